What follows belongs to an exercise in optimizing a design on an open flow for small area and a short achievable clock period; a production flow would make more cautious choices.
RTL that was checked went through simulation tests only; none was proved equivalent to the original.
Order is by start time. A run may have started before the one above it ended, and the first run may already hold edits.
The series may have gaps, and a smaller design here may also do less where the tests do not look.
The RTL of runs 2 to 13, 17 and 19 to 21 was laid out without a check of its function.

[flow/design.v]
module multiplier_bf16 (
    input  [15:0] A,
    input  [15:0] B,
    output [15:0] P
);
    wire sign;
    wire [9:0] exponent_sum;
    wire [7:0] exponent;
    wire [15:0] mantissa_product;
    wire [6:0] mantissa;
    wire normalized;
    wire A_is_zero = (A[14:7] == 8'b0);    
    wire B_is_zero = (B[14:7] == 8'b0);
    wire A_is_inf  = (A[14:7] == 8'hFF) && (A[6:0] == 0);
    wire B_is_inf  = (B[14:7] == 8'hFF) && (B[6:0] == 0);
    wire A_is_nan  = (A[14:7] == 8'hFF) && (A[6:0] != 0);
    wire B_is_nan  = (B[14:7] == 8'hFF) && (B[6:0] != 0);
    assign sign = A[15] ^ B[15]; 
    assign exponent_sum = {2'b0, A[14:7]} + {2'b0, B[14:7]} - 10'd127; 
    assign mantissa_product = {1'b1, A[6:0]} * {1'b1, B[6:0]}; 
    assign normalized = mantissa_product[15];  
    assign mantissa   = normalized ? mantissa_product[14:8] : mantissa_product[13:7];  
    wire [9:0] exponent_full = normalized ? exponent_sum + 10'd1 : exponent_sum;  
    assign exponent   = exponent_full[7:0];
    wire underflow = exponent_full[9] | (exponent_full == 10'd0);
    wire overflow  = ~exponent_full[9] & (exponent_full[8] | (exponent_full[7:0] == 8'hFF));
    assign P = (A_is_nan | B_is_nan) ? {1'b0, 8'hFF, 7'b1} :     
               ((A_is_inf & B_is_zero) | (B_is_inf & A_is_zero)) ? {1'b0, 8'hFF, 7'b1} :  
               (A_is_inf | B_is_inf) ? {sign, 8'hFF, 7'b0} :   
               (A_is_zero | B_is_zero) ? {sign, 15'b0} :      
               underflow ? {sign, 15'b0} :                    
               overflow ? {sign, 8'hFF, 7'b0} :               
               {sign, exponent[7:0], mantissa};              
endmodule
module adder_bf16 (
    input  [15:0] A,    
    input  [15:0] B,    
    output [15:0] S     
);
    wire signA, signB, signS;
    wire [7:0] exponentA, exponentB, exponentS;
    wire [7:0] mantissaA, mantissaB;          
    wire [9:0] aligned_mantissaA, aligned_mantissaB;
    wire [10:0] sum_mantissa;
    wire [7:0] exponent_diff;
    wire [7:0] final_exponent;
    wire [6:0] final_mantissa;
    wire [7:0] adjusted_exponent;
    wire A_is_zero = (A[14:0] == 0);
    wire B_is_zero = (B[14:0] == 0);
    wire A_is_inf  = (A[14:7] == 8'hFF) && (A[6:0] == 0);
    wire B_is_inf  = (B[14:7] == 8'hFF) && (B[6:0] == 0);
    wire A_is_nan  = (A[14:7] == 8'hFF) && (A[6:0] != 0);
    wire B_is_nan  = (B[14:7] == 8'hFF) && (B[6:0] != 0);
    assign signA = A[15];
    assign signB = B[15];
    assign exponentA = A[14:7];
    assign exponentB = B[14:7];
    assign mantissaA = (exponentA == 0) ? {1'b0, A[6:0]} : {1'b1, A[6:0]};
    assign mantissaB = (exponentB == 0) ? {1'b0, B[6:0]} : {1'b1, B[6:0]};
    assign exponent_diff    = (exponentA > exponentB) ? (exponentA - exponentB) : (exponentB - exponentA);
    wire       a_ge_b = (exponentA >= exponentB);
    wire [7:0] mantissa_small = a_ge_b ? mantissaB : mantissaA;
    wire [9:0] shifted_small  = {mantissa_small, 2'b00} >> exponent_diff;
    assign aligned_mantissaA = a_ge_b ? {mantissaA, 2'b00} : shifted_small;
    assign aligned_mantissaB = a_ge_b ? shifted_small : {mantissaB, 2'b00};
    assign exponentS = (exponentA >= exponentB) ? exponentA : exponentB;
    assign sum_mantissa = (signA == signB) ? (aligned_mantissaA + aligned_mantissaB) :
                                             (aligned_mantissaA >= aligned_mantissaB ?
                                              (aligned_mantissaA - aligned_mantissaB) :
                                              (aligned_mantissaB - aligned_mantissaA));
    assign signS = (aligned_mantissaA >= aligned_mantissaB) ? signA : signB;
    reg [3:0] lz;
    reg       lz_found;
    integer   lz_i;
    always @* begin
        lz = 4'd0;
        lz_found = 1'b0;
        for (lz_i = 9; lz_i >= 0; lz_i = lz_i - 1) begin
            if (!lz_found) begin
                if (sum_mantissa[lz_i]) lz_found = 1'b1;
                else lz = lz + 4'd1;
            end
        end
    end
    wire [9:0] norm_mantissa = sum_mantissa[9:0] << lz;
    wire       sum_is_zero   = (sum_mantissa == 11'd0);
    wire       underflow     = ~sum_mantissa[10] & ({4'b0, exponentS} <= {8'b0, lz});
    wire       overflow      = sum_mantissa[10] & (exponentS == 8'hFE);
    assign adjusted_exponent = sum_mantissa[10] ? (exponentS + 8'd1) : (exponentS - {4'b0, lz});
    assign final_mantissa    = sum_mantissa[10] ? sum_mantissa[9:3] : norm_mantissa[8:2];
    assign final_exponent    = adjusted_exponent;
    wire [15:0] normal_result = sum_is_zero ? 16'h0000 :
                                underflow   ? {signS, 15'b0} :
                                overflow    ? {signS, 8'hFF, 7'b0} :
                                {signS, final_exponent, final_mantissa};
    assign S = (A_is_nan | B_is_nan) ? {1'b0, 8'hFF, 7'b1} :                  
               (A_is_inf & B_is_inf & (signA != signB)) ? {1'b0, 8'hFF, 7'b1} :  
               (A_is_inf) ? A :
               (B_is_inf) ? B :
               (A_is_zero & B_is_zero) ? {signA & signB, 15'b0} :
               (A_is_zero) ? B :
               (B_is_zero) ? A :
               normal_result;
endmodule
module bf16_mac_tree (
    input clk,
    input reset,
    input [15:0] in0, in1, in2, in3,
    input [15:0] in4, in5, in6, in7,
    input [15:0] in8, in9, in10, in11,
    input [15:0] in12, in13, in14, in15,
    output reg [15:0] out
);
    reg [15:0] in_reg[0:15];
    wire [15:0] prod[0:7];
    wire [15:0] sum[0:6];
    wire [15:0] final_sum;
    always @(posedge clk or posedge reset) begin
        if (reset) begin
            in_reg[0]  <= 0; in_reg[1]  <= 0; in_reg[2]  <= 0; in_reg[3]  <= 0;
            in_reg[4]  <= 0; in_reg[5]  <= 0; in_reg[6]  <= 0; in_reg[7]  <= 0;
            in_reg[8]  <= 0; in_reg[9]  <= 0; in_reg[10] <= 0; in_reg[11] <= 0;
            in_reg[12] <= 0; in_reg[13] <= 0; in_reg[14] <= 0; in_reg[15] <= 0;
        end else begin
            in_reg[0]  <= in0;  in_reg[1]  <= in1;  in_reg[2]  <= in2;  in_reg[3]  <= in3;
            in_reg[4]  <= in4;  in_reg[5]  <= in5;  in_reg[6]  <= in6;  in_reg[7]  <= in7;
            in_reg[8]  <= in8;  in_reg[9]  <= in9;  in_reg[10] <= in10; in_reg[11] <= in11;
            in_reg[12] <= in12; in_reg[13] <= in13; in_reg[14] <= in14; in_reg[15] <= in15;
        end
    end
    multiplier_bf16 m0 (.A(in_reg[0]), .B(in_reg[1]), .P(prod[0]));
    multiplier_bf16 m1 (.A(in_reg[2]), .B(in_reg[3]), .P(prod[1]));
    multiplier_bf16 m2 (.A(in_reg[4]), .B(in_reg[5]), .P(prod[2]));
    multiplier_bf16 m3 (.A(in_reg[6]), .B(in_reg[7]), .P(prod[3]));
    multiplier_bf16 m4 (.A(in_reg[8]), .B(in_reg[9]), .P(prod[4]));
    multiplier_bf16 m5 (.A(in_reg[10]), .B(in_reg[11]), .P(prod[5]));
    multiplier_bf16 m6 (.A(in_reg[12]), .B(in_reg[13]), .P(prod[6]));
    multiplier_bf16 m7 (.A(in_reg[14]), .B(in_reg[15]), .P(prod[7]));
    adder_bf16 a0 (.A(prod[0]), .B(prod[1]), .S(sum[0]));
    adder_bf16 a1 (.A(prod[2]), .B(prod[3]), .S(sum[1]));
    adder_bf16 a2 (.A(prod[4]), .B(prod[5]), .S(sum[2]));
    adder_bf16 a3 (.A(prod[6]), .B(prod[7]), .S(sum[3]));
    adder_bf16 a4 (.A(sum[0]), .B(sum[1]), .S(sum[4]));
    adder_bf16 a5 (.A(sum[2]), .B(sum[3]), .S(sum[5]));
    adder_bf16 a6 (.A(sum[4]), .B(sum[5]), .S(final_sum));
    always @(posedge clk or posedge reset) begin
        if (reset)
            out <= 16'b0;
        else
            out <= final_sum;
    end
endmodule
[flow/run.sh]
#!/bin/bash
# synth_recipe.tcl (not shown) runs the flow's synth.tcl, then flattens the netlist and writes it again
# the make line also repeats each setting of config.mk as NAME=value (left out here)
make -C /OpenROAD-flow-scripts/flow DESIGN_CONFIG=/design/flow/config.mk WORK_HOME=/design/flow/orfs CLKGATE_MAP_FILE= SYNTH_SCRIPT=/design/flow/synth_recipe.tcl finish
[flow/config.mk]
export PLATFORM = sky130hd
export DESIGN_NAME = bf16_mac_tree
export DESIGN_NICKNAME = bf16_mac_tree
export VERILOG_FILES = /design/flow/design.v
export SDC_FILE = /design/flow/constraint.sdc
export NUM_CORES = 4
export LEC_CHECK = 0
export CAP_MARGIN = 20
export CORE_MARGIN = 2
export CORE_UTILIZATION = 40
export SLEW_MARGIN = 20
[flow/constraint.sdc]
create_clock -name core_clock -period 46.0 [get_ports {clk}]
set_input_delay 9.2000 -clock core_clock [delete_from_list [all_inputs] [get_ports {clk}]]
set_output_delay 9.2000 -clock core_clock [all_outputs]
set_load 0.01 [all_outputs]
==> results of run 1 <==
## metal layers
layer / GRT usage / vias up / share of wire
met1: 0.363 / 40400 / 0.42
met4: 0.125 / 0 / 0.050
li1: - / 39300 / -
met2: 0.485 / 3435 / 0.47
met5: 0 / - / 0
met3: 0.0297 / 759 / 0.062
## stage by stage
stage | hold WS (ps) | TNS, ps | instance area (µm²)
3_3_place_gp | 1530 | -30700 | 84800
5_1_grt | 1600 | -3790 | 89800
3_5_place_dp | 1540 | -35550 | 84900
6_report | 1590 | 0 | 89800
4_1_cts | 1560 | 0 | 86200
2_1_floorplan | 891 | 0 | 75100
## cells by family (layout without fill, tap and decap cells)
| group | after synthesis | count (layout) | share of synthesized area |
|---|---|---|---|
| and+or+nand+nor | 3992 | 3993 | 0.270 |
| AOI/OAI and AO/OA | 2995 | 2995 | 0.281 |
| buffers and inverters | 1384 | 2209 | 0.0709 |
| adders and majority gates | 1037 | 1037 | 0.203 |
| xor gates and xnor gates | 391 | 391 | 0.0478 |
| DFF | 272 | 272 | 0.0906 |
| muxes | 257 | 257 | 0.0363 |
## worst max-delay path: cells and delay by family (launching register included)
| family | cells | cell delay (ps) |
|---|---|---|
| XOR/XNOR | 7 | 1310 |
| adder cells (fa/ha/maj) | 34 | 10220 |
| buffers and inverters | 31 | 3730 |
| multiplexers | 13 | 3400 |
| flip-flops | 1 | 470 |
| AO/OA/AOI/OAI | 81 | 14000 |
| AND/OR/NAND/NOR | 74 | 10710 |
## cell usage in the layout, fill, tap and decap left out, drive strengths merged, types with 45 or more instances in the layout
cell	n
inv	1031
nor2	985
nand2	898
buf	841
ha	728
a21oi	638
o21ai	567
and2	371
nor3	319
fa	307
nand3	300
clkdlybuf4s50	273
dfrtp	272
xnor2	261
nand4	186
mux2i	174
nor4	167
a21o	161
o211ai	149
a211oi	142
a31oi	135
xor2	122
or3	113
o21a	108
and3	105
or2	105
nand2b	101
o21bai	95
nor2b	93
mux2	80
o31ai	79
o22ai	65
or4	59
a211o	57
o221ai	54
a221oi	50
a31o	47
a21boi	46
o311ai	45
a2111oi	45
## repair_timing
| item | in CTS | in global routing |
|---|---|---|
| pin swaps | 4 | 146 |
| setup endpoints to repair | 15 | 15 |
| gates cloned | 0 | 1 |
| hold buffers | 0 | 0 |
| resized for setup | 60 | 582 |
| setup buffers | 3 | 143 |
## how the worst max path moves through the flow
stage                            start  depth (start not counted)  slack (ps)                end
2_1_floorplan  in_reg[13][5]$_DFF_PP0_                        234        1280  out[12]$_DFF_PP0_
3_3_place_gp    in_reg[3][2]$_DFF_PP0_                        229       -2180   out[4]$_DFF_PP0_
3_5_place_dp    in_reg[3][2]$_DFF_PP0_                        228       -2580   out[4]$_DFF_PP0_
4_1_cts         in_reg[5][2]$_DFF_PP0_                        232          20  out[14]$_DFF_PP0_
6_report        in_reg[3][2]$_DFF_PP0_                        240        1970  out[14]$_DFF_PP0_
5_1_grt         in_reg[3][2]$_DFF_PP0_                        241        -370   out[2]$_DFF_PP0_
## area by class of cell
| class | count | share of cell area |
|---|---|---|
| repair buffers | 1114 | 0.102 |
| inverters | 1038 | 0.0437 |
| multi-input cells | 8673 | 0.731 |
| flip-flops and latches | 272 | 0.0764 |
| clock buffers | 40 | 0.00935 |
| well taps | 2495 | 0.0348 |
| clock inverters | 17 | 0.00247 |
==> impl_metrics.py, run 1 <==
metrics = {
    "synth": {
        "yosysSeqAreaShare": 0.0906,
        "ys.flop_type": "dfrtp_1",
        "synth.area.top_cells": "ha_1 12%, dfrtp_1 9.1%, fa_1 8.2%, inv_1 5.1%, nor2_1 4.9%",
        "synth_edf_count": 0,
        "syn-cell-area_um2": 75100,
        "synth.distinct_cells": 151,
        "yosysTopAreaCellShare": 0.121,
        "synth_top_cells_by_count": "1013 x inv_1, 983 x nor2_1, 894 x nand2_1",
        "synthArstFlopShare": 1.00,
        "yosys_warnings": 4,
        "ys_seq_elements": 272,
        "synth.avg_cell_area_um2": 7.28,
        "syn_nets": 11600,
        "synthCells": 10300,
        "yosys.cell_count.top_type": "inv_1",
        "yosys.area.top_type": "ha_1",
    },
    "setup_path": {
        "r2r_cells": 240,
        "crit_arrival_ps": 44650,
        "max_stage_delay_ps": 540,
        "reg2reg_from": "in_reg[3][2]$_DFF_PP0_",
        "critPathKind": "flop to flop",
        "critPathRequiredTime_ps": 46610,
        "rrSetupSlack_ps": 1970,
        "worst_setup_path_start_kind": "flop",
        "cp-end-kind": "flop",
        "cp_max_fo": 11,
        "slowest_stage": "fa_1",
        "cpMostUsedCell": "ha_1",
        "r2r_end": "out[14]$_DFF_PP0_",
    },
    "placed_design": {
        "gp_congestion": 1.00,
        "portBuffers": 273,
        "dp_slack_ps": -2580,
        "dp_hpwl_um": 234000,
        "dp.cells": 13400,
    },
    "global_routing": {
        "antenna_found_initial": 1,
        "grt_pass1_vias": 81800,
        "grt_pass1_wl_um": 449000,
        "grt_start_max_net_pins": 89,
        "grt_usage": 0.285,
        "grt-ovfl-total": 0,
    },
    "finish": {
        "seqCellArea_um2": 6860,
        "largest_reg_flops": 256,
        "area_growth_syn_to_layout_pct": 19.5,
        "finalCoreUtilization": 0.480,
        "nets": 12400,
        "drive_gt1_frac": 0.156,
        "fillers": 18600,
        "antenna_cells": 0,
        "stdcell_count": 13600,
        "multiInputGateArea_um2": 65700,
    },
    "route": {
        "drc": 0,
        "ant_nets": 0,
        "vias_per_cell": 6.15,
        "drt-total-wl_um": 287000,
        "dr_total_vias": 83900,
        "dr.pass1.iters": 7,
        "drtIter0Drc": 7925,
        "routedWlPerCell_um": 21.0,
    },
    "worst_hold_path": {
        "hold_path_class": "flop to flop",
        "whs_path_depth": 6,
        "hold_start": "in_reg[0][15]$_DFF_PP0_",
        "hold_end": "out[15]$_DFF_PP0_",
    },
    "clock_tree": {
        "cts_buffers": 31,
        "cts_buffer_depth": 3,
        "clock_latency_ps": 680,
        "htreeDepth": 1,
        "clkTransAtPathRegs_ps": 60,
        "numClockSinks": 272,
        "clock-root-buffer": "clkbuf_16",
        "cts_tree": "done",
    },
    "sta": {
        "timing.fmax_mhz": 22.7,
        "slew_headroom": 0.222,
        "tightestPinTransition_ps": 1160,
        "skew_ps": 48.9,
        "finalSetupViolCount": 0,
        "fin_crit_sh": 0.957,
        "finalCriticalPeriod_ps": 44030,
        "final_hold_viol_count": 0,
        "finalMaxSlewViolations": 0,
        "fin_ws_ps": 1970,
    },
    "die": {
        "fp.dieH_um": 437,
        "initial_core_util": 0.401,
        "core_area_um2": 187000,
        "die_w_um": 437,
        "io_pins": 274,
        "die_area_um2": 191000,
        "rows": 159,
    },
    "flow_run": {
        "cap_violations": 0,
    },
    "outcome": {
        "outcome": "finished clean",
    },
}
Power of run 1 is left out: the tool's default activity adds up to more than one toggle a clock period on the data nets, which glitch-free logic cannot reach.
==> run 2, diff against run 1 <==
==> flow/design.v (replaced) <==
module multiplier_bf16 (
    input  [15:0] A,
    input  [15:0] B,
    output [15:0] P
);
    wire [7:0] ea = A[14:7];
    wire [7:0] eb = B[14:7];
    wire       sign = A[15] ^ B[15];
    wire za = ~|ea;
    wire zb = ~|eb;
    wire ma = &ea;
    wire mb = &eb;
    wire na = ma & (|A[6:0]);
    wire nb = mb & (|B[6:0]);
    wire ia = ma & ~(|A[6:0]);
    wire ib = mb & ~(|B[6:0]);
    wire [7:0] x = {1'b1, A[6:0]};
    wire [7:0] y = {1'b1, B[6:0]};
    wire [8:0] s [0:7];
    wire [7:0] c [0:7];
    wire [15:0] mp;
    genvar i, j;
    generate
        for (i = 0; i < 8; i = i + 1) begin : r0
            assign s[0][i] = x[i] & y[0];
            assign c[0][i] = 1'b0;
        end
        assign s[0][8] = 1'b0;
        assign mp[0] = s[0][0];
        for (j = 1; j < 8; j = j + 1) begin : rows
            for (i = 0; i < 8; i = i + 1) begin : cols
                wire pp = x[i] & y[j];
                wire a1 = s[j-1][i+1];
                wire a2 = c[j-1][i];
                assign s[j][i] = pp ^ a1 ^ a2;
                assign c[j][i] = (pp & a1) | (pp & a2) | (a1 & a2);
            end
            assign s[j][8] = 1'b0;
            assign mp[j] = s[j][0];
        end
        wire [8:0] rc;
        assign rc[0] = 1'b0;
        for (i = 0; i < 8; i = i + 1) begin : fin
            wire a1 = s[7][i+1];
            wire a2 = c[7][i];
            assign mp[8+i] = a1 ^ a2 ^ rc[i];
            assign rc[i+1] = (a1 & a2) | (a1 & rc[i]) | (a2 & rc[i]);
        end
    endgenerate
    wire       nrm = mp[15];
    wire [6:0] m   = nrm ? mp[14:8] : mp[13:7];
    wire [8:0] t;
    wire [8:0] tc;
    assign tc[0] = nrm;
    generate
        for (i = 0; i < 8; i = i + 1) begin : ex
            assign t[i]    = ea[i] ^ eb[i] ^ tc[i];
            assign tc[i+1] = (ea[i] & eb[i]) | (ea[i] & tc[i]) | (eb[i] & tc[i]);
        end
    endgenerate
    assign t[8] = tc[8];
    wire       uf = ~t[8] & ~t[7];                         
    wire       of = t[8] & (t[7] | (&t[6:1]));            
    wire [7:0] e  = t[7:0] - 8'd127;
    assign P = (na | nb | (ia & zb) | (ib & za)) ? 16'h7F81 :
               (ia | ib)                        ? {sign, 8'hFF, 7'b0} :
               (za | zb | uf)                   ? {sign, 15'b0} :
               of                               ? {sign, 8'hFF, 7'b0} :
                                                  {sign, e, m};
endmodule
module adder_bf16 (
    input  [15:0] A,
    input  [15:0] B,
    output [15:0] S
);
    wire       sa = A[15];
    wire       sb = B[15];
    wire [7:0] ea = A[14:7];
    wire [7:0] eb = B[14:7];
    wire za = ~|ea;
    wire zb = ~|eb;
    wire ma = &ea;
    wire mb = &eb;
    wire na = ma & (|A[6:0]);
    wire nb = mb & (|B[6:0]);
    wire ia = ma & ~(|A[6:0]);
    wire ib = mb & ~(|B[6:0]);
    wire [15:0] gc;
    assign gc[0] = 1'b1;
    genvar i;
    generate
        for (i = 0; i < 15; i = i + 1) begin : cmp
            assign gc[i+1] = (A[i] & ~B[i]) | (A[i] & gc[i]) | (~B[i] & gc[i]);
        end
    endgenerate
    wire agb = gc[15];
    wire [14:0] big   = agb ? A[14:0] : B[14:0];
    wire [14:0] sml = agb ? B[14:0] : A[14:0];
    wire        sbig  = agb ? sa : sb;
    wire [7:0]  eg    = big[14:7];
    wire [7:0] d;
    wire [8:0] dc;
    assign dc[0] = 1'b1;
    generate
        for (i = 0; i < 8; i = i + 1) begin : ds
            assign d[i]    = eg[i] ^ ~sml[7+i] ^ dc[i];
            assign dc[i+1] = (eg[i] & ~sml[7+i]) | (eg[i] & dc[i]) | (~sml[7+i] & dc[i]);
        end
    endgenerate
    wire [9:0] xs = {1'b1, sml[6:0], 2'b00};
    wire [9:0] ys = (|d[7:4]) ? 10'd0 : (xs >> d[3:0]);
    wire [9:0] xb = {1'b1, big[6:0], 2'b00};
    wire       op = sa ^ sb;
    wire [9:0] yo = ys ^ {10{op}};
    wire [10:0] sc;
    wire [10:0] sum;
    assign sc[0] = op;
    generate
        for (i = 0; i < 10; i = i + 1) begin : ad
            assign sum[i]  = xb[i] ^ yo[i] ^ sc[i];
            assign sc[i+1] = (xb[i] & yo[i]) | (xb[i] & sc[i]) | (yo[i] & sc[i]);
        end
    endgenerate
    assign sum[10] = sc[10] & ~op;
    reg [3:0] lz;
    integer k;
    always @* begin
        lz = 4'd11;
        for (k = 0; k <= 10; k = k + 1)
            if (sum[k]) lz = 4'd10 - k[3:0];
    end
    wire [10:0] ns = sum << lz;
    wire [8:0]  ex = {1'b0, eg} + 9'd1 - {5'b0, lz};
    wire zero = ~|sum;
    wire uf   = ex[8] | ~|ex;
    wire of   = &ex[7:0];
    wire [15:0] nres = zero ? 16'h0000 :
                       uf   ? {sbig, 15'b0} :
                       of   ? {sbig, 8'hFF, 7'b0} :
                              {sbig, ex[7:0], ns[9:3]};
    assign S = (na | nb | (ia & ib & (sa ^ sb))) ? 16'h7F81 :
               ia        ? A :
               ib        ? B :
               (za & zb) ? {sa & sb, 15'b0} :
               za        ? B :
               zb        ? A :
                           nres;
endmodule
module bf16_mac_tree (
    input clk,
    input reset,
    input [15:0] in0, in1, in2, in3,
    input [15:0] in4, in5, in6, in7,
    input [15:0] in8, in9, in10, in11,
    input [15:0] in12, in13, in14, in15,
    output reg [15:0] out
);
    wire [15:0] prod[0:7];
    wire [15:0] sum[0:3];
    reg  [15:0] sum_reg[0:3];
    wire [15:0] s4, s5, final_sum;
    multiplier_bf16 m0 (.A(in0),  .B(in1),  .P(prod[0]));
    multiplier_bf16 m1 (.A(in2),  .B(in3),  .P(prod[1]));
    multiplier_bf16 m2 (.A(in4),  .B(in5),  .P(prod[2]));
    multiplier_bf16 m3 (.A(in6),  .B(in7),  .P(prod[3]));
    multiplier_bf16 m4 (.A(in8),  .B(in9),  .P(prod[4]));
    multiplier_bf16 m5 (.A(in10), .B(in11), .P(prod[5]));
    multiplier_bf16 m6 (.A(in12), .B(in13), .P(prod[6]));
    multiplier_bf16 m7 (.A(in14), .B(in15), .P(prod[7]));
    adder_bf16 a0 (.A(prod[0]), .B(prod[1]), .S(sum[0]));
    adder_bf16 a1 (.A(prod[2]), .B(prod[3]), .S(sum[1]));
    adder_bf16 a2 (.A(prod[4]), .B(prod[5]), .S(sum[2]));
    adder_bf16 a3 (.A(prod[6]), .B(prod[7]), .S(sum[3]));
    reg live;
    always @(posedge clk) begin
        sum_reg[0] <= sum[0];
        sum_reg[1] <= sum[1];
        sum_reg[2] <= sum[2];
        sum_reg[3] <= sum[3];
    end
    always @(posedge clk or posedge reset) begin
        if (reset) live <= 1'b0;
        else       live <= 1'b1;
    end
    adder_bf16 a4 (.A(sum_reg[0]), .B(sum_reg[1]), .S(s4));
    adder_bf16 a5 (.A(sum_reg[2]), .B(sum_reg[3]), .S(s5));
    adder_bf16 a6 (.A(s4), .B(s5), .S(final_sum));
    always @(posedge clk or posedge reset) begin
        if (reset)
            out <= 16'b0;
        else
            out <= live ? final_sum : 16'b0;
    end
endmodule
==> impl_metrics.py, run 2 <==
metrics = {
    "outcome": {
        "outcome": "finished clean",
    },
    "finish": {
        "nets": 6489,
        "antenna_cells": 0,
        "fillers": 10100,
        "layout_common_cells": "787 x inv_1, 587 x nor2_1, 456 x fa_1, 438 x nand2_1, 286 x a21oi_1",
        "layout_commonest_cell": "inv_1",
        "area_growth_syn_to_layout_pct": 10.7,
        "largest_reg_flops": 64,
        "drive_gt1_frac": 0.0432,
    },
    "clock_tree": {
        "clock-root-buffer": "clkbuf_16",
        "holdBufCountCts": 0,
        "htreeDepth": 3,
        "post-cts-setup-buffers": 0,
        "numClockSinks": 81,
        "clock_latency_ps": 380,
        "cts_resized": 0,
        "cts_buffer_depth": 2,
        "cts_buffers": 9,
        "cts_tree": "done",
        "clkTransAtPathRegs_ps": 70,
    },
    "setup_path": {
        "slowest_stage": "nor3_1",
        "cpMostUsedCell": "fa_1",
        "max_stage_delay_ps": 770,
        "cp_max_fo": 39,
        "crit_arrival_ps": 31750,
        "cpLargestDelayFamily": "adder cells",
        "cp-end-kind": "flop",
        "worst_setup_path_start_kind": "input port",
        "critPathRequiredTime_ps": 46220,
        "cp_num_buf_inv": 13,
        "critPathKind": "input port to flop",
    },
    "sta": {
        "finalSetupViolCount": 0,
        "fin_ws_ps": 14470,
        "slew_headroom": 0.245,
        "grt_setup_unrepaired": "false",
        "skew_ps": 13.5,
        "timing.fmax_mhz": 31.7,
        "final_hold_viol_count": 0,
        "fin_setup_tns_ps": 0,
        "tightestPinTransition_ps": 1120,
        "fin_crit_sh": 0.685,
        "finalMaxSlewViolations": 0,
        "finalCriticalPeriod_ps": 31530,
    },
    "synth": {
        "ys_seq_elements": 81,
        "synth_edf_count": 0,
        "syn-cell-area_um2": 40300,
        "synthCells": 5371,
        "synth.distinct_cells": 120,
        "yosysSeqAreaShare": 0.0424,
        "syn_nets": 6333,
        "ys.flop_type": "dfxtp_1",
        "synth.avg_cell_area_um2": 7.50,
        "synthArstFlopShare": 0.210,
        "synth_top_cells_by_count": "787 x inv_1, 587 x nor2_1, 456 x fa_1",
        "yosys.area.top_type": "fa_1",
        "yosys_warnings": 5,
        "yosysTopAreaCellShare": 0.227,
        "synth.area.top_cells": "fa_1 23%, ha_1 7.7%, inv_1 7.3%, mux2i_1 6.0%, nor2_1 5.5%",
        "yosys.cell_count.top_type": "inv_1",
    },
    "die": {
        "die_w_um": 321,
        "core_area_um2": 100000,
        "fp.dieH_um": 321,
        "initial_core_util": 0.403,
        "die_area_um2": 103000,
        "rows": 116,
        "io_pins": 274,
    },
    "global_routing": {
        "grt-ovfl-total": 0,
        "grt_usage": 0.223,
        "grt_pass1_vias": 37700,
        "antenna_found_initial": 2,
        "grt_pass1_wl_um": 193000,
        "grt_start_max_net_pins": 46,
    },
    "placed_design": {
        "portBuffers": 273,
        "gp_congestion": 0.932,
        "dp_hpwl_um": 98200,
        "dp_slack_ps": 14110,
    },
    "route": {
        "ant_nets": 0,
        "dr_total_vias": 38500,
        "vias_per_cell": 5.64,
        "dr.pass1.iters": 6,
        "drc": 0,
        "drt-total-wl_um": 116000,
        "drtIter0Drc": 2776,
        "routedWlPerCell_um": 17.0,
    },
    "flow_run": {
        "cap_violations": 0,
    },
    "worst_hold_path": {
        "hold_path_class": "flop to flop",
    },
}
==> run 2: cell types whose count changed in the layout (fill, tap and decap cells not counted), moves of 219 or more <==
cell,before,now
nor2_1,946,587
ha_1,696,248
a21oi_1,571,286
nand2_1,881,438
buf_4,828,36
inv_1,1006,787
==> run 2: worst register-to-register path, delay by kind of cell (launching register included) <==
family | cells | cell delay, ps
xor gates and xnor gates | 5 | 1840
and+or+nand+nor | 14 | 2720
buffers and inverters | 10 | 1170
DFF | 1 | 490
adders and majority gates | 25 | 8170
AOI/OAI and AO/OA | 27 | 6520
muxes | 5 | 1800
==> run 2: cell families after synthesis <==
group | Yosys count | synth area share
AOI/OAI and AO/OA | 1182 | 0.197
xor gates and xnor gates | 199 | 0.0438
adders and majority gates | 730 | 0.310
buffers and inverters | 968 | 0.0919
DFF | 81 | 0.0424
muxes | 310 | 0.0807
other | 1 | 0.0000931
and+or+nand+nor | 1900 | 0.234
==> run 2: worst paths after layout <==
path	from	to	cells after the start	slack (ps)
setup reg to reg	sum_reg[0][0]$_SDFF_PP1_	out[5]$_DFF_PP0_	86	23090
min in group asynchronous	reset	out[10]$_DFF_PP0_	2	9260
max in group asynchronous	reset	out[6]$_DFF_PP0_	2	36240
hold / removal	live$_DFF_PP0_	out[12]$_DFF_PP0_	2	720
setup / recovery	in8[6]	sum_reg[2][3]$_SDFF_PP0_	79	14470
hold reg to reg	live$_DFF_PP0_	out[12]$_DFF_PP0_	2	720
==> run 2: stage by stage <==
step / utilization / instances / hold slack (ps) / cell area [µm²]
final: 0.446 / 6830 / 719 / 44600
after global placement: 0.443 / 6814 / 711 / 44300
after CTS: 0.446 / 6830 / 705 / 44600
after global routing: 0.446 / 6830 / 762 / 44600
after detailed placement: 0.443 / 6814 / 725 / 44300
after floorplan: - / 5371 / 548 / 40300
==> run 2: routing by layer <==
metal | wire [µm] | track usage
met1 | 53800 | 0.310
met2 | 55300 | 0.381
met3 | 5230 | 0.0184
met4 | 1650 | 0.0355
met5 | 13 | 0
==> run 2: final cells by class <==
| class | count | area (µm²) | area share |
|---|---|---|---|
| multi-input combinational | 4322 | 34900 | 0.784 |
| inverter | 804 | 3020 | 0.0677 |
| timing repair buffer | 309 | 3000 | 0.0674 |
| sequential | 81 | 1710 | 0.0383 |
| tap | 1298 | 1620 | 0.0364 |
| clock buffer | 11 | 243 | 0.00544 |
| clock inverter | 5 | 40.0 | 0.000898 |
Power of run 2 is left out for the same reason.
==> run 3, diff against run 2 <==
==> flow/flow/run.sh (new file) <==
#!/bin/bash
# Own layout flow: the standard flow, with an area-oriented ABC mapping and
# full-adder extraction only (no half adders) in the otherwise standard synthesis.
set -euo pipefail
W=$(pwd)
F=$W/flow
cat > $W/my_synth.tcl <<EOT
proc abc {args} {
  set i [lsearch -exact \$args -script]
  if {\$i >= 0} { set args [lreplace \$args [expr {\$i+1}] [expr {\$i+1}] $F/area.abc] }
  yosys abc {*}\$args
}
proc extract_fa {args} { yosys extract_fa -fa }
source $W/synth_recipe.tcl
EOT
bash standard.sh SYNTH_SCRIPT=$W/my_synth.tcl synth > $W/synth.log 2>&1
bash standard.sh > $W/layout.log 2>&1
==> flow/flow/area.abc (new file) <==
strash
dch
map -a
==> flow/standard.sh (new file) <==
#!/bin/bash
# synth_recipe.tcl (not shown) runs the flow's synth.tcl, then flattens the netlist and writes it again
# the make line also repeats each setting of config.mk as NAME=value (left out here)
make -C /OpenROAD-flow-scripts/flow DESIGN_CONFIG=/design/flow/config.mk WORK_HOME=/design/flow/orfs CLKGATE_MAP_FILE= SYNTH_SCRIPT=/design/flow/synth_recipe.tcl "${@:-finish}"
removed: flow/run.sh
==> impl_metrics.py, run 3 <==
metrics = {
    "synth": {
        "ys.flop_type": "dfxtp_1",
        "yosys_warnings": 5,
        "synth_xor_xnor_area_share": 0.0343,
        "synth_edf_count": 0,
        "synthCells": 5777,
        "synth_compound_area_frac": 0.208,
        "syn_nets": 6491,
        "synthAdderAreaFrac": 0.262,
        "yosysTopAreaCellShare": 0.261,
        "synth_top_cells_by_count": "1223 x clkinv_1, 1048 x nor2_1, 1046 x nand2_1",
        "synthArstFlopShare": 0.210,
        "synth.distinct_cells": 48,
        "synth.area.top_cells": "fa_1 26%, clkinv_1 13%, nor2_1 11%, nand2_1 11%, o21ai_0 7.8%",
        "yosys.area.top_type": "fa_1",
        "yosys.cell_count.top_type": "clkinv_1",
        "synth_top_family_by_area": "simple AND/OR/NAND/NOR gates",
        "syn-cell-area_um2": 35000,
        "ys_seq_elements": 81,
        "synth.avg_cell_area_um2": 6.05,
        "muxShareOfSynthArea": 0.00258,
        "synth_simple_gate_area_frac": 0.313,
        "yosysSeqAreaShare": 0.0488,
    },
    "sta": {
        "timing.fmax_mhz": 30.2,
        "fin_setup_tns_ps": 0,
        "tightestPinTransition_ps": 1010,
        "skew_ps": 9.13,
        "finalCriticalPeriod_ps": 33150,
        "slew_headroom": 0.316,
        "fin_crit_sh": 0.721,
        "final_hold_viol_count": 0,
        "finalMaxSlewViolations": 0,
        "finalSetupViolCount": 0,
        "grt_setup_unrepaired": "false",
    },
    "route": {
        "drt-total-wl_um": 110000,
        "drtIter0Drc": 3353,
        "ant_nets": 0,
        "drc": 0,
        "dr.pass1.iters": 6,
        "vias_per_cell": 5.36,
        "dr_total_vias": 38800,
        "routedWlPerCell_um": 15.2,
    },
    "clock_tree": {
        "cts_tree": "done",
        "cts_buffers": 9,
        "numClockSinks": 81,
        "cts_resized": 0,
        "clkTransAtPathRegs_ps": 70,
        "clock-root-buffer": "clkbuf_16",
        "htreeDepth": 3,
        "post-cts-setup-buffers": 0,
        "clock_latency_ps": 380,
        "holdBufCountCts": 0,
        "cts_buffer_depth": 2,
    },
    "global_routing": {
        "grt_pass1_wl_um": 181000,
        "antenna_found_initial": 0,
        "grt_pass1_vias": 35600,
        "grt_start_max_net_pins": 43,
        "top_usage_layer": "met2",
        "grt-ovfl-total": 0,
        "grtUsageMet2": 0.380,
        "met3_usage": 0.0254,
        "globalRouteMet1Util": 0.363,
        "grt_usage": 0.241,
    },
    "die": {
        "die_w_um": 300,
        "core_area_um2": 86600,
        "fp.dieH_um": 300,
        "initial_core_util": 0.404,
        "io_pins": 274,
        "die_area_um2": 89800,
        "rows": 108,
    },
    "setup_path": {
        "critPathRequiredTime_ps": 46220,
        "cp-end-kind": "flop",
        "cpMostUsedCell": "fa_1",
        "max_stage_delay_ps": 720,
        "cp_max_fo": 36,
        "crit_arrival_ps": 33380,
        "critPathKind": "input port to flop",
        "worst_setup_path_start_kind": "input port",
        "slowest_stage": "nand2_1",
    },
    "flow_run": {
        "cap_violations": 0,
    },
    "finish": {
        "drive_gt1_frac": 0.0136,
        "layout_common_cells": "1223 x clkinv_1, 1047 x nor2_1, 1046 x nand2_1, 544 x o21ai_0, 456 x fa_1",
        "nets": 6793,
        "layout_commonest_cell": "clkinv_1",
        "largest_reg_flops": 64,
        "antenna_cells": 0,
        "area_growth_syn_to_layout_pct": 13.3,
    },
    "worst_hold_path": {
        "hold_path_class": "flop to flop",
    },
    "placed_design": {
        "dp_hpwl_um": 95400,
        "portBuffers": 273,
        "gp_congestion": 0.985,
    },
    "outcome": {
        "outcome": "finished clean",
    },
}
## run 3: final timing paths
path	startpoint	end	slack, ps	cells past startpoint
worst min-delay path	live$_DFF_PP0_	out[7]$_DFF_PP0_	750	2
min in group asynchronous	reset	out[11]$_DFF_PP0_	9120	2
worst max-delay path	in15[1]	sum_reg[3][4]$_SDFF_PP0_	12850	99
worst min register to register	live$_DFF_PP0_	out[7]$_DFF_PP0_	750	2
worst max register to register	sum_reg[3][1]$_SDFF_PP0_	out[6]$_DFF_PP0_	21550	120
max in group asynchronous	reset	out[4]$_DFF_PP0_	36590	2
## run 3: kinds of logic (layout without fill, tap and decap cells)
logic type	Yosys count	after routing
and+or+nand+nor	2633	2633
AOI/OAI and AO/OA	1235	1235
buffers and inverters	1223	1529
adders and majority gates	458	458
xor gates and xnor gates	137	137
DFF	81	81
muxes	9	9
other	1	1
## run 3: final cells by class
cell class / count / area (µm²)
clock inverter: 4 / 32.5
sequential: 81 / 1710
fill: 9319 / 47000
multi-input combinational: 4473 / 28700
clock buffer: 11 / 264
inverter: 1223 / 4590
tap: 1155 / 1450
timing repair buffer: 291 / 2870
## run 3: worst max-delay path, delay by kind of cell
kind	cells	cell delay [ps]
xor+xnor	3	550
buf+inv	17	3190
simple gates	30	5750
compound gates	22	3870
fa+ha+maj	27	10820
## run 3: layer usage
layer,wire (µm),vias up
li1,-,19600
met1,53600,17800
met2,47600,1250
met3,7210,80
met4,1170,0
met5,0,-
## run 3: metrics by stage
stage	util	setup slack, ps	hold WS, ps	cells	cell area [µm²]
after CTS	0.457	13040	725	7237	39600
after global routing	0.457	10790	773	7238	39600
after floorplan	-	15500	586	5777	35000
final	0.457	12850	754	7238	39600
after detailed placement	0.453	12670	697	7222	39300
after global placement	0.453	13200	694	7222	39300
Power of run 3 is left out for the same reason.
==> run 4, diff against run 3 <==
--- a/flow/design.v
+++ b/flow/design.v
@@ -14,43 +14,132 @@
     wire nb = mb & (|B[6:0]);
     wire ia = ma & ~(|A[6:0]);
     wire ib = mb & ~(|B[6:0]);
-    wire [7:0] x = {1'b1, A[6:0]};
-    wire [7:0] y = {1'b1, B[6:0]};
-    wire [8:0] s [0:7];
-    wire [7:0] c [0:7];
+    wire [6:0] a = A[6:0];
+    wire [6:0] b = B[6:0];
     wire [15:0] mp;
-    genvar i, j;
-    generate
-        for (i = 0; i < 8; i = i + 1) begin : r0
-            assign s[0][i] = x[i] & y[0];
-            assign c[0][i] = 1'b0;
-        end
-        assign s[0][8] = 1'b0;
-        assign mp[0] = s[0][0];
-        for (j = 1; j < 8; j = j + 1) begin : rows
-            for (i = 0; i < 8; i = i + 1) begin : cols
-                wire pp = x[i] & y[j];
-                wire a1 = s[j-1][i+1];
-                wire a2 = c[j-1][i];
-                assign s[j][i] = pp ^ a1 ^ a2;
-                assign c[j][i] = (pp & a1) | (pp & a2) | (a1 & a2);
-            end
-            assign s[j][8] = 1'b0;
-            assign mp[j] = s[j][0];
-        end
-        wire [8:0] rc;
-        assign rc[0] = 1'b0;
-        for (i = 0; i < 8; i = i + 1) begin : fin
-            wire a1 = s[7][i+1];
-            wire a2 = c[7][i];
-            assign mp[8+i] = a1 ^ a2 ^ rc[i];
-            assign rc[i+1] = (a1 & a2) | (a1 & rc[i]) | (a2 & rc[i]);
-        end
-    endgenerate
+    wire w1 = (a[0] & b[6]) ^ (a[1] & b[5]);
+    wire w2 = (a[0] & b[6]) & (a[1] & b[5]);
+    wire w3 = (a[1] & b[6]) ^ (a[2] & b[5]) ^ (a[3] & b[4]);
+    wire w4 = ((a[1] & b[6]) & (a[2] & b[5])) | ((a[1] & b[6]) & (a[3] & b[4])) | ((a[2] & b[5]) & (a[3] & b[4]));
+    wire w5 = (a[4] & b[3]) ^ (a[5] & b[2]);
+    wire w6 = (a[4] & b[3]) & (a[5] & b[2]);
+    wire w7 = (a[2] & b[6]) ^ (a[3] & b[5]) ^ (a[4] & b[4]);
+    wire w8 = ((a[2] & b[6]) & (a[3] & b[5])) | ((a[2] & b[6]) & (a[4] & b[4])) | ((a[3] & b[5]) & (a[4] & b[4]));
+    wire w9 = (a[5] & b[3]) ^ (a[6] & b[2]);
+    wire w10 = (a[5] & b[3]) & (a[6] & b[2]);
+    wire w11 = (a[3] & b[6]) ^ (a[4] & b[5]) ^ (a[5] & b[4]);
+    wire w12 = ((a[3] & b[6]) & (a[4] & b[5])) | ((a[3] & b[6]) & (a[5] & b[4])) | ((a[4] & b[5]) & (a[5] & b[4]));
+    wire w13 = (a[0] & b[4]) ^ (a[1] & b[3]);
+    wire w14 = (a[0] & b[4]) & (a[1] & b[3]);
+    wire w15 = (a[0] & b[5]) ^ (a[1] & b[4]) ^ (a[2] & b[3]);
+    wire w16 = ((a[0] & b[5]) & (a[1] & b[4])) | ((a[0] & b[5]) & (a[2] & b[3])) | ((a[1] & b[4]) & (a[2] & b[3]));
+    wire w17 = (a[3] & b[2]) ^ (a[4] & b[1]);
+    wire w18 = (a[3] & b[2]) & (a[4] & b[1]);
+    wire w19 = w1 ^ (a[2] & b[4]) ^ (a[3] & b[3]);
+    wire w20 = (w1 & (a[2] & b[4])) | (w1 & (a[3] & b[3])) | ((a[2] & b[4]) & (a[3] & b[3]));
+    wire w21 = (a[4] & b[2]) ^ (a[5] & b[1]) ^ (a[6] & b[0]);
+    wire w22 = ((a[4] & b[2]) & (a[5] & b[1])) | ((a[4] & b[2]) & (a[6] & b[0])) | ((a[5] & b[1]) & (a[6] & b[0]));
+    wire w23 = w3 ^ w5 ^ (a[6] & b[1]);
+    wire w24 = (w3 & w5) | (w3 & (a[6] & b[1])) | (w5 & (a[6] & b[1]));
+    wire w25 = a[0] ^ b[0] ^ w2;
+    wire w26 = (a[0] & b[0]) | (a[0] & w2) | (b[0] & w2);
+    wire w27 = w7 ^ w9 ^ a[1];
+    wire w28 = (w7 & w9) | (w7 & a[1]) | (w9 & a[1]);
+    wire w29 = b[1] ^ w4 ^ w6;
+    wire w30 = (b[1] & w4) | (b[1] & w6) | (w4 & w6);
+    wire w31 = w11 ^ (a[6] & b[3]) ^ a[2];
+    wire w32 = (w11 & (a[6] & b[3])) | (w11 & a[2]) | ((a[6] & b[3]) & a[2]);
+    wire w33 = b[2] ^ w8 ^ w10;
+    wire w34 = (b[2] & w8) | (b[2] & w10) | (w8 & w10);
+    wire w35 = (a[4] & b[6]) ^ (a[5] & b[5]) ^ (a[6] & b[4]);
+    wire w36 = ((a[4] & b[6]) & (a[5] & b[5])) | ((a[4] & b[6]) & (a[6] & b[4])) | ((a[5] & b[5]) & (a[6] & b[4]));
+    wire w37 = a[3] ^ b[3] ^ w12;
+    wire w38 = (a[3] & b[3]) | (a[3] & w12) | (b[3] & w12);
+    wire w39 = (a[5] & b[6]) ^ (a[6] & b[5]) ^ a[4];
+    wire w40 = ((a[5] & b[6]) & (a[6] & b[5])) | ((a[5] & b[6]) & a[4]) | ((a[6] & b[5]) & a[4]);
+    wire w41 = (a[0] & b[3]) ^ (a[1] & b[2]);
+    wire w42 = (a[0] & b[3]) & (a[1] & b[2]);
+    wire w43 = w13 ^ (a[2] & b[2]) ^ (a[3] & b[1]);
+    wire w44 = (w13 & (a[2] & b[2])) | (w13 & (a[3] & b[1])) | ((a[2] & b[2]) & (a[3] & b[1]));
+    wire w45 = w15 ^ w17 ^ (a[5] & b[0]);
+    wire w46 = (w15 & w17) | (w15 & (a[5] & b[0])) | (w17 & (a[5] & b[0]));
+    wire w47 = w19 ^ w21 ^ w16;
+    wire w48 = (w19 & w21) | (w19 & w16) | (w21 & w16);
+    wire w49 = w23 ^ w25 ^ w20;
+    wire w50 = (w23 & w25) | (w23 & w20) | (w25 & w20);
+    wire w51 = w27 ^ w29 ^ w24;
+    wire w52 = (w27 & w29) | (w27 & w24) | (w29 & w24);
+    wire w53 = w31 ^ w33 ^ w28;
+    wire w54 = (w31 & w33) | (w31 & w28) | (w33 & w28);
+    wire w55 = w35 ^ w37 ^ w32;
+    wire w56 = (w35 & w37) | (w35 & w32) | (w37 & w32);
+    wire w57 = w39 ^ b[4] ^ w36;
+    wire w58 = (w39 & b[4]) | (w39 & w36) | (b[4] & w36);
+    wire w59 = (a[6] & b[6]) ^ a[5] ^ b[5];
+    wire w60 = ((a[6] & b[6]) & a[5]) | ((a[6] & b[6]) & b[5]) | (a[5] & b[5]);
+    wire w61 = (a[0] & b[2]) ^ (a[1] & b[1]);
+    wire w62 = (a[0] & b[2]) & (a[1] & b[1]);
+    wire w63 = w41 ^ (a[2] & b[1]) ^ (a[3] & b[0]);
+    wire w64 = (w41 & (a[2] & b[1])) | (w41 & (a[3] & b[0])) | ((a[2] & b[1]) & (a[3] & b[0]));
+    wire w65 = w43 ^ (a[4] & b[0]) ^ w42;
+    wire w66 = (w43 & (a[4] & b[0])) | (w43 & w42) | ((a[4] & b[0]) & w42);
+    wire w67 = w45 ^ w14 ^ w44;
+    wire w68 = (w45 & w14) | (w45 & w44) | (w14 & w44);
+    wire w69 = w47 ^ w18 ^ w46;
+    wire w70 = (w47 & w18) | (w47 & w46) | (w18 & w46);
+    wire w71 = w49 ^ w22 ^ w48;
+    wire w72 = (w49 & w22) | (w49 & w48) | (w22 & w48);
+    wire w73 = w51 ^ w26 ^ w50;
+    wire w74 = (w51 & w26) | (w51 & w50) | (w26 & w50);
+    wire w75 = w53 ^ w30 ^ w52;
+    wire w76 = (w53 & w30) | (w53 & w52) | (w30 & w52);
+    wire w77 = w55 ^ w34 ^ w54;
+    wire w78 = (w55 & w34) | (w55 & w54) | (w34 & w54);
+    wire w79 = w57 ^ w38 ^ w56;
+    wire w80 = (w57 & w38) | (w57 & w56) | (w38 & w56);
+    wire w81 = w59 ^ w40 ^ w58;
+    wire w82 = (w59 & w40) | (w59 & w58) | (w40 & w58);
+    wire w83 = a[6] ^ b[6] ^ w60;
+    wire w84 = (a[6] & b[6]) | (a[6] & w60) | (b[6] & w60);
+    wire [16:0] rc;
+    assign rc[0] = 1'b0;
+    assign mp[0] = (a[0] & b[0]) ^ 1'b0 ^ rc[0];
+    assign rc[1] = ((a[0] & b[0]) & 1'b0) | ((a[0] & b[0]) & rc[0]) | (1'b0 & rc[0]);
+    assign mp[1] = (a[0] & b[1]) ^ (a[1] & b[0]) ^ rc[1];
+    assign rc[2] = ((a[0] & b[1]) & (a[1] & b[0])) | ((a[0] & b[1]) & rc[1]) | ((a[1] & b[0]) & rc[1]);
+    assign mp[2] = w61 ^ (a[2] & b[0]) ^ rc[2];
+    assign rc[3] = (w61 & (a[2] & b[0])) | (w61 & rc[2]) | ((a[2] & b[0]) & rc[2]);
+    assign mp[3] = w63 ^ w62 ^ rc[3];
+    assign rc[4] = (w63 & w62) | (w63 & rc[3]) | (w62 & rc[3]);
+    assign mp[4] = w65 ^ w64 ^ rc[4];
+    assign rc[5] = (w65 & w64) | (w65 & rc[4]) | (w64 & rc[4]);
+    assign mp[5] = w67 ^ w66 ^ rc[5];
+    assign rc[6] = (w67 & w66) | (w67 & rc[5]) | (w66 & rc[5]);
+    assign mp[6] = w69 ^ w68 ^ rc[6];
+    assign rc[7] = (w69 & w68) | (w69 & rc[6]) | (w68 & rc[6]);
+    assign mp[7] = w71 ^ w70 ^ rc[7];
+    assign rc[8] = (w71 & w70) | (w71 & rc[7]) | (w70 & rc[7]);
+    assign mp[8] = w73 ^ w72 ^ rc[8];
+    assign rc[9] = (w73 & w72) | (w73 & rc[8]) | (w72 & rc[8]);
+    assign mp[9] = w75 ^ w74 ^ rc[9];
+    assign rc[10] = (w75 & w74) | (w75 & rc[9]) | (w74 & rc[9]);
+    assign mp[10] = w77 ^ w76 ^ rc[10];
+    assign rc[11] = (w77 & w76) | (w77 & rc[10]) | (w76 & rc[10]);
+    assign mp[11] = w79 ^ w78 ^ rc[11];
+    assign rc[12] = (w79 & w78) | (w79 & rc[11]) | (w78 & rc[11]);
+    assign mp[12] = w81 ^ w80 ^ rc[12];
+    assign rc[13] = (w81 & w80) | (w81 & rc[12]) | (w80 & rc[12]);
+    assign mp[13] = w83 ^ w82 ^ rc[13];
+    assign rc[14] = (w83 & w82) | (w83 & rc[13]) | (w82 & rc[13]);
+    assign mp[14] = 1'b1 ^ w84 ^ rc[14];
+    assign rc[15] = (1'b1 & w84) | (1'b1 & rc[14]) | (w84 & rc[14]);
+    assign mp[15] = 1'b0 ^ 1'b0 ^ rc[15];
+    assign rc[16] = (1'b0 & 1'b0) | (1'b0 & rc[15]) | (1'b0 & rc[15]);
     wire       nrm = mp[15];
     wire [6:0] m   = nrm ? mp[14:8] : mp[13:7];
     wire [8:0] t;
     wire [8:0] tc;
+    genvar i;
     assign tc[0] = nrm;
     generate
         for (i = 0; i < 8; i = i + 1) begin : ex
@@ -77,14 +166,17 @@
     wire       sb = B[15];
     wire [7:0] ea = A[14:7];
     wire [7:0] eb = B[14:7];
-    wire za = ~|ea;
-    wire zb = ~|eb;
-    wire ma = &ea;
-    wire mb = &eb;
-    wire na = ma & (|A[6:0]);
-    wire nb = mb & (|B[6:0]);
-    wire ia = ma & ~(|A[6:0]);
-    wire ib = mb & ~(|B[6:0]);
+    wire ma  = &ea;
+    wire mb  = &eb;
+    wire nfa = |A[6:0];
+    wire nfb = |B[6:0];
+    wire na  = ma & nfa;
+    wire nb  = mb & nfb;
+    wire ia  = ma & ~nfa;
+    wire ib  = mb & ~nfb;
+    wire nan_out = na | nb | (ia & ib & (sa ^ sb));
+    wire inf_out = ia | ib;
+    wire sinf    = ia ? sa : sb;
     wire [15:0] gc;
     assign gc[0] = 1'b1;
     genvar i;
@@ -94,22 +186,23 @@
         end
     endgenerate
     wire agb = gc[15];
-    wire [14:0] big   = agb ? A[14:0] : B[14:0];
-    wire [14:0] sml = agb ? B[14:0] : A[14:0];
-    wire        sbig  = agb ? sa : sb;
-    wire [7:0]  eg    = big[14:7];
+    wire [14:0] big  = agb ? A[14:0] : B[14:0];
+    wire [14:0] sml  = agb ? B[14:0] : A[14:0];
+    wire        sbig = agb ? sa : sb;
+    wire [7:0]  eg   = big[14:7];
+    wire [7:0]  es   = sml[14:7];
     wire [7:0] d;
     wire [8:0] dc;
     assign dc[0] = 1'b1;
     generate
         for (i = 0; i < 8; i = i + 1) begin : ds
-            assign d[i]    = eg[i] ^ ~sml[7+i] ^ dc[i];
-            assign dc[i+1] = (eg[i] & ~sml[7+i]) | (eg[i] & dc[i]) | (~sml[7+i] & dc[i]);
-        end
-    endgenerate
-    wire [9:0] xs = {1'b1, sml[6:0], 2'b00};
+            assign d[i]    = eg[i] ^ ~es[i] ^ dc[i];
+            assign dc[i+1] = (eg[i] & ~es[i]) | (eg[i] & dc[i]) | (~es[i] & dc[i]);
+        end
+    endgenerate
+    wire [9:0] xs = {|es, sml[6:0], 2'b00};
+    wire [9:0] xb = {|eg, big[6:0], 2'b00};
     wire [9:0] ys = (|d[7:4]) ? 10'd0 : (xs >> d[3:0]);
-    wire [9:0] xb = {1'b1, big[6:0], 2'b00};
     wire       op = sa ^ sb;
     wire [9:0] yo = ys ^ {10{op}};
     wire [10:0] sc;
@@ -122,29 +215,35 @@
         end
     endgenerate
     assign sum[10] = sc[10] & ~op;
-    reg [3:0] lz;
-    integer k;
-    always @* begin
-        lz = 4'd11;
-        for (k = 0; k <= 10; k = k + 1)
-            if (sum[k]) lz = 4'd10 - k[3:0];
-    end
-    wire [10:0] ns = sum << lz;
-    wire [8:0]  ex = {1'b0, eg} + 9'd1 - {5'b0, lz};
+    wire        z8 = ~|sum[10:3];
+    wire [10:0] v1 = z8 ? {sum[2:0], 8'b0} : sum;
+    wire        z4 = ~|v1[10:7];
+    wire [10:0] v2 = z4 ? {v1[6:0], 4'b0} : v1;
+    wire        z2 = ~|v2[10:9];
+    wire [10:0] v3 = z2 ? {v2[8:0], 2'b0} : v2;
+    wire        z1 = ~v3[10];
+    wire [10:0] v4 = z1 ? {v3[9:0], 1'b0} : v3;
+    wire [3:0]  lz = {z8, z4, z2, z1};
+    wire [8:0] u = 9'd1 - {5'b0, lz};
+    wire [8:0] ex;
+    wire [9:0] xc;
+    assign xc[0] = 1'b0;
+    generate
+        for (i = 0; i < 9; i = i + 1) begin : xa
+            wire g = (i < 8) ? eg[i] : 1'b0;
+            assign ex[i]   = g ^ u[i] ^ xc[i];
+            assign xc[i+1] = (g & u[i]) | (g & xc[i]) | (u[i] & xc[i]);
+        end
+    endgenerate
     wire zero = ~|sum;
-    wire uf   = ex[8] | ~|ex;
+    wire uf   = ex[8] | ~|ex[7:0];
     wire of   = &ex[7:0];
-    wire [15:0] nres = zero ? 16'h0000 :
-                       uf   ? {sbig, 15'b0} :
-                       of   ? {sbig, 8'hFF, 7'b0} :
-                              {sbig, ex[7:0], ns[9:3]};
-    assign S = (na | nb | (ia & ib & (sa ^ sb))) ? 16'h7F81 :
-               ia        ? A :
-               ib        ? B :
-               (za & zb) ? {sa & sb, 15'b0} :
-               za        ? B :
-               zb        ? A :
-                           nres;
+    assign S = nan_out ? 16'h7F81 :
+               inf_out ? {sinf, 8'hFF, 7'b0} :
+               zero    ? {sa & sb, 15'b0} :
+               uf      ? {sbig, 15'b0} :
+               of      ? {sbig, 8'hFF, 7'b0} :
+                         {sbig, ex[7:0], v4[9:3]};
 endmodule
 module bf16_mac_tree (
     input clk,
==> impl_metrics.py, run 4 <==
metrics = {
    "clock_tree": {
        "cts_buffers": 9,
        "clock_latency_ps": 350,
        "cts_buffer_depth": 2,
        "clkTransAtPathRegs_ps": 70,
        "post-cts-setup-buffers": 0,
        "numClockSinks": 81,
        "holdBufCountCts": 0,
        "htreeDepth": 3,
        "clock-root-buffer": "clkbuf_16",
        "cts_tree": "done",
        "cts_resized": 0,
    },
    "sta": {
        "slew_headroom": 0.336,
        "fin_ws_ps": 10830,
        "skew_ps": 8.21,
        "finalCriticalPeriod_ps": 35170,
        "finalSetupViolCount": 0,
        "fin_crit_sh": 0.765,
        "timing.fmax_mhz": 28.4,
        "finalMaxSlewViolations": 0,
        "final_hold_viol_count": 0,
        "grt_setup_unrepaired": "false",
        "tightestPinTransition_ps": 986,
        "fin_setup_tns_ps": 0,
    },
    "die": {
        "fp.dieH_um": 292,
        "core_area_um2": 82000,
        "die_area_um2": 85100,
        "rows": 105,
        "initial_core_util": 0.404,
        "die_w_um": 292,
        "io_pins": 274,
    },
    "flow_run": {
        "cap_violations": 0,
    },
    "global_routing": {
        "grt_start_max_net_pins": 53,
        "antenna_found_initial": 0,
        "grt-ovfl-total": 0,
        "grt_pass1_vias": 32700,
        "grt_usage": 0.219,
        "grt_pass1_wl_um": 158000,
    },
    "route": {
        "routedWlPerCell_um": 14.0,
        "drtIter0Drc": 1819,
        "drt-total-wl_um": 93500,
        "drc": 0,
        "vias_per_cell": 5.09,
        "ant_nets": 0,
        "dr.pass1.iters": 5,
        "dr_total_vias": 34000,
    },
    "synth": {
        "yosysTopAreaCellShare": 0.305,
        "synthCells": 5301,
        "syn_nets": 6064,
        "synth_top_cells_by_count": "1207 x clkinv_1, 993 x nand2_1, 937 x nor2_1",
        "synth.avg_cell_area_um2": 6.24,
        "synthArstFlopShare": 0.210,
        "syn-cell-area_um2": 33100,
        "yosys.cell_count.top_type": "clkinv_1",
        "synth.distinct_cells": 46,
        "ys.flop_type": "dfxtp_1",
        "yosys_warnings": 3,
        "yosys.area.top_type": "fa_1",
        "yosysSeqAreaShare": 0.0516,
        "ys_seq_elements": 81,
        "synth.area.top_cells": "fa_1 31%, clkinv_1 14%, nand2_1 11%, nor2_1 11%, o21ai_0 6.1%",
        "synth_edf_count": 0,
    },
    "finish": {
        "layout_commonest_cell": "clkinv_1",
        "antenna_cells": 0,
        "area_growth_syn_to_layout_pct": 13.6,
        "layout_common_cells": "1207 x clkinv_1, 993 x nand2_1, 937 x nor2_1, 505 x fa_1, 398 x o21ai_0",
        "drive_gt1_frac": 0.0113,
        "finalCoreUtilization": 0.459,
        "nets": 6358,
        "largest_reg_flops": 64,
        "fillers": 8838,
        "stdcell_count": 6670,
    },
    "setup_path": {
        "crit_arrival_ps": 35440,
        "cpLargestDelayFamily": "adder cells",
        "critPathRequiredTime_ps": 46270,
        "worst_setup_path_start_kind": "input port",
        "cp-end-kind": "flop",
        "cp_max_fo": 45,
        "cpMostUsedCell": "fa_1",
        "slowest_stage": "clkdlybuf4s50_1",
        "max_stage_delay_ps": 720,
        "cp_num_buf_inv": 16,
        "critPathKind": "input port to flop",
    },
    "placed_design": {
        "portBuffers": 273,
        "dp.cells": 6654,
        "dp_hpwl_um": 82800,
        "dp_slack_ps": 10490,
        "gp_congestion": 0.942,
    },
    "outcome": {
        "outcome": "finished clean",
    },
    "worst_hold_path": {
        "hold_path_class": "flop to flop",
    },
}
[run 4: cell count changes in the layout (fill, tap and decap cells not counted), sizes merged, moves of 18 or more]
cell / delta
o211ai: -27
o221ai: -38
nor2: -111
o22ai: -18
a211oi: -18
nand2: -53
a221oi: -26
fa: +49
o21ai: -143
nand4: -45
maj3: +28
[run 4: cell families (layout without fill, tap and decap cells)]
group,count (synthesis),after routing,share of synthesized area
AO/OA/AOI/OAI,921,921,0.157
XOR/XNOR,124,124,0.0328
adder cells (fa/ha/maj),535,535,0.315
buffers and inverters,1207,1506,0.137
flip-flops,81,81,0.0516
multiplexers,16,16,0.00484
other,1,1,0.000113
AND/OR/NAND/NOR,2416,2416,0.302
[run 4: tightest hold or removal path, delay by kind of cell (launching register included)]
| family | cells | cell delay (ps) |
|---|---|---|
| compound gates | 1 | 60 |
| simple gates | 1 | 120 |
| flops | 1 | 380 |
[run 4: cell type report]
| class | instances | area [µm²] | share of cell area |
|---|---|---|---|
| multi-input cells | 4013 | 26900 | 0.715 |
| inverters | 1207 | 4530 | 0.120 |
| repair buffers | 283 | 2810 | 0.0747 |
| flip-flops and latches | 81 | 1710 | 0.0454 |
| well taps | 1070 | 1340 | 0.0356 |
| clock buffers | 9 | 225 | 0.00599 |
| clock inverters | 7 | 109 | 0.00289 |
[run 4: final timing paths]
path	start	end	slack, ps	cells after the start
max	in9[3]	sum_reg[2][0]$_SDFF_PP1_	10830	101
min	live$_DFF_PP0_	out[15]$_DFF_PP0_	600	2
max reg2reg	sum_reg[1][2]$_SDFF_PP0_	out[0]$_DFF_PP0_	16110	150
min reg2reg	live$_DFF_PP0_	out[15]$_DFF_PP0_	600	2
max in group asynchronous	reset	out[10]$_DFF_PP0_	36550	2
min in group asynchronous	reset	out[6]$_DFF_PP0_	9150	2
[run 4: layer usage]
layer	routed length [µm]	vias up	GRT usage	share of wire
li1	-	17400	-	-
met1	44800	15800	0.310	0.48
met2	43900	661	0.369	0.47
met3	3450	86	0.0148	0.037
met4	1340	0	0.0404	0.014
met5	0	-	0	0
[run 4: per-stage QoR]
stage | hold WS (ps) | area [µm²]
global route | 621 | 37600
detailed placement | 590 | 37300
finish | 599 | 37600
floorplan | 521 | 33100
global placement | 588 | 37300
CTS | 601 | 37600
Power of run 4 is left out for the same reason.
==> run 5, diff against run 4 <==
==> flow/flow/run.sh (replaced) <==
#!/bin/bash
# Own layout flow: the standard flow, with an area-oriented ABC mapping and no
# full- or half-adder extraction in the otherwise standard synthesis.
set -euo pipefail
W=$(pwd)
F=$W/flow
cat > $W/my_synth.tcl <<EOT
proc abc {args} {
  set i [lsearch -exact \$args -script]
  if {\$i >= 0} { set args [lreplace \$args [expr {\$i+1}] [expr {\$i+1}] $F/area.abc] }
  yosys abc {*}\$args
}
proc extract_fa {args} { }
source $W/synth_recipe.tcl
EOT
bash standard.sh SYNTH_SCRIPT=$W/my_synth.tcl synth > $W/synth.log 2>&1
bash standard.sh > $W/layout.log 2>&1
==> impl_metrics.py, run 5 <==
metrics = {
    "global_routing": {
        "grt_pass1_vias": 40700,
        "grt_usage": 0.233,
        "grt_pass1_wl_um": 190000,
        "grt-ovfl-total": 0,
        "antenna_found_initial": 0,
        "grt_start_max_net_pins": 49,
    },
    "route": {
        "drtIter0Drc": 2855,
        "dr_total_vias": 45600,
        "ant_nets": 0,
        "dr.pass1.iters": 6,
        "drt-total-wl_um": 113000,
        "routedWlPerCell_um": 12.4,
        "vias_per_cell": 5.02,
        "drc": 0,
    },
    "sta": {
        "fin_setup_tns_ps": 0,
        "grt_setup_unrepaired": "false",
        "finalSetupViolCount": 0,
        "final_hold_viol_count": 0,
        "timing.fmax_mhz": 34.1,
        "slew_headroom": 0.273,
        "skew_ps": 4.26,
        "tightestPinTransition_ps": 1090,
        "hold_slack_ps": 657,
        "fin_crit_sh": 0.637,
        "finalMaxSlewViolations": 0,
        "finalCriticalPeriod_ps": 29300,
    },
    "setup_path": {
        "cp_num_buf_inv": 22,
        "worst_setup_path_start_kind": "input port",
        "slowest_stage": "o21ai_0",
        "critPathKind": "input port to flop",
        "reg2reg_from": "sum_reg[1][1]$_SDFF_PP0_",
        "cp-end-kind": "flop",
        "startpoint": "in6[2]",
        "max_stage_delay_ps": 710,
        "crit_arrival_ps": 29500,
        "cpLargestDelayFamily": "simple AND/OR/NAND/NOR gates",
        "cp_max_fo": 44,
        "cpMostUsedCell": "nand2_1",
        "critPathRequiredTime_ps": 46200,
    },
    "synth": {
        "synthArstFlopShare": 0.210,
        "synth.distinct_cells": 48,
        "yosysTopAreaCellShare": 0.178,
        "syn-cell-area_um2": 36800,
        "yosys_warnings": 3,
        "ys.flop_type": "dfxtp_1",
        "yosys.area.top_type": "nor2_1",
        "synth_top_cells_by_count": "1743 x nor2_1, 1742 x nand2_1, 1408 x clkinv_1",
        "synth.area.top_cells": "nor2_1 18%, nand2_1 18%, clkinv_1 14%, o21ai_0 8.0%, xor2_1 7.4%",
        "synth_edf_count": 0,
        "yosys.cell_count.top_type": "nor2_1",
        "syn_nets": 7870,
        "synthCells": 7612,
        "synth.avg_cell_area_um2": 4.83,
        "yosysSeqAreaShare": 0.0464,
        "ys_seq_elements": 81,
    },
    "clock_tree": {
        "htreeDepth": 3,
        "clock_latency_ps": 360,
        "cts_buffers": 9,
        "clkTransAtPathRegs_ps": 60,
        "holdBufCountCts": 0,
        "post-cts-setup-buffers": 0,
        "clock-root-buffer": "clkbuf_16",
        "cts_resized": 0,
        "cts_buffer_depth": 2,
        "numClockSinks": 81,
        "cts_tree": "done",
    },
    "worst_hold_path": {
        "hold_start": "live$_DFF_PP0_",
        "hold_path_class": "flop to flop",
    },
    "finish": {
        "antenna_cells": 0,
        "layout_common_cells": "1742 x nand2_1, 1742 x nor2_1, 1408 x clkinv_1, 582 x o21ai_0, 532 x a21oi_1",
        "area_growth_syn_to_layout_pct": 12.6,
        "fin_area_um2": 41400,
        "fillers": 10200,
        "drive_gt1_frac": 0.0277,
        "largest_reg_flops": 64,
        "nets": 8162,
        "stdcell_count": 9095,
    },
    "placed_design": {
        "dp.cells": 9079,
        "placed_cell_area_um2": 41100,
        "dp_hpwl_um": 98000,
        "gp_congestion": 0.975,
        "portBuffers": 273,
    },
    "die": {
        "rows": 111,
        "initial_core_util": 0.402,
        "core_area_um2": 91400,
        "die_w_um": 307,
        "io_pins": 274,
        "fp.dieH_um": 307,
        "die_area_um2": 94400,
    },
    "outcome": {
        "outcome": "finished clean",
    },
    "flow_run": {
        "cap_violations": 0,
    },
}
-- run 5: logic make-up after synthesis --
| family | after synthesis | synth area share |
|---|---|---|
| adders and majority gates | 22 | 0.00599 |
| and+or+nand+nor | 4127 | 0.459 |
| AOI/OAI and AO/OA | 1423 | 0.213 |
| other | 1 | 0.000102 |
| buffers and inverters | 1408 | 0.144 |
| xor gates and xnor gates | 539 | 0.128 |
| DFF | 81 | 0.0464 |
| muxes | 11 | 0.00303 |
-- run 5: worst register-to-register path: cells and delay by family (launching register included) --
kind	cells	cell delay, ps
adders and majority gates	4	1140
buffers and inverters	20	3060
xor gates and xnor gates	5	990
and+or+nand+nor	62	8510
AOI/OAI and AO/OA	52	10230
DFF	1	320
-- run 5: metal layers --
metal | vias up | wire length (µm) | global-route usage
met5 | - | 0 | 0
met4 | 0 | 1540 | 0.0398
met3 | 101 | 4420 | 0.0131
met2 | 953 | 51500 | 0.410
met1 | 19700 | 55000 | 0.318
li1 | 24900 | - | -
-- run 5: cell type report --
type | count | area [µm²] | share of cell area
clock buffers | 9 | 225 | 0.00544
well taps | 1186 | 1480 | 0.0358
repair buffers | 281 | 2790 | 0.0675
flip-flops and latches | 81 | 1710 | 0.0412
clock inverters | 7 | 86.3 | 0.00209
inverters | 1408 | 5290 | 0.128
multi-input cells | 6123 | 29800 | 0.720
-- run 5: metrics by stage --
step                      setup WS [ps]   util
final                             16700  0.453
after global routing              13570  0.453
after CTS                         16930  0.453
after detailed placement          16580  0.449
after global placement            16740  0.449
after floorplan                   18950      -
-- run 5: path summary, 6_finish.rpt --
check                      cells after the start                       end  slack [ps]
hold / removal                                 2         out[10]$_DFF_PP0_         660
setup reg to reg                             143          out[5]$_DFF_PP0_       21640
setup / recovery                             133  sum_reg[1][5]$_SDFF_PP0_       16700
max in group asynchronous                      2            live$_DFF_PP0_       36560
min in group asynchronous                      2          out[6]$_DFF_PP0_        9140
hold reg to reg                                2         out[10]$_DFF_PP0_         660
Power of run 5 is left out for the same reason.
==> run 6, diff against run 5 <==
--- a/flow/design.v
+++ b/flow/design.v
@@ -252,12 +252,12 @@
     input [15:0] in4, in5, in6, in7,
     input [15:0] in8, in9, in10, in11,
     input [15:0] in12, in13, in14, in15,
-    output reg [15:0] out
+    output [15:0] out
 );
-    wire [15:0] prod[0:7];
-    wire [15:0] sum[0:3];
-    reg  [15:0] sum_reg[0:3];
-    wire [15:0] s4, s5, final_sum;
+    wire [15:0] prod [0:7];
+    reg  [15:0] prod_r [0:7];
+    wire [15:0] sum [0:5];
+    reg  [15:0] s4_r, s5_r;
     multiplier_bf16 m0 (.A(in0),  .B(in1),  .P(prod[0]));
     multiplier_bf16 m1 (.A(in2),  .B(in3),  .P(prod[1]));
     multiplier_bf16 m2 (.A(in4),  .B(in5),  .P(prod[2]));
@@ -266,28 +266,31 @@
     multiplier_bf16 m5 (.A(in10), .B(in11), .P(prod[5]));
     multiplier_bf16 m6 (.A(in12), .B(in13), .P(prod[6]));
     multiplier_bf16 m7 (.A(in14), .B(in15), .P(prod[7]));
-    adder_bf16 a0 (.A(prod[0]), .B(prod[1]), .S(sum[0]));
-    adder_bf16 a1 (.A(prod[2]), .B(prod[3]), .S(sum[1]));
-    adder_bf16 a2 (.A(prod[4]), .B(prod[5]), .S(sum[2]));
-    adder_bf16 a3 (.A(prod[6]), .B(prod[7]), .S(sum[3]));
     reg live;
     always @(posedge clk) begin
-        sum_reg[0] <= sum[0];
-        sum_reg[1] <= sum[1];
-        sum_reg[2] <= sum[2];
-        sum_reg[3] <= sum[3];
+        prod_r[0] <= prod[0]; prod_r[1] <= prod[1];
+        prod_r[2] <= prod[2]; prod_r[3] <= prod[3];
+        prod_r[4] <= prod[4]; prod_r[5] <= prod[5];
+        prod_r[6] <= prod[6]; prod_r[7] <= prod[7];
     end
     always @(posedge clk or posedge reset) begin
         if (reset) live <= 1'b0;
         else       live <= 1'b1;
     end
-    adder_bf16 a4 (.A(sum_reg[0]), .B(sum_reg[1]), .S(s4));
-    adder_bf16 a5 (.A(sum_reg[2]), .B(sum_reg[3]), .S(s5));
-    adder_bf16 a6 (.A(s4), .B(s5), .S(final_sum));
+    adder_bf16 a0 (.A(prod_r[0]), .B(prod_r[1]), .S(sum[0]));
+    adder_bf16 a1 (.A(prod_r[2]), .B(prod_r[3]), .S(sum[1]));
+    adder_bf16 a2 (.A(prod_r[4]), .B(prod_r[5]), .S(sum[2]));
+    adder_bf16 a3 (.A(prod_r[6]), .B(prod_r[7]), .S(sum[3]));
+    adder_bf16 a4 (.A(sum[0]), .B(sum[1]), .S(sum[4]));
+    adder_bf16 a5 (.A(sum[2]), .B(sum[3]), .S(sum[5]));
     always @(posedge clk or posedge reset) begin
-        if (reset)
-            out <= 16'b0;
-        else
-            out <= live ? final_sum : 16'b0;
+        if (reset) begin
+            s4_r <= 16'b0;
+            s5_r <= 16'b0;
+        end else begin
+            s4_r <= live ? sum[4] : 16'b0;
+            s5_r <= live ? sum[5] : 16'b0;
+        end
     end
+    adder_bf16 a6 (.A(s4_r), .B(s5_r), .S(out));
 endmodule
==> impl_metrics.py, run 6 <==
metrics = {
    "outcome": {
        "outcome": "finished clean",
    },
    "clock_tree": {
        "holdBufCountCts": 0,
        "numClockSinks": 161,
        "cts_tree": "done",
        "cts_buffer_depth": 2,
        "clock-root-buffer": "clkbuf_16",
        "htreeDepth": 4,
        "cts_buffers": 17,
        "clock_latency_ps": 490,
        "cts_resized": 0,
        "post-cts-setup-buffers": 0,
        "clkTransAtPathRegs_ps": 70,
    },
    "finish": {
        "largest_reg_flops": 128,
        "layout_common_cells": "1687 x nor2_1, 1625 x nand2_1, 1453 x clkinv_1, 629 x a21oi_1, 535 x o21ai_0",
        "nets": 8155,
        "layout_commonest_cell": "nor2_1",
        "stdcell_count": 9176,
        "drive_gt1_frac": 0.0250,
        "area_growth_syn_to_layout_pct": 13.3,
    },
    "setup_path": {
        "cp_max_fo": 45,
        "crit_arrival_ps": 24430,
        "rrSetupSlack_ps": 21950,
        "max_stage_delay_ps": 630,
        "r2r_end": "s5_r[2]$_DFF_PP0_",
        "startpoint": "prod_r[7][1]$_SDFF_PP0_",
        "reg2reg_from": "prod_r[7][1]$_SDFF_PP0_",
        "slowest_stage": "a32oi_1",
        "critPathKind": "flop to flop",
        "critPathRequiredTime_ps": 46370,
        "cpMostUsedCell": "nand2_1",
        "worst_setup_path_start_kind": "flop",
        "cp-end-kind": "flop",
        "r2r_cells": 139,
        "crit_end": "s5_r[2]$_DFF_PP0_",
    },
    "sta": {
        "timing.fmax_mhz": 41.6,
        "tightestPinTransition_ps": 923,
        "grt_setup_unrepaired": "false",
        "finalSetupViolCount": 0,
        "finalCriticalPeriod_ps": 24050,
        "skew_ps": 16.2,
        "final_hold_viol_count": 0,
        "fin_crit_sh": 0.523,
        "fin_setup_tns_ps": 0,
        "finalMaxSlewViolations": 0,
        "slew_headroom": 0.379,
    },
    "placed_design": {
        "dp.cells": 9143,
        "dp_hpwl_um": 99000,
        "portBuffers": 273,
        "gp_congestion": 0.960,
    },
    "route": {
        "drt-total-wl_um": 114000,
        "drtIter0Drc": 2558,
        "routedWlPerCell_um": 12.4,
        "ant_nets": 0,
        "dr.pass1.iters": 5,
        "drc": 0,
        "vias_per_cell": 4.99,
        "dr_total_vias": 45800,
    },
    "global_routing": {
        "grt_pass1_wl_um": 192000,
        "grt_start_max_net_pins": 52,
        "grt_usage": 0.229,
        "antenna_found_initial": 1,
        "grt-ovfl-total": 0,
        "grt_pass1_vias": 41400,
    },
    "synth": {
        "synth.avg_cell_area_um2": 5.03,
        "synth.area.top_cells": "nor2_1 17%, nand2_1 16%, clkinv_1 14%, a21oi_1 8.3%, xor2_1 7.5%",
        "syn-cell-area_um2": 38200,
        "yosysTopAreaCellShare": 0.166,
        "synth_compound_area_frac": 0.211,
        "synthAdderAreaFrac": 0.00708,
        "ys_seq_elements": 161,
        "synth_simple_gate_area_frac": 0.414,
        "ys.flop_type": "dfxtp_1",
        "muxShareOfSynthArea": 0.00341,
        "synth_top_cells_by_count": "1689 x nor2_1, 1625 x nand2_1, 1454 x clkinv_1",
        "yosysSeqAreaShare": 0.0888,
        "synth_edf_count": 0,
        "yosys_warnings": 3,
        "synthCells": 7586,
        "synth.distinct_cells": 47,
        "syn_nets": 7844,
        "yosys.area.top_type": "nor2_1",
        "synth_top_family_by_area": "simple AND/OR/NAND/NOR gates",
        "synthArstFlopShare": 0.205,
        "yosys.cell_count.top_type": "nor2_1",
        "synth_xor_xnor_area_share": 0.133,
    },
    "die": {
        "initial_core_util": 0.403,
        "io_pins": 274,
        "fp.dieH_um": 313,
        "die_area_um2": 97900,
        "die_w_um": 313,
        "core_area_um2": 94700,
        "rows": 113,
    },
    "worst_hold_path": {
        "hold_path_class": "flop to flop",
    },
    "flow_run": {
        "cap_violations": 0,
    },
}
[run 6: cell types whose count changed in the layout (fill, tap and decap cells not counted), moves of 16 or more]
| cell | change |
|---|---|
| a221oi_1 | +16 |
| nand4_1 | -17 |
| nor2_1 | -55 |
| o21ai_0 | -47 |
| dfxtp_1 | +64 |
| o211ai_1 | -29 |
| a21oi_1 | +97 |
| or2_2 | -35 |
| nand2_1 | -117 |
| xnor2_1 | +25 |
| dfrtp_1 | +16 |
| clkinv_1 | +45 |
[run 6: worst min-delay path by stage]
stage                              start                 end  slack (ps)  cells past startpoint
after detailed placement  live$_DFF_PP0_  s5_r[14]$_DFF_PP0_         800                      2
after global placement    live$_DFF_PP0_   s5_r[3]$_DFF_PP0_         790                      4
final                     live$_DFF_PP0_   s5_r[0]$_DFF_PP0_         800                      2
after global routing      live$_DFF_PP0_   s5_r[0]$_DFF_PP0_         890                      2
after floorplan           live$_DFF_PP0_   s5_r[3]$_DFF_PP0_         700                      4
after CTS                 live$_DFF_PP0_   s5_r[0]$_DFF_PP0_         820                      2
[run 6: logic make-up (layout without fill, tap and decap cells)]
group,Yosys count,in the layout
AO/OA/AOI/OAI,1462,1462
AND/OR/NAND/NOR,3890,3890
buffers and inverters,1454,1778
multiplexers,13,13
XOR/XNOR,578,578
flip-flops,161,161
other,1,2
adder cells (fa/ha/maj),27,27
[run 6: through the flow]
stage / setup slack, ps / hold WS [ps] / instance area [µm²] / util
2_1_floorplan: 21180 / 696 / 38200 / -
3_3_place_gp: 22860 / 793 / 42700 / 0.450
3_5_place_dp: 21830 / 803 / 42700 / 0.450
4_1_cts: 21740 / 816 / 43300 / 0.457
5_1_grt: 18480 / 889 / 43300 / 0.457
6_report: 21950 / 804 / 43300 / 0.457
[run 6: worst max-delay path: cells and delay by family, from the launching register on]
| family | cells | cell delay, ps |
|---|---|---|
| buffers and inverters | 23 | 3900 |
| xor gates and xnor gates | 5 | 910 |
| AOI/OAI and AO/OA | 54 | 10680 |
| and+or+nand+nor | 53 | 6950 |
| adders and majority gates | 4 | 1040 |
| DFF | 1 | 350 |
[run 6: metal layers]
metal  vias up  part of all wire  track usage
met3       114             0.035       0.0169
met2       902              0.47        0.409
met1     19900              0.48        0.298
met5         -                 0            0
li1      24800                 -            -
met4         0             0.018       0.0547
[run 6: area by class of cell]
| class | count | area, µm² |
|---|---|---|
| clock inverter | 15 | 173 |
| inverter | 1454 | 5460 |
| tap | 1265 | 1580 |
| clock buffer | 17 | 425 |
| sequential | 161 | 3390 |
| antenna | 1 | 2.50 |
| timing repair buffer | 292 | 2880 |
| fill | 10700 | 51500 |
| multi-input combinational | 5971 | 29400 |
Power of run 6 is left out for the same reason.
==> run 7, diff against run 6 <==
==> flow/flow/run.sh (replaced) <==
#!/bin/bash
# Own layout flow: the standard flow with three changes.
#  - Synthesis keeps the module hierarchy until the final flatten (SYNTH_HIERARCHICAL=1),
#    maps with an area-oriented ABC script (flow/area.abc), and extracts full-adder
#    cells only inside multiplier_bf16 (no half adders, no adder cells elsewhere).
#  - Port buffers are sky130_fd_sc_hd__buf_1.
# Each step's full output goes to its own log in this folder.
set -euo pipefail
W=$(pwd)
F=$W/flow
cat > $W/my_synth.tcl <<EOT
proc abc {args} {
  set i [lsearch -exact \$args -script]
  if {\$i >= 0} { set args [lreplace \$args [expr {\$i+1}] [expr {\$i+1}] $F/area.abc] }
  yosys abc {*}\$args
}
proc extract_fa {args} { yosys extract_fa -fa multiplier_bf16 }
source $W/synth_recipe.tcl
EOT
bash standard.sh SYNTH_SCRIPT=$W/my_synth.tcl SYNTH_HIERARCHICAL=1 synth > $W/synth.log 2>&1
bash standard.sh "BUFFER_PORTS_ARGS=-buffer_cell sky130_fd_sc_hd__buf_1" > $W/layout.log 2>&1
==> impl_metrics.py, run 7 <==
metrics = {
    "outcome": {
        "outcome": "finished clean",
    },
    "synth": {
        "syn_nets": 6534,
        "synth_edf_count": 0,
        "synth_top_cells_by_count": "1245 x clkinv_1, 1188 x nand2_1, 1164 x nor2_1",
        "synth.distinct_cells": 36,
        "syn-cell-area_um2": 35800,
        "yosys.cell_count.top_type": "clkinv_1",
        "synthArstFlopShare": 0.205,
        "yosysSeqAreaShare": 0.0947,
        "yosysTopAreaCellShare": 0.224,
        "synth.avg_cell_area_um2": 6.09,
        "yosys.area.top_type": "fa_1",
        "ys_seq_elements": 161,
        "ys.flop_type": "dfxtp_1",
        "synth.area.top_cells": "fa_1 22%, clkinv_1 13%, nand2_1 12%, nor2_1 12%, dfxtp_1 7.2%",
        "synthCells": 5876,
        "yosys_warnings": 9,
    },
    "setup_path": {
        "slowest_stage": "nor4_1",
        "crit_arrival_ps": 23450,
        "cp-end-kind": "flop",
        "cpMostUsedCell": "nand2_1",
        "reg2reg_from": "prod_r[3][2]$_DFF_P_",
        "r2r_end": "s4_r[3]$_DFF_PP0_",
        "max_stage_delay_ps": 800,
        "critPathRequiredTime_ps": 46390,
        "worst_setup_path_start_kind": "flop",
        "r2r_cells": 148,
        "critPathKind": "flop to flop",
        "rrSetupSlack_ps": 22940,
        "cp_max_fo": 59,
    },
    "finish": {
        "largest_reg_flops": 128,
        "area_growth_syn_to_layout_pct": 9.14,
        "drive_gt1_frac": 0.0191,
        "nets": 6838,
        "layout_commonest_cell": "clkinv_1",
        "fillers": 9556,
        "layout_common_cells": "1245 x clkinv_1, 1188 x nand2_1, 1157 x nor2_1, 490 x o21ai_0, 400 x fa_1",
    },
    "placed_design": {
        "dp_slack_ps": 23250,
        "gp_congestion": 0.939,
        "dp_hpwl_um": 84700,
        "portBuffers": 273,
    },
    "die": {
        "core_area_um2": 88500,
        "fp.dieH_um": 303,
        "rows": 109,
        "initial_core_util": 0.404,
        "io_pins": 274,
        "die_w_um": 303,
        "die_area_um2": 91800,
    },
    "sta": {
        "slew_headroom": 0.262,
        "finalSetupViolCount": 0,
        "finalMaxSlewViolations": 0,
        "tightestPinTransition_ps": 1100,
        "skew_ps": 10.2,
        "grt_setup_unrepaired": "false",
        "fin_ws_ps": 22940,
        "fin_crit_sh": 0.501,
        "fin_setup_tns_ps": 0,
        "finalCriticalPeriod_ps": 23060,
        "final_hold_viol_count": 0,
        "timing.fmax_mhz": 43.4,
    },
    "worst_hold_path": {
        "whs_path_depth": 2,
        "hold_end": "s5_r[12]$_DFF_PP0_",
        "hold_path_class": "flop to flop",
        "hold_start": "live$_DFF_PP0_",
    },
    "route": {
        "routedWlPerCell_um": 13.2,
        "dr_total_vias": 37100,
        "vias_per_cell": 5.03,
        "dr.pass1.iters": 25,
        "drtIter0Drc": 2144,
        "ant_nets": 0,
        "drt-total-wl_um": 97500,
        "drc": 0,
    },
    "global_routing": {
        "grt-ovfl-total": 0,
        "grt_start_max_net_pins": 60,
        "antenna_found_initial": 4,
        "grt_pass1_vias": 34500,
        "grt_pass1_wl_um": 164000,
        "grt_usage": 0.213,
    },
    "clock_tree": {
        "numClockSinks": 161,
        "clock_latency_ps": 480,
        "htreeDepth": 4,
        "clock-root-buffer": "clkbuf_16",
        "holdBufCountCts": 0,
        "clkTransAtPathRegs_ps": 70,
        "cts_tree": "done",
        "cts_buffers": 17,
        "cts_buffer_depth": 2,
        "cts_resized": 0,
        "post-cts-setup-buffers": 0,
    },
    "flow_run": {
        "cap_violations": 0,
    },
}
[run 7: Yosys stat by module, one instance, submodules excluded]
module / cell area, µm² / cells inside
adder_bf16: 2290 / 488
bf16_mac_tree: 3640 / 228
multiplier_bf16: 2010 / 279
[run 7: final cells by class]
type / instances / area, µm² / area share
Antenna cell: 4 / 10.0 / 0.000256
Inverter: 1245 / 4670 / 0.120
Clock buffer: 21 / 503 / 0.0129
Multi-Input combinational cell: 4470 / 27800 / 0.711
Sequential cell: 161 / 3390 / 0.0868
Timing Repair Buffer: 285 / 1110 / 0.0286
Clock inverter: 11 / 136 / 0.00349
Tap cell: 1165 / 1460 / 0.0373
[run 7: kinds of logic (layout without fill, tap and decap cells)]
family / after synthesis / count (layout) / synth area share
fa+ha+maj: 407 / 407 / 0.226
other cells: 1 / 5 / 0.000105
simple gates: 2838 / 2838 / 0.327
mux: 21 / 21 / 0.00612
buf+inv: 1245 / 1562 / 0.131
xor+xnor: 245 / 245 / 0.0600
flops: 161 / 161 / 0.0947
compound gates: 958 / 958 / 0.155
[run 7: how the worst max path moves through the flow]
stage | start | endpoint | slack (ps) | cells past startpoint
2_1_floorplan | prod_r[4][2]$_DFF_P_ | s5_r[12]$_DFF_PP0_ | 24820 | 144
3_3_place_gp | prod_r[3][2]$_DFF_P_ | s4_r[14]$_DFF_PP0_ | 23230 | 150
3_5_place_dp | prod_r[3][2]$_DFF_P_ | s4_r[3]$_DFF_PP0_ | 23250 | 148
4_1_cts | prod_r[3][2]$_DFF_P_ | s4_r[3]$_DFF_PP0_ | 23130 | 148
5_1_grt | prod_r[3][1]$_DFF_P_ | s4_r[12]$_DFF_PP0_ | 19680 | 150
6_report | prod_r[3][2]$_DFF_P_ | s4_r[3]$_DFF_PP0_ | 22940 | 148
[run 7: through the flow]
step,area (µm²),hold WS (ps),utilization,cells
floorplan,35800,775,-,5876
global placement,38400,943,0.434,7326
detailed placement,38400,952,0.434,7326
CTS,39000,966,0.441,7358
global route,39000,1040,0.441,7362
finish,39000,964,0.441,7362
[run 7: worst max-delay path, delay by kind of cell, from the launching register on]
| kind | cells | cell delay [ps] |
|---|---|---|
| flops | 1 | 310 |
| mux | 2 | 820 |
| compound gates | 43 | 8270 |
| xor+xnor | 4 | 770 |
| simple gates | 78 | 10360 |
| buf+inv | 21 | 2390 |
[run 7: routing by layer]
layer,track usage,up-vias,part of all wire
li1,-,19400,-
met1,0.293,16900,0.47
met2,0.363,746,0.48
met3,0.0196,88,0.039
met4,0.0453,0,0.015
met5,0,-,0
Power of run 7 is left out for the same reason.
==> run 8, diff against run 7 <==
--- a/flow/design.v
+++ b/flow/design.v
@@ -177,32 +177,36 @@
     wire nan_out = na | nb | (ia & ib & (sa ^ sb));
     wire inf_out = ia | ib;
     wire sinf    = ia ? sa : sb;
-    wire [15:0] gc;
-    assign gc[0] = 1'b1;
+    wire [7:0] t;
+    wire [8:0] tc;
+    assign tc[0] = 1'b0;
     genvar i;
     generate
-        for (i = 0; i < 15; i = i + 1) begin : cmp
-            assign gc[i+1] = (A[i] & ~B[i]) | (A[i] & gc[i]) | (~B[i] & gc[i]);
-        end
-    endgenerate
-    wire agb = gc[15];
-    wire [14:0] big  = agb ? A[14:0] : B[14:0];
-    wire [14:0] sml  = agb ? B[14:0] : A[14:0];
-    wire        sbig = agb ? sa : sb;
-    wire [7:0]  eg   = big[14:7];
-    wire [7:0]  es   = sml[14:7];
-    wire [7:0] d;
-    wire [8:0] dc;
-    assign dc[0] = 1'b1;
-    generate
-        for (i = 0; i < 8; i = i + 1) begin : ds
-            assign d[i]    = eg[i] ^ ~es[i] ^ dc[i];
-            assign dc[i+1] = (eg[i] & ~es[i]) | (eg[i] & dc[i]) | (~es[i] & dc[i]);
-        end
-    endgenerate
-    wire [9:0] xs = {|es, sml[6:0], 2'b00};
-    wire [9:0] xb = {|eg, big[6:0], 2'b00};
-    wire [9:0] ys = (|d[7:4]) ? 10'd0 : (xs >> d[3:0]);
+        for (i = 0; i < 8; i = i + 1) begin : td
+            assign t[i]    = ea[i] ^ ~eb[i] ^ tc[i];
+            assign tc[i+1] = (ea[i] & ~eb[i]) | (ea[i] & tc[i]) | (~eb[i] & tc[i]);
+        end
+    endgenerate
+    wire ce = tc[8];
+    wire ee = &t;                       
+    wire [7:0] fc;
+    assign fc[0] = 1'b1;
+    generate
+        for (i = 0; i < 7; i = i + 1) begin : fcmp
+            assign fc[i+1] = (A[i] & ~B[i]) | (A[i] & fc[i]) | (~B[i] & fc[i]);
+        end
+    endgenerate
+    wire agb = ce | (ee & fc[7]);       
+    wire [6:0] fbig = agb ? A[6:0] : B[6:0];
+    wire [6:0] fsml = agb ? B[6:0] : A[6:0];
+    wire       hsml = agb ? |eb : |ea;
+    wire       sbig = agb ? sa : sb;
+    wire [7:0] eg   = ce ? ea : eb;
+    wire [9:0] xb = {|eg, fbig, 2'b00};
+    wire [9:0] xs = {hsml, fsml, 2'b00};
+    wire [9:0] xp = ce ? {1'b0, xs[9:1]} : xs;
+    wire [7:0] sh = t ^ {8{~ce}};
+    wire [9:0] ys = (|sh[7:4]) ? 10'd0 : (xp >> sh[3:0]);
     wire       op = sa ^ sb;
     wire [9:0] yo = ys ^ {10{op}};
     wire [10:0] sc;
==> impl_metrics.py, run 8 <==
metrics = {
    "outcome": {
        "outcome": "finished clean",
    },
    "global_routing": {
        "grt_pass1_vias": 34800,
        "globalRouteMet1Util": 0.287,
        "met3_usage": 0.0161,
        "grt_usage": 0.210,
        "grt_start_max_net_pins": 34,
        "grtUsageMet2": 0.359,
        "antenna_found_initial": 5,
        "top_usage_layer": "met2",
        "grt_pass1_wl_um": 162000,
        "grt-ovfl-total": 0,
    },
    "worst_hold_path": {
        "hold_start": "live$_DFF_PP0_",
        "whs_path_depth": 2,
        "hold_path_class": "flop to flop",
        "hold_end": "s5_r[12]$_DFF_PP0_",
    },
    "synth": {
        "synth_edf_count": 0,
        "yosys.area.top_type": "fa_1",
        "yosysSeqAreaShare": 0.0945,
        "synth_top_cells_by_count": "1273 x clkinv_1, 1160 x nand2_1, 961 x nor2_1",
        "yosys_warnings": 9,
        "yosys.cell_count.top_type": "clkinv_1",
        "synthCells": 5813,
        "ys_seq_elements": 161,
        "syn-cell-area_um2": 35800,
        "ys.flop_type": "dfxtp_1",
        "synth.avg_cell_area_um2": 6.16,
        "synth.area.top_cells": "fa_1 22%, clkinv_1 13%, nand2_1 12%, nor2_1 10%, dfxtp_1 7.2%",
        "syn_nets": 6471,
        "synthArstFlopShare": 0.205,
        "synth.distinct_cells": 33,
        "yosysTopAreaCellShare": 0.223,
    },
    "sta": {
        "timing.fmax_mhz": 45.1,
        "fin_setup_tns_ps": 0,
        "grt_setup_unrepaired": "false",
        "final_hold_viol_count": 0,
        "skew_ps": 15.9,
        "tightestPinTransition_ps": 927,
        "finalCriticalPeriod_ps": 22200,
        "fin_ws_ps": 23800,
        "slew_headroom": 0.378,
        "finalMaxSlewViolations": 0,
        "fin_crit_sh": 0.483,
        "finalSetupViolCount": 0,
    },
    "setup_path": {
        "critPathKind": "flop to flop",
        "cp-end-kind": "flop",
        "cpMostUsedCell": "nand2_1",
        "slowest_stage": "nand2_1",
        "r2r_cells": 127,
        "r2r_end": "s5_r[4]$_DFF_PP0_",
        "rrSetupSlack_ps": 23800,
        "reg2reg_from": "prod_r[4][7]$_DFF_P_",
        "max_stage_delay_ps": 780,
        "critPathRequiredTime_ps": 46390,
        "crit_arrival_ps": 22590,
        "cp_max_fo": 27,
        "worst_setup_path_start_kind": "flop",
    },
    "clock_tree": {
        "htreeDepth": 4,
        "numClockSinks": 161,
        "cts_resized": 0,
        "holdBufCountCts": 0,
        "clock_latency_ps": 490,
        "cts_buffer_depth": 2,
        "clkTransAtPathRegs_ps": 70,
        "clock-root-buffer": "clkbuf_16",
        "cts_tree": "done",
        "cts_buffers": 17,
        "post-cts-setup-buffers": 0,
    },
    "route": {
        "vias_per_cell": 5.05,
        "dr_total_vias": 36800,
        "drc": 0,
        "ant_nets": 0,
        "routedWlPerCell_um": 13.0,
        "drtIter0Drc": 2010,
        "drt-total-wl_um": 95000,
        "dr.pass1.iters": 6,
    },
    "finish": {
        "layout_commonest_cell": "clkinv_1",
        "largest_reg_flops": 128,
        "layout_common_cells": "1273 x clkinv_1, 1160 x nand2_1, 961 x nor2_1, 469 x o21ai_0, 400 x fa_1",
        "nets": 6765,
        "drive_gt1_frac": 0.0139,
        "area_growth_syn_to_layout_pct": 8.70,
    },
    "die": {
        "die_area_um2": 92000,
        "initial_core_util": 0.404,
        "core_area_um2": 88600,
        "rows": 109,
        "fp.dieH_um": 303,
        "die_w_um": 303,
        "io_pins": 274,
    },
    "placed_design": {
        "gp_congestion": 0.907,
        "portBuffers": 273,
        "dp_hpwl_um": 82500,
        "dp_slack_ps": 24110,
    },
    "flow_run": {
        "cap_violations": 0,
    },
}
==> run 8: Yosys stat by module, one instance, submodules excluded <==
module | times used | flip-flops and latches | area [µm²]
bf16_mac_tree | 1 | 161 | 3640
adder_bf16 | 7 | 0 | 2300
multiplier_bf16 | 8 | 0 | 2010
==> run 8: metal layers <==
metal | vias to the layer above | wire, µm
li1 | 19200 | -
met4 | 4 | 1480
met5 | - | 24
met3 | 92 | 3420
met1 | 16700 | 46200
met2 | 751 | 43900
==> run 8: logic make-up (layout without fill, tap and decap cells) <==
kind of cell / count (synthesis) / in the layout / share of synthesized area
AO/OA/AOI/OAI: 979 / 979 / 0.156
adder cells (fa/ha/maj): 400 / 400 / 0.223
multiplexers: 21 / 21 / 0.00587
other: 1 / 4 / 0.000105
XOR/XNOR: 301 / 301 / 0.0736
AND/OR/NAND/NOR: 2677 / 2677 / 0.313
flip-flops: 161 / 161 / 0.0945
buffers and inverters: 1273 / 1580 / 0.133
==> run 8: worst max-delay path by stage <==
| stage | startpoint | endpoint | depth (start not counted) |
|---|---|---|---|
| finish | prod_r[4][7]$_DFF_P_ | s5_r[4]$_DFF_PP0_ | 127 |
| global placement | prod_r[4][7]$_DFF_P_ | s5_r[2]$_DFF_PP0_ | 126 |
| floorplan | s4_r[7]$_DFF_PP0_ | out[1] | 62 |
| global route | prod_r[0][7]$_DFF_P_ | s4_r[1]$_DFF_PP0_ | 127 |
| CTS | prod_r[4][7]$_DFF_P_ | s5_r[4]$_DFF_PP0_ | 127 |
| detailed placement | prod_r[4][7]$_DFF_P_ | s5_r[6]$_DFF_PP0_ | 127 |
==> run 8: worst max-delay path: cells and delay by family, from the launching register on <==
kind | cells | cell delay (ps)
flip-flops | 1 | 360
XOR/XNOR | 4 | 960
buffers and inverters | 20 | 3080
AND/OR/NAND/NOR | 71 | 11010
AO/OA/AOI/OAI | 32 | 6600
==> run 8: per-stage QoR <==
stage          cell area, µm²  utilization  std cells  hold WS, ps
2_1_floorplan           35800            -       5813          777
3_3_place_gp            38300        0.432       7253          905
3_5_place_dp            38300        0.432       7253          917
4_1_cts                 38900        0.439       7285          929
5_1_grt                 39000        0.439       7288         1020
6_report                39000        0.439       7288          901
==> run 8: cell type report <==
type,instances,area (µm²)
diodes,3,7.51
clock buffers,17,425
clock inverters,15,188
fillers,9572,49700
inverters,1273,4780
multi-input cells,4379,27700
flip-flops and latches,161,3390
well taps,1165,1460
repair buffers,275,1040
Power of run 8 is left out for the same reason.
==> run 9, diff against run 8 <==
--- a/flow/flow/run.sh
+++ b/flow/flow/run.sh
@@ -1,7 +1,7 @@
 #!/bin/bash
 # Own layout flow: the standard flow with three changes.
 #  - Synthesis keeps the module hierarchy until the final flatten (SYNTH_HIERARCHICAL=1),
-#    maps with an area-oriented ABC script (flow/area.abc), and extracts full-adder
+#    maps with the ABC script flow/area.abc, and extracts full-adder
 #    cells only inside multiplier_bf16 (no half adders, no adder cells elsewhere).
 #  - Port buffers are sky130_fd_sc_hd__buf_1.
 # Each step's full output goes to its own log in this folder.
==> flow/flow/area.abc (replaced) <==
strash
dc2
dch
map -D 4000
==> impl_metrics.py, run 9 <==
metrics = {
    "route": {
        "vias_per_cell": 5.47,
        "ant_nets": 0,
        "drc": 0,
        "drtIter0Drc": 3164,
        "routedWlPerCell_um": 14.4,
        "drt-total-wl_um": 116000,
        "dr_total_vias": 44100,
        "dr.pass1.iters": 8,
    },
    "sta": {
        "hold_slack_ps": 923,
        "tightestPinTransition_ps": 1060,
        "skew_ps": 20.6,
        "fin_setup_tns_ps": 0,
        "slew_headroom": 0.284,
        "finalMaxSlewViolations": 0,
        "finalSetupViolCount": 0,
        "finalCriticalPeriod_ps": 19000,
        "final_hold_viol_count": 0,
        "timing.fmax_mhz": 52.6,
        "grt_setup_unrepaired": "false",
        "fin_crit_sh": 0.413,
    },
    "setup_path": {
        "cp_max_fo": 21,
        "worst_setup_path_start_kind": "flop",
        "crit_arrival_ps": 9800,
        "critPathRequiredTime_ps": 36800,
        "max_stage_delay_ps": 840,
        "cp-end-kind": "output port",
        "slowest_stage": "nand2_1",
        "critPathKind": "flop to output port",
    },
    "synth": {
        "yosys.area.top_type": "fa_1",
        "synth_xor_xnor_area_share": 0.0400,
        "synth_edf_count": 0,
        "synth_compound_area_frac": 0.160,
        "synthArstFlopShare": 0.205,
        "syn-cell-area_um2": 39700,
        "synth_top_cells_by_count": "1393 x nand2_1, 1140 x clkinv_1, 890 x nand3_1",
        "synth.area.top_cells": "fa_1 20%, nand2_1 13%, nand3_1 11%, clkinv_1 11%, nor2_1 7.2%",
        "synthCells": 6451,
        "synthAdderAreaFrac": 0.202,
        "synth.distinct_cells": 38,
        "synth.avg_cell_area_um2": 6.15,
        "yosysSeqAreaShare": 0.0854,
        "ys.flop_type": "dfxtp_1",
        "yosys.cell_count.top_type": "nand2_1",
        "syn_nets": 7109,
        "ys_seq_elements": 161,
        "yosys_warnings": 9,
        "muxShareOfSynthArea": 0.00706,
        "synth_top_family_by_area": "simple AND/OR/NAND/NOR gates",
        "yosysTopAreaCellShare": 0.202,
        "synth_simple_gate_area_frac": 0.397,
    },
    "die": {
        "die_area_um2": 102000,
        "core_area_um2": 98400,
        "die_w_um": 319,
        "initial_core_util": 0.403,
        "rows": 115,
        "fp.dieH_um": 319,
        "io_pins": 274,
    },
    "outcome": {
        "outcome": "finished clean",
    },
    "clock_tree": {
        "holdBufCountCts": 0,
        "numClockSinks": 161,
        "clkTransAtPathRegs_ps": 70,
        "cts_tree": "done",
        "clock-root-buffer": "clkbuf_16",
        "post-cts-setup-buffers": 0,
        "htreeDepth": 4,
        "clock_latency_ps": 500,
        "cts_resized": 0,
        "cts_buffer_depth": 2,
        "cts_buffers": 17,
    },
    "global_routing": {
        "antenna_found_initial": 0,
        "grt_pass1_vias": 41200,
        "grt_usage": 0.229,
        "grt_start_max_net_pins": 39,
        "grt-ovfl-total": 0,
        "grt_pass1_wl_um": 199000,
    },
    "placed_design": {
        "dp_hpwl_um": 99200,
        "portBuffers": 273,
        "gp_congestion": 0.948,
    },
    "finish": {
        "antenna_cells": 0,
        "seqCellArea_um2": 3390,
        "drive_gt1_frac": 0.0267,
        "largest_reg_flops": 128,
        "layout_common_cells": "1393 x nand2_1, 1140 x clkinv_1, 890 x nand3_1, 761 x nor2_1, 400 x fa_1",
        "area_growth_syn_to_layout_pct": 8.72,
        "layout_commonest_cell": "nand2_1",
        "multiInputGateArea_um2": 32000,
        "fillers": 10700,
        "nets": 7422,
    },
    "flow_run": {
        "cap_violations": 0,
    },
    "worst_hold_path": {
        "hold_path_class": "flop to flop",
    },
}
-- run 9: cell count changes after synthesis, moves of 113 or more --
cell / before / now
clkinv_1: 1273 / 1140
nand4_1: 112 / 293
nor2_1: 961 / 761
o211ai_1: 14 / 127
o21ai_0: 469 / 299
nand3_1: 151 / 890
nand2_1: 1160 / 1393
xor2_1: 212 / 87
-- run 9: stage by stage --
step / util / setup slack [ps] / std cells / cell area [µm²]
detailed placement: 0.432 / 27460 / 8032 / 42500
CTS: 0.438 / 27060 / 8064 / 43100
floorplan: - / 28440 / 6451 / 39700
global placement: 0.432 / 27510 / 8031 / 42500
global route: 0.438 / 25090 / 8064 / 43100
finish: 0.438 / 27000 / 8064 / 43100
-- run 9: logic make-up after synthesis --
logic type | after synthesis
other | 1
AOI/OAI and AO/OA | 1011
DFF | 161
adders and majority gates | 400
xor gates and xnor gates | 153
buffers and inverters | 1140
and+or+nand+nor | 3557
muxes | 28
-- run 9: cell type report --
class,instances,share of cell area
inverter,1140,0.0992
timing repair buffer,294,0.0279
clock buffer,19,0.0105
clock inverter,13,0.00374
multi-input combinational,5150,0.743
tap,1287,0.0373
sequential,161,0.0785
-- run 9: critical path, delay by kind of cell, from the launching register on --
kind	cells	cell delay (ps)
and+or+nand+nor	23	4770
buffers and inverters	4	770
AOI/OAI and AO/OA	12	3370
DFF	1	410
-- run 9: per-layer routing --
metal	global-route usage	up-vias	wire length, µm
met5	0	-	0
met4	0.0421	0	1210
met3	0.0202	91	5330
met2	0.377	1125	53600
met1	0.327	20400	56000
li1	-	22500	-
-- run 9: Yosys stat by module (local to each module, per instance) --
module / cells / copies in the design / flops+latches
bf16_mac_tree: 228 / 1 / 161
adder_bf16: 569 / 7 / 0
multiplier_bf16: 280 / 8 / 0
-- run 9: final timing paths --
check                                startpoint  cells past startpoint  slack [ps]                  to
setup / recovery              s4_r[7]$_DFF_PP0_                     39       27000              out[2]
min in group asynchronous                 reset                      2        8660   s4_r[5]$_DFF_PP0_
hold reg to reg                  live$_DFF_PP0_                      2         920   s4_r[6]$_DFF_PP0_
hold / removal                   live$_DFF_PP0_                      2         920   s4_r[6]$_DFF_PP0_
max in group asynchronous                 reset                      3       36900  s4_r[11]$_DFF_PP0_
setup reg to reg           prod_r[0][7]$_DFF_P_                     82       27580  s4_r[11]$_DFF_PP0_
Power of run 9 is left out for the same reason.
==> run 10, diff against run 9 <==
==> flow/flow/area.abc (replaced) <==
strash
dc2
dch
map -D 7000
==> impl_metrics.py, run 10 <==
metrics = {
    "finish": {
        "drive_gt1_frac": 0.0234,
        "nets": 6711,
        "fillers": 9385,
        "multiInputGateArea_um2": 27600,
        "largest_reg_flops": 128,
        "seqCellArea_um2": 3390,
        "area_growth_syn_to_layout_pct": 8.78,
        "fin_area_um2": 38500,
        "layout_common_cells": "1463 x nand2_1, 1153 x clkinv_1, 733 x nor2_1, 439 x o21ai_0, 400 x fa_1",
        "layout_commonest_cell": "nand2_1",
    },
    "sta": {
        "grt_setup_unrepaired": "false",
        "finalMaxSlewViolations": 0,
        "fin_setup_tns_ps": 0,
        "final_hold_viol_count": 0,
        "fin_crit_sh": 0.440,
        "tightestPinTransition_ps": 967,
        "slew_headroom": 0.348,
        "finalCriticalPeriod_ps": 20250,
        "skew_ps": 12.7,
        "timing.fmax_mhz": 49.4,
        "finalSetupViolCount": 0,
    },
    "clock_tree": {
        "clock_latency_ps": 480,
        "cts_tree": "done",
        "cts_buffer_depth": 2,
        "cts_resized": 0,
        "clock-root-buffer": "clkbuf_16",
        "numClockSinks": 161,
        "cts_buffers": 17,
        "htreeDepth": 4,
        "clkTransAtPathRegs_ps": 60,
        "holdBufCountCts": 0,
        "post-cts-setup-buffers": 0,
    },
    "placed_design": {
        "placed_cell_area_um2": 37900,
        "gp_congestion": 0.942,
        "dp_hpwl_um": 83500,
        "portBuffers": 273,
    },
    "route": {
        "dr_total_vias": 36700,
        "drt-total-wl_um": 96200,
        "routedWlPerCell_um": 13.3,
        "vias_per_cell": 5.07,
        "ant_nets": 0,
        "dr.pass1.iters": 5,
        "drtIter0Drc": 2079,
        "drc": 0,
    },
    "synth": {
        "synthArstFlopShare": 0.205,
        "synth_compound_area_frac": 0.149,
        "yosys.cell_count.top_type": "nand2_1",
        "synth.distinct_cells": 34,
        "synth_simple_gate_area_frac": 0.335,
        "synth_top_family_by_area": "simple AND/OR/NAND/NOR gates",
        "synth.avg_cell_area_um2": 6.14,
        "muxShareOfSynthArea": 0.00198,
        "yosysTopAreaCellShare": 0.226,
        "synthAdderAreaFrac": 0.226,
        "synthCells": 5758,
        "synth_xor_xnor_area_share": 0.0691,
        "synth_top_cells_by_count": "1463 x nand2_1, 1154 x clkinv_1, 733 x nor2_1",
        "ys.flop_type": "dfxtp_1",
        "yosysSeqAreaShare": 0.0958,
        "yosys_warnings": 9,
        "syn-cell-area_um2": 35400,
        "yosys.area.top_type": "fa_1",
        "ys_seq_elements": 161,
        "syn_nets": 6416,
        "synth_edf_count": 0,
        "synth.area.top_cells": "fa_1 23%, nand2_1 16%, clkinv_1 12%, nor2_1 7.8%, dfxtp_1 7.2%",
    },
    "setup_path": {
        "cp-end-kind": "output port",
        "cpMostUsedCell": "nand2_1",
        "worst_setup_path_start_kind": "flop",
        "slowest_stage": "nand2_1",
        "critPathKind": "flop to output port",
        "max_stage_delay_ps": 850,
        "critPathRequiredTime_ps": 36800,
        "cp_max_fo": 32,
        "crit_arrival_ps": 11050,
    },
    "worst_hold_path": {
        "hold_path_class": "flop to flop",
    },
    "die": {
        "initial_core_util": 0.402,
        "die_w_um": 301,
        "io_pins": 274,
        "core_area_um2": 88000,
        "die_area_um2": 90800,
        "rows": 109,
        "fp.dieH_um": 301,
    },
    "global_routing": {
        "antenna_found_initial": 0,
        "grt-ovfl-total": 0,
        "grt_usage": 0.215,
        "grt_pass1_vias": 35000,
        "grt_pass1_wl_um": 165000,
        "grt_start_max_net_pins": 34,
    },
    "outcome": {
        "outcome": "finished clean",
    },
    "flow_run": {
        "cap_violations": 0,
    },
}
[run 10: cell types whose count changed in the layout (fill, tap and decap cells not counted), moves of 70 or more]
cell      change
o211ai_1     -98
nand3_1     -665
nand2_1      +70
xor2_1      +105
nand4_1     -168
o21ai_0     +147
[run 10: per-module statistics from Yosys, one instance, submodules excluded]
module	flops+latches	cells	copies in the design
bf16_mac_tree	161	228	1
multiplier_bf16	0	280	8
adder_bf16	0	470	7
[run 10: cell families (layout without fill, tap and decap cells)]
logic type / Yosys count / in the layout
compound gates: 934 / 934
xor+xnor: 279 / 279
fa+ha+maj: 400 / 400
buf+inv: 1154 / 1462
flops: 161 / 161
mux: 7 / 7
other cells: 1 / 2
simple gates: 2822 / 2822
[run 10: worst paths after layout]
kind / slack (ps) / to / start / cells past startpoint
max: 25750 / out[3] / s4_r[7]$_DFF_PP0_ / 65
min: 920 / s5_r[12]$_DFF_PP0_ / live$_DFF_PP0_ / 2
max reg2reg: 26280 / s5_r[1]$_DFF_PP0_ / prod_r[4][7]$_DFF_P_ / 135
min reg2reg: 920 / s5_r[12]$_DFF_PP0_ / live$_DFF_PP0_ / 2
max in group asynchronous: 36930 / s5_r[12]$_DFF_PP0_ / reset / 2
min in group asynchronous: 8730 / s4_r[3]$_DFF_PP0_ / reset / 2
[run 10: layer usage]
metal  share of wire  global-route usage
met1            0.46               0.282
met2            0.48               0.378
met3           0.037              0.0204
met4           0.021              0.0578
met5               0                   0
[run 10: worst max-delay path, delay by kind of cell (launching register included)]
kind	cells	cell delay [ps]
DFF	1	350
AOI/OAI and AO/OA	8	1640
buffers and inverters	8	1210
xor gates and xnor gates	2	170
and+or+nand+nor	47	7170
[run 10: cell type report]
type                    instances  area share
flip-flops and latches        161      0.0881
repair buffers                276      0.0272
well taps                    1165      0.0379
multi-input cells            4443       0.719
clock buffers                  18      0.0112
inverters                    1154       0.113
diodes                          1   0.0000651
clock inverters                14     0.00433
[run 10: stage by stage]
step | hold WS, ps | util | worst slack [ps] | cells
after global placement | 940 | 0.430 | 26320 | 7199
after detailed placement | 922 | 0.430 | 26370 | 7199
after CTS | 932 | 0.437 | 25800 | 7231
after global routing | 1020 | 0.437 | 23450 | 7231
after floorplan | 777 | - | 28180 | 5758
final | 917 | 0.437 | 25750 | 7232
Power of run 10 is left out for the same reason.
==> run 11, diff against run 10 <==
--- a/flow/config.mk
+++ b/flow/config.mk
@@ -8,4 +8,5 @@
 export CAP_MARGIN = 20
 export CORE_MARGIN = 2
 export CORE_UTILIZATION = 40
+export CTS_BUF_LIST = sky130_fd_sc_hd__clkbuf_4 sky130_fd_sc_hd__clkbuf_8
 export SLEW_MARGIN = 20
==> impl_metrics.py, run 11 <==
metrics = {
    "flow_run": {
        "cap_violations": 0,
    },
    "global_routing": {
        "grt_start_max_net_pins": 34,
        "grt-ovfl-total": 0,
        "top_usage_layer": "met2",
        "met3_usage": 0.0191,
        "grt_usage": 0.215,
        "grtUsageMet2": 0.378,
        "grt_pass1_wl_um": 165000,
        "grt_pass1_vias": 35000,
        "globalRouteMet1Util": 0.281,
        "antenna_found_initial": 1,
    },
    "clock_tree": {
        "cts_resized": 0,
        "cts_buffer_depth": 2,
        "clkTransAtPathRegs_ps": 90,
        "post-cts-setup-buffers": 0,
        "clock_latency_ps": 540,
        "cts_buffers": 17,
        "htreeDepth": 4,
        "cts_tree": "done",
        "clock-root-buffer": "clkbuf_8",
        "numClockSinks": 161,
        "holdBufCountCts": 0,
    },
    "placed_design": {
        "dp_hpwl_um": 83500,
        "portBuffers": 273,
        "gp_congestion": 0.942,
        "dp_slack_ps": 26370,
    },
    "synth": {
        "synth.area.top_cells": "fa_1 23%, nand2_1 16%, clkinv_1 12%, nor2_1 7.8%, dfxtp_1 7.2%",
        "syn-cell-area_um2": 35400,
        "yosys_warnings": 9,
        "yosys.area.top_type": "fa_1",
        "yosysSeqAreaShare": 0.0958,
        "yosysTopAreaCellShare": 0.226,
        "syn_nets": 6416,
        "synth.avg_cell_area_um2": 6.14,
        "synth.distinct_cells": 34,
        "yosys.cell_count.top_type": "nand2_1",
        "synth_top_cells_by_count": "1463 x nand2_1, 1154 x clkinv_1, 733 x nor2_1",
        "synthArstFlopShare": 0.205,
        "ys_seq_elements": 161,
        "ys.flop_type": "dfxtp_1",
        "synthCells": 5758,
        "synth_edf_count": 0,
    },
    "sta": {
        "timing.fmax_mhz": 49.2,
        "tightestPinTransition_ps": 968,
        "final_hold_viol_count": 0,
        "slew_headroom": 0.353,
        "fin_crit_sh": 0.441,
        "finalCriticalPeriod_ps": 20310,
        "fin_setup_tns_ps": 0,
        "skew_ps": 14.7,
        "finalSetupViolCount": 0,
        "grt_setup_unrepaired": "false",
        "fin_ws_ps": 25690,
        "finalMaxSlewViolations": 0,
    },
    "route": {
        "dr.pass1.iters": 6,
        "dr_total_vias": 36600,
        "drt-total-wl_um": 96200,
        "ant_nets": 0,
        "drtIter0Drc": 1920,
        "drc": 0,
        "routedWlPerCell_um": 13.3,
        "vias_per_cell": 5.07,
    },
    "finish": {
        "largest_reg_flops": 128,
        "drive_gt1_frac": 0.0236,
        "layout_common_cells": "1463 x nand2_1, 1153 x clkinv_1, 733 x nor2_1, 439 x o21ai_0, 400 x fa_1",
        "fillers": 9414,
        "area_growth_syn_to_layout_pct": 8.25,
        "nets": 6711,
        "layout_commonest_cell": "nand2_1",
    },
    "outcome": {
        "outcome": "finished clean",
    },
    "setup_path": {
        "cpMostUsedCell": "nand2_1",
        "crit_arrival_ps": 11110,
        "critPathRequiredTime_ps": 36800,
        "slowest_stage": "nand2_1",
        "max_stage_delay_ps": 850,
        "cp_max_fo": 32,
        "cp-end-kind": "output port",
        "worst_setup_path_start_kind": "flop",
        "critPathKind": "flop to output port",
    },
    "die": {
        "core_area_um2": 88000,
        "rows": 109,
        "die_area_um2": 90800,
        "fp.dieH_um": 301,
        "initial_core_util": 0.402,
        "io_pins": 274,
        "die_w_um": 301,
    },
    "worst_hold_path": {
        "hold_path_class": "flop to flop",
    },
}
-- run 11: changes by cell type in the layout (fill, tap and decap cells not counted), sizes merged --
cell	before	now
diode	1	2
-- run 11: metal layers --
layer  wire length, µm  part of all wire  vias to the layer above
met4              2020             0.021                        0
met1             44600              0.46                    16700
met2             46200              0.48                      791
li1                  -                 -                    19000
met5                 0                 0                        -
met3              3420             0.036                      114
-- run 11: path summary, 6_finish.rpt --
kind | start | cells past startpoint | slack, ps | end
max | s4_r[7]$_DFF_PP0_ | 65 | 25690 | out[3]
min | live$_DFF_PP0_ | 2 | 920 | s5_r[12]$_DFF_PP0_
max reg2reg | prod_r[4][7]$_DFF_P_ | 135 | 26260 | s5_r[1]$_DFF_PP0_
min reg2reg | live$_DFF_PP0_ | 2 | 920 | s5_r[12]$_DFF_PP0_
max in group asynchronous | reset | 2 | 36990 | s5_r[15]$_DFF_PP0_
min in group asynchronous | reset | 2 | 8660 | s4_r[3]$_DFF_PP0_
-- run 11: final cells by class --
cell class	count	area, µm²	area share
Multi-Input combinational cell	4443	27600	0.722
Inverter	1154	4330	0.113
Sequential cell	161	3390	0.0885
Tap cell	1165	1460	0.0381
Timing Repair Buffer	276	1050	0.0274
Clock buffer	18	241	0.00631
Clock inverter	14	166	0.00435
Antenna cell	2	5.00	0.000131
-- run 11: cells by family (layout without fill, tap and decap cells) --
kind of cell	count (synthesis)	after routing	share of synthesized area
AOI/OAI and AO/OA	934	934	0.149
xor gates and xnor gates	279	279	0.0691
adders and majority gates	400	400	0.226
buffers and inverters	1154	1462	0.122
DFF	161	161	0.0958
muxes	7	7	0.00198
other	1	3	0.000106
and+or+nand+nor	2822	2822	0.335
-- run 11: worst max-delay path, delay by kind of cell (launching register included) --
kind | cells | cell delay [ps]
XOR/XNOR | 2 | 170
buffers and inverters | 8 | 1210
flip-flops | 1 | 360
AO/OA/AOI/OAI | 8 | 1640
AND/OR/NAND/NOR | 47 | 7180
-- run 11: metrics by stage --
stage          utilization  area [µm²]  hold slack, ps  instances
4_1_cts              0.435       38300             939       7231
3_5_place_dp         0.430       37900             922       7199
6_report             0.435       38300             923       7233
5_1_grt              0.435       38300            1020       7232
3_3_place_gp         0.430       37900             940       7199
2_1_floorplan            -       35400             777       5758
-- run 11: per-module statistics from Yosys (local to each module, per instance) --
module           times used  cell area [µm²]
adder_bf16                7             2250
bf16_mac_tree             1             3640
multiplier_bf16           8             2000
Power of run 11 is left out for the same reason.
==> run 12, diff against run 11 <==
--- a/flow/config.mk
+++ b/flow/config.mk
@@ -7,6 +7,6 @@
 export LEC_CHECK = 0
 export CAP_MARGIN = 20
 export CORE_MARGIN = 2
-export CORE_UTILIZATION = 40
-export CTS_BUF_LIST = sky130_fd_sc_hd__clkbuf_4 sky130_fd_sc_hd__clkbuf_8
+export CORE_UTILIZATION = 60
+export PLACE_DENSITY = 0.7
 export SLEW_MARGIN = 20
==> impl_metrics.py, run 12 <==
metrics = {
    "outcome": {
        "outcome": "finished clean",
    },
    "setup_path": {
        "r2r_end": "s4_r[3]$_DFF_PP0_",
        "reg2reg_from": "prod_r[2][7]$_DFF_P_",
        "max_stage_delay_ps": 850,
        "slowest_stage": "nand2_1",
        "critPathRequiredTime_ps": 36800,
        "cp-end-kind": "output port",
        "worst_setup_path_start_kind": "flop",
        "crit_arrival_ps": 11010,
        "critPathKind": "flop to output port",
        "r2r_cells": 126,
        "cp_max_fo": 32,
        "rrSetupSlack_ps": 26130,
        "cpMostUsedCell": "nand2_1",
    },
    "global_routing": {
        "grt_usage": 0.314,
        "grt_pass1_wl_um": 160000,
        "grt-ovfl-total": 0,
        "grt_start_max_net_pins": 34,
        "top_usage_layer": "met2",
        "grtUsageMet2": 0.524,
        "antenna_found_initial": 1,
        "grt_pass1_vias": 34800,
        "globalRouteMet1Util": 0.434,
        "met3_usage": 0.0349,
    },
    "synth": {
        "synthCells": 5758,
        "ys_seq_elements": 161,
        "synth_top_cells_by_count": "1463 x nand2_1, 1154 x clkinv_1, 733 x nor2_1",
        "ys.flop_type": "dfxtp_1",
        "synthArstFlopShare": 0.205,
        "yosys.area.top_type": "fa_1",
        "yosys_warnings": 9,
        "synth.distinct_cells": 34,
        "syn_nets": 6416,
        "synth.avg_cell_area_um2": 6.14,
        "synth.area.top_cells": "fa_1 23%, nand2_1 16%, clkinv_1 12%, nor2_1 7.8%, dfxtp_1 7.2%",
        "yosysSeqAreaShare": 0.0958,
        "synth_edf_count": 0,
        "yosysTopAreaCellShare": 0.226,
        "syn-cell-area_um2": 35400,
        "yosys.cell_count.top_type": "nand2_1",
    },
    "finish": {
        "nets": 6710,
        "layout_common_cells": "1463 x nand2_1, 1153 x clkinv_1, 733 x nor2_1, 439 x o21ai_0, 400 x fa_1",
        "layout_commonest_cell": "nand2_1",
        "largest_reg_flops": 128,
        "drive_gt1_frac": 0.0234,
        "fillers": 5615,
        "area_growth_syn_to_layout_pct": 7.41,
    },
    "clock_tree": {
        "clock_latency_ps": 490,
        "cts_tree": "done",
        "htreeDepth": 4,
        "post-cts-setup-buffers": 0,
        "clkTransAtPathRegs_ps": 70,
        "cts_resized": 0,
        "cts_buffer_depth": 2,
        "numClockSinks": 161,
        "clock-root-buffer": "clkbuf_16",
        "cts_buffers": 17,
        "holdBufCountCts": 0,
    },
    "die": {
        "io_pins": 274,
        "fp.dieH_um": 247,
        "core_area_um2": 58000,
        "initial_core_util": 0.609,
        "rows": 88,
        "die_area_um2": 60900,
        "die_w_um": 247,
    },
    "worst_hold_path": {
        "hold_start": "live$_DFF_PP0_",
        "hold_end": "s5_r[12]$_DFF_PP0_",
        "whs_path_depth": 2,
        "hold_path_class": "flop to flop",
    },
    "route": {
        "dr.pass1.iters": 6,
        "dr_total_vias": 37500,
        "drc": 0,
        "routedWlPerCell_um": 13.8,
        "ant_nets": 0,
        "drtIter0Drc": 2678,
        "vias_per_cell": 5.49,
        "drt-total-wl_um": 94100,
    },
    "sta": {
        "grt_setup_unrepaired": "false",
        "finalCriticalPeriod_ps": 20210,
        "slew_headroom": 0.352,
        "final_hold_viol_count": 0,
        "fin_setup_tns_ps": 0,
        "timing.fmax_mhz": 49.5,
        "finalMaxSlewViolations": 0,
        "fin_ws_ps": 25790,
        "finalSetupViolCount": 0,
        "tightestPinTransition_ps": 970,
        "fin_crit_sh": 0.439,
        "skew_ps": 22.5,
    },
    "flow_run": {
        "cap_violations": 0,
    },
    "placed_design": {
        "dp_hpwl_um": 81000,
        "dp_slack_ps": 26460,
        "gp_congestion": 1.01,
        "portBuffers": 273,
    },
}
[run 12: critical path, delay by kind of cell, from the launching register on]
| family | cells | cell delay [ps] |
|---|---|---|
| buffers and inverters | 9 | 1370 |
| XOR/XNOR | 2 | 230 |
| flip-flops | 1 | 350 |
| AO/OA/AOI/OAI | 7 | 1130 |
| AND/OR/NAND/NOR | 50 | 7450 |
[run 12: modules after synthesis (local to each module, per instance)]
| module | copies in the design | flops+latches |
|---|---|---|
| bf16_mac_tree | 1 | 161 |
| adder_bf16 | 7 | 0 |
| multiplier_bf16 | 8 | 0 |
[run 12: how the worst max path moves through the flow]
stage	startpoint	slack, ps	depth (start not counted)	endpoint
floorplan	s4_r[7]$_DFF_PP0_	28180	67	out[3]
global placement	s4_r[7]$_DFF_PP0_	26550	67	out[5]
detailed placement	s4_r[7]$_DFF_PP0_	26460	68	out[5]
CTS	s4_r[7]$_DFF_PP0_	25900	68	out[5]
global route	prod_r[2][7]$_DFF_P_	23530	134	s4_r[3]$_DFF_PP0_
finish	s4_r[7]$_DFF_PP0_	25790	68	out[5]
[run 12: cell type report]
type / count / area, µm² / area share
multi-input combinational: 4443 / 27600 / 0.728
inverter: 1154 / 4330 / 0.114
sequential: 161 / 3390 / 0.0892
timing repair buffer: 275 / 1040 / 0.0274
tap: 765 / 957 / 0.0252
clock buffer: 17 / 425 / 0.0112
clock inverter: 15 / 190 / 0.00501
antenna: 2 / 5.00 / 0.000132
[run 12: cell families after synthesis]
| logic type | after synthesis | synth area share |
|---|---|---|
| other | 1 | 0.000106 |
| AOI/OAI and AO/OA | 934 | 0.149 |
| xor gates and xnor gates | 279 | 0.0691 |
| buffers and inverters | 1154 | 0.122 |
| adders and majority gates | 400 | 0.226 |
| DFF | 161 | 0.0958 |
| and+or+nand+nor | 2822 | 0.335 |
| muxes | 7 | 0.00198 |
[run 12: through the flow]
step	cells	utilization	hold slack (ps)	instance area (µm²)
2_1_floorplan	5758	-	777	35400
3_3_place_gp	6798	0.644	926	37400
3_5_place_dp	6798	0.644	941	37400
4_1_cts	6830	0.654	942	38000
5_1_grt	6831	0.655	1010	38000
6_report	6832	0.655	936	38000
[run 12: per-layer routing]
metal  wire length (µm)  up-vias
met1              43400    17100
met4               2110        0
met5                  0        -
met2              43000     1219
met3               5610      157
li1                   -    19100
Power of run 12 is left out for the same reason.
==> run 13, diff against run 12 <==
==> flow/flow/area.abc (replaced) <==
strash
dc2
dch
map -D 7000
topo
buffer -c
dnsize -c
--- a/flow/config.mk
+++ b/flow/config.mk
@@ -7,6 +7,5 @@
 export LEC_CHECK = 0
 export CAP_MARGIN = 20
 export CORE_MARGIN = 2
-export CORE_UTILIZATION = 60
-export PLACE_DENSITY = 0.7
+export CORE_UTILIZATION = 40
 export SLEW_MARGIN = 20
==> impl_metrics.py, run 13 <==
metrics = {
    "sta": {
        "fin_crit_sh": 0.428,
        "skew_ps": 17.9,
        "timing.fmax_mhz": 50.8,
        "grt_setup_unrepaired": "false",
        "slew_headroom": 0.358,
        "finalMaxSlewViolations": 0,
        "final_hold_viol_count": 0,
        "tightestPinTransition_ps": 960,
        "finalCriticalPeriod_ps": 19680,
        "fin_setup_tns_ps": 0,
        "finalSetupViolCount": 0,
    },
    "die": {
        "fp.dieH_um": 302,
        "io_pins": 274,
        "initial_core_util": 0.403,
        "core_area_um2": 88200,
        "die_area_um2": 91400,
        "die_w_um": 302,
        "rows": 109,
    },
    "route": {
        "routedWlPerCell_um": 13.2,
        "drt-total-wl_um": 95600,
        "drc": 0,
        "drtIter0Drc": 2117,
        "vias_per_cell": 5.07,
        "dr.pass1.iters": 6,
        "dr_total_vias": 36700,
        "ant_nets": 0,
    },
    "finish": {
        "layout_commonest_cell": "nand2_1",
        "antenna_cells": 0,
        "area_growth_syn_to_layout_pct": 7.92,
        "layout_common_cells": "1463 x nand2_1, 1140 x inv_1, 733 x nor2_1, 439 x o21ai_0, 400 x fa_1",
        "nets": 6712,
        "largest_reg_flops": 128,
        "drive_gt1_frac": 0.0175,
    },
    "clock_tree": {
        "clkTransAtPathRegs_ps": 80,
        "cts_resized": 0,
        "cts_tree": "done",
        "post-cts-setup-buffers": 0,
        "cts_buffers": 17,
        "numClockSinks": 161,
        "htreeDepth": 4,
        "clock-root-buffer": "clkbuf_16",
        "cts_buffer_depth": 2,
        "clock_latency_ps": 490,
        "holdBufCountCts": 0,
    },
    "global_routing": {
        "grt_pass1_wl_um": 165000,
        "grt_usage": 0.212,
        "grt_start_max_net_pins": 34,
        "antenna_found_initial": 0,
        "grt_pass1_vias": 35100,
        "grt-ovfl-total": 0,
    },
    "synth": {
        "synthCells": 5819,
        "yosys.cell_count.top_type": "nand2_1",
        "ys.flop_type": "dfxtp_1",
        "yosys_warnings": 9,
        "synth_edf_count": 0,
        "ys_seq_elements": 161,
        "synth.area.top_cells": "fa_1 22%, nand2_1 15%, inv_1 12%, nor2_1 7.7%, dfxtp_1 7.2%",
        "synth.avg_cell_area_um2": 6.12,
        "syn_nets": 6477,
        "yosysSeqAreaShare": 0.0952,
        "synth.distinct_cells": 38,
        "synth_top_cells_by_count": "1463 x nand2_1, 1140 x inv_1, 733 x nor2_1",
        "yosys.area.top_type": "fa_1",
        "syn-cell-area_um2": 35600,
        "synthArstFlopShare": 0.205,
        "yosysTopAreaCellShare": 0.225,
    },
    "setup_path": {
        "critPathRequiredTime_ps": 36800,
        "rrSetupSlack_ps": 27110,
        "critPathKind": "flop to output port",
        "crit_arrival_ps": 10480,
        "cp-end-kind": "output port",
        "max_stage_delay_ps": 690,
        "r2r_end": "s4_r[3]$_DFF_PP0_",
        "r2r_cells": 131,
        "worst_setup_path_start_kind": "flop",
        "cp_max_fo": 32,
        "cpMostUsedCell": "nand2_1",
        "reg2reg_from": "prod_r[0][7]$_DFF_P_",
        "slowest_stage": "nand2_1",
    },
    "placed_design": {
        "portBuffers": 273,
        "gp_congestion": 0.935,
        "dp_hpwl_um": 82400,
    },
    "flow_run": {
        "cap_violations": 0,
    },
    "outcome": {
        "outcome": "finished clean",
    },
    "worst_hold_path": {
        "hold_end": "s4_r[12]$_DFF_PP0_",
        "hold_start": "live$_DFF_PP0_",
        "hold_path_class": "flop to flop",
        "whs_path_depth": 2,
    },
}
run 13: cell types whose count changed after synthesis, moves of 15 or more:
| cell | change |
|---|---|
| clkinv_1 | -1140 |
| inv_1 | +1140 |
| clkbuf_1 | +43 |
| and2_1 | +15 |
| and2_2 | -15 |
| buf_2 | +15 |
run 13: area by class of cell:
| type | count | area [µm²] |
|---|---|---|
| Inverter | 1154 | 4330 |
| Clock buffer | 18 | 439 |
| Tap cell | 1165 | 1460 |
| Multi-Input combinational cell | 4443 | 27600 |
| Sequential cell | 161 | 3390 |
| Timing Repair Buffer | 277 | 1050 |
| Clock inverter | 14 | 144 |
| Fill cell | 9485 | 49800 |
run 13: per-module statistics from Yosys, one instance, submodules excluded:
module | cell area (µm²) | cells | times used | flops+latches
bf16_mac_tree | 3680 | 231 | 1 | 161
adder_bf16 | 2270 | 476 | 7 | 0
multiplier_bf16 | 2000 | 282 | 8 | 0
run 13: worst max-delay path by stage:
stage                            to  depth (start not counted)                  from
2_1_floorplan  prod_r[0][2]$_DFF_P_                         36                in1[3]
3_3_place_gp                 out[3]                         68     s4_r[7]$_DFF_PP0_
3_5_place_dp                 out[3]                         68     s4_r[7]$_DFF_PP0_
4_1_cts                      out[3]                         68     s4_r[7]$_DFF_PP0_
5_1_grt           s4_r[3]$_DFF_PP0_                        132  prod_r[2][7]$_DFF_P_
6_report                     out[3]                         68     s4_r[7]$_DFF_PP0_
run 13: cell families after synthesis:
family,count (synthesis),share of synthesized area
AO/OA/AOI/OAI,934,0.148
other,1,0.000105
buffers and inverters,1215,0.129
flip-flops,161,0.0952
multiplexers,7,0.00197
AND/OR/NAND/NOR,2822,0.332
adder cells (fa/ha/maj),400,0.225
XOR/XNOR,279,0.0687
run 13: layer usage:
metal,track usage,vias up,part of all wire
met5,0,-,0
met3,0.0231,68,0.047
met2,0.356,917,0.46
met1,0.297,16800,0.48
met4,0.0401,0,0.010
li1,-,18900,-
run 13: stage by stage:
step,hold slack (ps),cell area (µm²),worst slack [ps],std cells,util
4_1_cts,942,38400,26230,7232,0.435
3_3_place_gp,929,37800,26930,7200,0.429
3_5_place_dp,926,37800,26810,7200,0.429
5_1_grt,1040,38400,24080,7232,0.435
6_report,922,38400,26320,7232,0.435
2_1_floorplan,515,35600,28490,5819,-
run 13: critical path, delay by kind of cell (launching register included):
family | cells | cell delay, ps
AND/OR/NAND/NOR | 49 | 6760
AO/OA/AOI/OAI | 8 | 1440
buffers and inverters | 9 | 1250
flip-flops | 1 | 370
XOR/XNOR | 2 | 160
Power of run 13 is left out for the same reason.
==> run 14, diff against run 13 <==
--- a/flow/design.v
+++ b/flow/design.v
@@ -228,26 +228,43 @@
     wire        z1 = ~v3[10];
     wire [10:0] v4 = z1 ? {v3[9:0], 1'b0} : v3;
     wire [3:0]  lz = {z8, z4, z2, z1};
-    wire [8:0] u = 9'd1 - {5'b0, lz};
-    wire [8:0] ex;
-    wire [9:0] xc;
-    assign xc[0] = 1'b0;
+    wire [8:0] ic;
+    wire [7:0] eg1;
+    assign ic[0] = 1'b1;
     generate
-        for (i = 0; i < 9; i = i + 1) begin : xa
-            wire g = (i < 8) ? eg[i] : 1'b0;
-            assign ex[i]   = g ^ u[i] ^ xc[i];
-            assign xc[i+1] = (g & u[i]) | (g & xc[i]) | (u[i] & xc[i]);
+        for (i = 0; i < 8; i = i + 1) begin : inc
+            assign eg1[i]  = eg[i] ^ ic[i];
+            assign ic[i+1] = eg[i] & ic[i];
         end
     endgenerate
-    wire zero = ~|sum;
-    wire uf   = ex[8] | ~|ex[7:0];
-    wire of   = &ex[7:0];
+    wire [3:0] hm;                      
+    wire [4:0] hb;
+    assign hb[0] = 1'b1;
+    generate
+        for (i = 0; i < 4; i = i + 1) begin : dec
+            assign hm[i]   = eg1[4+i] ^ hb[i];
+            assign hb[i+1] = ~eg1[4+i] & hb[i];
+        end
+    endgenerate
+    wire [3:0] lo;                      
+    wire [4:0] lb;
+    assign lb[0] = 1'b0;
+    generate
+        for (i = 0; i < 4; i = i + 1) begin : sub
+            assign lo[i]   = eg1[i] ^ lz[i] ^ lb[i];
+            assign lb[i+1] = (~eg1[i] & lz[i]) | (~eg1[i] & lb[i]) | (lz[i] & lb[i]);
+        end
+    endgenerate
+    wire [7:0] ex = {lb[4] ? hm : eg1[7:4], lo};
+    wire zero = ~v4[10];                           
+    wire uf   = ~|eg[7:4] & (lz > eg[3:0]);        
+    wire of   = sum[10] & (eg == 8'hFE);           
     assign S = nan_out ? 16'h7F81 :
                inf_out ? {sinf, 8'hFF, 7'b0} :
                zero    ? {sa & sb, 15'b0} :
                uf      ? {sbig, 15'b0} :
                of      ? {sbig, 8'hFF, 7'b0} :
-                         {sbig, ex[7:0], v4[9:3]};
+                         {sbig, ex, v4[9:3]};
 endmodule
 module bf16_mac_tree (
     input clk,
==> flow/flow/run.sh (replaced) <==
#!/bin/bash
# Own layout flow: the standard flow with these changes.
#  - Synthesis keeps the module hierarchy until the final flatten (SYNTH_HIERARCHICAL=1).
#  - Full-adder cells (no half adders) are extracted only in multiplier_bf16, whose logic
#    is not run through Yosys's "abc -fast" before extraction; the other modules are.
#  - ABC maps each module with the script flow/area.abc (delay target plus buffering
#    and down-sizing) instead of ORFS's script.
#  - Port buffers are sky130_fd_sc_hd__buf_1.
# Each step's full output goes to its own log in this folder.
set -euo pipefail
W=$(pwd)
F=$W/flow
head -1 $W/synth_recipe.tcl | grep -q '^proc synth {args} { yosys synth -nofsm -noshare {\*}$args }$'
cat > $W/my_synth.tcl <<EOT
proc abc {args} {
  set i [lsearch -exact \$args -script]
  if {\$i >= 0} { set args [lreplace \$args [expr {\$i+1}] [expr {\$i+1}] $F/area.abc] }
  yosys abc {*}\$args
}
proc extract_fa {args} { yosys extract_fa -fa multiplier_bf16 }
proc synth {args} {
  if {[lsearch -exact \$args fine:] >= 0} {
    yosys synth -nofsm -noshare -noabc {*}\$args
    yosys abc -fast adder_bf16 bf16_mac_tree
    yosys opt -fast
  } else {
    yosys synth -nofsm -noshare {*}\$args
  }
}
EOT
tail -n +2 $W/synth_recipe.tcl >> $W/my_synth.tcl
bash standard.sh SYNTH_SCRIPT=$W/my_synth.tcl SYNTH_HIERARCHICAL=1 synth > $W/synth.log 2>&1
bash standard.sh "BUFFER_PORTS_ARGS=-buffer_cell sky130_fd_sc_hd__buf_1" > $W/layout.log 2>&1
==> impl_metrics.py, run 14 <==
metrics = {
    "outcome": {
        "outcome": "finished clean",
    },
    "synth": {
        "ys.flop_type": "dfxtp_1",
        "muxShareOfSynthArea": 0.00413,
        "yosysSeqAreaShare": 0.0998,
        "synth_top_cells_by_count": "1214 x nand2_1, 958 x nor2_1, 736 x inv_1",
        "synth.avg_cell_area_um2": 6.33,
        "synth_xor_xnor_area_share": 0.0743,
        "synth_simple_gate_area_frac": 0.329,
        "synth.area.top_cells": "fa_1 24%, nand2_1 13%, nor2_1 11%, inv_1 8.1%, dfxtp_1 7.6%",
        "synthCells": 5362,
        "synthArstFlopShare": 0.205,
        "synth_compound_area_frac": 0.165,
        "syn-cell-area_um2": 33900,
        "syn_nets": 6020,
        "yosys.area.top_type": "fa_1",
        "yosys.cell_count.top_type": "nand2_1",
        "synthAdderAreaFrac": 0.236,
        "yosys_warnings": 9,
        "ys_seq_elements": 161,
        "yosysTopAreaCellShare": 0.236,
        "synth.distinct_cells": 40,
        "synth_edf_count": 0,
        "synth_top_family_by_area": "simple AND/OR/NAND/NOR gates",
    },
    "route": {
        "vias_per_cell": 5.17,
        "dr_total_vias": 35000,
        "drtIter0Drc": 2267,
        "dr.pass1.iters": 5,
        "drt-total-wl_um": 99200,
        "routedWlPerCell_um": 14.7,
        "drc": 0,
        "ant_nets": 0,
    },
    "setup_path": {
        "cpMostUsedCell": "nand2_1",
        "critPathKind": "flop to output port",
        "worst_setup_path_start_kind": "flop",
        "r2r_cells": 117,
        "critPathRequiredTime_ps": 36800,
        "rrSetupSlack_ps": 27390,
        "slowest_stage": "inv_1",
        "cp-end-kind": "output port",
        "reg2reg_from": "prod_r[5][8]$_DFF_P_",
        "cp_max_fo": 20,
        "r2r_end": "s5_r[14]$_DFF_PP0_",
        "max_stage_delay_ps": 500,
        "crit_arrival_ps": 10170,
    },
    "clock_tree": {
        "numClockSinks": 161,
        "holdBufCountCts": 0,
        "cts_resized": 0,
        "htreeDepth": 4,
        "clock-root-buffer": "clkbuf_16",
        "cts_tree": "done",
        "cts_buffer_depth": 2,
        "clkTransAtPathRegs_ps": 80,
        "post-cts-setup-buffers": 0,
        "cts_buffers": 17,
        "clock_latency_ps": 490,
    },
    "sta": {
        "fin_crit_sh": 0.421,
        "slew_headroom": 0.377,
        "timing.fmax_mhz": 51.6,
        "fin_setup_tns_ps": 0,
        "skew_ps": 16.0,
        "grt_setup_unrepaired": "false",
        "tightestPinTransition_ps": 933,
        "finalMaxSlewViolations": 0,
        "finalCriticalPeriod_ps": 19380,
        "final_hold_viol_count": 0,
        "finalSetupViolCount": 0,
    },
    "flow_run": {
        "cap_violations": 0,
    },
    "die": {
        "fp.dieH_um": 295,
        "initial_core_util": 0.405,
        "die_w_um": 295,
        "die_area_um2": 87200,
        "rows": 106,
        "io_pins": 274,
        "core_area_um2": 83800,
    },
    "global_routing": {
        "grt_start_max_net_pins": 34,
        "antenna_found_initial": 9,
        "grt_usage": 0.230,
        "grt_pass1_vias": 33100,
        "grt_pass1_wl_um": 164000,
        "grt-ovfl-total": 0,
    },
    "finish": {
        "area_growth_syn_to_layout_pct": 8.39,
        "layout_common_cells": "1214 x nand2_1, 958 x nor2_1, 736 x inv_1, 424 x o21ai_0, 400 x fa_1",
        "layout_commonest_cell": "nand2_1",
        "nets": 6263,
        "drive_gt1_frac": 0.0276,
        "largest_reg_flops": 128,
    },
    "placed_design": {
        "portBuffers": 273,
        "dp_hpwl_um": 86100,
        "gp_congestion": 0.930,
    },
    "worst_hold_path": {
        "hold_start": "live$_DFF_PP0_",
        "hold_path_class": "flop to flop",
        "whs_path_depth": 2,
        "hold_end": "s4_r[5]$_DFF_PP0_",
    },
}
[run 14: cell types whose count changed in the layout (fill, tap and decap cells not counted), sizes merged, moves of 21 or more]
cell / delta
inv: -406
nand2: -242
nor2: +225
nand3: -139
nor3: +48
a21oi: +43
nand4: -35
or2: +35
xor2: +32
xnor2: -23
o221ai: -21
o31ai: +21
[run 14: cell families (layout without fill, tap and decap cells)]
group,count (synthesis),in the layout
AOI/OAI and AO/OA,996,996
and+or+nand+nor,2692,2692
muxes,14,14
adders and majority gates,400,400
other,1,6
DFF,161,161
buffers and inverters,810,1066
xor gates and xnor gates,288,288
[run 14: how the worst max path moves through the flow]
stage | from | to | depth (start not counted)
after detailed placement | in4[2] | prod_r[2][6]$_DFF_P_ | 29
after CTS | s5_r[8]$_DFF_PP0_ | out[14] | 63
after floorplan | in1[6] | prod_r[0][0]$_DFF_P_ | 27
after global routing | prod_r[5][8]$_DFF_P_ | s5_r[14]$_DFF_PP0_ | 121
after global placement | in4[2] | prod_r[2][5]$_DFF_P_ | 29
final | s5_r[8]$_DFF_PP0_ | out[14] | 63
[run 14: stage by stage]
| step | instances | worst slack [ps] | hold WS, ps | cell area [µm²] | utilization |
|---|---|---|---|---|---|
| 2_1_floorplan | 5362 | 27480 | 515 | 33900 | - |
| 3_3_place_gp | 6720 | 26600 | 940 | 36200 | 0.431 |
| 3_5_place_dp | 6720 | 26510 | 944 | 36200 | 0.431 |
| 4_1_cts | 6752 | 26720 | 953 | 36800 | 0.439 |
| 5_1_grt | 6753 | 24870 | 1030 | 36800 | 0.439 |
| 6_report | 6757 | 26630 | 953 | 36800 | 0.439 |
[run 14: modules after synthesis (local to each module, per instance)]
module,times used,area (µm²),cells
multiplier_bf16,8,1810,231
bf16_mac_tree,1,3680,231
adder_bf16,7,2250,469
[run 14: final cells by class]
type / instances / area (µm²)
fillers: 9116 / 47000
multi-input cells: 4391 / 27500
flip-flops and latches: 161 / 3390
inverters: 758 / 2850
well taps: 1134 / 1420
repair buffers: 276 / 1050
clock buffers: 17 / 425
clock inverters: 15 / 188
diodes: 5 / 12.5
[run 14: worst max-delay path: cells and delay by family (launching register included)]
family,cells,cell delay [ps]
AND/OR/NAND/NOR,43,5560
AO/OA/AOI/OAI,10,1870
buffers and inverters,6,1150
XOR/XNOR,3,490
flip-flops,1,460
multiplexers,1,120
[run 14: layer usage]
layer | up-vias | share of wire | global-route usage
met1 | 16200 | 0.46 | 0.317
met2 | 894 | 0.47 | 0.392
met5 | - | 0.00014 | 0
met4 | 2 | 0.015 | 0.0443
li1 | 17800 | - | -
met3 | 85 | 0.050 | 0.0229
Power of run 14 is left out for the same reason.
==> run 15, diff against run 14 <==
==> flow/flow/run.sh (replaced) <==
#!/bin/bash
# Own layout flow: the standard flow with three changes.
#  - Synthesis keeps the module hierarchy until the final flatten (SYNTH_HIERARCHICAL=1),
#    maps with the ABC script flow/area.abc, and extracts full-adder
#    cells only inside multiplier_bf16 (no half adders, no adder cells elsewhere).
#  - Port buffers are sky130_fd_sc_hd__buf_1.
# Each step's full output goes to its own log in this folder.
set -euo pipefail
W=$(pwd)
F=$W/flow
cat > $W/my_synth.tcl <<EOT
proc abc {args} {
  set i [lsearch -exact \$args -script]
  if {\$i >= 0} { set args [lreplace \$args [expr {\$i+1}] [expr {\$i+1}] $F/area.abc] }
  yosys abc {*}\$args
}
proc extract_fa {args} { yosys extract_fa -fa multiplier_bf16 }
source $W/synth_recipe.tcl
EOT
bash standard.sh SYNTH_SCRIPT=$W/my_synth.tcl SYNTH_HIERARCHICAL=1 synth > $W/synth.log 2>&1
bash standard.sh "BUFFER_PORTS_ARGS=-buffer_cell sky130_fd_sc_hd__buf_1" > $W/layout.log 2>&1
==> impl_metrics.py, run 15 <==
metrics = {
    "outcome": {
        "outcome": "finished clean",
    },
    "setup_path": {
        "slowest_stage": "inv_1",
        "max_stage_delay_ps": 480,
        "cp-end-kind": "output port",
        "cp_max_fo": 20,
        "cpMostUsedCell": "nand2_1",
        "rrSetupSlack_ps": 27600,
        "crit_arrival_ps": 9840,
        "critPathKind": "flop to output port",
        "worst_setup_path_start_kind": "flop",
        "r2r_cells": 123,
        "critPathRequiredTime_ps": 36800,
    },
    "sta": {
        "skew_ps": 17.5,
        "final_hold_viol_count": 0,
        "fin_crit_sh": 0.414,
        "timing.fmax_mhz": 52.5,
        "finalSetupViolCount": 0,
        "tightestPinTransition_ps": 961,
        "slew_headroom": 0.352,
        "finalMaxSlewViolations": 0,
        "grt_setup_unrepaired": "false",
        "fin_ws_ps": 26960,
        "fin_setup_tns_ps": 0,
        "finalCriticalPeriod_ps": 19040,
    },
    "clock_tree": {
        "cts_tree": "done",
        "clock-root-buffer": "clkbuf_16",
        "numClockSinks": 161,
        "clock_latency_ps": 510,
        "clkTransAtPathRegs_ps": 60,
        "holdBufCountCts": 0,
        "cts_buffers": 17,
        "htreeDepth": 4,
        "post-cts-setup-buffers": 0,
        "cts_buffer_depth": 2,
        "cts_resized": 0,
    },
    "synth": {
        "ys_seq_elements": 161,
        "yosysSeqAreaShare": 0.0955,
        "yosysTopAreaCellShare": 0.226,
        "yosys_warnings": 9,
        "synth.avg_cell_area_um2": 6.15,
        "synth.area.top_cells": "fa_1 23%, nand2_1 13%, inv_1 12%, nor2_1 9.5%, dfxtp_1 7.2%",
        "yosys.area.top_type": "fa_1",
        "synthCells": 5770,
        "synthArstFlopShare": 0.205,
        "synth_edf_count": 0,
        "yosys.cell_count.top_type": "nand2_1",
        "ys.flop_type": "dfxtp_1",
        "synth.distinct_cells": 38,
        "syn-cell-area_um2": 35500,
        "synth_top_cells_by_count": "1246 x nand2_1, 1112 x inv_1, 894 x nor2_1",
        "syn_nets": 6428,
    },
    "finish": {
        "largest_reg_flops": 128,
        "drive_gt1_frac": 0.0240,
        "nets": 6654,
        "fin_area_um2": 38300,
        "finalCoreUtilization": 0.434,
        "layout_commonest_cell": "nand2_1",
        "area_growth_syn_to_layout_pct": 7.81,
        "antenna_cells": 0,
        "layout_common_cells": "1246 x nand2_1, 1112 x inv_1, 894 x nor2_1, 432 x o21ai_0, 400 x fa_1",
    },
    "route": {
        "vias_per_cell": 5.05,
        "drc": 0,
        "drtIter0Drc": 2184,
        "drt-total-wl_um": 95900,
        "routedWlPerCell_um": 13.4,
        "dr.pass1.iters": 5,
        "dr_total_vias": 36300,
        "ant_nets": 0,
    },
    "global_routing": {
        "grt_pass1_vias": 34500,
        "grt_usage": 0.214,
        "globalRouteMet1Util": 0.289,
        "grt-ovfl-total": 0,
        "grt_pass1_wl_um": 164000,
        "top_usage_layer": "met2",
        "met3_usage": 0.0214,
        "antenna_found_initial": 2,
        "grt_start_max_net_pins": 34,
        "grtUsageMet2": 0.366,
    },
    "worst_hold_path": {
        "hold_path_class": "flop to flop",
        "whs_path_depth": 2,
    },
    "die": {
        "core_area_um2": 88100,
        "initial_core_util": 0.403,
        "die_area_um2": 91100,
        "io_pins": 274,
        "rows": 109,
        "fp.dieH_um": 302,
        "die_w_um": 302,
    },
    "placed_design": {
        "placed_cell_area_um2": 37700,
        "dp_hpwl_um": 82000,
        "portBuffers": 273,
        "gp_congestion": 0.922,
        "dp_slack_ps": 27560,
    },
    "flow_run": {
        "cap_violations": 0,
    },
}
==> run 15: path summary, 6_finish.rpt <==
kind,from,to
setup / recovery,s5_r[8]$_DFF_PP0_,out[14]
hold / removal,live$_DFF_PP0_,s4_r[2]$_DFF_PP0_
setup reg to reg,prod_r[3][8]$_DFF_P_,s4_r[14]$_DFF_PP0_
hold reg to reg,live$_DFF_PP0_,s4_r[2]$_DFF_PP0_
max in group asynchronous,reset,s5_r[15]$_DFF_PP0_
min in group asynchronous,reset,live$_DFF_PP0_
==> run 15: cells by family after synthesis <==
| group | count (synthesis) | synth area share |
|---|---|---|
| mux | 14 | 0.00395 |
| simple gates | 2724 | 0.321 |
| other cells | 1 | 0.000106 |
| buf+inv | 1194 | 0.128 |
| fa+ha+maj | 400 | 0.226 |
| flops | 161 | 0.0955 |
| compound gates | 1004 | 0.159 |
| xor+xnor | 272 | 0.0671 |
==> run 15: critical path, delay by kind of cell (launching register included) <==
kind,cells,cell delay (ps)
simple gates,46,5610
compound gates,9,1640
buf+inv,7,1160
xor+xnor,3,430
flops,1,410
mux,1,120
==> run 15: per-module statistics from Yosys, one instance, submodules excluded <==
module	cells inside	flip-flops and latches	times used	cell area, µm²
adder_bf16	469	0	7	2250
multiplier_bf16	282	0	8	2000
bf16_mac_tree	231	161	1	3680
==> run 15: metrics by stage <==
step	instances	hold slack [ps]
floorplan	5770	515
global placement	7142	927
detailed placement	7142	937
CTS	7173	956
global route	7173	1020
finish	7173	933
==> run 15: final cells by class <==
cell class              instances  area (µm²)
fillers                      9637       49900
well taps                    1165        1460
clock buffers                  20         457
clock inverters                11         130
inverters                    1126        4230
flip-flops and latches        161        3390
multi-input cells            4415       27600
repair buffers                275        1040
==> run 15: per-layer routing <==
metal | wire length, µm | share of wire
met3 | 3950 | 0.041
met1 | 45200 | 0.47
met5 | 26 | 0.00027
met2 | 45100 | 0.47
met4 | 1650 | 0.017
Power of run 15 is left out for the same reason.
==> run 16, diff against run 15 <==
==> flow/flow/run.sh (replaced) <==
#!/bin/bash
# Own layout flow: the standard flow with these changes.
#  - Synthesis keeps the module hierarchy until the final flatten (SYNTH_HIERARCHICAL=1).
#  - Full-adder cells (no half adders) are extracted only in multiplier_bf16, whose logic
#    is not run through Yosys's "abc -fast" before extraction; the other modules are.
#  - ABC maps each module with the script flow/area.abc (delay target plus buffering
#    and down-sizing) instead of ORFS's script.
#  - Port buffers are sky130_fd_sc_hd__buf_1.
# Each step's full output goes to its own log in this folder.
set -euo pipefail
W=$(pwd)
F=$W/flow
head -1 $W/synth_recipe.tcl | grep -q '^proc synth {args} { yosys synth -nofsm -noshare {\*}$args }$'
cat > $W/my_synth.tcl <<EOT
proc abc {args} {
  set i [lsearch -exact \$args -script]
  if {\$i >= 0} { set args [lreplace \$args [expr {\$i+1}] [expr {\$i+1}] $F/area.abc] }
  yosys abc {*}\$args
}
proc extract_fa {args} { yosys extract_fa -fa multiplier_bf16 }
proc synth {args} {
  if {[lsearch -exact \$args fine:] >= 0} {
    yosys synth -nofsm -noshare -noabc {*}\$args
    yosys abc -fast adder_bf16 bf16_mac_tree
    yosys opt -fast
  } else {
    yosys synth -nofsm -noshare {*}\$args
  }
}
EOT
tail -n +2 $W/synth_recipe.tcl >> $W/my_synth.tcl
bash standard.sh SYNTH_SCRIPT=$W/my_synth.tcl SYNTH_HIERARCHICAL=1 synth > $W/synth.log 2>&1
bash standard.sh "BUFFER_PORTS_ARGS=-buffer_cell sky130_fd_sc_hd__buf_1" > $W/layout.log 2>&1
==> flow/flow/area.abc (replaced) <==
strash
dc2
dch
map -D 7000
topo
buffer -N 6
dnsize -c
==> impl_metrics.py, run 16 <==
metrics = {
    "outcome": {
        "outcome": "finished clean",
    },
    "setup_path": {
        "cp_max_fo": 20,
        "cp.depth": 62,
        "crit_arrival_ps": 10270,
        "critPathRequiredTime_ps": 36800,
        "worst_setup_path_start_kind": "flop",
        "slowest_stage": "inv_1",
        "critPathKind": "flop to output port",
        "max_stage_delay_ps": 590,
        "cpLargestDelayFamily": "simple AND/OR/NAND/NOR gates",
        "cp_num_buf_inv": 6,
        "cp-end-kind": "output port",
        "r2r_cells": 116,
        "cpMostUsedCell": "nand2_1",
    },
    "synth": {
        "ys_seq_elements": 161,
        "synth.distinct_cells": 36,
        "yosys.cell_count.top_type": "nand2_1",
        "synth.area.top_cells": "fa_1 23%, nand2_1 13%, nor2_1 10%, inv_1 8.2%, dfxtp_1 7.4%",
        "synthCells": 5526,
        "synthArstFlopShare": 0.205,
        "synth.avg_cell_area_um2": 6.25,
        "yosys_warnings": 9,
        "yosys.area.top_type": "fa_1",
        "syn-cell-area_um2": 34500,
        "yosysSeqAreaShare": 0.0981,
        "ys.flop_type": "dfxtp_1",
        "syn_nets": 6184,
        "synth_top_cells_by_count": "1221 x nand2_1, 958 x nor2_1, 758 x inv_1",
        "synth_edf_count": 0,
        "yosysTopAreaCellShare": 0.232,
    },
    "sta": {
        "hold_slack_ps": 913,
        "fin_setup_tns_ps": 0,
        "finalSetupViolCount": 0,
        "final_hold_viol_count": 0,
        "finalCriticalPeriod_ps": 19470,
        "finalMaxSlewViolations": 0,
        "skew_ps": 20.6,
        "timing.fmax_mhz": 51.4,
        "slew_headroom": 0.342,
        "grt_setup_unrepaired": "false",
        "tightestPinTransition_ps": 976,
        "fin_ws_ps": 26530,
        "fin_crit_sh": 0.423,
    },
    "clock_tree": {
        "cts_buffer_depth": 2,
        "cts_buffers": 17,
        "htreeDepth": 4,
        "numClockSinks": 161,
        "clock-root-buffer": "clkbuf_16",
        "holdBufCountCts": 0,
        "clkTransAtPathRegs_ps": 60,
        "clock_latency_ps": 480,
        "cts_resized": 0,
        "cts_tree": "done",
        "post-cts-setup-buffers": 0,
    },
    "worst_hold_path": {
        "whs_path_depth": 2,
        "hold_path_class": "flop to flop",
    },
    "global_routing": {
        "grt_pass1_vias": 33100,
        "grt_start_max_net_pins": 34,
        "antenna_found_initial": 2,
        "grt-ovfl-total": 0,
        "grt_pass1_wl_um": 160000,
        "grt_usage": 0.214,
    },
    "route": {
        "routedWlPerCell_um": 14.1,
        "vias_per_cell": 5.15,
        "drt-total-wl_um": 95200,
        "ant_nets": 0,
        "drtIter0Drc": 2299,
        "drc": 0,
        "dr.pass1.iters": 7,
        "dr_total_vias": 34800,
    },
    "finish": {
        "area_growth_syn_to_layout_pct": 6.47,
        "nets": 6264,
        "seqCellArea_um2": 3390,
        "layout_commonest_cell": "nand2_1",
        "fillers": 9263,
        "multiInputGateArea_um2": 27400,
        "fin_area_um2": 36800,
        "drive_gt1_frac": 0.0265,
        "layout_common_cells": "1221 x nand2_1, 958 x nor2_1, 758 x inv_1, 431 x o21ai_0, 400 x fa_1",
        "largest_reg_flops": 128,
    },
    "placed_design": {
        "portBuffers": 273,
        "placed_cell_area_um2": 36200,
        "gp_congestion": 0.939,
        "dp_slack_ps": 26390,
        "dp_hpwl_um": 81700,
    },
    "die": {
        "rows": 107,
        "io_pins": 274,
        "initial_core_util": 0.404,
        "die_w_um": 298,
        "die_area_um2": 88700,
        "core_area_um2": 85400,
        "fp.dieH_um": 298,
    },
    "flow_run": {
        "cap_violations": 0,
    },
}
-- run 16: cell types whose count changed in the layout (fill, tap and decap cells not counted), sizes merged, moves of 16 or more --
cell and delta:
xor2 +32, nand2 -32, xnor2 -16, nor2 +64, inv -348, a22oi -16, nand3 -48, o22ai -16
-- run 16: area by class of cell --
class	count	share of cell area
Timing Repair Buffer	277	0.0287
Inverter	758	0.0774
Clock inverter	14	0.00381
Sequential cell	161	0.0922
Tap cell	1144	0.0389
Multi-Input combinational cell	4391	0.747
Antenna cell	2	0.000136
Clock buffer	18	0.0123
-- run 16: final timing paths --
check / startpoint / end / slack [ps]
max in group asynchronous: reset / s5_r[4]$_DFF_PP0_ / 36890
hold / removal: live$_DFF_PP0_ / s4_r[0]$_DFF_PP0_ / 910
setup reg to reg: prod_r[3][8]$_DFF_P_ / s4_r[14]$_DFF_PP0_ / 27180
setup / recovery: s5_r[8]$_DFF_PP0_ / out[14] / 26530
hold reg to reg: live$_DFF_PP0_ / s4_r[0]$_DFF_PP0_ / 910
min in group asynchronous: reset / s4_r[12]$_DFF_PP0_ / 8810
-- run 16: through the flow --
stage,util,cells
5_1_grt,0.430,6765
2_1_floorplan,-,5526
6_report,0.430,6765
3_3_place_gp,0.423,6731
4_1_cts,0.430,6763
3_5_place_dp,0.423,6731
-- run 16: tightest hold or removal path, stage by stage (launching register included) --
cell,delay [ps]
dfrtp_1,320
inv_1,360
nor2_1,200
-- run 16: logic make-up (layout without fill, tap and decap cells) --
kind of cell,Yosys count,in the layout,share of synthesized area
AND/OR/NAND/NOR,2692,2692,0.323
buffers and inverters,974,1067,0.107
multiplexers,14,14,0.00406
AO/OA/AOI/OAI,996,996,0.163
flip-flops,161,161,0.0981
XOR/XNOR,288,288,0.0731
other,1,3,0.000109
adder cells (fa/ha/maj),400,400,0.232
-- run 16: modules after synthesis (local to each module, per instance) --
module | copies in the design | cells | area, µm²
adder_bf16 | 7 | 484 | 2300
bf16_mac_tree | 1 | 234 | 3700
multiplier_bf16 | 8 | 238 | 1840
-- run 16: layer usage --
layer	global-route usage	part of all wire	routed length [µm]
met4	0.0611	0.024	2270
met2	0.369	0.47	45100
met5	0	0	0
met3	0.0199	0.041	3950
met1	0.286	0.46	43900
Power of run 16 is left out for the same reason.
==> run 17, diff against run 16 <==
--- a/flow/design.v
+++ b/flow/design.v
@@ -137,27 +137,42 @@
     assign rc[16] = (1'b0 & 1'b0) | (1'b0 & rc[15]) | (1'b0 & rc[15]);
     wire       nrm = mp[15];
     wire [6:0] m   = nrm ? mp[14:8] : mp[13:7];
-    wire [8:0] t;
-    wire [8:0] tc;
+    wire [8:0] s;
+    wire [8:0] sc;
     genvar i;
-    assign tc[0] = nrm;
+    assign sc[0] = 1'b0;
     generate
         for (i = 0; i < 8; i = i + 1) begin : ex
-            assign t[i]    = ea[i] ^ eb[i] ^ tc[i];
-            assign tc[i+1] = (ea[i] & eb[i]) | (ea[i] & tc[i]) | (eb[i] & tc[i]);
+            assign s[i]    = ea[i] ^ eb[i] ^ sc[i];
+            assign sc[i+1] = (ea[i] & eb[i]) | (ea[i] & sc[i]) | (eb[i] & sc[i]);
         end
     endgenerate
-    assign t[8] = tc[8];
-    wire       uf = ~t[8] & ~t[7];                         
-    wire       of = t[8] & (t[7] | (&t[6:1]));            
-    wire [7:0] e  = t[7:0] - 8'd127;
+    assign s[8] = sc[8];
+    wire [7:0] e0  = s[7:0] + 8'h81;                       
+    wire       uf0 = ~s[8] & ~s[7];                        
+    wire       uf1 = uf0 & ~(&s[6:0]);                     
+    wire       of1 = s[8] & (s[7] | (&s[6:2] & (s[1] | s[0])));    
+    wire       of0 = s[8] & (s[7] | (&s[6:1]));                      
+    wire [8:0] ic;
+    wire [7:0] e;
+    assign ic[0] = nrm;
+    generate
+        for (i = 0; i < 8; i = i + 1) begin : inc
+            assign e[i]    = e0[i] ^ ic[i];
+            assign ic[i+1] = e0[i] & ic[i];
+        end
+    endgenerate
+    wire       uf = nrm ? uf1 : uf0;
+    wire       of = nrm ? of1 : of0;
     assign P = (na | nb | (ia & zb) | (ib & za)) ? 16'h7F81 :
                (ia | ib)                        ? {sign, 8'hFF, 7'b0} :
                (za | zb | uf)                   ? {sign, 15'b0} :
                of                               ? {sign, 8'hFF, 7'b0} :
                                                   {sign, e, m};
 endmodule
-module adder_bf16 (
+module adder_bf16 #(
+    parameter LAST = 0
+) (
     input  [15:0] A,
     input  [15:0] B,
     output [15:0] S
@@ -177,18 +192,24 @@
     wire nan_out = na | nb | (ia & ib & (sa ^ sb));
     wire inf_out = ia | ib;
     wire sinf    = ia ? sa : sb;
-    wire [7:0] t;
-    wire [8:0] tc;
+    wire [7:0] p = ea ^ ~eb;
+    wire [7:0] g = ea & ~eb;
+    wire [7:0] t, u;
+    wire [8:0] tc, uc;
     assign tc[0] = 1'b0;
+    assign uc[0] = 1'b1;
     genvar i;
     generate
         for (i = 0; i < 8; i = i + 1) begin : td
-            assign t[i]    = ea[i] ^ ~eb[i] ^ tc[i];
-            assign tc[i+1] = (ea[i] & ~eb[i]) | (ea[i] & tc[i]) | (~eb[i] & tc[i]);
+            assign t[i]    = p[i] ^ tc[i];
+            assign tc[i+1] = g[i] | (p[i] & tc[i]);
+            assign u[i]    = p[i] ^ uc[i];
+            assign uc[i+1] = g[i] | (p[i] & uc[i]);
         end
     endgenerate
-    wire ce = tc[8];
-    wire ee = &t;                       
+    wire ce = tc[8];                    
+    wire cu = uc[8];                    
+    wire ee = cu & ~ce;                 
     wire [7:0] fc;
     assign fc[0] = 1'b1;
     generate
@@ -201,12 +222,11 @@
     wire [6:0] fsml = agb ? B[6:0] : A[6:0];
     wire       hsml = agb ? |eb : |ea;
     wire       sbig = agb ? sa : sb;
-    wire [7:0] eg   = ce ? ea : eb;
+    wire [7:0] eg   = cu ? ea : eb;
     wire [9:0] xb = {|eg, fbig, 2'b00};
     wire [9:0] xs = {hsml, fsml, 2'b00};
-    wire [9:0] xp = ce ? {1'b0, xs[9:1]} : xs;
-    wire [7:0] sh = t ^ {8{~ce}};
-    wire [9:0] ys = (|sh[7:4]) ? 10'd0 : (xp >> sh[3:0]);
+    wire [7:0] sh = cu ? u : ~t;
+    wire [9:0] ys = (|sh[7:4]) ? 10'd0 : (xs >> sh[3:0]);
     wire       op = sa ^ sb;
     wire [9:0] yo = ys ^ {10{op}};
     wire [10:0] sc;
@@ -219,15 +239,17 @@
         end
     endgenerate
     assign sum[10] = sc[10] & ~op;
-    wire        z8 = ~|sum[10:3];
-    wire [10:0] v1 = z8 ? {sum[2:0], 8'b0} : sum;
-    wire        z4 = ~|v1[10:7];
-    wire [10:0] v2 = z4 ? {v1[6:0], 4'b0} : v1;
-    wire        z2 = ~|v2[10:9];
-    wire [10:0] v3 = z2 ? {v2[8:0], 2'b0} : v2;
-    wire        z1 = ~v3[10];
-    wire [10:0] v4 = z1 ? {v3[9:0], 1'b0} : v3;
-    wire [3:0]  lz = {z8, z4, z2, z1};
+    reg [3:0] lz;
+    integer k;
+    always @* begin
+        lz = 4'd15;
+        for (k = 0; k <= 10; k = k + 1)
+            if (sum[k]) lz = 4'd10 - k[3:0];
+    end
+    wire [10:0] v1 = lz[3] ? {sum[2:0], 8'b0} : sum;
+    wire [10:0] v2 = lz[2] ? {v1[6:0], 4'b0} : v1;
+    wire [10:0] v3 = lz[1] ? {v2[8:0], 2'b0} : v2;
+    wire [10:0] v4 = lz[0] ? {v3[9:0], 1'b0} : v3;
     wire [8:0] ic;
     wire [7:0] eg1;
     assign ic[0] = 1'b1;
@@ -313,5 +335,5 @@
             s5_r <= live ? sum[5] : 16'b0;
         end
     end
-    adder_bf16 a6 (.A(s4_r), .B(s5_r), .S(out));
+    adder_bf16 #(.LAST(1)) a6 (.A(s4_r), .B(s5_r), .S(out));
 endmodule
--- a/flow/flow/run.sh
+++ b/flow/flow/run.sh
@@ -3,8 +3,9 @@
 #  - Synthesis keeps the module hierarchy until the final flatten (SYNTH_HIERARCHICAL=1).
 #  - Full-adder cells (no half adders) are extracted only in multiplier_bf16, whose logic
 #    is not run through Yosys's "abc -fast" before extraction; the other modules are.
-#  - ABC maps each module with the script flow/area.abc (delay target plus buffering
-#    and down-sizing) instead of ORFS's script.
+#  - ABC maps with flow/area.abc (a delay target plus buffering and down-sizing)
+#    instead of ORFS's script, except the adder copy that drives `out`
+#    (adder_bf16 with LAST=1), which it maps with flow/fast.abc.
 #  - Port buffers are sky130_fd_sc_hd__buf_1.
 # Each step's full output goes to its own log in this folder.
 set -euo pipefail
@@ -14,14 +15,15 @@
 cat > $W/my_synth.tcl <<EOT
 proc abc {args} {
   set i [lsearch -exact \$args -script]
-  if {\$i >= 0} { set args [lreplace \$args [expr {\$i+1}] [expr {\$i+1}] $F/area.abc] }
-  yosys abc {*}\$args
+  set base [lreplace \$args \$i [expr {\$i+1}]]
+  yosys abc {*}\$base -script $F/fast.abc {\$paramod*adder_bf16*}
+  yosys abc {*}\$base -script $F/area.abc adder_bf16 multiplier_bf16 bf16_mac_tree
 }
 proc extract_fa {args} { yosys extract_fa -fa multiplier_bf16 }
 proc synth {args} {
   if {[lsearch -exact \$args fine:] >= 0} {
     yosys synth -nofsm -noshare -noabc {*}\$args
-    yosys abc -fast adder_bf16 bf16_mac_tree
+    yosys abc -fast adder_bf16 {\$paramod*adder_bf16*} bf16_mac_tree
     yosys opt -fast
   } else {
     yosys synth -nofsm -noshare {*}\$args
==> flow/flow/area.abc (replaced) <==
strash
dc2
dch
map -D 7000
topo
buffer -c
dnsize -c
==> flow/flow/fast.abc (new file) <==
strash
dc2
dch
map -D 4000
topo
buffer -c
upsize -c
dnsize -c
==> impl_metrics.py, run 17 <==
metrics = {
    "global_routing": {
        "grt-ovfl-total": 0,
        "grt_pass1_wl_um": 164000,
        "top_usage_layer": "met2",
        "antenna_found_initial": 0,
        "grt_usage": 0.216,
        "met3_usage": 0.0216,
        "grt_start_max_net_pins": 34,
        "grt_pass1_vias": 34500,
        "grtUsageMet2": 0.381,
        "globalRouteMet1Util": 0.286,
    },
    "flow_run": {
        "cap_violations": 0,
    },
    "route": {
        "ant_nets": 0,
        "drc": 0,
        "dr_total_vias": 36600,
        "dr.pass1.iters": 5,
        "routedWlPerCell_um": 13.6,
        "drtIter0Drc": 2536,
        "vias_per_cell": 5.18,
        "drt-total-wl_um": 96300,
    },
    "sta": {
        "tightestPinTransition_ps": 1160,
        "skew_ps": 19.3,
        "finalSetupViolCount": 0,
        "grt_setup_unrepaired": "false",
        "timing.fmax_mhz": 62.8,
        "finalCriticalPeriod_ps": 15920,
        "slew_headroom": 0.220,
        "final_hold_viol_count": 0,
        "fin_setup_tns_ps": 0,
        "finalMaxSlewViolations": 0,
        "fin_crit_sh": 0.346,
    },
    "setup_path": {
        "slowest_stage": "nor2_1",
        "cp-end-kind": "flop",
        "reg2reg_from": "prod_r[7][8]$_DFF_P_",
        "cp_max_fo": 22,
        "r2r_cells": 116,
        "worst_setup_path_start_kind": "flop",
        "crit_end": "s5_r[14]$_DFF_PP0_",
        "critPathRequiredTime_ps": 46330,
        "cpMostUsedCell": "nand2_1",
        "startpoint": "prod_r[7][8]$_DFF_P_",
        "critPathKind": "flop to flop",
        "r2r_end": "s5_r[14]$_DFF_PP0_",
        "max_stage_delay_ps": 570,
        "crit_arrival_ps": 16250,
        "rrSetupSlack_ps": 30080,
    },
    "clock_tree": {
        "htreeDepth": 4,
        "cts_resized": 0,
        "holdBufCountCts": 0,
        "clock-root-buffer": "clkbuf_16",
        "cts_buffer_depth": 2,
        "post-cts-setup-buffers": 0,
        "clock_latency_ps": 490,
        "cts_tree": "done",
        "clkTransAtPathRegs_ps": 70,
        "numClockSinks": 161,
        "cts_buffers": 17,
    },
    "finish": {
        "layout_commonest_cell": "nor2_1",
        "largest_reg_flops": 128,
        "fin_area_um2": 37800,
        "stdcell_count": 7074,
        "multiInputGateArea_um2": 28000,
        "seqCellArea_um2": 3390,
        "layout_common_cells": "1190 x nor2_1, 1077 x nand2_1, 871 x inv_1, 417 x o21ai_0, 392 x fa_1",
        "area_growth_syn_to_layout_pct": 7.81,
        "antenna_cells": 0,
        "nets": 6556,
        "fillers": 9182,
        "drive_gt1_frac": 0.0265,
        "finalCoreUtilization": 0.435,
    },
    "synth": {
        "synth_edf_count": 0,
        "ys_seq_elements": 161,
        "syn-cell-area_um2": 35100,
        "ys.flop_type": "dfxtp_1",
        "synth.avg_cell_area_um2": 6.17,
        "yosys.area.top_type": "fa_1",
        "synth.distinct_cells": 62,
        "syn_nets": 6336,
        "yosys.cell_count.top_type": "nor2_1",
        "yosysSeqAreaShare": 0.0966,
        "yosysTopAreaCellShare": 0.224,
        "synth_top_cells_by_count": "1190 x nor2_1, 1077 x nand2_1, 871 x inv_1",
        "yosys_warnings": 11,
        "synthArstFlopShare": 0.205,
        "synth.area.top_cells": "fa_1 22%, nor2_1 13%, nand2_1 12%, inv_1 9.3%, dfxtp_1 7.3%",
        "synthCells": 5686,
    },
    "placed_design": {
        "gp_congestion": 0.913,
        "placed_cell_area_um2": 37200,
        "dp.cells": 7042,
        "portBuffers": 273,
        "dp_hpwl_um": 82800,
    },
    "worst_hold_path": {
        "whs_path_depth": 2,
        "hold_path_class": "flop to flop",
    },
    "die": {
        "core_area_um2": 86900,
        "fp.dieH_um": 300,
        "io_pins": 274,
        "initial_core_util": 0.404,
        "die_area_um2": 90100,
        "die_w_um": 300,
        "rows": 108,
    },
    "outcome": {
        "outcome": "finished clean",
    },
}
## run 17: changes by cell type after synthesis, moves of 16 or more
cell	previous run	this run
a21oi_1	299	349
a211oi_1	21	61
inv_1	758	871
xor2_1	224	162
o21ai_1	0	16
o22ai_1	58	84
clkinv_1	0	22
nand3_1	86	149
clkbuf_1	210	54
nor2_1	958	1190
nor3_1	115	72
nand2_1	1221	1077
or2_2	105	61
## run 17: through the flow
step | worst slack, ps | hold slack (ps)
floorplan | 30590 | 515
global placement | 29770 | 926
detailed placement | 29660 | 939
CTS | 30180 | 953
global route | 27500 | 1040
finish | 30080 | 918
## run 17: critical path: cells and delay by family, from the launching register on
kind	cells	cell delay (ps)
XOR/XNOR	2	210
buffers and inverters	20	2200
flip-flops	1	470
AO/OA/AOI/OAI	26	5090
AND/OR/NAND/NOR	68	7790
## run 17: how the worst min path moves through the flow
stage / from / slack [ps] / end
finish: live$_DFF_PP0_ / 920 / s4_r[5]$_DFF_PP0_
global route: live$_DFF_PP0_ / 1040 / s4_r[14]$_DFF_PP0_
CTS: live$_DFF_PP0_ / 950 / s4_r[0]$_DFF_PP0_
detailed placement: live$_DFF_PP0_ / 940 / s4_r[0]$_DFF_PP0_
global placement: live$_DFF_PP0_ / 930 / s5_r[8]$_DFF_PP0_
floorplan: live$_DFF_PP0_ / 520 / s5_r[13]$_DFF_PP0_
## run 17: layout make-up
class,instances,share of cell area
Timing Repair Buffer,282,0.0289
Tap cell,1155,0.0382
Clock inverter,15,0.00407
Sequential cell,161,0.0896
Multi-Input combinational cell,4547,0.739
Clock buffer,17,0.0112
Inverter,897,0.0890
## run 17: logic make-up after synthesis
logic type,count (synthesis),synth area share
xor+xnor,215,0.0539
fa+ha+maj,392,0.224
compound gates,1126,0.185
buf+inv,978,0.107
other cells,1,0.000107
simple gates,2806,0.332
flops,161,0.0966
mux,7,0.00200
## run 17: Yosys stat by module, one instance, submodules excluded, a selection
module	flops+latches	cells inside	cell area [µm²]	times used
adder_bf16	0	506	2330	6
multiplier_bf16	0	238	1850	8
bf16_mac_tree	161	231	3680	1
## run 17: per-layer routing
layer  vias up  part of all wire
met2       768              0.49
met4         0             0.014
li1      18800                 -
met3        85             0.035
met1     16900              0.46
met5         -                 0
Power of run 17 is left out for the same reason.
==> run 18, diff against run 17 <==
--- a/flow/design.v
+++ b/flow/design.v
@@ -170,9 +170,7 @@
                of                               ? {sign, 8'hFF, 7'b0} :
                                                   {sign, e, m};
 endmodule
-module adder_bf16 #(
-    parameter LAST = 0
-) (
+module adder_bf16 (
     input  [15:0] A,
     input  [15:0] B,
     output [15:0] S
@@ -335,5 +333,5 @@
             s5_r <= live ? sum[5] : 16'b0;
         end
     end
-    adder_bf16 #(.LAST(1)) a6 (.A(s4_r), .B(s5_r), .S(out));
+    adder_bf16 a6 (.A(s4_r), .B(s5_r), .S(out));
 endmodule
==> flow/flow/run.sh (replaced) <==
#!/bin/bash
# Own layout flow: the standard flow with these changes.
#  - Synthesis keeps the module hierarchy until the final flatten (SYNTH_HIERARCHICAL=1).
#  - Full-adder cells (no half adders) are extracted only in multiplier_bf16, whose logic
#    is not run through Yosys's "abc -fast" before extraction; the other modules are.
#  - ABC maps each module with the script flow/area.abc (delay target plus buffering
#    and down-sizing) instead of ORFS's script.
#  - Port buffers are sky130_fd_sc_hd__buf_1.
# Each step's full output goes to its own log in this folder.
set -euo pipefail
W=$(pwd)
F=$W/flow
head -1 $W/synth_recipe.tcl | grep -q '^proc synth {args} { yosys synth -nofsm -noshare {\*}$args }$'
cat > $W/my_synth.tcl <<EOT
proc abc {args} {
  set i [lsearch -exact \$args -script]
  if {\$i >= 0} { set args [lreplace \$args [expr {\$i+1}] [expr {\$i+1}] $F/area.abc] }
  yosys abc {*}\$args
}
proc extract_fa {args} { yosys extract_fa -fa multiplier_bf16 }
proc synth {args} {
  if {[lsearch -exact \$args fine:] >= 0} {
    yosys synth -nofsm -noshare -noabc {*}\$args
    yosys abc -fast adder_bf16 bf16_mac_tree
    yosys opt -fast
  } else {
    yosys synth -nofsm -noshare {*}\$args
  }
}
EOT
tail -n +2 $W/synth_recipe.tcl >> $W/my_synth.tcl
bash standard.sh SYNTH_SCRIPT=$W/my_synth.tcl SYNTH_HIERARCHICAL=1 synth > $W/synth.log 2>&1
bash standard.sh "BUFFER_PORTS_ARGS=-buffer_cell sky130_fd_sc_hd__buf_1" > $W/layout.log 2>&1
removed: flow/flow/fast.abc
==> impl_metrics.py, run 18 <==
metrics = {
    "outcome": {
        "outcome": "finished clean",
    },
    "global_routing": {
        "grt_usage": 0.223,
        "antenna_found_initial": 0,
        "grt-ovfl-total": 0,
        "grt_pass1_vias": 34300,
        "grt_start_max_net_pins": 34,
        "grt_pass1_wl_um": 167000,
    },
    "sta": {
        "finalMaxSlewViolations": 0,
        "fin_crit_sh": 0.379,
        "final_hold_viol_count": 0,
        "timing.fmax_mhz": 57.4,
        "fin_setup_tns_ps": 0,
        "grt_setup_unrepaired": "false",
        "tightestPinTransition_ps": 1120,
        "slew_headroom": 0.246,
        "finalSetupViolCount": 0,
        "finalCriticalPeriod_ps": 17420,
        "skew_ps": 7.86,
    },
    "finish": {
        "area_growth_syn_to_layout_pct": 7.92,
        "finalCoreUtilization": 0.434,
        "largest_reg_flops": 128,
        "drive_gt1_frac": 0.0203,
        "layout_commonest_cell": "nor2_1",
        "nets": 6549,
        "fin_area_um2": 37500,
        "layout_common_cells": "1246 x nor2_1, 1066 x nand2_1, 897 x inv_1, 425 x o21ai_0, 396 x a21oi_1",
        "antenna_cells": 0,
    },
    "synth": {
        "ys_seq_elements": 161,
        "yosysSeqAreaShare": 0.0976,
        "yosys_warnings": 10,
        "synth.distinct_cells": 40,
        "synthCells": 5685,
        "yosys.cell_count.top_type": "nor2_1",
        "synth_top_cells_by_count": "1246 x nor2_1, 1066 x nand2_1, 897 x inv_1",
        "ys.flop_type": "dfxtp_1",
        "synth_edf_count": 0,
        "synth.avg_cell_area_um2": 6.11,
        "synthArstFlopShare": 0.205,
        "syn-cell-area_um2": 34700,
        "syn_nets": 6335,
        "yosysTopAreaCellShare": 0.226,
        "synth.area.top_cells": "fa_1 23%, nor2_1 13%, nand2_1 12%, inv_1 9.7%, dfxtp_1 7.4%",
        "yosys.area.top_type": "fa_1",
    },
    "setup_path": {
        "slowest_stage": "dfrtp_1",
        "cpLargestDelayFamily": "simple AND/OR/NAND/NOR gates",
        "reg2reg_from": "prod_r[7][8]$_DFF_P_",
        "max_stage_delay_ps": 420,
        "r2r_end": "s5_r[14]$_DFF_PP0_",
        "cp_num_buf_inv": 13,
        "critPathKind": "flop to output port",
        "rrSetupSlack_ps": 30130,
        "critPathRequiredTime_ps": 36800,
        "worst_setup_path_start_kind": "flop",
        "crit_arrival_ps": 8220,
        "cp_max_fo": 22,
        "cpMostUsedCell": "nand2_1",
        "r2r_cells": 115,
        "cp-end-kind": "output port",
    },
    "die": {
        "io_pins": 274,
        "fp.dieH_um": 299,
        "core_area_um2": 86300,
        "die_w_um": 299,
        "initial_core_util": 0.402,
        "rows": 108,
        "die_area_um2": 89200,
    },
    "route": {
        "ant_nets": 0,
        "dr.pass1.iters": 6,
        "drc": 0,
        "drt-total-wl_um": 99600,
        "vias_per_cell": 5.16,
        "dr_total_vias": 36500,
        "drtIter0Drc": 2559,
        "routedWlPerCell_um": 14.1,
    },
    "clock_tree": {
        "holdBufCountCts": 0,
        "cts_resized": 0,
        "cts_buffers": 17,
        "htreeDepth": 4,
        "numClockSinks": 161,
        "clock_latency_ps": 500,
        "post-cts-setup-buffers": 0,
        "cts_tree": "done",
        "clkTransAtPathRegs_ps": 70,
        "clock-root-buffer": "clkbuf_16",
        "cts_buffer_depth": 2,
    },
    "worst_hold_path": {
        "hold_end": "s5_r[11]$_DFF_PP0_",
        "hold_start": "live$_DFF_PP0_",
        "whs_path_depth": 2,
        "hold_path_class": "flop to flop",
    },
    "placed_design": {
        "placed_cell_area_um2": 36900,
        "gp_congestion": 0.935,
        "portBuffers": 273,
        "dp_hpwl_um": 85500,
    },
    "flow_run": {
        "cap_violations": 0,
    },
}
-- run 18: kinds of logic after synthesis --
group,count (synthesis),share of synthesized area
buffers and inverters,1000,0.109
and+or+nand+nor,2790,0.330
DFF,161,0.0976
AOI/OAI and AO/OA,1131,0.184
muxes,7,0.00202
adders and majority gates,392,0.226
other,1,0.000108
xor gates and xnor gates,203,0.0512
-- run 18: final cells by class --
class	instances	area, µm²
Fill cell	9264	48900
Multi-Input combinational cell	4524	27500
Inverter	911	3420
Sequential cell	161	3390
Tap cell	1155	1450
Timing Repair Buffer	284	1110
Clock buffer	20	457
Clock inverter	12	123
-- run 18: worst max path at each step --
stage	startpoint	to	slack, ps	cells past startpoint
3_3_place_gp	s5_r[8]$_DFF_PP0_	out[14]	29260	58
5_1_grt	s5_r[8]$_DFF_PP0_	out[14]	27100	64
2_1_floorplan	s5_r[8]$_DFF_PP0_	out[14]	30680	62
3_5_place_dp	s5_r[8]$_DFF_PP0_	out[14]	29160	63
4_1_cts	s5_r[8]$_DFF_PP0_	out[14]	28590	63
6_report	s5_r[8]$_DFF_PP0_	out[14]	28580	63
-- run 18: modules after synthesis, one instance, submodules excluded --
module	cells inside	flops+latches	copies in the design
multiplier_bf16	239	0	8
bf16_mac_tree	231	161	1
adder_bf16	506	0	7
-- run 18: worst reg2reg max path: cells and delay by family, from the launching register on --
| family | cells | cell delay (ps) |
|---|---|---|
| AOI/OAI and AO/OA | 26 | 5180 |
| xor gates and xnor gates | 2 | 290 |
| buffers and inverters | 20 | 2180 |
| DFF | 1 | 480 |
| and+or+nand+nor | 67 | 7620 |
-- run 18: routing by layer --
layer | track usage | up-vias | wire [µm]
met5 | 0 | - | 0
li1 | - | 18700 | -
met1 | 0.309 | 16700 | 47100
met2 | 0.380 | 904 | 46700
met4 | 0.0408 | 0 | 1350
met3 | 0.0228 | 85 | 4410
-- run 18: per-stage QoR --
| stage | setup slack, ps | std cells | hold slack, ps |
|---|---|---|---|
| after floorplan | 30680 | 5685 | 515 |
| after global placement | 29260 | 7035 | 949 |
| after detailed placement | 29160 | 7035 | 946 |
| after CTS | 28590 | 7067 | 969 |
| after global routing | 27100 | 7067 | 1070 |
| final | 28580 | 7067 | 940 |
Power of run 18 is left out for the same reason.
==> run 19, diff against run 18 <==
--- a/flow/design.v
+++ b/flow/design.v
@@ -170,11 +170,15 @@
                of                               ? {sign, 8'hFF, 7'b0} :
                                                   {sign, e, m};
 endmodule
-module adder_bf16 (
+module adder_bf16 #(
+    parameter LEVEL = 1
+) (
     input  [15:0] A,
     input  [15:0] B,
+    input         kill,
     output [15:0] S
 );
+    wire kl = (LEVEL == 3) ? kill : 1'b0;
     wire       sa = A[15];
     wire       sb = B[15];
     wire [7:0] ea = A[14:7];
@@ -279,7 +283,8 @@
     wire zero = ~v4[10];                           
     wire uf   = ~|eg[7:4] & (lz > eg[3:0]);        
     wire of   = sum[10] & (eg == 8'hFE);           
-    assign S = nan_out ? 16'h7F81 :
+    assign S = kl      ? 16'h0000 :
+               nan_out ? 16'h7F81 :
                inf_out ? {sinf, 8'hFF, 7'b0} :
                zero    ? {sa & sb, 15'b0} :
                uf      ? {sbig, 15'b0} :
@@ -307,7 +312,7 @@
     multiplier_bf16 m5 (.A(in10), .B(in11), .P(prod[5]));
     multiplier_bf16 m6 (.A(in12), .B(in13), .P(prod[6]));
     multiplier_bf16 m7 (.A(in14), .B(in15), .P(prod[7]));
-    reg live;
+    reg live, live2;
     always @(posedge clk) begin
         prod_r[0] <= prod[0]; prod_r[1] <= prod[1];
         prod_r[2] <= prod[2]; prod_r[3] <= prod[3];
@@ -315,23 +320,23 @@
         prod_r[6] <= prod[6]; prod_r[7] <= prod[7];
     end
     always @(posedge clk or posedge reset) begin
-        if (reset) live <= 1'b0;
-        else       live <= 1'b1;
-    end
-    adder_bf16 a0 (.A(prod_r[0]), .B(prod_r[1]), .S(sum[0]));
-    adder_bf16 a1 (.A(prod_r[2]), .B(prod_r[3]), .S(sum[1]));
-    adder_bf16 a2 (.A(prod_r[4]), .B(prod_r[5]), .S(sum[2]));
-    adder_bf16 a3 (.A(prod_r[6]), .B(prod_r[7]), .S(sum[3]));
-    adder_bf16 a4 (.A(sum[0]), .B(sum[1]), .S(sum[4]));
-    adder_bf16 a5 (.A(sum[2]), .B(sum[3]), .S(sum[5]));
-    always @(posedge clk or posedge reset) begin
         if (reset) begin
-            s4_r <= 16'b0;
-            s5_r <= 16'b0;
+            live  <= 1'b0;
+            live2 <= 1'b0;
         end else begin
-            s4_r <= live ? sum[4] : 16'b0;
-            s5_r <= live ? sum[5] : 16'b0;
+            live  <= 1'b1;
+            live2 <= live;
         end
     end
-    adder_bf16 a6 (.A(s4_r), .B(s5_r), .S(out));
+    adder_bf16 #(.LEVEL(1)) a0 (.A(prod_r[0]), .B(prod_r[1]), .kill(1'b0), .S(sum[0]));
+    adder_bf16 #(.LEVEL(1)) a1 (.A(prod_r[2]), .B(prod_r[3]), .kill(1'b0), .S(sum[1]));
+    adder_bf16 #(.LEVEL(1)) a2 (.A(prod_r[4]), .B(prod_r[5]), .kill(1'b0), .S(sum[2]));
+    adder_bf16 #(.LEVEL(1)) a3 (.A(prod_r[6]), .B(prod_r[7]), .kill(1'b0), .S(sum[3]));
+    adder_bf16 #(.LEVEL(2)) a4 (.A(sum[0]), .B(sum[1]), .kill(1'b0), .S(sum[4]));
+    adder_bf16 #(.LEVEL(2)) a5 (.A(sum[2]), .B(sum[3]), .kill(1'b0), .S(sum[5]));
+    always @(posedge clk) begin
+        s4_r <= sum[4];
+        s5_r <= sum[5];
+    end
+    adder_bf16 #(.LEVEL(3)) a6 (.A(s4_r), .B(s5_r), .kill(~live2), .S(out));
 endmodule
--- a/flow/flow/run.sh
+++ b/flow/flow/run.sh
@@ -3,8 +3,10 @@
 #  - Synthesis keeps the module hierarchy until the final flatten (SYNTH_HIERARCHICAL=1).
 #  - Full-adder cells (no half adders) are extracted only in multiplier_bf16, whose logic
 #    is not run through Yosys's "abc -fast" before extraction; the other modules are.
-#  - ABC maps each module with the script flow/area.abc (delay target plus buffering
-#    and down-sizing) instead of ORFS's script.
+#  - ABC maps with flow/area.abc (a delay target plus buffering and down-sizing)
+#    instead of ORFS's script, except the adders of tree levels 2 and 3
+#    (adder_bf16 with LEVEL=2 or 3), which it maps with flow/level2.abc and
+#    flow/level3.abc, scripts that trade some area for speed.
 #  - Port buffers are sky130_fd_sc_hd__buf_1.
 # Each step's full output goes to its own log in this folder.
 set -euo pipefail
@@ -14,14 +16,16 @@
 cat > $W/my_synth.tcl <<EOT
 proc abc {args} {
   set i [lsearch -exact \$args -script]
-  if {\$i >= 0} { set args [lreplace \$args [expr {\$i+1}] [expr {\$i+1}] $F/area.abc] }
-  yosys abc {*}\$args
+  set base [lreplace \$args \$i [expr {\$i+1}]]
+  yosys abc {*}\$base -script $F/level3.abc {\$paramod*adder_bf16*LEVEL=*11}
+  yosys abc {*}\$base -script $F/level2.abc {\$paramod*adder_bf16*LEVEL=*10}
+  yosys abc {*}\$base -script $F/area.abc {\$paramod*adder_bf16*LEVEL=*01} multiplier_bf16 bf16_mac_tree
 }
 proc extract_fa {args} { yosys extract_fa -fa multiplier_bf16 }
 proc synth {args} {
   if {[lsearch -exact \$args fine:] >= 0} {
     yosys synth -nofsm -noshare -noabc {*}\$args
-    yosys abc -fast adder_bf16 bf16_mac_tree
+    yosys abc -fast {\$paramod*adder_bf16*} bf16_mac_tree
     yosys opt -fast
   } else {
     yosys synth -nofsm -noshare {*}\$args
==> flow/flow/level2.abc (new file) <==
strash
dc2
dch
map -D 5000
topo
buffer -c
upsize -c
dnsize -c
==> flow/flow/level3.abc (new file) <==
strash
dc2
dch
map -D 4000
topo
buffer -c
upsize -c
dnsize -c
==> impl_metrics.py, run 19 <==
metrics = {
    "sta": {
        "hold_slack_ps": 348,
        "fin_ws_ps": 29740,
        "skew_ps": 21.1,
        "tightestPinTransition_ps": 1200,
        "fin_setup_tns_ps": 0,
        "final_hold_viol_count": 0,
        "finalMaxSlewViolations": 0,
        "timing.fmax_mhz": 61.5,
        "finalSetupViolCount": 0,
        "finalCriticalPeriod_ps": 16260,
        "grt_setup_unrepaired": "false",
        "fin_crit_sh": 0.353,
        "slew_headroom": 0.191,
    },
    "flow_run": {
        "cap_violations": 0,
    },
    "clock_tree": {
        "cts_tree": "done",
        "holdBufCountCts": 0,
        "clock-root-buffer": "clkbuf_16",
        "post-cts-setup-buffers": 0,
        "cts_resized": 0,
        "clock_latency_ps": 500,
        "htreeDepth": 4,
        "cts_buffers": 17,
        "cts_buffer_depth": 2,
        "clkTransAtPathRegs_ps": 70,
        "numClockSinks": 162,
    },
    "route": {
        "dr_total_vias": 36100,
        "routedWlPerCell_um": 13.8,
        "drt-total-wl_um": 96100,
        "vias_per_cell": 5.18,
        "drc": 0,
        "ant_nets": 0,
        "drtIter0Drc": 2195,
        "dr.pass1.iters": 8,
    },
    "setup_path": {
        "cp_max_fo": 14,
        "cp.depth": 38,
        "critPathRequiredTime_ps": 36800,
        "r2r_cells": 85,
        "cp-end-kind": "output port",
        "max_stage_delay_ps": 510,
        "cpMostUsedCell": "nand2_1",
        "cpLargestDelayFamily": "compound AO/OA/AOI/OAI gates",
        "cp_num_buf_inv": 2,
        "critPathKind": "flop to output port",
        "slowest_stage": "nor2_1",
        "crit_arrival_ps": 7060,
        "worst_setup_path_start_kind": "flop",
    },
    "finish": {
        "layout_common_cells": "1110 x nor2_1, 1058 x nand2_1, 781 x inv_1, 392 x fa_1, 379 x o21ai_0",
        "largest_reg_flops": 128,
        "layout_commonest_cell": "nor2_1",
        "area_growth_syn_to_layout_pct": 7.74,
        "nets": 6451,
        "drive_gt1_frac": 0.0425,
        "antenna_cells": 0,
        "finalCoreUtilization": 0.435,
    },
    "global_routing": {
        "grt-ovfl-total": 0,
        "met3_usage": 0.0164,
        "grt_pass1_wl_um": 163000,
        "globalRouteMet1Util": 0.285,
        "grt_start_max_net_pins": 33,
        "antenna_found_initial": 0,
        "grt_pass1_vias": 34300,
        "top_usage_layer": "met2",
        "grtUsageMet2": 0.382,
        "grt_usage": 0.214,
    },
    "die": {
        "initial_core_util": 0.404,
        "rows": 108,
        "io_pins": 274,
        "die_area_um2": 90100,
        "fp.dieH_um": 300,
        "die_w_um": 300,
        "core_area_um2": 86900,
    },
    "placed_design": {
        "dp_slack_ps": 29700,
        "portBuffers": 273,
        "gp_congestion": 0.927,
        "dp_hpwl_um": 82700,
    },
    "synth": {
        "yosys_warnings": 12,
        "synth.avg_cell_area_um2": 6.29,
        "syn_nets": 6230,
        "synthCells": 5580,
        "syn-cell-area_um2": 35100,
    },
    "worst_hold_path": {
        "hold_path_class": "flop to flop",
        "whs_path_depth": 0,
    },
    "outcome": {
        "outcome": "finished clean",
    },
}
[run 19: worst paths after layout]
path | to | startpoint | slack, ps
worst min-delay path | live2$_DFF_PP0_ | live$_DFF_PP0_ | 350
worst max register to register | s4_r[9]$_DFF_P_ | prod_r[1][8]$_DFF_P_ | 31620
worst max-delay path | out[4] | s5_r[7]$_DFF_P_ | 29740
min in group asynchronous | live2$_DFF_PP0_ | reset | 8530
max in group asynchronous | live$_DFF_PP0_ | reset | 37360
worst min register to register | live2$_DFF_PP0_ | live$_DFF_PP0_ | 350
[run 19: layer usage]
metal,vias to the layer above,wire [µm]
met1,16600,45100
met3,73,3010
met5,-,0
met4,0,1270
li1,18700,-
met2,691,46700
[run 19: layout make-up]
cell class	count	area [µm²]
Inverter	828	3110
Multi-Input combinational cell	4513	28400
Fill cell	9305	49100
Tap cell	1155	1450
Timing Repair Buffer	279	1070
Clock buffer	18	429
Clock inverter	14	141
Sequential cell	162	3250
[run 19: stage by stage]
stage,area [µm²],instances
final,37800,6969
after global routing,37800,6969
after CTS,37800,6968
after detailed placement,37200,6936
after global placement,37200,6936
after floorplan,35100,5580
Power of run 19 is left out for the same reason.
==> run 20, diff against run 19 <==
==> flow/flow/level2.abc (replaced) <==
strash
dc2
dch
map -D 7000
topo
buffer -c
dnsize -c
==> flow/flow/level3.abc (replaced) <==
strash
dc2
dch
map
topo
buffer -c
upsize -c
dnsize -c
==> impl_metrics.py, run 20 <==
metrics = {
    "outcome": {
        "outcome": "finished clean",
    },
    "clock_tree": {
        "clkTransAtPathRegs_ps": 60,
        "clock-root-buffer": "clkbuf_16",
        "cts_buffer_depth": 2,
        "holdBufCountCts": 0,
        "clock_latency_ps": 480,
        "cts_resized": 0,
        "cts_tree": "done",
        "cts_buffers": 17,
        "htreeDepth": 4,
        "post-cts-setup-buffers": 0,
        "numClockSinks": 162,
    },
    "route": {
        "routedWlPerCell_um": 13.9,
        "vias_per_cell": 5.22,
        "dr.pass1.iters": 5,
        "drc": 0,
        "ant_nets": 0,
        "drt-total-wl_um": 98400,
        "dr_total_vias": 36900,
        "drtIter0Drc": 2425,
    },
    "finish": {
        "antenna_cells": 0,
        "nets": 6539,
        "area_growth_syn_to_layout_pct": 7.93,
        "drive_gt1_frac": 0.0254,
        "layout_commonest_cell": "nor2_1",
        "layout_common_cells": "1144 x nor2_1, 1080 x nand2_1, 835 x inv_1, 399 x o21ai_0, 392 x fa_1",
        "largest_reg_flops": 128,
    },
    "sta": {
        "timing.fmax_mhz": 62.6,
        "slew_headroom": 0.172,
        "final_hold_viol_count": 0,
        "tightestPinTransition_ps": 1230,
        "finalSetupViolCount": 0,
        "finalCriticalPeriod_ps": 15970,
        "fin_setup_tns_ps": 0,
        "finalMaxSlewViolations": 0,
        "grt_setup_unrepaired": "false",
        "fin_crit_sh": 0.347,
        "skew_ps": 13.9,
    },
    "die": {
        "core_area_um2": 86900,
        "die_w_um": 300,
        "rows": 108,
        "io_pins": 274,
        "initial_core_util": 0.404,
        "fp.dieH_um": 300,
        "die_area_um2": 90100,
    },
    "worst_hold_path": {
        "hold_path_class": "flop to flop",
        "whs_path_depth": 0,
    },
    "setup_path": {
        "crit_arrival_ps": 6770,
        "cp_num_buf_inv": 2,
        "cp_max_fo": 36,
        "r2r_cells": 114,
        "critPathKind": "flop to output port",
        "cpLargestDelayFamily": "simple AND/OR/NAND/NOR gates",
        "cp-end-kind": "output port",
        "worst_setup_path_start_kind": "flop",
        "max_stage_delay_ps": 710,
        "cp.depth": 33,
        "slowest_stage": "o211ai_4",
        "cpMostUsedCell": "nand3_2",
        "critPathRequiredTime_ps": 36800,
    },
    "placed_design": {
        "portBuffers": 273,
        "gp_congestion": 0.929,
        "dp_hpwl_um": 84800,
    },
    "global_routing": {
        "grt-ovfl-total": 0,
        "grt_pass1_wl_um": 168000,
        "grt_pass1_vias": 35000,
        "grt_usage": 0.220,
        "antenna_found_initial": 0,
        "grt_start_max_net_pins": 37,
    },
    "synth": {
        "synthCells": 5667,
        "yosys_warnings": 12,
        "synth.avg_cell_area_um2": 6.19,
        "syn_nets": 6317,
        "syn-cell-area_um2": 35100,
    },
    "flow_run": {
        "cap_violations": 0,
    },
}
-- run 20: cell type report --
type                       count  area [µm²]
sequential                   162        3250
clock inverter                14         143
tap                         1155        1450
fill                        9237       49000
multi-input combinational   4563       28200
timing repair buffer         282        1090
inverter                     863        3240
clock buffer                  18         439
-- run 20: through the flow --
stage | util | instances | area [µm²] | hold WS, ps | setup WS (ps)
floorplan | - | 5667 | 35100 | 331 | 30590
global placement | 0.429 | 7025 | 37300 | 333 | 29900
detailed placement | 0.429 | 7025 | 37300 | 343 | 29700
global route | 0.436 | 7057 | 37900 | 361 | 27860
finish | 0.436 | 7057 | 37900 | 356 | 30030
CTS | 0.436 | 7057 | 37900 | 359 | 30080
-- run 20: path summary, 6_finish.rpt --
path                                       from  slack (ps)          endpoint
max                             s4_r[9]$_DFF_P_       30030            out[3]
min                              live$_DFF_PP0_         360   live2$_DFF_PP0_
max reg2reg                prod_r[7][8]$_DFF_P_       30120  s5_r[14]$_DFF_P_
min reg2reg                      live$_DFF_PP0_         360   live2$_DFF_PP0_
max in group asynchronous                 reset       37360   live2$_DFF_PP0_
min in group asynchronous                 reset        8540    live$_DFF_PP0_
-- run 20: layer usage --
layer,share of wire,GRT usage,up-vias,wire length (µm)
met5,0,0,-,0
li1,-,-,18900,-
met1,0.46,0.294,17000,45500
met4,0.017,0.0526,0,1720
met3,0.037,0.0188,96,3640
met2,0.48,0.384,787,47500
Power of run 20 is left out for the same reason.
==> run 21, diff against run 20 <==
==> flow/flow/level2.abc (replaced) <==
strash
dc2
dch
map -D 5000
topo
buffer -c
upsize -c
dnsize -c
==> impl_metrics.py, run 21 <==
metrics = {
    "global_routing": {
        "grt_pass1_vias": 34900,
        "antenna_found_initial": 0,
        "grt_usage": 0.216,
        "grt_pass1_wl_um": 166000,
        "grt_start_max_net_pins": 37,
        "grt-ovfl-total": 0,
    },
    "setup_path": {
        "cp_max_fo": 36,
        "r2r_cells": 85,
        "cpLargestDelayFamily": "simple AND/OR/NAND/NOR gates",
        "max_stage_delay_ps": 710,
        "cp_num_buf_inv": 2,
        "critPathRequiredTime_ps": 36800,
        "worst_setup_path_start_kind": "flop",
        "cpMostUsedCell": "nand3_2",
        "slowest_stage": "o211ai_4",
        "cp.depth": 33,
        "crit_arrival_ps": 6780,
        "critPathKind": "flop to output port",
        "rrSetupSlack_ps": 31630,
        "cp-end-kind": "output port",
    },
    "route": {
        "drc": 0,
        "dr.pass1.iters": 5,
        "drt-total-wl_um": 97700,
        "routedWlPerCell_um": 13.9,
        "drtIter0Drc": 2278,
        "vias_per_cell": 5.24,
        "dr_total_vias": 36800,
        "ant_nets": 0,
    },
    "die": {
        "rows": 109,
        "die_w_um": 302,
        "core_area_um2": 88100,
        "fp.dieH_um": 302,
        "die_area_um2": 91100,
        "io_pins": 274,
        "initial_core_util": 0.403,
    },
    "finish": {
        "largest_reg_flops": 128,
        "fillers": 9489,
        "finalCoreUtilization": 0.434,
        "drive_gt1_frac": 0.0435,
        "area_growth_syn_to_layout_pct": 7.78,
        "layout_commonest_cell": "nor2_1",
        "layout_common_cells": "1096 x nor2_1, 1052 x nand2_1, 781 x inv_1, 392 x fa_1, 367 x o21ai_0",
        "nets": 6494,
        "antenna_cells": 0,
    },
    "sta": {
        "skew_ps": 17.4,
        "fin_crit_sh": 0.347,
        "fin_setup_tns_ps": 0,
        "timing.fmax_mhz": 62.6,
        "finalSetupViolCount": 0,
        "slew_headroom": 0.212,
        "tightestPinTransition_ps": 1170,
        "finalCriticalPeriod_ps": 15980,
        "finalMaxSlewViolations": 0,
        "grt_setup_unrepaired": "false",
        "final_hold_viol_count": 0,
    },
    "clock_tree": {
        "cts_tree": "done",
        "clkTransAtPathRegs_ps": 70,
        "post-cts-setup-buffers": 0,
        "numClockSinks": 162,
        "cts_buffers": 17,
        "clock_latency_ps": 490,
        "htreeDepth": 4,
        "cts_buffer_depth": 2,
        "cts_resized": 0,
        "holdBufCountCts": 0,
        "clock-root-buffer": "clkbuf_16",
    },
    "synth": {
        "synthCells": 5623,
        "syn_nets": 6273,
        "synth.avg_cell_area_um2": 6.31,
        "yosys_warnings": 12,
        "syn-cell-area_um2": 35500,
    },
    "placed_design": {
        "dp_hpwl_um": 84100,
        "gp_congestion": 0.917,
        "portBuffers": 273,
    },
    "worst_hold_path": {
        "hold_path_class": "flop to flop",
        "whs_path_depth": 0,
    },
    "outcome": {
        "outcome": "finished clean",
    },
    "flow_run": {
        "cap_violations": 0,
    },
}
## run 21: metal layers
metal  track usage  wire, µm  up-vias  part of all wire
met2         0.375     47300      728              0.48
li1              -         -    18900                 -
met3        0.0185      3250      117             0.033
met5             0         0        -                 0
met1         0.290     45300    17100              0.46
met4        0.0553      1910        0             0.020
## run 21: cell type report
cell class                      instances  area (µm²)  share of cell area
Tap cell                             1165        1460              0.0381
Inverter                              829        3110              0.0813
Timing Repair Buffer                  279        1070              0.0280
Clock buffer                           17         425              0.0111
Multi-Input combinational cell       4555       28700               0.752
Sequential cell                       162        3250              0.0850
Clock inverter                         15         186             0.00487
## run 21: metrics by stage
step | std cells | hold WS [ps] | area [µm²] | worst slack [ps]
2_1_floorplan | 5623 | 331 | 35500 | 30590
3_3_place_gp | 6990 | 335 | 37600 | 29890
3_5_place_dp | 6990 | 345 | 37600 | 29660
4_1_cts | 7022 | 362 | 38200 | 30060
5_1_grt | 7022 | 382 | 38300 | 29240
6_report | 7022 | 354 | 38300 | 30020
## run 21: worst paths after layout
kind,startpoint,end
setup / recovery,s4_r[9]$_DFF_P_,out[3]
hold / removal,live$_DFF_PP0_,live2$_DFF_PP0_
min in group asynchronous,reset,live$_DFF_PP0_
max in group asynchronous,reset,live2$_DFF_PP0_
hold reg to reg,live$_DFF_PP0_,live2$_DFF_PP0_
setup reg to reg,prod_r[3][8]$_DFF_P_,s4_r[9]$_DFF_P_
Power of run 21 is left out for the same reason.
==> run 22, diff against run 21 <==
--- a/flow/design.v
+++ b/flow/design.v
@@ -185,12 +185,10 @@
     wire [7:0] eb = B[14:7];
     wire ma  = &ea;
     wire mb  = &eb;
-    wire nfa = |A[6:0];
-    wire nfb = |B[6:0];
-    wire na  = ma & nfa;
-    wire nb  = mb & nfb;
-    wire ia  = ma & ~nfa;
-    wire ib  = mb & ~nfb;
+    wire na  = ma & A[0];
+    wire nb  = mb & B[0];
+    wire ia  = ma & ~A[0];
+    wire ib  = mb & ~B[0];
     wire nan_out = na | nb | (ia & ib & (sa ^ sb));
     wire inf_out = ia | ib;
     wire sinf    = ia ? sa : sb;
@@ -225,7 +223,8 @@
     wire       hsml = agb ? |eb : |ea;
     wire       sbig = agb ? sa : sb;
     wire [7:0] eg   = cu ? ea : eb;
-    wire [9:0] xb = {|eg, fbig, 2'b00};
+    wire       hbig = cu ? |ea : |eb;
+    wire [9:0] xb = {hbig, fbig, 2'b00};
     wire [9:0] xs = {hsml, fsml, 2'b00};
     wire [7:0] sh = cu ? u : ~t;
     wire [9:0] ys = (|sh[7:4]) ? 10'd0 : (xs >> sh[3:0]);
--- a/flow/config.mk
+++ b/flow/config.mk
@@ -8,4 +8,5 @@
 export CAP_MARGIN = 20
 export CORE_MARGIN = 2
 export CORE_UTILIZATION = 40
+export CTS_BUF_LIST = sky130_fd_sc_hd__clkbuf_4 sky130_fd_sc_hd__clkbuf_8
 export SLEW_MARGIN = 20
==> impl_metrics.py, run 22 <==
metrics = {
    "sta": {
        "slew_headroom": 0.372,
        "finalMaxSlewViolations": 0,
        "finalSetupViolCount": 0,
        "skew_ps": 23.3,
        "grt_setup_unrepaired": "false",
        "fin_crit_sh": 0.347,
        "fin_ws_ps": 30060,
        "timing.fmax_mhz": 62.7,
        "tightestPinTransition_ps": 934,
        "finalCriticalPeriod_ps": 15940,
        "fin_setup_tns_ps": 0,
        "hold_slack_ps": 368,
        "final_hold_viol_count": 0,
    },
    "clock_tree": {
        "cts_resized": 0,
        "clock_latency_ps": 550,
        "post-cts-setup-buffers": 0,
        "holdBufCountCts": 0,
        "cts_buffer_depth": 2,
        "clkTransAtPathRegs_ps": 90,
        "numClockSinks": 162,
        "cts_tree": "done",
        "clock-root-buffer": "clkbuf_8",
        "htreeDepth": 4,
        "cts_buffers": 17,
    },
    "outcome": {
        "outcome": "finished clean",
    },
    "placed_design": {
        "gp_congestion": 0.959,
        "dp_slack_ps": 29650,
        "dp_hpwl_um": 90000,
        "portBuffers": 273,
        "dp.cells": 6964,
    },
    "setup_path": {
        "critPathRequiredTime_ps": 36800,
        "cp-end-kind": "output port",
        "cpMostUsedCell": "nand3_2",
        "max_stage_delay_ps": 570,
        "cp_max_fo": 27,
        "crit_arrival_ps": 6740,
        "slowest_stage": "nor3_4",
        "r2r_cells": 83,
        "critPathKind": "flop to output port",
        "worst_setup_path_start_kind": "flop",
    },
    "finish": {
        "largest_reg_flops": 128,
        "fillers": 9395,
        "nets": 6478,
        "drive_gt1_frac": 0.0407,
        "layout_common_cells": "1135 x nand2_1, 1030 x nor2_1, 762 x inv_1, 392 x fa_1, 379 x o21ai_0",
        "area_growth_syn_to_layout_pct": 7.29,
        "layout_commonest_cell": "nand2_1",
        "stdcell_count": 6998,
    },
    "synth": {
        "syn-cell-area_um2": 35200,
        "synthCells": 5590,
        "syn_nets": 6240,
        "synth.avg_cell_area_um2": 6.30,
        "yosys_warnings": 12,
    },
    "global_routing": {
        "grt_pass1_wl_um": 174000,
        "grt_usage": 0.232,
        "antenna_found_initial": 3,
        "grt-ovfl-total": 0,
        "grt_start_max_net_pins": 40,
        "grt_pass1_vias": 35100,
    },
    "route": {
        "wl_met1_um": 49800,
        "drc": 0,
        "drtIter0Drc": 2310,
        "dr_total_vias": 36600,
        "ant_nets": 0,
        "dr.pass1.iters": 6,
        "top_layer": "met5",
        "wl_met3_um": 4400,
        "wl_met2_um": 48100,
        "drt-total-wl_um": 104000,
        "vias_per_cell": 5.23,
        "routedWlPerCell_um": 14.9,
    },
    "die": {
        "fp.dieH_um": 301,
        "rows": 108,
        "die_area_um2": 90500,
        "io_pins": 274,
        "core_area_um2": 87000,
        "initial_core_util": 0.405,
        "die_w_um": 301,
    },
    "flow_run": {
        "cap_violations": 0,
    },
    "worst_hold_path": {
        "hold_path_class": "flop to flop",
        "whs_path_depth": 0,
    },
}
==> run 22: final cells by class <==
type	instances	area (µm²)	area share
timing repair buffer	283	1100	0.0291
clock buffer	18	241	0.00639
clock inverter	14	129	0.00341
antenna	2	5.00	0.000132
inverter	806	3030	0.0800
multi-input combinational	4558	28600	0.757
sequential	162	3250	0.0860
tap	1155	1450	0.0382
==> run 22: metal layers <==
layer / up-vias / global-route usage
li1: 18800 / -
met1: 16800 / 0.319
met2: 884 / 0.392
met3: 116 / 0.0222
met4: 2 / 0.0552
met5: - / 0
==> run 22: metrics by stage <==
stage | instance area [µm²] | util
5_1_grt | 37800 | 0.434
3_3_place_gp | 37400 | 0.430
4_1_cts | 37800 | 0.434
2_1_floorplan | 35200 | -
6_report | 37800 | 0.434
3_5_place_dp | 37400 | 0.430
==> run 22: final timing paths <==
kind | from | slack [ps] | end
setup / recovery | s5_r[7]$_DFF_P_ | 30060 | out[3]
hold / removal | live$_DFF_PP0_ | 370 | live2$_DFF_PP0_
setup reg to reg | prod_r[6][8]$_DFF_P_ | 31560 | s5_r[6]$_DFF_P_
hold reg to reg | live$_DFF_PP0_ | 370 | live2$_DFF_PP0_
max in group asynchronous | reset | 37430 | live$_DFF_PP0_
min in group asynchronous | reset | 8460 | live2$_DFF_PP0_
==> run 22: worst max-delay path: cells and delay by family, from the launching register on <==
kind / cells / cell delay, ps
buf+inv: 3 / 510
flops: 1 / 450
simple gates: 22 / 3030
compound gates: 9 / 2200
Power of run 22 is left out for the same reason.
==> run 23, diff against run 22 <==
--- a/flow/config.mk
+++ b/flow/config.mk
@@ -8,5 +8,4 @@
 export CAP_MARGIN = 20
 export CORE_MARGIN = 2
 export CORE_UTILIZATION = 40
-export CTS_BUF_LIST = sky130_fd_sc_hd__clkbuf_4 sky130_fd_sc_hd__clkbuf_8
 export SLEW_MARGIN = 20
==> impl_metrics.py, run 23 <==
metrics = {
    "outcome": {
        "outcome": "finished clean",
    },
    "finish": {
        "layout_common_cells": "1135 x nand2_1, 1030 x nor2_1, 762 x inv_1, 392 x fa_1, 379 x o21ai_0",
        "fillers": 9367,
        "layout_commonest_cell": "nand2_1",
        "largest_reg_flops": 128,
        "seqCellArea_um2": 3250,
        "nets": 6478,
        "area_growth_syn_to_layout_pct": 7.81,
        "multiInputGateArea_um2": 28600,
        "drive_gt1_frac": 0.0406,
    },
    "route": {
        "routedWlPerCell_um": 14.9,
        "drtIter0Drc": 2396,
        "dr_total_vias": 36600,
        "dr.pass1.iters": 6,
        "vias_per_cell": 5.24,
        "ant_nets": 0,
        "drt-total-wl_um": 104000,
        "drc": 0,
    },
    "die": {
        "die_area_um2": 90500,
        "io_pins": 274,
        "die_w_um": 301,
        "initial_core_util": 0.405,
        "rows": 108,
        "core_area_um2": 87000,
        "fp.dieH_um": 301,
    },
    "synth": {
        "syn_nets": 6240,
        "synth.avg_cell_area_um2": 6.30,
        "yosys_warnings": 12,
        "synthCells": 5590,
        "syn-cell-area_um2": 35200,
    },
    "global_routing": {
        "grt_pass1_vias": 35100,
        "antenna_found_initial": 3,
        "grt_pass1_wl_um": 174000,
        "grt_start_max_net_pins": 40,
        "grt_usage": 0.232,
        "grt-ovfl-total": 0,
    },
    "placed_design": {
        "portBuffers": 273,
        "dp_hpwl_um": 90000,
        "gp_congestion": 0.959,
    },
    "sta": {
        "final_hold_viol_count": 0,
        "slew_headroom": 0.381,
        "fin_crit_sh": 0.345,
        "timing.fmax_mhz": 63.0,
        "tightestPinTransition_ps": 920,
        "grt_setup_unrepaired": "false",
        "finalMaxSlewViolations": 0,
        "finalSetupViolCount": 0,
        "finalCriticalPeriod_ps": 15880,
        "skew_ps": 17.9,
        "fin_setup_tns_ps": 0,
    },
    "setup_path": {
        "crit_arrival_ps": 16280,
        "cp-end-kind": "flop",
        "reg2reg_from": "prod_r[2][8]$_DFF_P_",
        "r2r_cells": 83,
        "critPathKind": "input port to flop",
        "critPathRequiredTime_ps": 46400,
        "cp_max_fo": 10,
        "startpoint": "in14[1]",
        "worst_setup_path_start_kind": "input port",
    },
    "worst_hold_path": {
        "hold_start": "live$_DFF_PP0_",
        "whs_path_depth": 0,
        "hold_path_class": "flop to flop",
    },
    "clock_tree": {
        "post-cts-setup-buffers": 0,
        "cts_buffers": 17,
        "cts_resized": 0,
        "clock_latency_ps": 480,
        "clkTransAtPathRegs_ps": 70,
        "clock-root-buffer": "clkbuf_16",
        "numClockSinks": 162,
        "holdBufCountCts": 0,
        "htreeDepth": 4,
        "cts_buffer_depth": 2,
        "cts_tree": "done",
    },
    "flow_run": {
        "cap_violations": 0,
    },
}
run 23: final timing paths:
path / to / slack [ps]
worst min-delay path: live2$_DFF_PP0_ / 360
worst max register to register: s4_r[6]$_DFF_P_ / 31550
max in group asynchronous: live$_DFF_PP0_ / 37360
min in group asynchronous: live2$_DFF_PP0_ / 8530
worst min register to register: live2$_DFF_PP0_ / 360
worst max-delay path: prod_r[7][10]$_DFF_P_ / 30120
run 23: layer usage:
layer	track usage	vias to the layer above	routed length, µm
li1	-	18800	-
met5	0	-	34
met2	0.393	883	48300
met4	0.0537	4	1930
met1	0.318	16800	49600
met3	0.0233	129	4420
run 23: layout make-up:
cell class              instances  area share
multi-input cells            4558       0.753
flip-flops and latches        162      0.0856
inverters                     806      0.0796
well taps                    1155      0.0380
repair buffers                283      0.0289
clock buffers                  18      0.0113
clock inverters                14     0.00339
diodes                          1   0.0000659
run 23: per-stage QoR:
| stage | cells | hold slack (ps) | cell area, µm² | worst slack [ps] | utilization |
|---|---|---|---|---|---|
| 6_report | 6997 | 362 | 38000 | 30120 | 0.437 |
| 5_1_grt | 6997 | 379 | 38000 | 29360 | 0.437 |
| 4_1_cts | 6996 | 368 | 38000 | 30160 | 0.437 |
| 3_5_place_dp | 6964 | 340 | 37400 | 29650 | 0.430 |
| 3_3_place_gp | 6964 | 337 | 37400 | 29780 | 0.430 |
| 2_1_floorplan | 5590 | 331 | 35200 | 30590 | - |
run 23: worst max-delay path, stage by stage:
cell and delay [ps]:
buf_1 300, inv_1 130, nor2_1 170, fa_1 460
fa_1 590, fa_1 450, a221oi_1 270, o21ai_0 220
fa_1 440, fa_1 410, fa_1 400, fa_1 390
fa_1 400, fa_1 390, fa_1 400, nor2_1 490
clkinv_1 410, nor2_1 260, nor2_1 80, nand2_1 90
xor2_1 150, nor2_1 50, o21ai_0 120
Power of run 23 is left out for the same reason.
==> run 24, diff against run 23 <==
--- a/flow/config.mk
+++ b/flow/config.mk
@@ -8,4 +8,5 @@
 export CAP_MARGIN = 20
 export CORE_MARGIN = 2
 export CORE_UTILIZATION = 40
+export PLACE_DENSITY = 0.9
 export SLEW_MARGIN = 20
==> impl_metrics.py, run 24 <==
metrics = {
    "clock_tree": {
        "post-cts-setup-buffers": 0,
        "htreeDepth": 4,
        "clkTransAtPathRegs_ps": 70,
        "cts_resized": 0,
        "holdBufCountCts": 0,
        "numClockSinks": 162,
        "clock_latency_ps": 510,
        "cts_buffer_depth": 2,
        "cts_tree": "done",
        "cts_buffers": 17,
        "clock-root-buffer": "clkbuf_16",
    },
    "sta": {
        "finalMaxSlewViolations": 0,
        "skew_ps": 22.8,
        "tightestPinTransition_ps": 931,
        "slew_headroom": 0.373,
        "grt_setup_unrepaired": "false",
        "final_hold_viol_count": 0,
        "finalCriticalPeriod_ps": 15930,
        "timing.fmax_mhz": 62.8,
        "finalSetupViolCount": 0,
        "hold_slack_ps": 357,
        "fin_crit_sh": 0.346,
        "fin_setup_tns_ps": 0,
    },
    "route": {
        "dr_total_vias": 37900,
        "drc": 0,
        "ant_nets": 0,
        "vias_per_cell": 5.42,
        "drtIter0Drc": 3085,
        "dr.pass1.iters": 6,
        "drt-total-wl_um": 98300,
        "routedWlPerCell_um": 14.1,
    },
    "finish": {
        "area_growth_syn_to_layout_pct": 7.90,
        "layout_common_cells": "1135 x nand2_1, 1030 x nor2_1, 762 x inv_1, 392 x fa_1, 379 x o21ai_0",
        "layout_commonest_cell": "nand2_1",
        "drive_gt1_frac": 0.0399,
        "largest_reg_flops": 128,
        "finalCoreUtilization": 0.437,
        "nets": 6473,
    },
    "die": {
        "io_pins": 274,
        "fp.dieH_um": 301,
        "initial_core_util": 0.405,
        "die_w_um": 301,
        "rows": 108,
        "die_area_um2": 90500,
        "core_area_um2": 87000,
    },
    "synth": {
        "syn-cell-area_um2": 35200,
        "synthCells": 5590,
        "yosys_warnings": 12,
        "syn_nets": 6240,
        "synth.avg_cell_area_um2": 6.30,
    },
    "worst_hold_path": {
        "hold_start": "live$_DFF_PP0_",
        "hold_path_class": "flop to flop",
    },
    "setup_path": {
        "crit_arrival_ps": 6730,
        "max_stage_delay_ps": 540,
        "critPathKind": "flop to output port",
        "startpoint": "s4_r[8]$_DFF_P_",
        "slowest_stage": "o211ai_2",
        "cp_max_fo": 26,
        "cp-end-kind": "output port",
        "cpMostUsedCell": "nand3_2",
        "reg2reg_from": "prod_r[0][8]$_DFF_P_",
        "critPathRequiredTime_ps": 36800,
        "worst_setup_path_start_kind": "flop",
    },
    "global_routing": {
        "grt_usage": 0.215,
        "grt-ovfl-total": 0,
        "grt_pass1_wl_um": 165000,
        "grt_start_max_net_pins": 33,
        "antenna_found_initial": 0,
        "grt_pass1_vias": 35700,
    },
    "placed_design": {
        "gp_congestion": 0.971,
        "portBuffers": 273,
        "dp_hpwl_um": 83500,
    },
    "flow_run": {
        "cap_violations": 0,
    },
    "outcome": {
        "outcome": "finished clean",
    },
}
## run 24: layout make-up
cell class	count	area (µm²)
well taps	1155	1450
clock inverters	14	164
diodes	1	2.50
flip-flops and latches	162	3250
fillers	8901	49000
inverters	806	3030
repair buffers	278	1060
multi-input cells	4558	28600
clock buffers	18	439
## run 24: worst max-delay path: cells and delay by family (launching register included)
| kind | cells | cell delay [ps] |
|---|---|---|
| buffers and inverters | 4 | 870 |
| AND/OR/NAND/NOR | 20 | 2380 |
| flip-flops | 1 | 370 |
| AO/OA/AOI/OAI | 12 | 2620 |
## run 24: path summary, 6_finish.rpt
path | endpoint | slack, ps | cells past startpoint
max in group asynchronous | live$_DFF_PP0_ | 37380 | 2
min reg2reg | live2$_DFF_PP0_ | 360 | 0
min | live2$_DFF_PP0_ | 360 | 0
max | out[1] | 30070 | 36
max reg2reg | s4_r[12]$_DFF_P_ | 31620 | 85
min in group asynchronous | live2$_DFF_PP0_ | 8520 | 2
## run 24: metal layers
layer,GRT usage,part of all wire,vias to the layer above
li1,-,-,18800
met1,0.291,0.45,17600
met2,0.362,0.47,1378
met3,0.0236,0.063,166
met4,0.0634,0.023,0
met5,0,0,-
## run 24: metrics by stage
step	setup slack, ps	instance area (µm²)	cells
after global placement	29860	37400	6959
after floorplan	30590	35200	5590
final	30070	38000	6992
after detailed placement	29600	37400	6959
after CTS	30150	38000	6991
after global routing	29410	38000	6991
Power of run 24 is left out for the same reason.
==> run 25, diff against run 24 <==
--- a/flow/flow/run.sh
+++ b/flow/flow/run.sh
@@ -34,4 +34,4 @@
 EOT
 tail -n +2 $W/synth_recipe.tcl >> $W/my_synth.tcl
 bash standard.sh SYNTH_SCRIPT=$W/my_synth.tcl SYNTH_HIERARCHICAL=1 synth > $W/synth.log 2>&1
-bash standard.sh "BUFFER_PORTS_ARGS=-buffer_cell sky130_fd_sc_hd__buf_1" > $W/layout.log 2>&1
+bash standard.sh "BUFFER_PORTS_ARGS=-buffer_cell sky130_fd_sc_hd__buf_1" POST_RESIZE_TCL=$F/post_resize.tcl > $W/layout.log 2>&1
==> flow/flow/post_resize.tcl (new file) <==
repair_design -buffer_gain 8.0 -verbose
--- a/flow/config.mk
+++ b/flow/config.mk
@@ -8,5 +8,4 @@
 export CAP_MARGIN = 20
 export CORE_MARGIN = 2
 export CORE_UTILIZATION = 40
-export PLACE_DENSITY = 0.9
 export SLEW_MARGIN = 20
==> impl_metrics.py, run 25 <==
metrics = {
    "setup_path": {
        "slowest_stage": "fa_1",
        "cp_num_buf_inv": 3,
        "r2r_end": "s5_r[14]$_DFF_P_",
        "crit_arrival_ps": 15700,
        "rrSetupSlack_ps": 32640,
        "cp-end-kind": "flop",
        "r2r_cells": 95,
        "crit_chain": "buf_1, buf_4, clkinvlp_2, nor2_1, fa_1, fa_1, fa_1, fa_1, fa_1, fa_1, fa_1, fa_1, fa_1, fa_1, fa_1, nor2_4, nor2_2, nor2_1, o41ai_1, nand2_4, nand3_4, a211oi_1",
        "max_stage_delay_ps": 540,
        "cpLargestDelayFamily": "adder cells",
        "worst_setup_path_start_kind": "input port",
        "reg2reg_from": "prod_r[7][8]$_DFF_P_",
        "cpMostUsedCell": "fa_1",
        "critPathRequiredTime_ps": 46370,
        "cp_max_fo": 10,
        "critPathKind": "input port to flop",
    },
    "placed_design": {
        "dp_hpwl_um": 97100,
        "gp_congestion": 0.959,
        "portBuffers": 273,
    },
    "sta": {
        "finalCriticalPeriod_ps": 15340,
        "finalSetupViolCount": 0,
        "tightestPinTransition_ps": 565,
        "slew_headroom": 0.620,
        "grt_setup_unrepaired": "false",
        "fin_setup_tns_ps": 0,
        "finalMaxSlewViolations": 0,
        "timing.fmax_mhz": 65.2,
        "skew_ps": 19.5,
        "fin_crit_sh": 0.333,
        "final_hold_viol_count": 0,
    },
    "clock_tree": {
        "cts_buffers": 17,
        "holdBufCountCts": 0,
        "clkTransAtPathRegs_ps": 70,
        "cts_resized": 0,
        "numClockSinks": 162,
        "htreeDepth": 4,
        "clock-root-buffer": "clkbuf_16",
        "clock_latency_ps": 490,
        "post-cts-setup-buffers": 0,
        "cts_buffer_depth": 2,
        "cts_tree": "done",
    },
    "worst_hold_path": {
        "hold_start": "live$_DFF_PP0_",
        "whs_path_depth": 0,
        "hold_path_class": "flop to flop",
        "hold_end": "live2$_DFF_PP0_",
    },
    "route": {
        "drt-total-wl_um": 111000,
        "drtIter0Drc": 2416,
        "dr_total_vias": 39400,
        "ant_nets": 0,
        "routedWlPerCell_um": 14.8,
        "drc": 0,
        "dr.pass1.iters": 5,
        "vias_per_cell": 5.27,
    },
    "die": {
        "core_area_um2": 87000,
        "io_pins": 274,
        "die_area_um2": 90500,
        "initial_core_util": 0.405,
        "fp.dieH_um": 301,
        "die_w_um": 301,
        "rows": 108,
    },
    "synth": {
        "yosys_warnings": 12,
        "syn-cell-area_um2": 35200,
        "synthCells": 5590,
        "syn_nets": 6240,
        "synth.avg_cell_area_um2": 6.30,
    },
    "global_routing": {
        "grt_usage": 0.250,
        "grt_pass1_vias": 38900,
        "grt_start_max_net_pins": 33,
        "antenna_found_initial": 2,
        "grt-ovfl-total": 0,
        "grt_pass1_wl_um": 189000,
    },
    "finish": {
        "area_growth_syn_to_layout_pct": 33.3,
        "nets": 6954,
        "layout_common_cells": "956 x nand2_1, 831 x nor2_1, 401 x buf_4, 391 x fa_1, 387 x inv_1",
        "fillers": 8356,
        "layout_commonest_cell": "nand2_1",
        "drive_gt1_frac": 0.262,
        "largest_reg_flops": 128,
    },
    "flow_run": {
        "cap_violations": 0,
    },
    "outcome": {
        "outcome": "finished clean",
    },
}
==> run 25: layout make-up <==
type	instances	area [µm²]	share of cell area
inverter	806	3440	0.0732
multi-input combinational	4558	32500	0.692
clock buffer	17	425	0.00905
sequential	162	3250	0.0692
antenna	1	2.50	0.0000533
timing repair buffer	759	5740	0.122
tap	1155	1450	0.0308
clock inverter	15	190	0.00405
==> run 25: how the worst max path moves through the flow <==
stage                     from                     to  depth (start not counted)
2_1_floorplan           in1[6]  prod_r[0][10]$_DFF_P_                         21
3_3_place_gp            in4[2]  prod_r[2][10]$_DFF_P_                         22
3_5_place_dp            in9[4]   prod_r[4][4]$_DFF_P_                         22
4_1_cts                 in9[4]   prod_r[4][4]$_DFF_P_                         22
5_1_grt        s5_r[8]$_DFF_P_                out[14]                         38
6_report                in9[4]   prod_r[4][5]$_DFF_P_                         22
==> run 25: through the flow <==
| stage | utilization | hold WS (ps) | setup slack [ps] | std cells | cell area, µm² |
|---|---|---|---|---|---|
| CTS | 0.540 | 367 | 30720 | 7472 | 47000 |
| global route | 0.540 | 391 | 30320 | 7473 | 47000 |
| floorplan | - | 331 | 30590 | 5590 | 35200 |
| detailed placement | 0.533 | 336 | 30200 | 7440 | 46400 |
| global placement | 0.430 | 337 | 29780 | 6964 | 37400 |
| finish | 0.540 | 361 | 30660 | 7473 | 47000 |
==> run 25: layer usage <==
layer / vias to the layer above / GRT usage / wire, µm
met5: - / 0 / 13
met4: 2 / 0.0700 / 2620
met3: 163 / 0.0223 / 4390
met2: 933 / 0.432 / 53100
met1: 18400 / 0.333 / 50700
li1: 19900 / - / -
Power of run 25 is left out for the same reason.
==> run 26, diff against run 25 <==
==> flow/flow/post_resize.tcl (replaced) <==
repair_design -buffer_gain 4.0 -verbose
==> impl_metrics.py, run 26 <==
metrics = {
    "sta": {
        "finalMaxSlewViolations": 0,
        "skew_ps": 19.5,
        "timing.fmax_mhz": 65.2,
        "fin_setup_tns_ps": 0,
        "finalCriticalPeriod_ps": 15340,
        "grt_setup_unrepaired": "false",
        "final_hold_viol_count": 0,
        "tightestPinTransition_ps": 565,
        "slew_headroom": 0.620,
        "finalSetupViolCount": 0,
        "fin_crit_sh": 0.333,
    },
    "die": {
        "core_area_um2": 87000,
        "io_pins": 274,
        "rows": 108,
        "initial_core_util": 0.405,
        "die_w_um": 301,
        "die_area_um2": 90500,
        "fp.dieH_um": 301,
    },
    "clock_tree": {
        "post-cts-setup-buffers": 0,
        "clock_latency_ps": 490,
        "cts_resized": 0,
        "cts_buffer_depth": 2,
        "htreeDepth": 4,
        "cts_tree": "done",
        "clkTransAtPathRegs_ps": 70,
        "cts_buffers": 17,
        "numClockSinks": 162,
        "holdBufCountCts": 0,
        "clock-root-buffer": "clkbuf_16",
    },
    "finish": {
        "layout_commonest_cell": "nand2_1",
        "fillers": 8356,
        "largest_reg_flops": 128,
        "nets": 6954,
        "area_growth_syn_to_layout_pct": 33.3,
        "seqCellArea_um2": 3250,
        "drive_gt1_frac": 0.262,
        "multiInputGateArea_um2": 32500,
        "layout_common_cells": "956 x nand2_1, 831 x nor2_1, 401 x buf_4, 391 x fa_1, 387 x inv_1",
    },
    "outcome": {
        "outcome": "finished clean",
    },
    "global_routing": {
        "antenna_found_initial": 2,
        "grt-ovfl-total": 0,
        "grt_pass1_wl_um": 189000,
        "grt_usage": 0.250,
        "grt_start_max_net_pins": 33,
        "grt_pass1_vias": 38900,
    },
    "synth": {
        "syn-cell-area_um2": 35200,
        "synth.avg_cell_area_um2": 6.30,
        "synthCells": 5590,
        "syn_nets": 6240,
        "yosys_warnings": 12,
    },
    "route": {
        "vias_per_cell": 5.27,
        "dr.pass1.iters": 5,
        "dr_total_vias": 39400,
        "routedWlPerCell_um": 14.8,
        "drt-total-wl_um": 111000,
        "drc": 0,
        "ant_nets": 0,
        "drtIter0Drc": 2416,
    },
    "placed_design": {
        "portBuffers": 273,
        "dp_hpwl_um": 97100,
        "gp_congestion": 0.959,
    },
    "worst_hold_path": {
        "hold_end": "live2$_DFF_PP0_",
        "hold_path_class": "flop to flop",
        "hold_start": "live$_DFF_PP0_",
        "whs_path_depth": 0,
    },
    "setup_path": {
        "worst_setup_path_start_kind": "input port",
        "r2r_cells": 95,
        "cp_max_fo": 10,
        "reg2reg_from": "prod_r[7][8]$_DFF_P_",
        "crit_arrival_ps": 15700,
        "critPathRequiredTime_ps": 46370,
        "r2r_end": "s5_r[14]$_DFF_P_",
        "critPathKind": "input port to flop",
        "cp-end-kind": "flop",
        "rrSetupSlack_ps": 32640,
    },
    "flow_run": {
        "cap_violations": 0,
    },
}
## run 26: critical path: stages
cell        delay (ps)
buf_1              110
buf_4              160
clkinvlp_2         250
nor2_1             200
fa_1               460
fa_1               510
fa_1               540
fa_1               440
fa_1               420
fa_1               380
fa_1               390
fa_1               380
fa_1               380
fa_1               390
fa_1               430
nor2_4             250
nor2_2              90
nor2_1             100
o41ai_1            100
nand2_4            110
nand3_4            110
a211oi_1           290
## run 26: per-layer routing
metal | track usage | vias to the layer above | wire length (µm)
met3 | 0.0223 | 163 | 4390
met2 | 0.432 | 933 | 53100
li1 | - | 19900 | -
met5 | 0 | - | 13
met1 | 0.333 | 18400 | 50700
met4 | 0.0700 | 2 | 2620
## run 26: worst max path at each step
stage,from,end,slack [ps],depth (start not counted)
floorplan,in1[6],prod_r[0][10]$_DFF_P_,30590,21
global placement,in4[2],prod_r[2][10]$_DFF_P_,29780,22
detailed placement,in9[4],prod_r[4][4]$_DFF_P_,30200,22
CTS,in9[4],prod_r[4][4]$_DFF_P_,30720,22
global route,s5_r[8]$_DFF_P_,out[14],30320,38
finish,in9[4],prod_r[4][5]$_DFF_P_,30660,22
## run 26: per-stage QoR
stage / cells / cell area (µm²) / worst slack, ps / util / hold slack [ps]
after floorplan: 5590 / 35200 / 30590 / - / 331
after global placement: 6964 / 37400 / 29780 / 0.430 / 337
after detailed placement: 7440 / 46400 / 30200 / 0.533 / 336
after CTS: 7472 / 47000 / 30720 / 0.540 / 367
after global routing: 7473 / 47000 / 30320 / 0.540 / 391
final: 7473 / 47000 / 30660 / 0.540 / 361
## run 26: final cells by class
type / count / area share
multi-input cells: 4558 / 0.692
flip-flops and latches: 162 / 0.0692
repair buffers: 759 / 0.122
clock buffers: 17 / 0.00905
inverters: 806 / 0.0732
well taps: 1155 / 0.0308
diodes: 1 / 0.0000533
clock inverters: 15 / 0.00405
Power of run 26 is left out for the same reason.

-- afterwards: timing with drivers on the ports --
Ports are ideal in the flow. The routed layouts listed here were re-timed in OpenROAD. Step 1 (the two cells are an assumption about what drives the block):
set clk [get_ports {clk}]
set_driving_cell -lib_cell sky130_fd_sc_hd__clkbuf_16 $clk
set_driving_cell -lib_cell sky130_fd_sc_hd__buf_2 [delete_from_list [all_inputs] $clk]
Step 2 moves the port delays by t, midway between the first and last clock arrival at a register: inputs arrive t later, outputs are due t later. That takes back most of the time a late clock gives input paths. a / b / c = ideal ports / drivers / drivers and shift; a / b = the first two.
| run | shift t [ns] | setup WS [ns] | worst setup path after step 2 |
|---|---|---|---|
| run 1 | 0.748 | 1.968 / 1.968 / 1.968 | register to register |
| run 2 | 0.439 | 14.468 / 14.509 / 14.071 | input to register |
| run 3 | 0.424 | 12.848 / 12.868 / 12.443 | input to register |
| run 4 | 0.404 | 10.832 / 10.858 / 10.454 | input to register |
| run 5 | 0.405 | 16.696 / 16.717 / 16.312 | input to register |
| run 6 | 0.547 | 21.947 / 21.947 / 21.947 | register to register |
| run 7 | 0.546 | 22.938 / 22.938 / 22.938 | register to register |
| run 8 | 0.548 | 23.803 / 23.803 / 23.803 | register to register |
| run 9 | 0.559 | 27.003 / 26.931 / 27.490 | register to output |
| run 10 | 0.536 | 25.746 / 25.687 / 26.223 | register to output |
| run 11 | 0.602 | 25.693 / 25.627 / 26.229 | register to output |
| run 12 | 0.536 | 25.787 / 25.734 / 26.130 | register to register |
| run 13 | 0.533 | 26.320 / 26.263 / 26.796 | register to output |
| run 14 | 0.540 | 26.625 / 26.562 / 26.462 | input to register |
| run 15 | 0.563 | 26.959 / 26.893 / 27.456 | register to output |
| run 16 | 0.536 | 26.531 / 26.468 / 26.382 | input to register |
| run 17 | 0.546 | 30.082 / 30.082 / 29.647 | input to register |
| run 18 | 0.553 | 28.577 / 28.514 / 29.067 | register to output |
| run 19 | 0.551 | 29.743 / 29.677 / 29.741 | input to register |
| run 20 | 0.534 | 30.033 / 29.969 / 29.681 | input to register |
| run 21 | 0.547 | 30.019 / 29.957 / 29.736 | input to register |
| run 22 | 0.591 | 30.058 / 30.001 / 29.610 | input to register |
| run 23 | 0.530 | 30.116 / 30.079 / 29.618 | input to register |
| run 24 | 0.555 | 30.071 / 30.011 / 29.591 | input to register |
| run 25 | 0.550 | 30.663 / 30.703 / 30.153 | input to register |
| run 26 | 0.550 | 30.663 / 30.703 / 30.153 | input to register |
After both steps setup and hold are still met in every run listed.
